Background: an optimization exercise with open tools, aiming at small area. Do not read the settings as production practice.
Only simulation tests tie the RTL to the original design; equivalence was not proved.
The runs stand in the order in which they began. Some may have run side by side, so a run need not build on the results above it, and the first need not be the original design.
The series may have gaps, and a smaller design here may also do less where the tests do not look.
The flow treats the clock pin as an ideal source. Dropping or thinning the clock tree relies on that and would not hold on a real chip.
Power and IR drop assume default switching activity.

## config.mk

```make
export PLATFORM = sky130hd
export DESIGN_NAME = top_happy_birthday
export DESIGN_NICKNAME = top_happy_birthday
export VERILOG_FILES = /design/flow/design.v
export SDC_FILE = /design/flow/constraint.sdc
export NUM_CORES = 4
export LEC_CHECK = 0
export CAP_MARGIN = 20
export CORE_MARGIN = 2
export CORE_UTILIZATION = 40
export SLEW_MARGIN = 20
```

## constraint.sdc

```tcl
create_clock -name core_clock -period 13.0 [get_ports {i_clk}]
set_input_delay 2.6000 -clock core_clock [delete_from_list [all_inputs] [get_ports {i_clk}]]
set_output_delay 2.6000 -clock core_clock [all_outputs]
set_load 0.01 [all_outputs]
```

## design.v

```verilog
module bcd_to_7seg(
    input  [3:0] bcd,
    output reg [6:0] seg    
);
    always @(*) begin
        case(bcd)
            4'd0: seg = 7'b0000001;
            4'd1: seg = 7'b1001111;
            4'd2: seg = 7'b0010010;
            4'd3: seg = 7'b0000110;
            4'd4: seg = 7'b1001100;
            4'd5: seg = 7'b0100100;
            4'd6: seg = 7'b0100000;
            4'd7: seg = 7'b0001111;
            4'd8: seg = 7'b0000000;
            4'd9: seg = 7'b0000100;
            default: seg = 7'b1111111;
        endcase
    end
endmodule
module data_generator (
    input  wire       i_clk,     
    input  wire       i_rst,     
    input  wire       i_en,                
    output reg  [9:0] o_count    
);
    always @(posedge i_clk) begin
        if (i_rst) begin
            o_count <= 10'd0;
        end else if (i_en) begin
            if (o_count == 10'd1023)
                o_count <= 10'd0;
            else
                o_count <= o_count + 10'd1;
        end
    end
endmodule
module transmitter (
    input  wire        i_clk,        
    input  wire        i_rst,        
    input  wire        i_tx_ena_n,    
    input  wire [9:0]  i_data,       
    output reg         o_serial,     
    output reg         o_tx_done     
);
    reg [9:0] shift_reg;
    reg [3:0] bit_cnt;
    reg       busy;  
    always @(posedge i_clk) begin
        if (i_rst) begin
            shift_reg <= 10'd0;
            bit_cnt   <= 4'd0;
            o_serial  <= 1'b0;
            o_tx_done <= 1'b0;
            busy      <= 1'b0;  
        end else begin
            o_tx_done <= 1'b0; 
            if (!busy && !i_tx_ena_n) begin      
                shift_reg <= i_data;
                bit_cnt   <= 4'd0;
                busy      <= 1'b1;
            end else if (busy) begin                 
                o_serial  <= shift_reg[0];       
                shift_reg <= shift_reg >> 1;
                bit_cnt   <= bit_cnt + 1'b1;
                if (bit_cnt == 4'd9) begin
                    busy      <= 1'b0;
                    o_tx_done <= 1'b1;           
                end
            end
        end
    end
endmodule
module receiver (
    input  wire i_clk,       
    input  wire i_rst,       
    input  wire i_serial,    
    input  wire [8:0] i_pattern,   
    output reg  o_hit         
);
    reg [8:0] shift_reg;     
    always @(posedge i_clk) begin
        if (i_rst) begin
            shift_reg <= 9'd0;
            o_hit     <= 1'b0;
        end else begin
            shift_reg <= {i_serial, shift_reg[8:1]};
            if (shift_reg == i_pattern)
                o_hit <= 1'b1;
            else
                o_hit <= 1'b0;
        end
    end
endmodule
module one_sec_timer(
    input  wire i_clk,
    input  wire i_rst,
    output reg  o_sec_pulse
);
    reg [13:0] clk_cnt;
    always @(posedge i_clk) begin
        if (i_rst) begin
            clk_cnt <= 14'd0;
            o_sec_pulse <= 1'b0;
        end else begin
            if (clk_cnt == 14'd9999) begin   
                clk_cnt <= 14'd0;
                o_sec_pulse <= 1'b1;         
            end else begin
                clk_cnt <= clk_cnt + 14'd1;
                o_sec_pulse <= 1'b0;
            end
        end
    end
endmodule 
module hit_counter(
    input  wire       i_clk,
    input  wire       i_rst,
    input  wire       i_hit,
    input  wire       i_sec_pulse,
    output reg [13:0] o_hit_count  
);
    always @(posedge i_clk) begin
        if (i_rst) begin
            o_hit_count <= 14'd0;
        end else if (i_sec_pulse) begin
            o_hit_count <= 14'd0;  
        end else if (i_hit) begin      
            o_hit_count <= o_hit_count + 14'd1;
        end
    end
endmodule
module top_happy_birthday #(
    parameter integer NumDig = 4
)(
    input  wire                   i_clk,
    input  wire                   i_rst,
    input  wire                   i_tx_ena_n,
    input  wire  [8:0]            i_pattern,
    output wire  [NumDig*7-1 : 0]  o_hit_count,
    output wire                   o_hit_count_valid
);
    wire [9:0]  count_data;
    wire        serial_wire;
    wire        tx_done;
    wire        hit_pulse;
    wire        sec_pulse;
    wire [13:0] hit_count_raw;
    reg  [13:0] hit_count_latched;
    data_generator hb_counter (
        .i_clk   (i_clk),
        .i_rst   (i_rst),
        .i_en    (tx_done),
        .o_count (count_data)
    );
    transmitter hb_tx (
        .i_clk      (i_clk),
        .i_rst      (i_rst),
        .i_tx_ena_n (i_tx_ena_n),
        .i_data     (count_data),
        .o_serial   (serial_wire),
        .o_tx_done  (tx_done)
    );
    receiver hb_rx (
        .i_clk    (i_clk),
        .i_rst    (i_rst),
        .i_serial (serial_wire),
        .i_pattern(i_pattern),
        .o_hit    (hit_pulse)
    );
    one_sec_timer hb_timer (
        .i_clk       (i_clk),
        .i_rst       (i_rst),
        .o_sec_pulse (sec_pulse)
    );
    hit_counter hb_hit_counter (
        .i_clk       (i_clk),
        .i_rst       (i_rst),
        .i_hit       (hit_pulse),
        .i_sec_pulse (sec_pulse),
        .o_hit_count (hit_count_raw)
    );
    always @(posedge i_clk) begin
        if (i_rst)
            hit_count_latched <= 14'd0;
        else if (sec_pulse)
            hit_count_latched <= hit_count_raw;
    end
    reg [3:0] d0, d1, d2, d3;
    integer temp;
    always @(*) begin
        temp = hit_count_latched;
        d0 = temp % 10; temp = temp / 10;
        d1 = temp % 10; temp = temp / 10;
        d2 = temp % 10; temp = temp / 10;
        d3 = temp % 10;
    end
    wire [6:0] seg0, seg1, seg2, seg3;
    bcd_to_7seg u0 (.bcd(d0), .seg(seg0));
    bcd_to_7seg u1 (.bcd(d1), .seg(seg1));
    bcd_to_7seg u2 (.bcd(d2), .seg(seg2));
    bcd_to_7seg u3 (.bcd(d3), .seg(seg3));
    assign o_hit_count = {seg3, seg2, seg1, seg0};
    assign o_hit_count_valid = sec_pulse;
endmodule
```

## run.sh

```bash
#!/bin/bash
# synth_recipe.tcl (not shown) runs the flow's synth.tcl, then flattens the netlist and writes it again
# the make line also repeats each setting of config.mk as NAME=value (left out here)
make -C /OpenROAD-flow-scripts/flow DESIGN_CONFIG=/design/flow/config.mk WORK_HOME=/design/flow/orfs CLKGATE_MAP_FILE= SYNTH_SCRIPT=/design/flow/synth_recipe.tcl finish
```

==> key figures, run 1 <==
Place
  – DP HPWL: 22.8 mm
  – IO Port Bufs: 40
  – Routability congestion estimate from global placement: 0.938

Timing
  – Final period util: 0.966
  – Rel. slew slack: 0.384
  – Fmax achieved: 79.7 MHz
  – Max Slew Vio Count: 0
  – Minimum clock period: 12.55 ns
  – Final hold vios: 0
  – Slew @ Worst Pin: 0.922 ns
  – # setup viols final: 0
  – Clk_skew: 0.00309 ns

Worst hold path
  – Tightest Hold Check Type: reg -> reg
  – Worst hold endpoint: hb_timer.clk_cnt[0]
  – Hold depth: 1
  – Hold path start: hb_timer.clk_cnt[0]

Clock network
  – CTS H-Tree Depth: 3
  – CTS Sinks: 80
  – Cts hold-fix bufs: 0
  – CTS buffer count: 9
  – Worst skew pair latency: 0.33 ns
  – CTS tree: yes
  – Clock root cell: clkbuf_16
  – Clock Pin Slew Worst Setup and Hold Paths: 0.05 ns
  – Clk buf depth: 2

Global route
  – GRT overflow: 0
  – Largest net degree at the start of global routing: 51
  – Vias in the first global route: 10.2k
  – First-pass GRT wire length: 50.7 mm
  – Antenna violations before repair: 0
  – GR Util All Layers: 0.208

Run status
  – Outcome: no timing/DRC/antenna violations

Logic synthesis
  – Largest area contributor in the netlist: dfxtp_1
  – Synth top cells by count: 195 x nor2_1, 121 x nand2_1, 106 x a21oi_1, 80 x dfxtp_1, 77 x o21ai_0
  – Instance count of the mapped netlist: 1,502
  – EDFF count, synth: 0
  – Async set or reset register ratio after synthesis: 0
  – Post-Syn Nets: 1,559
  – Ys flop type: dfxtp_1
  – Share of the synthesized area in the top cell type: 0.148
  – Syn Area/Cell: 7.20 um^2
  – Yosys reg bits: 80
  – Netlist cell types: 119
  – Mapped cell area: 10,800 um^2
  – Count leader, synth: nor2_1
  – Largest cells by area after synthesis: dfxtp_1 15%, nor2_1 6.8%, ha_1 5.2%
  – Register area share after synthesis: 0.148
  – Yosys warns: 7

Critical path
  – Flop-to-flop setup slack: 11.28 ns
  – WP data arrival: 9.95 ns
  – Number of buffers and inverters on the critical path: 6
  – Critical path type: reg -> out
  – Slowest library cell on the worst path: clkdlybuf4s50_1
  – Worst Path Max Fanout: 16
  – Crit path max-delay family: compound AO/OA/AOI/OAI gates
  – RR Endpoint: hb_hit_counter.o_hit_count[13]
  – Worst Path Required: 10.40 ns
  – Crit path capture type: output port
  – R2R Path Start: hb_hit_counter.o_hit_count[3]
  – FF-to-FF path depth: 8
  – CP max stage delay: 0.55 ns
  – Critical path startpoint category: flip-flop

Drt
  – Vias: 11.6k
  – Router iterations before antenna repair: 7
  – DRT antenna net count: 0
  – Vias per std cell: 6.17
  – Average routed wire per standard cell: 16.6 um
  – DR iter-0 viols: 1,179
  – Final wirelength: 31.1 mm
  – Drt drc: 0

Cells and area
  – Ant diodes: 0
  – Nets@finish: 1,588
  – Leading registers by flop count: hb_hit_counter.o_hit_count (14), hb_timer.clk_cnt (14), hit_count_latched (14)
  – Layout cells sized above 1: 0.145
  – Layout area overhead: 14.0%
  – Fin util: 0.461

Job
  – Maxcap violations: 0

Die
  – Die Area: 28,400 um^2
  – IO Pins: 41
  – Chip height: 168 um
  – Core ar.: 26,700 um^2
  – Num rows: 60
  – Die Width: 168 um
  – Starting density of the core: 0.405
==> per-stage QoR <==
step                      setup TNS, ns  setup WS, ns  instance area [um^2]  hold WS [ns]  instances
after floorplan                       0          1.03                 10800         0.418       1502
after global placement                0        0.0404                 11500         0.433       1837
after detailed placement         -0.868        -0.183                 11500         0.445       1837
after CTS                             0       0.00323                 11900         0.453       1854
after global routing            -0.0954       -0.0386                 12300         0.469       1876
final                                 0         0.447                 12300         0.450       1876
==> worst max-delay path by stage <==
stage,start,to,cells past startpoint
after detailed placement,hit_count_latched[11],o_hit_count[25],45
after global routing,hit_count_latched[11],o_hit_count[22],42
after floorplan,hit_count_latched[11],o_hit_count[23],49
final,hit_count_latched[11],o_hit_count[21],39
after CTS,hit_count_latched[11],o_hit_count[9],37
after global placement,hit_count_latched[11],o_hit_count[26],45
==> routing by layer <==
| metal | global-route usage | vias up | wire length (um) |
|---|---|---|---|
| met5 | 0 | - | 0 |
| li1 | - | 5708 | - |
| met3 | 0.0192 | 65 | 1570 |
| met4 | 0.0637 | 0 | 811 |
| met1 | 0.278 | 5389 | 14000 |
| met2 | 0.355 | 406 | 14700 |
==> logic make-up (layout without fill, tap and decap cells) <==
group	Yosys count	in the layout	synth area share
buf+inv	146	179	0.0637
flops	80	80	0.148
xor+xnor	74	74	0.0637
mux	64	64	0.0616
compound gates	482	482	0.325
fa+ha+maj	52	52	0.0586
simple gates	604	604	0.280
==> final cells by class <==
| cell class | count | area (um^2) |
|---|---|---|
| repair buffers | 115 | 968 |
| inverters | 49 | 190 |
| well taps | 341 | 427 |
| clock buffers | 15 | 268 |
| flip-flops and latches | 80 | 1600 |
| multi-input cells | 1276 | 8880 |
| fillers | 2705 | 14400 |
==> repair_timing <==
item,4_1_cts,5_1_grt
endpoints found under the setup margin,21,27
buffers inserted,2,22
gates resized for setup,14,64
pin swaps,2,12
==> placed cells by master, fill, tap and decap left out, types with 22 or more instances in the layout <==
master | synthesis | routed
o21ai_0 | 77 | 75
a21oi_1 | 106 | 102
nor3_1 | 50 | 45
a211oi_1 | 26 | 22
nand3_1 | 42 | 41
nand2_1 | 121 | 116
clkdlybuf4s50_1 | 0 | 38
nor4_1 | 25 | 22
a31oi_1 | 29 | 26
nor2_1 | 195 | 191
buf_4 | 18 | 73
or3_1 | 24 | 22
xor2_1 | 25 | 24
dfxtp_1 | 80 | 80
inv_1 | 41 | 40
nand4_1 | 23 | 23
xnor2_1 | 45 | 41
ha_1 | 45 | 44
mux2i_1 | 54 | 54
Power of run 1 is not shown: the default activity estimate is doubtful for this run.
==> run 2: changes to the inputs <==
==> design.v (replaced) <==
module bcd_to_7seg(
    input  [3:0] bcd,
    output [6:0] seg
);
    wire A = bcd[3], B = bcd[2], C = bcd[1], D = bcd[0];
    assign seg[6] = ~A & ~C & (B ^ D);                   
    assign seg[5] = B & (C ^ D);                         
    assign seg[4] = ~B & C & ~D;                         
    assign seg[3] = (~A & ~B & ~C & D) | (B & ~(C ^ D));  
    assign seg[2] = D | (B & ~C);                        
    assign seg[1] = (~A & ~B & (C | D)) | (C & D);       
    assign seg[0] = (~A & ~B & ~C) | (B & C & D);        
endmodule
module transmitter (
    input  wire i_clk,
    input  wire i_rst,
    input  wire i_tx_ena_n,
    output reg  o_serial
);
    reg [9:0] cnt;
    reg       cy;      
    reg       bw;      
    reg [3:0] st;
    wire done = (st == 4'd11);
    wire busy = (st != 4'd0) && !done;
    wire load = !busy && !i_tx_ena_n;
    always @(posedge i_clk) begin
        if (i_rst) begin
            cnt      <= 10'd0;
            cy       <= 1'b0;
            bw       <= 1'b0;
            st       <= 4'd0;
            o_serial <= 1'b0;
        end else if (load) begin
            cy <= 1'b1;
            bw <= done;
            st <= 4'd1;
        end else if (busy) begin
            o_serial <= cnt[0] ^ bw;
            bw       <= bw & ~cnt[0];
            cnt      <= {cnt[0] ^ cy, cnt[9:1]};
            cy       <= cy & cnt[0];
            st       <= (st == 4'd10) ? 4'd11 : st + 4'd1;
        end else begin
            st <= 4'd0;
        end
    end
endmodule
module receiver (
    input  wire       i_clk,
    input  wire       i_rst,
    input  wire       i_serial,
    input  wire [8:0] i_pattern,
    output reg        o_hit
);
    reg [8:0] shift_reg;
    always @(posedge i_clk) begin
        if (i_rst) begin
            shift_reg <= 9'd0;
            o_hit     <= 1'b0;
        end else begin
            shift_reg <= {i_serial, shift_reg[8:1]};
            o_hit     <= (shift_reg == i_pattern);
        end
    end
endmodule
module one_sec_timer(
    input  wire i_clk,
    input  wire i_rst,
    output wire o_sec_pulse
);
    reg [13:0] s;
    wire fb = ~(s[13] ^ s[10] ^ s[9] ^ s[8]);
    assign o_sec_pulse = ~s[0] & ~s[1] & ~s[2] & ~s[3] & s[4] & ~s[6] &
                         s[7] & s[8] & ~s[9] & ~s[10] & ~s[11];
    always @(posedge i_clk) begin
        if (i_rst)
            s <= 14'd0;
        else if (o_sec_pulse)
            s <= 14'd1;
        else
            s <= {s[12:0], fb};
    end
endmodule
module hit_counter(
    input  wire        i_clk,
    input  wire        i_rst,
    input  wire        i_hit,
    input  wire        i_sec_pulse,
    output reg  [15:0] o_hit_count
);
    wire c0 = i_hit;
    wire c1 = c0 & (o_hit_count[3:0]   == 4'd9);
    wire c2 = c1 & (o_hit_count[7:4]   == 4'd9);
    wire c3 = c2 & (o_hit_count[11:8]  == 4'd9);
    function [3:0] inc10(input [3:0] d);
        inc10 = (d == 4'd9) ? 4'd0 : d + 4'd1;
    endfunction
    always @(posedge i_clk) begin
        if (i_rst || i_sec_pulse) begin
            o_hit_count <= 16'd0;
        end else begin
            if (c0) o_hit_count[3:0]   <= inc10(o_hit_count[3:0]);
            if (c1) o_hit_count[7:4]   <= inc10(o_hit_count[7:4]);
            if (c2) o_hit_count[11:8]  <= inc10(o_hit_count[11:8]);
            if (c3) o_hit_count[15:12] <= inc10(o_hit_count[15:12]);
        end
    end
endmodule
module top_happy_birthday #(
    parameter integer NumDig = 4
)(
    input  wire                   i_clk,
    input  wire                   i_rst,
    input  wire                   i_tx_ena_n,
    input  wire  [8:0]            i_pattern,
    output wire  [NumDig*7-1 : 0] o_hit_count,
    output wire                   o_hit_count_valid
);
    wire        serial_wire;
    wire        hit_pulse;
    wire        sec_pulse;
    wire [15:0] hit_count_bcd;
    reg  [15:0] hit_count_latched;
    transmitter hb_tx (
        .i_clk      (i_clk),
        .i_rst      (i_rst),
        .i_tx_ena_n (i_tx_ena_n),
        .o_serial   (serial_wire)
    );
    receiver hb_rx (
        .i_clk    (i_clk),
        .i_rst    (i_rst),
        .i_serial (serial_wire),
        .i_pattern(i_pattern),
        .o_hit    (hit_pulse)
    );
    one_sec_timer hb_timer (
        .i_clk       (i_clk),
        .i_rst       (i_rst),
        .o_sec_pulse (sec_pulse)
    );
    hit_counter hb_hit_counter (
        .i_clk       (i_clk),
        .i_rst       (i_rst),
        .i_hit       (hit_pulse),
        .i_sec_pulse (sec_pulse),
        .o_hit_count (hit_count_bcd)
    );
    always @(posedge i_clk) begin
        if (i_rst)
            hit_count_latched <= 16'd0;
        else if (sec_pulse)
            hit_count_latched <= hit_count_bcd;
    end
    wire [6:0] seg0, seg1, seg2, seg3;
    bcd_to_7seg u0 (.bcd(hit_count_latched[3:0]),   .seg(seg0));
    bcd_to_7seg u1 (.bcd(hit_count_latched[7:4]),   .seg(seg1));
    bcd_to_7seg u2 (.bcd(hit_count_latched[11:8]),  .seg(seg2));
    bcd_to_7seg u3 (.bcd(hit_count_latched[15:12]), .seg(seg3));
    assign o_hit_count = {seg3, seg2, seg1, seg0};
    assign o_hit_count_valid = sec_pulse;
endmodule
==> key figures, run 2 <==
Global route
  – Met3 Use GR: 0.0287
  – GRT met2 Usage: 0.212
  – First-pass GRT wire length: 9.96 mm
  – Largest net degree at the start of global routing: 53
  – GRT overflow: 0
  – GR peak layer: met2
  – Antenna violations before repair: 0
  – Vias in the first global route: 2,177
  – Met1 Use GR: 0.187
  – GR Util All Layers: 0.138

Logic synthesis
  – Yosys warns: 5
  – Post-synthesis adder-cell area fraction: 0.0495
  – Ys flop type: dfxtp_1
  – Register area share after synthesis: 0.445
  – EDFF count, synth: 0
  – Async set or reset register ratio after synthesis: 0
  – Netlist cell types: 44
  – Yosys reg bits: 73
  – Mapped cell area: 3290 um^2
  – Synth top cells by count: 73 x dfxtp_1, 39 x nor2_1, 28 x mux2i_1, 25 x nor2b_1, 16 x inv_1
  – Mux contribution to synthesized area: 0.0853
  – Count leader, synth: dfxtp_1
  – Post-Synth Simple-Gate Area: 0.244
  – Largest cells by area after synthesis: dfxtp_1 44%, mux2i_1 8.5%, ha_1 5.0%
  – Syn Area/Cell: 9.44 um^2
  – Instance count of the mapped netlist: 348
  – Post-Syn Nets: 373
  – Share of the synthesized area in the top cell type: 0.445
  – Synth Area in XOR/XNOR: 0.0640
  – Largest area contributor in the netlist: dfxtp_1
  – Compound-gate portion of the synthesized area: 0.0712
  – Largest family of logic cells by synthesized area: simple AND/OR/NAND/NOR gates

Critical path
  – Worst Path Max Fanout: 7
  – Worst Path Required: 10.40 ns
  – Flop-to-flop setup slack: 11.25 ns
  – RR Endpoint: hb_hit_counter.o_hit_count[15]
  – WP data arrival: 2.05 ns
  – R2R Path Start: hb_hit_counter.o_hit_count[2]
  – FF-to-FF path depth: 4
  – Critical path type: reg -> out
  – Critical path startpoint category: flip-flop
  – Crit path capture type: output port

Pwr
  – Leakage: 1.67 nW
  – Maximum VDD drop: 0.0000629 V
  – Pwr Density: 106 nW/um^2

Worst hold path
  – Tightest Hold Check Type: reg -> reg
  – Hold depth: 1
  – Worst hold endpoint: hb_timer.s[2]
  – Hold path start: hb_timer.s[1]

Timing
  – # setup viols final: 0
  – Setup TNS: 0 ns
  – Final period util: 0.357
  – Slew @ Worst Pin: 0.523 ns
  – Worst Setup Slack, final: 8.35 ns
  – Fmax achieved: 215 MHz
  – Minimum clock period: 4.65 ns
  – Final hold vios: 0
  – Rel. slew slack: 0.651
  – Max Slew Vio Count: 0
  – Clk_skew: 0.0113 ns
  – RSZ-0062 raised after global routing: false

Cells and area
  – Most frequent cells in the layout: 73 x dfxtp_1, 40 x clkdlybuf4s50_1, 39 x nor2_1, 28 x mux2i_1, 25 x nor2b_1
  – Filler cell count: 812
  – Layout cells sized above 1: 0.0694
  – Register Area: 1460 um^2
  – Ant diodes: 0
  – Fin util: 0.488
  – Layout area overhead: 20.3%
  – Multi-input gate area: 1690 um^2
  – Leading registers by flop count: hb_hit_counter.o_hit_count (16), hit_count_latched (16), hb_timer.s (14)
  – Commonest non-fill, non-tap cell in the layout: dfxtp_1
  – Nets@finish: 409

Clock network
  – CTS H-Tree Depth: 3
  – Clock root cell: clkbuf_8
  – Clk buf depth: 2
  – CTS Sinks: 73
  – Cts repair resizes: 0
  – CTS tree: yes
  – Cts hold-fix bufs: 0
  – Clock Pin Slew Worst Setup and Hold Paths: 0.08 ns
  – Post-CTS setup buffers: 0
  – CTS buffer count: 9
  – Worst skew pair latency: 0.34 ns

Die
  – Die Area: 8950 um^2
  – Core ar.: 8090 um^2
  – Num rows: 33
  – Starting density of the core: 0.406
  – IO Pins: 41
  – Die Width: 94.6 um
  – Chip height: 94.6 um

Drt
  – Router iterations before antenna repair: 4
  – Vias: 2,418
  – Final wirelength: 5.77 mm
  – Average routed wire per standard cell: 11.7 um
  – DRT antenna net count: 0
  – DR iter-0 viols: 83
  – Drt drc: 0
  – Vias per std cell: 4.89

Job
  – Maxcap violations: 0

Place
  – IO Port Bufs: 40
  – DP HPWL: 4.03 mm
  – Place WS: 8.55 ns
  – Routability congestion estimate from global placement: 0.698

Run status
  – Outcome: no timing/DRC/antenna violations
## run 2: cell types whose count changed after synthesis, sizes merged, moves of 32 or more
cell and delta:
nand2 -113, o21ai -75, buf -50, xnor2 -34, nand3 -35, nor2 -156
a21oi -101, nor3 -38, ha -32
## run 2: logic make-up (layout without fill, tap and decap cells)
kind of cell | Yosys count | count (layout)
flip-flops | 73 | 73
adder cells (fa/ha/maj) | 13 | 13
AND/OR/NAND/NOR | 141 | 141
AO/OA/AOI/OAI | 36 | 36
XOR/XNOR | 24 | 24
multiplexers | 28 | 28
buffers and inverters | 33 | 74
## run 2: per-stage QoR
| step | hold WS (ns) | total power, mW | cells | cell area (um^2) |
|---|---|---|---|---|
| after detailed placement | 0.456 | 0.254 | 478 | 3760 |
| after floorplan | 0.437 | 0.247 | 348 | 3290 |
| after global routing | 0.476 | 0.437 | 494 | 3950 |
| after global placement | 0.454 | 0.253 | 478 | 3760 |
| after CTS | 0.468 | 0.424 | 494 | 3950 |
| final | 0.464 | 0.419 | 494 | 3950 |
## run 2: cell type report
cell class / count / share of cell area
Multi-Input combinational cell: 242 / 0.427
Timing Repair Buffer: 42 / 0.105
Clock inverter: 7 / 0.0180
Sequential cell: 73 / 0.370
Tap cell: 105 / 0.0332
Clock buffer: 9 / 0.0313
Inverter: 16 / 0.0152
## run 2: critical path, stage by stage, from the launching register on
cell and delay, ns:
dfxtp_1 0.48, inv_1 0.10, ha_1 0.31, nand2b_1 0.14, o41ai_1 0.07, clkdlybuf4s50_1 0.60
## run 2: worst max path at each step
stage | slack, ns | startpoint | cells after the start | endpoint
final | 8.35 | hit_count_latched[4] | 5 | o_hit_count[10]
after global routing | 8.23 | hit_count_latched[9] | 5 | o_hit_count[17]
after CTS | 8.35 | hit_count_latched[4] | 5 | o_hit_count[10]
after detailed placement | 8.55 | i_rst | 5 | hb_hit_counter.o_hit_count[4]
after global placement | 8.59 | i_rst | 5 | hb_hit_counter.o_hit_count[0]
after floorplan | 9.18 | hb_timer.s[3] | 4 | o_hit_count_valid
## run 2: layer usage
metal  share of wire  vias up
li1                -     1257
met5               0        -
met1            0.51     1116
met2            0.44       35
met4           0.017        0
met3           0.032       10
## run 2: power by group
part | switching, mW | internal (mW)
logic | 0.0105 | 0.00928
clock network | 0.0833 | 0.0881
registers | 0.00180 | 0.226
total | 0.0956 | 0.324
==> run 3: changes to the inputs <==
==> flow/run.sh (new file) <==
#!/bin/bash
# Standard ORFS layout, with two changes that only affect buffer choice:
#  - the port buffers are sky130 buf_1 cells instead of the default choice;
#  - CTS builds its tree without dummy load cells.
set -euo pipefail
export BUFFER_PORTS_ARGS="-inputs -outputs -buffer_cell sky130_fd_sc_hd__buf_1"
export CTS_ARGS="-sink_clustering_enable -repair_clock_nets -dont_use_dummy_load"
bash standard.sh > make_flow.log 2>&1
==> standard.sh (new file) <==
#!/bin/bash
# synth_recipe.tcl (not shown) runs the flow's synth.tcl, then flattens the netlist and writes it again
# the make line also repeats each setting of config.mk as NAME=value (left out here)
make -C /OpenROAD-flow-scripts/flow DESIGN_CONFIG=/design/flow/config.mk WORK_HOME=/design/flow/orfs CLKGATE_MAP_FILE= SYNTH_SCRIPT=/design/flow/synth_recipe.tcl "${@:-finish}"
removed: run.sh
==> key figures, run 3 <==
Logic synthesis
  – Register area share after synthesis: 0.445
  – Mapped cell area: 3290 um^2
  – Post-Syn Nets: 373
  – Syn Area/Cell: 9.44 um^2
  – Yosys warns: 5
  – Largest cells by area after synthesis: dfxtp_1 44%, mux2i_1 8.5%, ha_1 5.0%
  – EDFF count, synth: 0
  – Synth top cells by count: 73 x dfxtp_1, 39 x nor2_1, 28 x mux2i_1, 25 x nor2b_1, 16 x inv_1
  – Netlist cell types: 44
  – Largest area contributor in the netlist: dfxtp_1
  – Ys flop type: dfxtp_1
  – Share of the synthesized area in the top cell type: 0.445
  – Count leader, synth: dfxtp_1
  – Yosys reg bits: 73
  – Async set or reset register ratio after synthesis: 0
  – Instance count of the mapped netlist: 348

Die
  – Chip height: 94.6 um
  – Die Width: 94.6 um
  – Core ar.: 8090 um^2
  – Die Area: 8950 um^2
  – IO Pins: 41
  – Num rows: 33
  – Starting density of the core: 0.406

Timing
  – # setup viols final: 0
  – Clk_skew: 0.0255 ns
  – RSZ-0062 raised after global routing: false
  – Slew @ Worst Pin: 0.990 ns
  – Setup TNS: 0 ns
  – Max Slew Vio Count: 0
  – Final hold vios: 0
  – Minimum clock period: 4.21 ns
  – Final period util: 0.324
  – Rel. slew slack: 0.340
  – Fmax achieved: 238 MHz

Clock network
  – Cts hold-fix bufs: 0
  – CTS tree: yes
  – Clk buf depth: 2
  – Clock Pin Slew Worst Setup and Hold Paths: 0.08 ns
  – Worst skew pair latency: 0.34 ns
  – Post-CTS setup buffers: 0
  – Clock root cell: clkbuf_8
  – CTS H-Tree Depth: 3
  – Cts repair resizes: 0
  – CTS buffer count: 9
  – CTS Sinks: 73

Critical path
  – FF-to-FF path depth: 4
  – Worst Path Required: 10.40 ns
  – Critical Path Start: hb_timer.s[3]
  – Worst-path cell chain: nor4b_1 > nand4_1 > buf_4 > inv_1 > buf_1
  – Slowest library cell on the worst path: dfxtp_1
  – Crit path max-delay family: buffers and inverters
  – RR Endpoint: hb_hit_counter.o_hit_count[15]
  – Number of buffers and inverters on the critical path: 3
  – Critical path type: reg -> out
  – Worst Path Max Fanout: 24
  – CP max stage delay: 0.32 ns
  – Critical path startpoint category: flip-flop
  – Crit path capture type: output port
  – R2R Path Start: hb_hit_counter.o_hit_count[2]
  – Flop-to-flop setup slack: 11.24 ns
  – WP data arrival: 1.61 ns

Worst hold path
  – Hold path start: hb_timer.s[0]
  – Hold depth: 1
  – Tightest Hold Check Type: reg -> reg
  – Worst hold endpoint: hb_timer.s[1]

Global route
  – Vias in the first global route: 2,049
  – GRT overflow: 0
  – First-pass GRT wire length: 9.12 mm
  – Largest net degree at the start of global routing: 53
  – Antenna violations before repair: 0
  – GR Util All Layers: 0.128

Job
  – Maxcap violations: 0

Pwr
  – Leakage: 1.55 nW
  – Total power: 0.375 mW
  – Maximum VDD drop: 0.0000448 V
  – Pwr Density: 104 nW/um^2

Drt
  – Average routed wire per standard cell: 11.4 um
  – DRT antenna net count: 0
  – Drt drc: 0
  – Vias per std cell: 4.86
  – Vias: 2,360
  – Router iterations before antenna repair: 4
  – DR iter-0 viols: 76
  – Final wirelength: 5.55 mm

Cells and area
  – Filler cell count: 811
  – Layout cells sized above 1: 0.0525
  – Commonest non-fill, non-tap cell in the layout: dfxtp_1
  – Most frequent cells in the layout: 73 x dfxtp_1, 39 x nor2_1, 39 x buf_1, 28 x mux2i_1, 25 x nor2b_1
  – Layout area overhead: 10.3%
  – Leading registers by flop count: hb_hit_counter.o_hit_count (16), hit_count_latched (16), hb_timer.s (14)
  – Nets@finish: 408
  – Ant diodes: 0

Place
  – IO Port Bufs: 40
  – DP HPWL: 3.84 mm
  – Routability congestion estimate from global placement: 0.719

Run status
  – Outcome: no timing/DRC/antenna violations
run 3: cell counts after synthesis:
Identical to the previous run, type by type.
run 3: worst max path at each step:
stage | cells after the start | to | slack, ns
final | 5 | o_hit_count_valid | 8.79
after global routing | 5 | o_hit_count_valid | 8.64
after CTS | 5 | o_hit_count_valid | 8.75
after detailed placement | 4 | hb_hit_counter.o_hit_count[0] | 8.64
after global placement | 4 | hb_hit_counter.o_hit_count[6] | 8.67
after floorplan | 4 | o_hit_count_valid | 9.18
run 3: cells by family (layout without fill, tap and decap cells):
logic type	count (synthesis)	after routing	share of synthesized area
flip-flops	73	73	0.445
buffers and inverters	33	66	0.0411
adder cells (fa/ha/maj)	13	13	0.0495
multiplexers	28	28	0.0853
AND/OR/NAND/NOR	141	141	0.244
AO/OA/AOI/OAI	36	36	0.0712
XOR/XNOR	24	24	0.0640
run 3: routing by layer:
layer	vias to the layer above	GRT usage	wire length [um]
li1	1254	-	-
met1	1063	0.170	2930
met2	33	0.199	2350
met3	10	0.0263	170
met4	0	0.0616	106
met5	-	0	0
run 3: area by class of cell:
type,instances,area (um^2),area share
clock buffer,9,124,0.0342
inverter,16,60.1,0.0166
multi-input combinational,242,1690,0.466
sequential,73,1460,0.403
tap,105,131,0.0362
timing repair buffer,41,159,0.0438
run 3: through the flow:
| step | hold slack [ns] | area (um^2) | setup slack, ns | cells | util |
|---|---|---|---|---|---|
| final | 0.459 | 3620 | 8.79 | 486 | 0.448 |
| after CTS | 0.463 | 3620 | 8.75 | 486 | 0.448 |
| after detailed placement | 0.453 | 3500 | 8.64 | 477 | 0.433 |
| after floorplan | 0.437 | 3290 | 9.18 | 348 | - |
| after global routing | 0.480 | 3620 | 8.64 | 486 | 0.448 |
| after global placement | 0.453 | 3500 | 8.67 | 477 | 0.433 |
run 3: power by group:
group	total (mW)	internal, mW	switching (mW)
Combinational	0.0172	0.00696	0.0102
Clock	0.130	0.0617	0.0682
Sequential	0.228	0.227	0.00182
==> run 4: changes to the inputs <==
==> flow/run.sh (replaced) <==
#!/bin/bash
set -euo pipefail
export BUFFER_PORTS_ARGS="-inputs -outputs -buffer_cell sky130_fd_sc_hd__buf_1"
export CTS_ARGS="-sink_clustering_enable -repair_clock_nets -dont_use_dummy_load -buf_list sky130_fd_sc_hd__clkbuf_16 -root_buf sky130_fd_sc_hd__clkbuf_16 -sink_clustering_size 100 -sink_clustering_max_diameter 500"
bash standard.sh > make_flow.log 2>&1
==> key figures, run 4 <==
Logic synthesis
  – Compound-gate portion of the synthesized area: 0.0712
  – Netlist cell types: 44
  – Mapped cell area: 3290 um^2
  – Post-Synth Simple-Gate Area: 0.244
  – Synth top cells by count: 73 x dfxtp_1, 39 x nor2_1, 28 x mux2i_1, 25 x nor2b_1, 16 x inv_1
  – Syn Area/Cell: 9.44 um^2
  – Post-synthesis adder-cell area fraction: 0.0495
  – Largest cells by area after synthesis: dfxtp_1 44%, mux2i_1 8.5%, ha_1 5.0%
  – Yosys reg bits: 73
  – Async set or reset register ratio after synthesis: 0
  – Count leader, synth: dfxtp_1
  – Largest family of logic cells by synthesized area: simple AND/OR/NAND/NOR gates
  – Ys flop type: dfxtp_1
  – Post-Syn Nets: 373
  – Synth Area in XOR/XNOR: 0.0640
  – Mux contribution to synthesized area: 0.0853
  – Instance count of the mapped netlist: 348
  – Yosys warns: 5
  – Largest area contributor in the netlist: dfxtp_1
  – Register area share after synthesis: 0.445
  – Share of the synthesized area in the top cell type: 0.445
  – EDFF count, synth: 0

Die
  – Num rows: 33
  – IO Pins: 41
  – Die Width: 94.6 um
  – Die Area: 8950 um^2
  – Chip height: 94.6 um
  – Core ar.: 8090 um^2
  – Starting density of the core: 0.406

Pwr
  – Sw Ratio: 0.198
  – P_int: 0.355 mW
  – Seq pwr share: 0.517
  – Combinational fraction of design power: 0.039
  – Total power: 0.443 mW
  – Maximum VDD drop: 0.0000661 V
  – Clock power share: 0.444
  – Pwr Density: 119 nW/um^2
  – Sw power: 0.0878 mW
  – Leakage: 1.59 nW

Timing
  – Max Slew Vio Count: 0
  – Clk_skew: 0.0160 ns
  – Final hold vios: 0
  – RSZ-0062 raised after global routing: false
  – Worst hold margin: 0.459 ns
  – Minimum clock period: 4.19 ns
  – Fmax achieved: 238 MHz
  – Worst Setup Slack, final: 8.81 ns
  – Setup TNS: 0 ns
  – # setup viols final: 0
  – Final period util: 0.323
  – Slew @ Worst Pin: 0.985 ns
  – Rel. slew slack: 0.343

Clock network
  – Cts repair resizes: 0
  – Worst skew pair latency: 0.33 ns
  – Clock Pin Slew Worst Setup and Hold Paths: 0.06 ns
  – CTS tree: yes
  – Cts hold-fix bufs: 0
  – CTS Sinks: 73
  – CTS H-Tree Depth: 3
  – Clock root cell: clkbuf_16
  – CTS buffer count: 9
  – Post-CTS setup buffers: 0
  – Clk buf depth: 2

Place
  – IO Port Bufs: 40
  – Place WS: 8.64 ns
  – Post-DP Area: 3500 um^2
  – Routability congestion estimate from global placement: 0.719
  – Placed cell count: 477
  – DP HPWL: 3.84 mm

Drt
  – Drt drc: 0
  – Vias per std cell: 4.86
  – Routed wire length on met3: 159 um
  – Final wirelength: 5.61 mm
  – Average routed wire per standard cell: 11.5 um
  – Router iterations before antenna repair: 4
  – DR iter-0 viols: 53
  – Met2 wire length: 2.42 mm
  – M1 WL: 2.92 mm
  – DRT antenna net count: 0
  – Vias: 2,361
  – Max Used Layer: met4

Critical path
  – CP max stage delay: 0.32 ns
  – Slowest library cell on the worst path: dfxtp_1
  – WP data arrival: 1.59 ns
  – Critical path startpoint category: flip-flop
  – R2R Path Start: hb_hit_counter.o_hit_count[0]
  – Worst-path cell chain: nor4b_1 > nand4_1 > buf_4 > inv_1 > buf_1
  – Worst Path Required: 10.40 ns
  – Critical Path Start: hb_timer.s[3]
  – Critical path type: reg -> out
  – Crit path capture type: output port
  – Worst Path Max Fanout: 24

Global route
  – Vias in the first global route: 2,066
  – First-pass GRT wire length: 9.26 mm
  – GRT overflow: 0
  – Antenna violations before repair: 0
  – GR Util All Layers: 0.132
  – Largest net degree at the start of global routing: 53

Cells and area
  – Layout cells sized above 1: 0.0525
  – Fin util: 0.460
  – Filler cell count: 801
  – Finished Cell Area: 3730 um^2
  – Leading registers by flop count: hb_hit_counter.o_hit_count (16), hit_count_latched (16), hb_timer.s (14)
  – Nets@finish: 408
  – Commonest non-fill, non-tap cell in the layout: dfxtp_1
  – Multi-input gate area: 1690 um^2
  – Ant diodes: 0
  – Register Area: 1460 um^2
  – Most frequent cells in the layout: 73 x dfxtp_1, 39 x nor2_1, 39 x buf_1, 28 x mux2i_1, 25 x nor2b_1
  – Post-route non-filler standard cell count: 486
  – Layout area overhead: 13.4%

Run status
  – Outcome: no timing/DRC/antenna violations

Job
  – Maxcap violations: 0

Worst hold path
  – Tightest Hold Check Type: reg -> reg
  – Hold path start: hb_timer.s[0]
## run 4: cells by family after synthesis
family,count (synthesis)
flops,73
fa+ha+maj,13
buf+inv,33
simple gates,141
compound gates,36
mux,28
xor+xnor,24
## run 4: final cells by class
| class | instances | share of cell area |
|---|---|---|
| Multi-Input combinational cell | 242 | 0.453 |
| Sequential cell | 73 | 0.392 |
| Clock buffer | 9 | 0.0604 |
| Timing Repair Buffer | 41 | 0.0426 |
| Tap cell | 105 | 0.0353 |
| Inverter | 16 | 0.0161 |
## run 4: worst max-delay path: cells and delay by family, from the launching register on
| kind | cells | cell delay, ns |
|---|---|---|
| AND/OR/NAND/NOR | 2 | 0.44 |
| flip-flops | 1 | 0.32 |
| buffers and inverters | 3 | 0.51 |
## run 4: routing by layer
metal | vias up | global-route usage
met1 | 1060 | 0.173
met3 | 8 | 0.0311
met2 | 33 | 0.202
met5 | - | 0
met4 | 0 | 0.0725
li1 | 1260 | -
## run 4: final timing paths
kind | slack (ns) | depth (start not counted) | end
max | 8.81 | 5 | o_hit_count_valid
min | 0.46 | 1 | hb_timer.s[1]
max reg2reg | 11.24 | 4 | hb_hit_counter.o_hit_count[15]
min reg2reg | 0.46 | 1 | hb_timer.s[1]
## run 4: power groups by stage
stage	Combinational, mW	Sequential (mW)	Clock, mW
floorplan	0.0143	0.233	0
global placement	0.0173	0.233	0
detailed placement	0.0175	0.233	0
CTS	0.0175	0.229	0.203
global route	0.0194	0.229	0.212
finish	0.0172	0.229	0.196
==> run 5: changes to the inputs <==
==> design.v (replaced) <==
module bcd_to_7seg(
    input  [3:0] bcd,
    output [6:0] seg
);
    wire [3:0] d = bcd;
    assign seg[6] = (~d[0] & d[1] & ~d[3]) | (d[2] & ~d[3]);  
    assign seg[5] = (d[0] & d[1] & d[3]);  
    assign seg[4] = (~d[0] & d[1] & d[2]);  
    assign seg[3] = (~d[0] & ~d[3]);  
    assign seg[2] = (~d[0] & ~d[2]) | (d[0] & d[1] & d[2]) | (~d[3]);  
    assign seg[1] = (~d[0] & ~d[1]) | (~d[0] & d[3]);  
    assign seg[0] = (~d[0] & ~d[1]) | (~d[1] & ~d[2]);  
endmodule
module transmitter (
    input  wire i_clk,
    input  wire i_rst,
    input  wire i_tx_ena_n,
    output reg  o_serial
);
    reg [9:0] cnt;
    reg       cy;
    reg       bw;
    reg [3:0] st;
    wire done = (~st[0] & st[2] & ~st[3]);
    wire busy = (st[0]) | (st[3]);
    wire load = !busy && !i_tx_ena_n;
    wire [3:0] st_next;         
    assign st_next[0] = (st[3]);
    assign st_next[1] = (~st[2] & ~st[3]) | (st[2] & st[3]);
    assign st_next[2] = (~st[1]) | (~st[3]);
    assign st_next[3] = (~st[0]) | (st[1] & ~st[2]) | (st[1] & ~st[3]);
    wire sh   = busy & ~i_rst;
    wire hold = ~busy & ~i_rst;
    always @(posedge i_clk)
        cnt <= ({10{sh}} & {cnt[0] ^ cy, cnt[9:1]}) | ({10{hold}} & cnt);
    always @(posedge i_clk) begin
        if (i_rst) begin
            cy       <= 1'b0;
            bw       <= 1'b0;
            st       <= 4'b0000;
            o_serial <= 1'b0;
        end else if (load) begin
            cy <= 1'b1;
            bw <= done;
            st <= 4'b1000;
        end else if (busy) begin
            o_serial <= cnt[0] ^ bw;
            bw       <= bw & ~cnt[0];
            cy       <= cy & cnt[0];
            st       <= st_next;
        end else begin
            st <= 4'b0000;
        end
    end
endmodule
module receiver (
    input  wire       i_clk,
    input  wire       i_rst,
    input  wire       i_serial,
    input  wire [8:0] i_pattern,
    output reg        o_hit
);
    localparam [8:0] INV = 9'b010101010;
    reg  [8:0] q;
    wire [8:0] shift_reg = q ^ INV;
    always @(posedge i_clk) begin
        if (i_rst) begin
            q     <= INV;
            o_hit <= 1'b0;
        end else begin
            q     <= {i_serial, shift_reg[8:1]} ^ INV;
            o_hit <= (shift_reg == i_pattern);
        end
    end
endmodule
module one_sec_timer(
    input  wire i_clk,
    input  wire i_rst,
    output wire o_sec_pulse
);
    localparam [13:0] INV = 14'b10101010101010;
    reg  [13:0] q;
    wire [13:0] s = q ^ INV;
    wire fb = ~(s[13] ^ s[10] ^ s[9] ^ s[8]);
    assign o_sec_pulse = ~s[0] & ~s[1] & ~s[2] & ~s[3] & s[4] & ~s[6] &
                         s[7] & s[8] & ~s[9] & ~s[10] & ~s[11];
    always @(posedge i_clk) begin
        if (i_rst)
            q <= INV;
        else if (o_sec_pulse)
            q <= 14'd1 ^ INV;
        else
            q <= {s[12:0], fb} ^ INV;
    end
endmodule
module hit_counter(
    input  wire        i_clk,
    input  wire        i_rst,
    input  wire        i_hit,
    input  wire        i_sec_pulse,
    output reg  [15:0] o_hit_count
);
    localparam [3:0] ZERO = 4'b1001;
    function [3:0] next_digit(input [3:0] d);
        next_digit = {(d[1] & d[2]) | (~d[3]),
                      (~d[1] & ~d[2]) | (~d[0] & ~d[3]),
                      (~d[0] & d[1]) | (d[2]),
                      (d[0] & d[2]) | (~d[2] & ~d[3])};
    endfunction
    function is_nine(input [3:0] d);
        is_nine = (d[0] & ~d[3]);
    endfunction
    wire c0 = i_hit;
    wire c1 = c0 & is_nine(o_hit_count[3:0]);
    wire c2 = c1 & is_nine(o_hit_count[7:4]);
    wire c3 = c2 & is_nine(o_hit_count[11:8]);
    always @(posedge i_clk) begin
        if (i_rst || i_sec_pulse) begin
            o_hit_count <= {4{ZERO}};
        end else begin
            if (c0) o_hit_count[3:0]   <= next_digit(o_hit_count[3:0]);
            if (c1) o_hit_count[7:4]   <= next_digit(o_hit_count[7:4]);
            if (c2) o_hit_count[11:8]  <= next_digit(o_hit_count[11:8]);
            if (c3) o_hit_count[15:12] <= next_digit(o_hit_count[15:12]);
        end
    end
endmodule
module top_happy_birthday #(
    parameter integer NumDig = 4
)(
    input  wire                   i_clk,
    input  wire                   i_rst,
    input  wire                   i_tx_ena_n,
    input  wire  [8:0]            i_pattern,
    output wire  [NumDig*7-1 : 0] o_hit_count,
    output wire                   o_hit_count_valid
);
    wire        serial_wire;
    wire        hit_pulse;
    wire        sec_pulse;
    wire [15:0] hit_count_bcd;
    reg  [15:0] hit_count_latched;
    transmitter hb_tx (
        .i_clk      (i_clk),
        .i_rst      (i_rst),
        .i_tx_ena_n (i_tx_ena_n),
        .o_serial   (serial_wire)
    );
    receiver hb_rx (
        .i_clk    (i_clk),
        .i_rst    (i_rst),
        .i_serial (serial_wire),
        .i_pattern(i_pattern),
        .o_hit    (hit_pulse)
    );
    one_sec_timer hb_timer (
        .i_clk       (i_clk),
        .i_rst       (i_rst),
        .o_sec_pulse (sec_pulse)
    );
    hit_counter hb_hit_counter (
        .i_clk       (i_clk),
        .i_rst       (i_rst),
        .i_hit       (hit_pulse),
        .i_sec_pulse (sec_pulse),
        .o_hit_count (hit_count_bcd)
    );
    localparam [3:0] ZERO = 4'b1001;   
    wire ld_new  = sec_pulse & ~i_rst;
    wire ld_keep = ~sec_pulse & ~i_rst;
    always @(posedge i_clk)
        hit_count_latched <= ({16{ld_new}} & hit_count_bcd) |
                             ({16{ld_keep}} & hit_count_latched) |
                             ({16{i_rst}} & {4{ZERO}});
    wire [6:0] seg0, seg1, seg2, seg3;
    bcd_to_7seg u0 (.bcd(hit_count_latched[3:0]),   .seg(seg0));
    bcd_to_7seg u1 (.bcd(hit_count_latched[7:4]),   .seg(seg1));
    bcd_to_7seg u2 (.bcd(hit_count_latched[11:8]),  .seg(seg2));
    bcd_to_7seg u3 (.bcd(hit_count_latched[15:12]), .seg(seg3));
    assign o_hit_count = {seg3, seg2, seg1, seg0};
    assign o_hit_count_valid = sec_pulse;
endmodule
==> flow/run.sh (replaced) <==
#!/bin/bash
# Standard ORFS layout, with two changes that only affect buffer choice:
#  - the port buffers are sky130 buf_1 cells instead of the default choice;
#  - CTS builds its tree without dummy load cells.
set -euo pipefail
export BUFFER_PORTS_ARGS="-inputs -outputs -buffer_cell sky130_fd_sc_hd__buf_1"
export CTS_ARGS="-sink_clustering_enable -repair_clock_nets -dont_use_dummy_load"
bash standard.sh > make_flow.log 2>&1
==> key figures, run 5 <==
Logic synthesis
  – Instance count of the mapped netlist: 340
  – Mapped cell area: 2980 um^2
  – Netlist cell types: 52
  – Syn Area/Cell: 8.75 um^2
  – Ys flop type: dfxtp_1
  – Async set or reset register ratio after synthesis: 0
  – Largest cells by area after synthesis: dfxtp_1 49%, nand2_1 6.9%, nor2_1 5.8%
  – EDFF count, synth: 0
  – Yosys warns: 5
  – Post-Syn Nets: 354
  – Count leader, synth: dfxtp_1
  – Synth top cells by count: 73 x dfxtp_1, 55 x nand2_1, 46 x nor2_1, 30 x a21oi_1, 17 x mux2i_1
  – Yosys reg bits: 73
  – Largest area contributor in the netlist: dfxtp_1
  – Register area share after synthesis: 0.491
  – Share of the synthesized area in the top cell type: 0.491

Clock network
  – Cts repair resizes: 0
  – CTS buffer count: 9
  – CTS H-Tree Depth: 3
  – Cts hold-fix bufs: 0
  – Post-CTS setup buffers: 0
  – Clock Pin Slew Worst Setup and Hold Paths: 0.06 ns
  – Worst skew pair latency: 0.34 ns
  – CTS Sinks: 73
  – CTS tree: yes
  – Clock root cell: clkbuf_8
  – Clk buf depth: 2

Die
  – IO Pins: 41
  – Num rows: 31
  – Chip height: 90.2 um
  – Starting density of the core: 0.412
  – Core ar.: 7210 um^2
  – Die Area: 8140 um^2
  – Die Width: 90.2 um

Cells and area
  – Layout area overhead: 10.4%
  – Filler cell count: 732
  – Layout cells sized above 1: 0.0568
  – Largest Register: hit_count_latched
  – Most frequent cells in the layout: 73 x dfxtp_1, 55 x nand2_1, 46 x nor2_1, 39 x buf_1, 30 x a21oi_1
  – Commonest non-fill, non-tap cell in the layout: dfxtp_1
  – Largest register FFs: 16
  – Leading registers by flop count: hit_count_latched (16), hb_timer.q (14), hb_hit_counter.o_hit_count (12)
  – Ant diodes: 0
  – Fin util: 0.455
  – Post-route non-filler standard cell count: 469
  – Nets@finish: 386

Pwr
  – Clock power share: 0.350
  – Combinational fraction of design power: 0.041
  – P_int: 0.294 mW
  – Sw power: 0.0828 mW
  – Leakage: 1.17 nW
  – Pwr Density: 115 nW/um^2
  – Seq pwr share: 0.609
  – Maximum VDD drop: 0.0000816 V
  – Sw Ratio: 0.220
  – Total power: 0.377 mW

Timing
  – Rel. slew slack: 0.401
  – Max Slew Vio Count: 0
  – Slew @ Worst Pin: 0.895 ns
  – Setup TNS: 0 ns
  – Fmax achieved: 231 MHz
  – Final hold vios: 0
  – Clk_skew: 0.0239 ns
  – RSZ-0062 raised after global routing: false
  – Final period util: 0.333
  – Minimum clock period: 4.33 ns
  – # setup viols final: 0
  – Worst hold margin: 0.360 ns

Global route
  – Antenna violations before repair: 0
  – GR Util All Layers: 0.141
  – Largest net degree at the start of global routing: 45
  – First-pass GRT wire length: 9.36 mm
  – GRT overflow: 0
  – Vias in the first global route: 2,097

Drt
  – Vias per std cell: 4.95
  – Vias: 2,321
  – Drt drc: 0
  – Average routed wire per standard cell: 11.7 um
  – DR iter-0 viols: 82
  – DRT antenna net count: 0
  – Final wirelength: 5.48 mm
  – Router iterations before antenna repair: 4

Critical path
  – Worst-path cell chain: or3_4 > nor3_4 > buf_4 > buf_1
  – Critical path startpoint category: flip-flop
  – Worst Path Max Fanout: 18
  – Critical path type: reg -> out
  – Slowest library cell on the worst path: or3_4
  – WP data arrival: 1.73 ns
  – FF-to-FF path depth: 4
  – Crit path capture type: output port
  – Worst Path Required: 10.40 ns
  – CP max stage delay: 0.42 ns

Worst hold path
  – Hold depth: 1
  – Tightest Hold Check Type: reg -> reg

Job
  – Maxcap violations: 0

Place
  – Routability congestion estimate from global placement: 0.760
  – Placed cell count: 460
  – IO Port Bufs: 40
  – DP HPWL: 3.68 mm

Run status
  – Outcome: no timing/DRC/antenna violations
## run 5: power by group through the flow
stage	combinational, mW	clock [mW]	sequential, mW
floorplan	0.0122	0	0.234
global placement	0.0155	0	0.234
global route	0.0179	0.144	0.230
CTS	0.0160	0.138	0.229
detailed placement	0.0159	0	0.234
finish	0.0156	0.132	0.229
## run 5: final cells by class
class | count | area (um^2) | area share
clock buffers | 9 | 124 | 0.0377
well taps | 99 | 124 | 0.0377
inverters | 12 | 45.0 | 0.0137
flip-flops and latches | 73 | 1460 | 0.445
multi-input cells | 235 | 1370 | 0.418
repair buffers | 41 | 159 | 0.0484
## run 5: final timing paths
kind	from	endpoint	slack, ns
max reg2reg	hb_timer.q[6]	hit_count_latched[7]	11.49
min	hb_timer.q[12]	hb_timer.q[13]	0.36
min reg2reg	hb_timer.q[12]	hb_timer.q[13]	0.36
max	hb_timer.q[6]	o_hit_count_valid	8.67
## run 5: cells by family after synthesis
family                     synth area share
muxes                                0.0572
buffers and inverters                0.0496
adders and majority gates           0.00841
xor gates and xnor gates             0.0353
AOI/OAI and AO/OA                     0.132
and+or+nand+nor                       0.227
DFF                                   0.491
## run 5: critical path, delay by kind of cell (launching register included)
kind	cells	cell delay (ns)
simple gates	2	0.58
buf+inv	2	0.51
flops	1	0.31
## run 5: through the flow
step | worst slack [ns] | area (um^2)
5_1_grt | 8.57 | 3290
6_report | 8.67 | 3290
2_1_floorplan | 9.22 | 2980
3_5_place_dp | 8.50 | 3160
3_3_place_gp | 8.56 | 3160
4_1_cts | 8.63 | 3290
## run 5: layer usage
metal	global-route usage	share of wire	vias to the layer above
li1	-	-	1216
met1	0.176	0.50	1057
met2	0.225	0.45	46
met3	0.0427	0.038	2
met4	0.0615	0.0049	0
met5	0	0	-
==> run 6: changes to the inputs <==
==> design.v: back to that of run 2 <==
==> flow/run.sh (replaced) <==
#!/bin/bash
# Standard ORFS layout, with changes that only affect buffer choice:
#  - the port buffers are sky130 buf_1 cells instead of the default choice;
#  - CTS builds its tree without dummy loads, and post_cts.tcl then downsizes
#    each clock buffer as far as the clock-pin slew allows.
set -euo pipefail
here=$(pwd)
export BUFFER_PORTS_ARGS="-inputs -outputs -buffer_cell sky130_fd_sc_hd__buf_1"
export CTS_ARGS="-sink_clustering_enable -repair_clock_nets -dont_use_dummy_load"
export POST_CTS_TCL=$here/flow/post_cts.tcl
export CLK_SLEW_LIMIT_NS=${CLK_SLEW_LIMIT_NS:-0.075}
bash standard.sh > make_flow.log 2>&1
==> flow/post_cts.tcl (new file) <==
set limit $::env(CLK_SLEW_LIMIT_NS)
set sizes {sky130_fd_sc_hd__clkbuf_1 sky130_fd_sc_hd__clkbuf_2 sky130_fd_sc_hd__clkbuf_4 sky130_fd_sc_hd__clkbuf_8 sky130_fd_sc_hd__clkbuf_16}
proc worst_clk_slew {} {
  estimate_parasitics -placement
  set w 0.0
  foreach p [get_pins -of_objects [all_registers] -filter "name==CLK"] {
    set s [get_property $p slew_max]
    if {$s > $w} { set w $s }
  }
  return $w
}
set bufs {}
foreach inst [[ord::get_db_block] getInsts] {
  if {[string match "clkbuf_*_i_clk" [$inst getName]]} { lappend bufs [$inst getName] }
}
# leaves (level > 0) first, then the root
set bufs [lsort -decreasing $bufs]
puts "clock buffers: $bufs; worst clock slew [worst_clk_slew]"
foreach b $bufs {
  set orig [[[ord::get_db_block] findInst $b] getMaster]
  set orig [$orig getName]
  foreach s $sizes {
    if {$s eq $orig} { break }
    replace_cell $b $s
    set w [worst_clk_slew]
    if {$w <= $limit} { puts "$b: $orig -> $s (worst clock slew $w)"; break }
    replace_cell $b $orig
  }
}
puts "worst clock slew after sizing [worst_clk_slew]"
detailed_placement
check_placement -verbose
estimate_parasitics -placement
==> key figures, run 6 <==
Global route
  – Vias in the first global route: 2,049
  – Antenna violations before repair: 0
  – GR Util All Layers: 0.128
  – First-pass GRT wire length: 9.12 mm
  – Largest net degree at the start of global routing: 53
  – GRT overflow: 0

Die
  – Chip height: 94.6 um
  – Num rows: 33
  – Die Area: 8950 um^2
  – IO Pins: 41
  – Starting density of the core: 0.406
  – Die Width: 94.6 um
  – Core ar.: 8090 um^2

Timing
  – Final hold vios: 0
  – Minimum clock period: 4.21 ns
  – RSZ-0062 raised after global routing: false
  – Rel. slew slack: 0.340
  – # setup viols final: 0
  – Final period util: 0.324
  – Setup TNS: 0 ns
  – Fmax achieved: 238 MHz
  – Slew @ Worst Pin: 0.990 ns
  – Worst hold margin: 0.459 ns
  – Max Slew Vio Count: 0
  – Clk_skew: 0.0255 ns

Cells and area
  – Leading registers by flop count: hb_hit_counter.o_hit_count (16), hit_count_latched (16), hb_timer.s (14)
  – Finished Cell Area: 3620 um^2
  – Fin util: 0.448
  – Layout cells sized above 1: 0.0525
  – Ant diodes: 0
  – Post-route non-filler standard cell count: 486
  – Nets@finish: 408
  – Commonest non-fill, non-tap cell in the layout: dfxtp_1
  – Layout area overhead: 10.3%
  – Most frequent cells in the layout: 73 x dfxtp_1, 39 x nor2_1, 39 x buf_1, 28 x mux2i_1, 25 x nor2b_1

Logic synthesis
  – Yosys warns: 5
  – Count leader, synth: dfxtp_1
  – Mapped cell area: 3290 um^2
  – Share of the synthesized area in the top cell type: 0.445
  – Syn Area/Cell: 9.44 um^2
  – Post-Syn Nets: 373
  – Register area share after synthesis: 0.445
  – Async set or reset register ratio after synthesis: 0
  – Largest cells by area after synthesis: dfxtp_1 44%, mux2i_1 8.5%, ha_1 5.0%
  – Netlist cell types: 44
  – EDFF count, synth: 0
  – Largest area contributor in the netlist: dfxtp_1
  – Ys flop type: dfxtp_1
  – Synth top cells by count: 73 x dfxtp_1, 39 x nor2_1, 28 x mux2i_1, 25 x nor2b_1, 16 x inv_1
  – Instance count of the mapped netlist: 348
  – Yosys reg bits: 73

Critical path
  – Crit path capture type: output port
  – WP data arrival: 1.61 ns
  – Worst-path cell chain: nor4b_1 > nand4_1 > buf_4 > inv_1 > buf_1
  – Crit path max-delay family: buffers and inverters
  – Critical path type: reg -> out
  – Slowest library cell on the worst path: dfxtp_1
  – CP max stage delay: 0.32 ns
  – Flop-to-flop setup slack: 11.24 ns
  – RR Endpoint: hb_hit_counter.o_hit_count[15]
  – Worst Path Max Fanout: 24
  – Worst Path Required: 10.40 ns
  – FF-to-FF path depth: 4
  – Number of buffers and inverters on the critical path: 3
  – R2R Path Start: hb_hit_counter.o_hit_count[2]
  – Critical path startpoint category: flip-flop
  – CP Depth: 5

Place
  – DP HPWL: 3.84 mm
  – Post-DP Area: 3500 um^2
  – Routability congestion estimate from global placement: 0.719
  – IO Port Bufs: 40
  – Placed cell count: 477

Drt
  – Drt drc: 0
  – Final wirelength: 5.55 mm
  – Router iterations before antenna repair: 4
  – DR iter-0 viols: 76
  – Vias: 2,360
  – Vias per std cell: 4.86
  – Average routed wire per standard cell: 11.4 um
  – DRT antenna net count: 0

Clock network
  – CTS Sinks: 73
  – CTS tree: yes
  – Clock Pin Slew Worst Setup and Hold Paths: 0.08 ns
  – Worst skew pair latency: 0.34 ns

Worst hold path
  – Hold depth: 1
  – Tightest Hold Check Type: reg -> reg
  – Hold path start: hb_timer.s[0]
  – Worst hold endpoint: hb_timer.s[1]

Pwr
  – Pwr Density: 104 nW/um^2
  – Maximum VDD drop: 0.0000448 V
  – Leakage: 1.55 nW

Run status
  – Outcome: no timing/DRC/antenna violations

Job
  – Maxcap violations: 0
## run 6: power by group
group | switching, mW | leakage (nW) | internal, mW | total, mW
Clock | 0.0682 | 0.0647 | 0.0617 | 0.130
Sequential | 0.00182 | 0.590 | 0.227 | 0.228
Combinational | 0.0102 | 0.893 | 0.00696 | 0.0172
## run 6: how the worst max path moves through the flow
stage	slack (ns)	end	from
2_1_floorplan	9.18	o_hit_count_valid	hb_timer.s[3]
3_3_place_gp	8.67	hb_hit_counter.o_hit_count[6]	i_rst
3_5_place_dp	8.64	hb_hit_counter.o_hit_count[0]	i_rst
5_1_grt	8.64	o_hit_count_valid	hb_timer.s[1]
6_report	8.79	o_hit_count_valid	hb_timer.s[3]
## run 6: logic make-up after synthesis
family	synth area share
XOR/XNOR	0.0640
buffers and inverters	0.0411
adder cells (fa/ha/maj)	0.0495
flip-flops	0.445
AO/OA/AOI/OAI	0.0712
multiplexers	0.0853
AND/OR/NAND/NOR	0.244
## run 6: per-layer routing
| layer | global-route usage | part of all wire | vias up |
|---|---|---|---|
| met5 | 0 | 0 | - |
| met4 | 0.0616 | 0.019 | 0 |
| met1 | 0.170 | 0.53 | 1063 |
| met3 | 0.0263 | 0.031 | 10 |
| met2 | 0.199 | 0.42 | 33 |
| li1 | - | - | 1254 |
## run 6: area by class of cell
cell class | count | area, um^2
Clock buffer | 9 | 124
Fill cell | 811 | 4470
Inverter | 16 | 60.1
Multi-Input combinational cell | 242 | 1690
Sequential cell | 73 | 1460
Tap cell | 105 | 131
Timing Repair Buffer | 41 | 159
## run 6: stage by stage
step	power [mW]	setup slack, ns
final	0.375	8.79
after global routing	0.391	8.64
after floorplan	0.247	9.18
after global placement	0.251	8.67
after detailed placement	0.251	8.64
## run 6: worst reg2reg max path: stages (launching register included)
cell,delay (ns)
dfxtp_1,0.36
and4b_1,0.51
nand4_4,0.16
or4b_1,0.49
a31oi_1,0.16
==> run 7: changes to the inputs <==
--- a/flow/run.sh
+++ b/flow/run.sh
@@ -9,4 +9,4 @@
 export CTS_ARGS="-sink_clustering_enable -repair_clock_nets -dont_use_dummy_load"
 export POST_CTS_TCL=$here/flow/post_cts.tcl
-export CLK_SLEW_LIMIT_NS=${CLK_SLEW_LIMIT_NS:-0.075}
+export CLK_SLEW_LIMIT_NS=${CLK_SLEW_LIMIT_NS:-0.115}
 bash standard.sh > make_flow.log 2>&1
==> key figures, run 7 <==
Timing
  – Rel. slew slack: 0.340
  – # setup viols final: 0
  – Minimum clock period: 4.35 ns
  – Slew @ Worst Pin: 0.991 ns
  – Fmax achieved: 230 MHz
  – Final hold vios: 0
  – Max Slew Vio Count: 0
  – Setup TNS: 0 ns
  – Final period util: 0.335
  – RSZ-0062 raised after global routing: false
  – Clk_skew: 0.0275 ns

Critical path
  – Critical Path Sink: o_hit_count[10]
  – Critical Path Start: hit_count_latched[5]
  – RR Endpoint: hb_hit_counter.o_hit_count[15]
  – FF-to-FF path depth: 4
  – Flop-to-flop setup slack: 11.23 ns
  – Critical path startpoint category: flip-flop
  – Crit path capture type: output port
  – R2R Path Start: hb_rx.o_hit
  – Worst Path Required: 10.40 ns
  – Critical path type: reg -> out
  – WP data arrival: 1.75 ns
  – Worst Path Max Fanout: 7

Clock network
  – Worst skew pair latency: 0.47 ns
  – CTS Sinks: 73
  – CTS tree: yes
  – Clock Pin Slew Worst Setup and Hold Paths: 0.10 ns

Global route
  – GRT overflow: 0
  – Antenna violations before repair: 0
  – Vias in the first global route: 2,043
  – GRT met2 Usage: 0.199
  – Largest net degree at the start of global routing: 53
  – First-pass GRT wire length: 9.14 mm
  – Met3 Use GR: 0.0287
  – GR Util All Layers: 0.129
  – GR peak layer: met2
  – Met1 Use GR: 0.171

Pwr
  – Combinational fraction of design power: 0.050
  – Sw power: 0.0773 mW
  – Clock power share: 0.287
  – Sw Ratio: 0.225
  – P_int: 0.267 mW
  – Seq pwr share: 0.663
  – Pwr Density: 96.3 nW/um^2
  – Leakage: 1.53 nW
  – Maximum VDD drop: 0.0000393 V

Drt
  – Drt drc: 0
  – Final wirelength: 5.57 mm
  – DR iter-0 viols: 60
  – Vias: 2,363
  – Vias per std cell: 4.86
  – DRT antenna net count: 0
  – Average routed wire per standard cell: 11.5 um
  – Router iterations before antenna repair: 4

Die
  – Chip height: 94.6 um
  – Starting density of the core: 0.406
  – IO Pins: 41
  – Num rows: 33
  – Die Width: 94.6 um
  – Core ar.: 8090 um^2
  – Die Area: 8950 um^2

Cells and area
  – Most frequent cells in the layout: 73 x dfxtp_1, 39 x nor2_1, 39 x buf_1, 28 x mux2i_1, 25 x nor2b_1
  – Commonest non-fill, non-tap cell in the layout: dfxtp_1
  – Multi-input gate area: 1690 um^2
  – Fin util: 0.441
  – Ant diodes: 0
  – Filler cell count: 819
  – Leading registers by flop count: hb_hit_counter.o_hit_count (16), hit_count_latched (16), hb_timer.s (14)
  – Nets@finish: 408
  – Layout cells sized above 1: 0.0525
  – Layout area overhead: 8.72%
  – Register Area: 1460 um^2

Logic synthesis
  – Synth top cells by count: 73 x dfxtp_1, 39 x nor2_1, 28 x mux2i_1, 25 x nor2b_1, 16 x inv_1
  – Count leader, synth: dfxtp_1
  – Yosys warns: 5
  – Instance count of the mapped netlist: 348
  – Mapped cell area: 3290 um^2
  – Ys flop type: dfxtp_1
  – Largest cells by area after synthesis: dfxtp_1 44%, mux2i_1 8.5%, ha_1 5.0%
  – Register area share after synthesis: 0.445
  – Post-Syn Nets: 373
  – Share of the synthesized area in the top cell type: 0.445
  – Yosys reg bits: 73
  – Syn Area/Cell: 9.44 um^2
  – Largest area contributor in the netlist: dfxtp_1
  – Async set or reset register ratio after synthesis: 0
  – EDFF count, synth: 0
  – Netlist cell types: 44

Job
  – Maxcap violations: 0

Place
  – IO Port Bufs: 40
  – DP HPWL: 3.84 mm
  – Routability congestion estimate from global placement: 0.719

Worst hold path
  – Tightest Hold Check Type: reg -> reg

Run status
  – Outcome: no timing/DRC/antenna violations
run 7: critical path, cell delays in order (launching register included):
cell	delay (ns)
dfxtp_1	0.48
inv_1	0.12
ha_1	0.29
nand2b_1	0.14
o41ai_1	0.07
buf_1	0.19
run 7: area by class of cell:
cell class                 count  share of cell area
clock buffer                   9              0.0200
inverter                      16              0.0168
multi-input combinational    242               0.473
sequential                    73               0.409
tap                          105              0.0368
timing repair buffer          41              0.0445
run 7: cells by family (layout without fill, tap and decap cells):
logic type / count (synthesis) / after routing / share of synthesized area
AND/OR/NAND/NOR: 141 / 141 / 0.244
adder cells (fa/ha/maj): 13 / 13 / 0.0495
XOR/XNOR: 24 / 24 / 0.0640
multiplexers: 28 / 28 / 0.0853
buffers and inverters: 33 / 66 / 0.0411
AO/OA/AOI/OAI: 36 / 36 / 0.0712
flip-flops: 73 / 73 / 0.445
run 7: worst min path at each step:
stage	startpoint	endpoint	cells past startpoint
5_1_grt	hb_timer.s[12]	hb_timer.s[13]	1
6_report	hb_timer.s[12]	hb_timer.s[13]	1
3_5_place_dp	hb_timer.s[5]	hb_timer.s[6]	1
3_3_place_gp	hb_timer.s[5]	hb_timer.s[6]	1
2_1_floorplan	hb_timer.s[12]	hb_timer.s[13]	1
run 7: per-stage QoR:
stage	area [um^2]	total power [mW]	worst slack, ns	hold WS [ns]	std cells
finish	3570	0.344	8.65	0.443	486
global route	3570	0.360	8.50	0.455	486
detailed placement	3500	0.251	8.64	0.453	477
global placement	3500	0.251	8.67	0.453	477
floorplan	3290	0.247	9.18	0.437	348
run 7: power by group through the flow:
stage | Sequential (mW) | Clock (mW) | Combinational (mW)
6_report | 0.228 | 0.0987 | 0.0172
5_1_grt | 0.229 | 0.112 | 0.0194
3_5_place_dp | 0.233 | 0 | 0.0175
2_1_floorplan | 0.233 | 0 | 0.0143
3_3_place_gp | 0.233 | 0 | 0.0173
run 7: metal layers:
metal / wire length [um] / vias up / share of wire
met2: 2330 / 32 / 0.42
met5: 0 / - / 0
met3: 160 / 11 / 0.029
met4: 123 / 0 / 0.022
met1: 2950 / 1065 / 0.53
li1: - / 1255 / -
==> run 8: changes to the inputs <==
==> design.v: back to that of run 5 <==
--- a/flow/run.sh
+++ b/flow/run.sh
@@ -3,5 +3,7 @@
 #  - the port buffers are sky130 buf_1 cells instead of the default choice;
 #  - CTS builds its tree without dummy loads, and post_cts.tcl then downsizes
-#    each clock buffer as far as the clock-pin slew allows.
+#    each clock buffer as far as the clock-pin slew allows;
+#  - after global routing, repair_timing -recover_power downsizes gates that
+#    have slack to spare.
 set -euo pipefail
 here=$(pwd)
@@ -10,3 +12,4 @@
 export POST_CTS_TCL=$here/flow/post_cts.tcl
 export CLK_SLEW_LIMIT_NS=${CLK_SLEW_LIMIT_NS:-0.115}
+export RECOVER_POWER=${RECOVER_POWER:-100}
 bash standard.sh > make_flow.log 2>&1
==> key figures, run 8 <==
Cells and area
  – Nets@finish: 386
  – Post-route non-filler standard cell count: 469
  – Most frequent cells in the layout: 73 x dfxtp_1, 55 x nand2_1, 46 x nor2_1, 39 x buf_1, 30 x a21oi_1
  – Leading registers by flop count: hit_count_latched (16), hb_timer.q (14), hb_hit_counter.o_hit_count (12)
  – Commonest non-fill, non-tap cell in the layout: dfxtp_1
  – Fin util: 0.446
  – Layout cells sized above 1: 0.0351
  – Ant diodes: 0
  – Multi-input gate area: 1360 um^2
  – Layout area overhead: 8.20%
  – Largest register FFs: 16
  – Register Area: 1460 um^2
  – Largest Register: hit_count_latched
  – Filler cell count: 729

Logic synthesis
  – Async set or reset register ratio after synthesis: 0
  – Mapped cell area: 2980 um^2
  – Instance count of the mapped netlist: 340
  – EDFF count, synth: 0
  – Share of the synthesized area in the top cell type: 0.491
  – Count leader, synth: dfxtp_1
  – Largest cells by area after synthesis: dfxtp_1 49%, nand2_1 6.9%, nor2_1 5.8%
  – Yosys reg bits: 73
  – Ys flop type: dfxtp_1
  – Largest area contributor in the netlist: dfxtp_1
  – Post-Syn Nets: 354
  – Yosys warns: 5
  – Synth top cells by count: 73 x dfxtp_1, 55 x nand2_1, 46 x nor2_1, 30 x a21oi_1, 17 x mux2i_1
  – Syn Area/Cell: 8.75 um^2
  – Netlist cell types: 52
  – Register area share after synthesis: 0.491

Critical path
  – WP data arrival: 2.79 ns
  – Worst-path cell chain: or3_4 > nor3_4 > clkbuf_1 > buf_1
  – Crit path capture type: output port
  – Critical path type: reg -> out
  – Worst Path Required: 10.40 ns
  – CP max stage delay: 0.93 ns
  – RR Endpoint: hit_count_latched[7]
  – FF-to-FF path depth: 4
  – Worst Path Max Fanout: 18
  – Slowest library cell on the worst path: clkbuf_1
  – R2R Path Start: hb_timer.q[6]
  – Flop-to-flop setup slack: 10.81 ns
  – Critical path startpoint category: flip-flop

Job
  – Maxcap violations: 1

Timing
  – RSZ-0062 raised after global routing: false
  – Final hold vios: 0
  – Clk_skew: 0.0334 ns
  – Minimum clock period: 5.39 ns
  – Max Slew Vio Count: 45
  – Final period util: 0.415
  – Slew @ Worst Pin: 1.84 ns
  – Rel. slew slack: -0.230
  – Worst hold margin: 0.367 ns
  – Fmax achieved: 185 MHz
  – # setup viols final: 0
  – Setup TNS: 0 ns

Die
  – Core ar.: 7210 um^2
  – Die Area: 8140 um^2
  – IO Pins: 41
  – Starting density of the core: 0.412
  – Num rows: 31
  – Die Width: 90.2 um
  – Chip height: 90.2 um

Drt
  – Router iterations before antenna repair: 4
  – Vias per std cell: 4.94
  – DR iter-0 viols: 96
  – Drt drc: 0
  – Average routed wire per standard cell: 11.7 um
  – Final wirelength: 5.50 mm
  – Vias: 2,315
  – DRT antenna net count: 0

Place
  – DP HPWL: 3.68 mm
  – Placed cell count: 460
  – IO Port Bufs: 40
  – Routability congestion estimate from global placement: 0.760

Worst hold path
  – Worst hold endpoint: hb_timer.q[13]
  – Hold path start: hb_timer.q[12]
  – Hold depth: 1
  – Tightest Hold Check Type: reg -> reg

Run status
  – Outcome: failed layout checks
  – Violated Checks: max-capacitance violations, max-slew violations

Global route
  – Vias in the first global route: 2,098
  – GRT overflow: 0
  – GR Util All Layers: 0.142
  – Antenna violations before repair: 0
  – Largest net degree at the start of global routing: 45
  – First-pass GRT wire length: 9.40 mm

Pwr
  – Total power: 0.348 mW
  – Pwr Density: 108 nW/um^2
  – Maximum VDD drop: 0.0000811 V
  – Leakage: 1.14 nW

Clock network
  – Clock Pin Slew Worst Setup and Hold Paths: 0.10 ns
  – Worst skew pair latency: 0.75 ns
  – CTS tree: yes
  – CTS Sinks: 73
-- run 8: cell count changes after synthesis, sizes merged, moves of 9 or more --
| cell | before | now |
|---|---|---|
| mux2i | 28 | 17 |
| nor2b | 25 | 2 |
| ha | 13 | 2 |
| nand2 | 10 | 55 |
| a21oi | 9 | 30 |
| nor3 | 14 | 5 |
-- run 8: worst max path at each step --
stage               slack (ns)                end           from  depth (start not counted)
finish                    7.61  o_hit_count_valid  hb_timer.q[6]                          4
global route              7.35  o_hit_count_valid  hb_timer.q[6]                          4
detailed placement        8.50          flip-flop          i_rst                          4
global placement          8.56          flip-flop          i_rst                          4
floorplan                 9.22  o_hit_count_valid  hb_timer.q[6]                          4
-- run 8: kinds of logic after synthesis --
kind of cell    synth area share
fa+ha+maj                0.00841
buf+inv                   0.0496
mux                       0.0572
xor+xnor                  0.0353
simple gates               0.227
compound gates             0.132
flops                      0.491
-- run 8: layer usage --
metal | GRT usage | up-vias | wire length, um
met2 | 0.226 | 48 | 2400
met3 | 0.0553 | 7 | 254
li1 | - | 1215 | -
met1 | 0.176 | 1045 | 2790
met4 | 0.0500 | 0 | 53
met5 | 0 | - | 0
-- run 8: report_power, final --
group          total, mW  internal, mW  switching, mW
logic             0.0153       0.00504         0.0103
registers          0.229         0.227        0.00227
clock network      0.104        0.0357         0.0681
-- run 8: through the flow --
stage | setup slack [ns] | cell area (um^2)
floorplan | 9.22 | 2980
global placement | 8.56 | 3160
finish | 7.61 | 3220
detailed placement | 8.50 | 3160
global route | 7.35 | 3220
-- run 8: final cells by class --
class / instances / share of cell area
flip-flops and latches: 73 / 0.454
well taps: 99 / 0.0385
clock buffers: 9 / 0.0237
multi-input cells: 235 / 0.422
inverters: 12 / 0.0140
repair buffers: 41 / 0.0478
-- run 8: critical path, delay by kind of cell (launching register included) --
family	cells	cell delay, ns
flip-flops	1	0.33
AND/OR/NAND/NOR	2	0.56
buffers and inverters	2	1.15
==> run 9: changes to the inputs <==
--- a/flow/run.sh
+++ b/flow/run.sh
@@ -4,6 +4,6 @@
 #  - CTS builds its tree without dummy loads, and post_cts.tcl then downsizes
 #    each clock buffer as far as the clock-pin slew allows;
-#  - after global routing, repair_timing -recover_power downsizes gates that
-#    have slack to spare.
+#  - post_cts.tcl also downsizes logic gates to drive strength 1 (timing has
+#    ample slack).
 set -euo pipefail
 here=$(pwd)
@@ -12,4 +12,4 @@
 export POST_CTS_TCL=$here/flow/post_cts.tcl
 export CLK_SLEW_LIMIT_NS=${CLK_SLEW_LIMIT_NS:-0.115}
-export RECOVER_POWER=${RECOVER_POWER:-100}
+
 bash standard.sh > make_flow.log 2>&1
--- a/flow/post_cts.tcl
+++ b/flow/post_cts.tcl
@@ -32,2 +32,29 @@
 check_placement -verbose
 estimate_parasitics -placement
+
+# Downsize logic gates to drive strength 1 (or 0 where that is the smallest):
+# synthesis maps some gates at higher drive strengths than this design's
+# slack needs. Registers, clock buffers and plain buffers are left alone; the
+# repair_design run after global routing fixes any slew or load this causes.
+set lib_cells {}
+foreach c [get_lib_cells sky130_fd_sc_hd__*] { dict set lib_cells [get_name $c] 1 }
+set downsized 0
+foreach inst [[ord::get_db_block] getInsts] {
+  set m [[$inst getMaster] getName]
+  if {![regexp {^sky130_fd_sc_hd__([a-z0-9]+)_([0-9]+)$} $m -> base size]} { continue }
+  if {[regexp {^(df|sdf|edf|clk|buf|dly|tap|fill|decap|conb|diode)} $base]} { continue }
+  foreach s {0 1} {
+    set cand sky130_fd_sc_hd__${base}_$s
+    if {$s < $size && [dict exists $lib_cells $cand]} {
+      replace_cell [$inst getName] $cand
+      incr downsized
+      break
+    }
+  }
+}
+puts "downsized $downsized gates"
+detailed_placement
+check_placement -verbose
+estimate_parasitics -placement
+report_worst_slack -max
+report_check_types -max_slew -max_capacitance
==> key figures, run 9 <==
Run status
  – Outcome: no timing/DRC/antenna violations

Place
  – Routability congestion estimate from global placement: 0.760
  – DP HPWL: 3.68 mm
  – IO Port Bufs: 40
  – Post-DP Area: 3160 um^2

Clock network
  – CTS Sinks: 73
  – Worst skew pair latency: 0.75 ns
  – Clock Pin Slew Worst Setup and Hold Paths: 0.10 ns
  – CTS tree: yes

Global route
  – Antenna violations before repair: 0
  – GRT overflow: 0
  – Largest net degree at the start of global routing: 45
  – First-pass GRT wire length: 9.43 mm
  – GR Util All Layers: 0.143
  – Vias in the first global route: 2,103

Cells and area
  – Layout cells sized above 1: 0.0297
  – Register Area: 1460 um^2
  – Multi-input gate area: 1330 um^2
  – Leading registers by flop count: hit_count_latched (16), hb_timer.q (14), hb_hit_counter.o_hit_count (12)
  – Most frequent cells in the layout: 73 x dfxtp_1, 55 x nand2_1, 46 x nor2_1, 39 x buf_1, 30 x a21oi_1
  – Commonest non-fill, non-tap cell in the layout: dfxtp_1
  – Largest Register: hit_count_latched
  – Filler cell count: 735
  – Nets@finish: 386
  – Ant diodes: 0
  – Finished Cell Area: 3200 um^2
  – Layout area overhead: 7.44%
  – Largest register FFs: 16

Timing
  – Slew @ Worst Pin: 0.887 ns
  – Setup TNS: 0 ns
  – # setup viols final: 0
  – Fmax achieved: 208 MHz
  – Final hold vios: 0
  – Clk_skew: 0.0330 ns
  – Minimum clock period: 4.82 ns
  – Final period util: 0.371
  – RSZ-0062 raised after global routing: false
  – Rel. slew slack: 0.407
  – Max Slew Vio Count: 0

Critical path
  – Crit path capture type: output port
  – Critical path startpoint category: flip-flop
  – Critical path type: reg -> out
  – Worst Path Max Fanout: 18
  – CP max stage delay: 0.42 ns
  – WP data arrival: 2.22 ns
  – Number of buffers and inverters on the critical path: 2
  – Worst-path cell chain: or3_1 > nor3_1 > buf_4 > buf_1
  – Worst Path Required: 10.40 ns
  – Slowest library cell on the worst path: or3_1
  – Crit path max-delay family: simple AND/OR/NAND/NOR gates

Logic synthesis
  – Post-Syn Nets: 354
  – Synth top cells by count: 73 x dfxtp_1, 55 x nand2_1, 46 x nor2_1, 30 x a21oi_1, 17 x mux2i_1
  – Largest area contributor in the netlist: dfxtp_1
  – Largest cells by area after synthesis: dfxtp_1 49%, nand2_1 6.9%, nor2_1 5.8%
  – Yosys warns: 5
  – Ys flop type: dfxtp_1
  – Register area share after synthesis: 0.491
  – Instance count of the mapped netlist: 340
  – Netlist cell types: 52
  – Share of the synthesized area in the top cell type: 0.491
  – Count leader, synth: dfxtp_1
  – Syn Area/Cell: 8.75 um^2
  – Yosys reg bits: 73
  – EDFF count, synth: 0
  – Async set or reset register ratio after synthesis: 0
  – Mapped cell area: 2980 um^2

Pwr
  – Maximum VDD drop: 0.0000810 V
  – Pwr Density: 109 nW/um^2
  – Leakage: 1.14 nW
  – Total power: 0.348 mW

Die
  – Chip height: 90.2 um
  – IO Pins: 41
  – Starting density of the core: 0.412
  – Die Width: 90.2 um
  – Die Area: 8140 um^2
  – Num rows: 31
  – Core ar.: 7210 um^2

Drt
  – Vias: 2,311
  – Vias per std cell: 4.93
  – Final wirelength: 5.50 mm
  – Drt drc: 0
  – Average routed wire per standard cell: 11.7 um
  – Router iterations before antenna repair: 4
  – DR iter-0 viols: 92
  – DRT antenna net count: 0

Worst hold path
  – Tightest Hold Check Type: reg -> reg

Job
  – Maxcap violations: 0
-- run 9: logic make-up after synthesis --
group / count (synthesis) / synth area share
simple gates: 142 / 0.227
flops: 73 / 0.491
compound gates: 62 / 0.132
buf+inv: 32 / 0.0496
mux: 17 / 0.0572
xor+xnor: 12 / 0.0353
fa+ha+maj: 2 / 0.00841
-- run 9: worst paths after layout --
check,start,endpoint,slack (ns),depth (start not counted)
worst max-delay path,hb_timer.q[6],o_hit_count_valid,8.18,4
worst min-delay path,hb_timer.q[12],hb_timer.q[13],0.37,1
worst max register to register,hb_timer.q[6],hb_hit_counter.o_hit_count[6],11.30,3
worst min register to register,hb_timer.q[12],hb_timer.q[13],0.37,1
-- run 9: cell type report --
type	count	area share
clock buffers	9	0.0239
inverters	12	0.0141
multi-input cells	235	0.416
flip-flops and latches	73	0.457
well taps	99	0.0387
repair buffers	41	0.0497
-- run 9: stage by stage --
step,setup slack [ns],util,hold WS [ns],instances
2_1_floorplan,9.22,-,0.343,340
3_3_place_gp,8.56,0.438,0.351,460
3_5_place_dp,8.50,0.438,0.348,460
5_1_grt,7.99,0.443,0.384,469
6_report,8.18,0.443,0.367,469
-- run 9: worst register-to-register path, stage by stage (launching register included) --
cell	delay (ns)
dfxtp_1	0.32
or3_1	0.42
o31ai_2	0.68
nor3_1	0.13
-- run 9: routing by layer --
metal | vias up | GRT usage | share of wire
met4 | 0 | 0.0500 | 0.0096
li1 | 1216 | - | -
met1 | 1038 | 0.177 | 0.51
met5 | - | 0 | 0
met3 | 7 | 0.0553 | 0.047
met2 | 50 | 0.226 | 0.44
-- run 9: where the power goes --
part           total [mW]  switching [mW]  internal [mW]
Sequential          0.229         0.00222          0.227
Combinational      0.0153          0.0103        0.00501
Clock               0.103          0.0678         0.0357
Total               0.348          0.0803          0.268
==> run 10: changes to the inputs <==
--- a/design.v
+++ b/design.v
@@ -6,7 +6,7 @@
     assign seg[6] = (~d[0] & d[1] & ~d[3]) | (d[2] & ~d[3]);  
     assign seg[5] = (d[0] & d[1] & d[3]);  
-    assign seg[4] = (~d[0] & d[1] & d[2]);  
+    assign seg[4] = (~d[0] & ~d[2] & d[3]);  
     assign seg[3] = (~d[0] & ~d[3]);  
-    assign seg[2] = (~d[0] & ~d[2]) | (d[0] & d[1] & d[2]) | (~d[3]);  
+    assign seg[2] = (d[1] & d[2]) | (~d[3]);  
     assign seg[1] = (~d[0] & ~d[1]) | (~d[0] & d[3]);  
     assign seg[0] = (~d[0] & ~d[1]) | (~d[1] & ~d[2]);  
@@ -22,12 +22,12 @@
     reg       bw;
     reg [3:0] st;
-    wire done = (~st[0] & st[2] & ~st[3]);
-    wire busy = (st[0]) | (st[3]);
+    wire done = (st[0] & st[1] & ~st[3]);
+    wire busy = (~st[0]) | (~st[1]);
     wire load = !busy && !i_tx_ena_n;
     wire [3:0] st_next;         
-    assign st_next[0] = (st[3]);
-    assign st_next[1] = (~st[2] & ~st[3]) | (st[2] & st[3]);
-    assign st_next[2] = (~st[1]) | (~st[3]);
-    assign st_next[3] = (~st[0]) | (st[1] & ~st[2]) | (st[1] & ~st[3]);
+    assign st_next[0] = (~st[2] & ~st[3]);
+    assign st_next[1] = (~st[0] & ~st[1]);
+    assign st_next[2] = (st[0]) | (~st[1] & ~st[3]);
+    assign st_next[3] = (~st[0] & st[2]) | (st[2] & ~st[3]);
     wire sh   = busy & ~i_rst;
     wire hold = ~busy & ~i_rst;
@@ -36,12 +36,10 @@
     always @(posedge i_clk) begin
         if (i_rst) begin
-            cy       <= 1'b0;
-            bw       <= 1'b0;
-            st       <= 4'b0000;
+            st       <= 4'b1111;
             o_serial <= 1'b0;
         end else if (load) begin
             cy <= 1'b1;
             bw <= done;
-            st <= 4'b1000;
+            st <= 4'b1101;
         end else if (busy) begin
             o_serial <= cnt[0] ^ bw;
@@ -50,5 +48,5 @@
             st       <= st_next;
         end else begin
-            st <= 4'b0000;
+            st <= 4'b1111;
         end
     end
@@ -82,7 +80,7 @@
     reg  [13:0] q;
     wire [13:0] s = q ^ INV;
-    wire fb = ~(s[13] ^ s[10] ^ s[9] ^ s[8]);
-    assign o_sec_pulse = ~s[0] & ~s[1] & ~s[2] & ~s[3] & s[4] & ~s[6] &
-                         s[7] & s[8] & ~s[9] & ~s[10] & ~s[11];
+    wire fb = ~(s[13] ^ s[12]);
+    assign o_sec_pulse = s[0] & s[1] & s[3] & ~s[5] & s[6] & ~s[7] & ~s[8] &
+                         ~s[9] & ~s[10] & s[11] & s[12];
     always @(posedge i_clk) begin
         if (i_rst)
@@ -103,6 +101,6 @@
     localparam [3:0] ZERO = 4'b1001;
     function [3:0] next_digit(input [3:0] d);
-        next_digit = {(d[1] & d[2]) | (~d[3]),
-                      (~d[1] & ~d[2]) | (~d[0] & ~d[3]),
+        next_digit = {(~d[0] & ~d[2]) | (d[0] & d[1] & d[2]) | (~d[3]),
+                      (~d[0] & ~d[2]) | (~d[1] & ~d[2]),
                       (~d[0] & d[1]) | (d[2]),
                       (d[0] & d[2]) | (~d[2] & ~d[3])};
==> key figures, run 10 <==
Cells and area
  – Register Area: 1480 um^2
  – Layout area overhead: 8.67%
  – Leading registers by flop count: hit_count_latched (16), hb_timer.q (14), hb_hit_counter.o_hit_count (12)
  – Fin util: 0.450
  – Most frequent cells in the layout: 71 x dfxtp_1, 47 x nor2_1, 43 x nand2_1, 39 x buf_1, 30 x a21oi_1
  – Multi-input gate area: 1180 um^2
  – Filler cell count: 684
  – Commonest non-fill, non-tap cell in the layout: dfxtp_1
  – Largest register FFs: 16
  – Largest Register: hit_count_latched
  – Finished Cell Area: 3060 um^2
  – Layout cells sized above 1: 0.0316
  – Ant diodes: 0
  – Nets@finish: 364

Global route
  – GRT overflow: 0
  – First-pass GRT wire length: 7.98 mm
  – GR Util All Layers: 0.135
  – Largest net degree at the start of global routing: 49
  – Vias in the first global route: 1,797
  – Antenna violations before repair: 0

Die
  – Chip height: 87.9 um
  – Starting density of the core: 0.414
  – IO Pins: 41
  – Die Area: 7720 um^2
  – Die Width: 87.9 um
  – Num rows: 30
  – Core ar.: 6790 um^2

Pwr
  – Pwr Density: 114 nW/um^2
  – Leakage: 1.13 nW
  – Total power: 0.348 mW
  – Maximum VDD drop: 0.0000528 V

Critical path
  – Crit path capture type: output port
  – Crit path max-delay family: simple AND/OR/NAND/NOR gates
  – Critical path type: reg -> out
  – R2R Path Start: hb_timer.q[3]
  – Flop-to-flop setup slack: 10.91 ns
  – RR Endpoint: hb_hit_counter.o_hit_count[1]
  – Slowest library cell on the worst path: or3_1
  – Worst Path Max Fanout: 28
  – Number of buffers and inverters on the critical path: 2
  – FF-to-FF path depth: 5
  – WP data arrival: 1.90 ns
  – CP max stage delay: 0.36 ns
  – CP Depth: 4
  – Critical path startpoint category: flip-flop
  – Worst Path Required: 10.40 ns
  – Worst-path cell chain: or3_1 > nor3_1 > buf_4 > buf_1

Logic synthesis
  – Yosys reg bits: 73
  – Async set or reset register ratio after synthesis: 0
  – Largest cells by area after synthesis: dfxtp_1 51%, nor2_1 6.3%, nand2_1 5.7%
  – Largest area contributor in the netlist: dfxtp_1
  – Ys flop type: dfxtp_1
  – Post-Syn Nets: 327
  – Instance count of the mapped netlist: 313
  – Synth top cells by count: 71 x dfxtp_1, 47 x nor2_1, 43 x nand2_1, 30 x a21oi_1, 15 x o21ai_0
  – Count leader, synth: dfxtp_1
  – EDFF count, synth: 2
  – Syn Area/Cell: 8.99 um^2
  – Mapped cell area: 2810 um^2
  – Share of the synthesized area in the top cell type: 0.505
  – Yosys warns: 5
  – Register area share after synthesis: 0.527
  – Netlist cell types: 41

Drt
  – DRT antenna net count: 0
  – Router iterations before antenna repair: 4
  – Vias per std cell: 4.86
  – Final wirelength: 4.89 mm
  – Vias: 2,159
  – DR iter-0 viols: 76
  – Average routed wire per standard cell: 11.0 um
  – Drt drc: 0

Worst hold path
  – Worst hold endpoint: hb_timer.q[3]
  – Hold path start: hb_timer.q[2]
  – Hold depth: 1
  – Tightest Hold Check Type: reg -> reg

Place
  – IO Port Bufs: 40
  – Post-DP Area: 3010 um^2
  – DP HPWL: 3.19 mm
  – Place WS: 8.64 ns
  – Routability congestion estimate from global placement: 0.732

Timing
  – # setup viols final: 0
  – Final period util: 0.346
  – RSZ-0062 raised after global routing: false
  – Rel. slew slack: 0.402
  – Setup TNS: 0 ns
  – Minimum clock period: 4.50 ns
  – Worst Setup Slack, final: 8.50 ns
  – Clk_skew: 0.0618 ns
  – Final hold vios: 0
  – Slew @ Worst Pin: 0.896 ns
  – Max Slew Vio Count: 0
  – Fmax achieved: 222 MHz

Run status
  – Outcome: no timing/DRC/antenna violations

Clock network
  – CTS Sinks: 73
  – Clock Pin Slew Worst Setup and Hold Paths: 0.09 ns
  – CTS tree: yes
  – Worst skew pair latency: 0.50 ns

Job
  – Maxcap violations: 0
-- run 10: cell count changes in the layout (fill, tap and decap cells not counted), moves of 3 or more --
cell / before / now
nand2_1: 55 / 43
and3_1: 8 / 4
nand4b_1: 1 / 4
o21ai_0: 8 / 15
nand2b_1: 2 / 7
o211ai_1: 5 / 1
nand3_1: 7 / 2
mux2i_1: 17 / 8
a211o_1: 0 / 9
-- run 10: worst max path at each step --
stage	startpoint	end
2_1_floorplan	hb_timer.q[3]	o_hit_count_valid
5_1_grt	hb_timer.q[3]	o_hit_count_valid
6_report	hb_timer.q[3]	o_hit_count_valid
3_5_place_dp	i_rst	flip-flop
3_3_place_gp	i_rst	flip-flop
-- run 10: report_power, final --
part | internal (mW) | switching [mW] | total (mW)
sequential | 0.229 | 0.00220 | 0.231
combinational | 0.00479 | 0.00964 | 0.0144
clock | 0.0351 | 0.0680 | 0.103
-- run 10: per-stage QoR --
step / hold slack (ns) / instances
after floorplan: 0.343 / 313
after global placement: 0.348 / 435
after detailed placement: 0.350 / 435
after global routing: 0.375 / 444
final: 0.349 / 444
-- run 10: final cells by class --
type / instances / share of cell area
repair buffers: 41 / 0.0520
flip-flops and latches: 73 / 0.485
clock buffers: 9 / 0.0246
inverters: 12 / 0.0147
multi-input cells: 213 / 0.385
well taps: 96 / 0.0393
-- run 10: cell families after synthesis --
family                   after synthesis  synth area share
buffers and inverters                 27            0.0440
XOR/XNOR                              10            0.0311
AO/OA/AOI/OAI                         69             0.152
flip-flops                            73             0.527
AND/OR/NAND/NOR                      124             0.209
adder cells (fa/ha/maj)                2           0.00890
multiplexers                           8            0.0285
-- run 10: layer usage --
layer / vias to the layer above / track usage / share of wire
li1: 1131 / - / -
met1: 990 / 0.167 / 0.51
met2: 27 / 0.203 / 0.44
met3: 11 / 0.0424 / 0.028
met4: 0 / 0.0839 / 0.027
met5: - / 0 / 0
==> run 11: changes to the inputs <==
--- a/config.mk
+++ b/config.mk
@@ -8,4 +8,4 @@
 export CAP_MARGIN = 20
 export CORE_MARGIN = 2
-export CORE_UTILIZATION = 40
+export CORE_UTILIZATION = 70
 export SLEW_MARGIN = 20
==> key figures, run 11 <==
Run status
  – Outcome: no timing/DRC/antenna violations

Cells and area
  – Multi-input gate area: 1180 um^2
  – Register Area: 1480 um^2
  – Finished Cell Area: 2990 um^2
  – Layout cells sized above 1: 0.0287
  – Commonest non-fill, non-tap cell in the layout: dfxtp_1
  – Leading registers by flop count: hit_count_latched (16), hb_timer.q (14), hb_hit_counter.o_hit_count (12)
  – Nets@finish: 364
  – Largest register FFs: 16
  – Layout area overhead: 6.23%
  – Filler cell count: 304
  – Largest Register: hit_count_latched
  – Ant diodes: 0
  – Most frequent cells in the layout: 71 x dfxtp_1, 47 x nor2_1, 43 x nand2_1, 39 x buf_1, 30 x a21oi_1

Global route
  – Vias in the first global route: 1,843
  – First-pass GRT wire length: 7.71 mm
  – Largest net degree at the start of global routing: 49
  – Met1 Use GR: 0.286
  – Antenna violations before repair: 0
  – GR peak layer: met2
  – Met3 Use GR: 0.0417
  – GR Util All Layers: 0.226
  – GRT overflow: 0
  – GRT met2 Usage: 0.371

Logic synthesis
  – EDFF count, synth: 2
  – Synth top cells by count: 71 x dfxtp_1, 47 x nor2_1, 43 x nand2_1, 30 x a21oi_1, 15 x o21ai_0
  – Netlist cell types: 41
  – Share of the synthesized area in the top cell type: 0.505
  – Async set or reset register ratio after synthesis: 0
  – Register area share after synthesis: 0.527
  – Syn Area/Cell: 8.99 um^2
  – Largest area contributor in the netlist: dfxtp_1
  – Yosys warns: 5
  – Largest cells by area after synthesis: dfxtp_1 51%, nor2_1 6.3%, nand2_1 5.7%
  – Mapped cell area: 2810 um^2
  – Instance count of the mapped netlist: 313
  – Ys flop type: dfxtp_1
  – Yosys reg bits: 73
  – Count leader, synth: dfxtp_1
  – Post-Syn Nets: 327

Worst hold path
  – Hold path start: hb_timer.q[2]
  – Worst hold endpoint: hb_timer.q[3]
  – Hold depth: 1
  – Tightest Hold Check Type: reg -> reg

Die
  – Die Area: 4540 um^2
  – IO Pins: 41
  – Core ar.: 3940 um^2
  – Die Width: 67.4 um
  – Chip height: 67.4 um
  – Starting density of the core: 0.713
  – Num rows: 23

Pwr
  – Clock power share: 0.275
  – Seq pwr share: 0.682
  – Sw power: 0.0762 mW
  – Leakage: 1.12 nW
  – Combinational fraction of design power: 0.043
  – Total power: 0.339 mW
  – Sw Ratio: 0.225
  – Pwr Density: 113 nW/um^2
  – P_int: 0.263 mW
  – Maximum VDD drop: 0.0000943 V

Critical path
  – CP max stage delay: 0.36 ns
  – Flop-to-flop setup slack: 10.95 ns
  – Worst-path cell chain: or3_1 > nor3_1 > buf_4 > buf_1
  – Crit path capture type: output port
  – RR Endpoint: hb_hit_counter.o_hit_count[1]
  – Critical path type: reg -> out
  – WP data arrival: 2.10 ns
  – Worst Path Required: 10.40 ns
  – Critical path startpoint category: flip-flop
  – Worst Path Max Fanout: 28
  – FF-to-FF path depth: 5
  – Slowest library cell on the worst path: or3_1
  – R2R Path Start: hb_timer.q[3]

Drt
  – DR iter-0 viols: 75
  – Vias: 2,223
  – Vias per std cell: 5.59
  – Router iterations before antenna repair: 4
  – Average routed wire per standard cell: 12.4 um
  – Drt drc: 0
  – Final wirelength: 4.93 mm
  – DRT antenna net count: 0

Clock network
  – CTS Sinks: 73
  – Clock Pin Slew Worst Setup and Hold Paths: 0.10 ns
  – CTS tree: yes
  – Worst skew pair latency: 0.69 ns

Timing
  – Final hold vios: 0
  – Max Slew Vio Count: 0
  – Rel. slew slack: 0.401
  – # setup viols final: 0
  – RSZ-0062 raised after global routing: false
  – Minimum clock period: 4.70 ns
  – Fmax achieved: 213 MHz
  – Final period util: 0.361
  – Worst hold margin: 0.376 ns
  – Slew @ Worst Pin: 0.898 ns
  – Setup TNS: 0 ns
  – Clk_skew: 0.0172 ns

Job
  – Maxcap violations: 0

Place
  – Post-DP Area: 2960 um^2
  – IO Port Bufs: 40
  – Routability congestion estimate from global placement: 0.728
  – DP HPWL: 3.38 mm
[run 11: cell types whose count changed in the layout (fill, tap and decap cells not counted)]
cell,delta
clkbuf_8,-2
clkbuf_1,+1
clkbuf_2,-2
clkbuf_4,+3
[run 11: layout make-up]
cell class                 count  share of cell area
inverter                      12              0.0151
timing repair buffer          41              0.0532
multi-input combinational    213               0.394
sequential                    73               0.496
tap                           50              0.0209
clock buffer                   9              0.0214
[run 11: worst max path at each step]
stage | start | to | cells after the start
after floorplan | hb_timer.q[3] | o_hit_count_valid | 3
final | hb_timer.q[3] | o_hit_count_valid | 4
after global placement | i_rst | flip-flop | 3
after global routing | hb_timer.q[3] | o_hit_count_valid | 4
after detailed placement | i_rst | flip-flop | 3
[run 11: logic make-up (layout without fill, tap and decap cells)]
kind of cell / after synthesis / count (layout) / share of synthesized area
buf+inv: 27 / 62 / 0.0440
simple gates: 124 / 124 / 0.209
xor+xnor: 10 / 10 / 0.0311
flops: 73 / 73 / 0.527
fa+ha+maj: 2 / 2 / 0.00890
compound gates: 69 / 69 / 0.152
mux: 8 / 8 / 0.0285
[run 11: layer usage]
| metal | vias up | part of all wire |
|---|---|---|
| met2 | 48 | 0.45 |
| li1 | 1131 | - |
| met1 | 1033 | 0.50 |
| met3 | 11 | 0.034 |
| met4 | 0 | 0.017 |
| met5 | - | 0 |
[run 11: critical path, delay by kind of cell (launching register included)]
family / cells / cell delay (ns)
buffers and inverters: 2 / 0.54
DFF: 1 / 0.32
and+or+nand+nor: 2 / 0.54
[run 11: per-stage QoR]
stage | setup WS [ns] | utilization | std cells
after global routing | 8.24 | 0.758 | 398
after detailed placement | 8.66 | 0.750 | 389
after global placement | 8.73 | 0.750 | 389
after floorplan | 9.19 | - | 313
final | 8.30 | 0.758 | 398
[run 11: power by group through the flow]
stage | Sequential [mW] | Clock [mW] | Combinational (mW)
3_5_place_dp | 0.236 | 0 | 0.0149
5_1_grt | 0.232 | 0.103 | 0.0170
2_1_floorplan | 0.236 | 0 | 0.0115
6_report | 0.231 | 0.0932 | 0.0147
3_3_place_gp | 0.236 | 0 | 0.0145
==> run 12: changes to the inputs <==
--- a/flow/run.sh
+++ b/flow/run.sh
@@ -1,4 +1,7 @@
 #!/bin/bash
-# Standard ORFS layout, with changes that only affect buffer choice:
+# Standard ORFS layout of the standard synthesis, with changes to how the
+# layout is made:
+#  - after the standard synthesis, reopt.ys.sh re-maps the combinational
+#    logic for area with ABC (registers are kept exactly as synthesised);
 #  - the port buffers are sky130 buf_1 cells instead of the default choice;
 #  - CTS builds its tree without dummy loads, and post_cts.tcl then downsizes
@@ -6,4 +9,6 @@
 #  - post_cts.tcl also downsizes logic gates to drive strength 1 (timing has
 #    ample slack).
+# Each tool's output goes to a log file here (make_*.log, reopt_yosys.log),
+# besides ORFS's own logs under orfs/logs.
 set -euo pipefail
 here=$(pwd)
@@ -12,4 +17,10 @@
 export POST_CTS_TCL=$here/flow/post_cts.tcl
 export CLK_SLEW_LIMIT_NS=${CLK_SLEW_LIMIT_NS:-0.115}
+res=$here/orfs/results/$FLOW_PLATFORM/top_happy_birthday/base
 
+bash standard.sh synth > make_synth.log 2>&1
+cp "$res/1_2_yosys.v" "$here/standard_synth.v"
+export DONT_USE_LIST="$(grep -o 'sky130_fd_sc_hd__lpflow[a-z0-9_]*\|sky130_fd_sc_hd__probe[a-z0-9_]*' $FLOW_HOME/platforms/sky130hd/config.mk | sort -u | tr '\n' ' ')"
+bash flow/reopt.ys.sh "$here/standard_synth.v" "$res/1_2_yosys.v" "$here/reopt_yosys.log"
+rm -f "$res/1_synth.odb"
 bash standard.sh > make_flow.log 2>&1
==> flow/area.abc (new file) <==
strash
dch -f
map -a
strash
dch -f
map -a
strash
dch -f
map -a
topo
==> flow/mkcells.py (new file) <==
#!/usr/bin/env python3
"""Writes Verilog models of the sky130hd library cells: combinational cells as
assign statements from their liberty functions, sequential cells as
blackboxes (so a re-mapping keeps every register instance as it is)."""
import re, sys
lib = open(sys.argv[1]).read()
out = []
for m in re.finditer(r'\n\s*cell\s*\(\s*"?(sky130_fd_sc_hd__\w+)"?\s*\)\s*\{', lib):
    name = m.group(1)
    # cell body: up to next "cell (" at same level (approximate)
    start = m.end()
    nxt = re.search(r'\n\s*cell\s*\(', lib[start:])
    body = lib[start: start + nxt.start()] if nxt else lib[start:]
    seq = bool(re.search(r'\b(ff|latch|statetable)\s*\(', body))
    pins = []
    for pm in re.finditer(r'\n\s*pin\s*\(\s*"?(\w+)"?\s*\)\s*\{', body):
        ps = pm.end()
        # pin block: find matching brace
        depth = 1; i = ps
        while depth and i < len(body):
            if body[i] == '{': depth += 1
            elif body[i] == '}': depth -= 1
            i += 1
        pb = body[ps:i]
        d = re.search(r'direction\s*:\s*"?(\w+)"?', pb)
        f = re.search(r'\n\s*function\s*:\s*"([^"]*)"', pb)
        pins.append((pm.group(1), d.group(1) if d else None, f.group(1) if f else None))
    ins = [p for p in pins if p[1] == 'input']
    outs = [p for p in pins if p[1] == 'output']
    if not outs: continue
    ports = ", ".join([f"input {p[0]}" for p in ins] + [f"output {p[0]}" for p in outs])
    if seq or any(p[2] is None for p in outs):
        out.append(f"(* blackbox *)\nmodule {name}({ports});\nendmodule\n")
        continue
    lines = [f"module {name}({ports});"]
    for p in outs:
        f = p[2]
        f = f.replace('!', '~').replace('+', '|').replace('*', '&')
        f = re.sub(r'(?<=[\w)])\s+(?=[\w(~])', ' & ', f)
        lines.append(f"  assign {p[0]} = {f};")
    lines.append("endmodule\n")
    out.append("\n".join(lines))
open(sys.argv[2], "w").write("\n".join(out))
==> flow/reopt.ys.sh (new file) <==
#!/bin/bash
# Re-map the combinational logic of the standard synthesis netlist for area.
# Every register instance is kept as it is (name, cell type and connections):
# the library's sequential cells are read as blackboxes, the combinational
# cells as their logic functions, and ABC re-maps only the logic between them.
# usage: reopt.ys.sh IN.v OUT.v LOG
set -euo pipefail
here=$(cd "$(dirname "$0")"; pwd)
IN=$1; OUT=$2; LOG=$3
LIB=$FLOW_HOME/platforms/sky130hd/lib/sky130_fd_sc_hd__tt_025C_1v80.lib
YOSYS=$FLOW_HOME/../tools/install/yosys/bin/yosys
[[ -x $YOSYS ]] || YOSYS=yosys
tmp=$(mktemp -d "$PWD/reopt.XXXXXX")
python3 "$here/mkcells.py" "$LIB" "$tmp/cells.v"
DU=""
for c in $DONT_USE_LIST; do DU="$DU -dont_use $c"; done
printf 'set_driving_cell sky130_fd_sc_hd__buf_1\nset_load 5\n' > "$tmp/abc.constr"
"$YOSYS" -l "$LOG" -p "
read_verilog $tmp/cells.v
read_verilog $IN
hierarchy -top $FLOW_TOP
flatten
techmap
opt -purge
abc -liberty $LIB $DU -script $here/area.abc -constr $tmp/abc.constr -D 13000
read_liberty -lib $LIB
opt_clean -purge
hilomap -singleton -hicell sky130_fd_sc_hd__conb_1 HI -locell sky130_fd_sc_hd__conb_1 LO
check -assert
stat -liberty $LIB
write_verilog -noattr -nohex -nodec $OUT
" > /dev/null
rm -rf "$tmp"
==> key figures, run 12 <==
Cells and area
  – Layout cells sized above 1: 0.0270
  – Layout area overhead: 11.0%
  – Ant diodes: 0
  – Largest Register: hit_count_latched
  – Nets@finish: 385
  – Fin util: 0.802
  – Largest register FFs: 16
  – Leading registers by flop count: hit_count_latched (16), hb_timer.q (14), hb_hit_counter.o_hit_count (12)
  – Most frequent cells in the layout: 71 x dfxtp_1, 49 x clkinv_1, 44 x nor2_1, 40 x nand2_1, 40 x buf_1
  – Post-route non-filler standard cell count: 419
  – Commonest non-fill, non-tap cell in the layout: dfxtp_1

Timing
  – Worst Setup Slack, final: 8.56 ns
  – Minimum clock period: 4.44 ns
  – Fmax achieved: 225 MHz
  – Max Slew Vio Count: 0
  – # setup viols final: 0
  – Setup TNS: 0 ns
  – Final hold vios: 0
  – Rel. slew slack: 0.411
  – Clk_skew: 0.0180 ns
  – RSZ-0062 raised after global routing: false
  – Final period util: 0.342
  – Slew @ Worst Pin: 0.880 ns

Drt
  – DRT antenna net count: 0
  – Final wirelength: 5.07 mm
  – Vias: 2,270
  – Average routed wire per standard cell: 12.1 um
  – Drt drc: 0
  – Router iterations before antenna repair: 4
  – DR iter-0 viols: 118
  – Vias per std cell: 5.42

Critical path
  – Worst Path Max Fanout: 25
  – WP data arrival: 1.84 ns
  – CP max stage delay: 0.34 ns
  – Worst-path cell chain: nor3_1 > nand4_1 > nor2_1 > buf_4 > buf_1
  – Worst Path Required: 10.40 ns
  – Crit path capture type: output port
  – Number of buffers and inverters on the critical path: 2
  – Crit path max-delay family: buffers and inverters
  – Critical path type: reg -> out
  – Slowest library cell on the worst path: dfxtp_1
  – Critical path startpoint category: flip-flop

Pwr
  – Leakage: 1.02 nW
  – Maximum VDD drop: 0.0000916 V
  – Pwr Density: 116 nW/um^2
  – Total power: 0.339 mW

Die
  – Die Area: 4260 um^2
  – Starting density of the core: 0.722
  – Num rows: 22
  – Die Width: 65.2 um
  – Chip height: 65.2 um
  – IO Pins: 41
  – Core ar.: 3630 um^2

Place
  – Place WS: 8.51 ns
  – Placed cell count: 410
  – DP HPWL: 3.46 mm
  – IO Port Bufs: 40
  – Routability congestion estimate from global placement: 0.850

Clock network
  – Worst skew pair latency: 0.69 ns
  – CTS Sinks: 73
  – Clock Pin Slew Worst Setup and Hold Paths: 0.11 ns
  – CTS tree: yes

Global route
  – Vias in the first global route: 2,024
  – Antenna violations before repair: 0
  – GRT overflow: 0
  – First-pass GRT wire length: 8.51 mm
  – Largest net degree at the start of global routing: 26
  – GR Util All Layers: 0.263

Run status
  – Outcome: no timing/DRC/antenna violations

Worst hold path
  – Tightest Hold Check Type: reg -> reg

Job
  – Maxcap violations: 0

Logic synthesis
  – Mapped cell area: 2630 um^2
  – Syn Area/Cell: 8.20 um^2
  – Yosys warns: 5
  – Post-Syn Nets: 332
  – Instance count of the mapped netlist: 320
==> run 12: cell type report <==
cell class                      count  area, um^2
Multi-Input combinational cell    198         960
Timing Repair Buffer               42         165
Fill cell                         257         719
Tap cell                           48        60.1
Clock buffer                        9        63.8
Sequential cell                    73        1480
Inverter                           49         184
==> run 12: metal layers <==
| layer | wire length [um] | GRT usage | vias to the layer above | share of wire |
|---|---|---|---|---|
| met4 | 80 | 0.0911 | 0 | 0.016 |
| met5 | 0 | 0 | - | 0 |
| met2 | 2420 | 0.444 | 62 | 0.48 |
| met1 | 2310 | 0.310 | 1024 | 0.46 |
| met3 | 259 | 0.0925 | 7 | 0.051 |
| li1 | - | - | 1177 | - |
==> run 12: power breakdown <==
part / internal (mW) / switching (mW)
Combinational: 0.00525 / 0.0107
Sequential: 0.229 / 0.00227
Clock: 0.0292 / 0.0628
Total: 0.263 / 0.0758
==> run 12: path summary, 6_finish.rpt <==
path                       from                             to  slack, ns  cells past startpoint
setup / recovery  hb_timer.q[1]              o_hit_count_valid       8.56                      5
hold / removal    hb_timer.q[4]                  hb_timer.q[5]       0.39                      1
setup reg to reg  hb_timer.q[8]  hb_hit_counter.o_hit_count[6]      10.71                      7
hold reg to reg   hb_timer.q[4]                  hb_timer.q[5]       0.39                      1
==> run 12: worst register-to-register path, delay by kind of cell, from the launching register on <==
family | cells | cell delay (ns)
AND/OR/NAND/NOR | 3 | 0.84
buffers and inverters | 3 | 0.78
flip-flops | 1 | 0.35
AO/OA/AOI/OAI | 1 | 0.26
==> run 12: per-stage QoR <==
step	hold slack, ns	cell area [um^2]
detailed placement	0.362	2850
global placement	0.370	2850
finish	0.388	2910
floorplan	0.352	2630
global route	0.396	2910
==> run 13: changes to the inputs <==
--- a/flow/run.sh
+++ b/flow/run.sh
@@ -4,6 +4,8 @@
 #  - after the standard synthesis, reopt.ys.sh re-maps the combinational
 #    logic for area with ABC (registers are kept exactly as synthesised);
+#    the smallest of several ABC scripts' results is kept;
 #  - the port buffers are sky130 buf_1 cells instead of the default choice;
-#  - CTS builds its tree without dummy loads, and post_cts.tcl then downsizes
+#  - CTS builds its tree without dummy loads; post_cts.tcl merges its leaf
+#    buffers in sibling pairs and then downsizes
 #    each clock buffer as far as the clock-pin slew allows;
 #  - post_cts.tcl also downsizes logic gates to drive strength 1 (timing has
@@ -17,4 +19,5 @@
 export POST_CTS_TCL=$here/flow/post_cts.tcl
 export CLK_SLEW_LIMIT_NS=${CLK_SLEW_LIMIT_NS:-0.115}
+export CLK_MERGE_PAIRS=${CLK_MERGE_PAIRS:-1}
 res=$here/orfs/results/$FLOW_PLATFORM/top_happy_birthday/base
 
@@ -22,5 +25,14 @@
 cp "$res/1_2_yosys.v" "$here/standard_synth.v"
 export DONT_USE_LIST="$(grep -o 'sky130_fd_sc_hd__lpflow[a-z0-9_]*\|sky130_fd_sc_hd__probe[a-z0-9_]*' $FLOW_HOME/platforms/sky130hd/config.mk | sort -u | tr '\n' ' ')"
-bash flow/reopt.ys.sh "$here/standard_synth.v" "$res/1_2_yosys.v" "$here/reopt_yosys.log"
+# Several ABC scripts (map*.abc: plain area mapping, and deep AIG synthesis
+# with different settings before it) run side by side; the smallest result
+# is used.
+for s in 0 1 2 3; do
+  bash flow/reopt.ys.sh "$here/standard_synth.v" "$here/reopt_$s.v" "$here/reopt_yosys_$s.log" "$here/flow/map$s.abc" "$here/reopt_$s.stat" &
+done
+wait
+best=$(python3 flow/pick.py $here/reopt_[0-3].stat)
+echo "using $best" > reopt_choice.log
+cp "$here/reopt_$best.v" "$res/1_2_yosys.v"
 rm -f "$res/1_synth.odb"
 bash standard.sh > make_flow.log 2>&1
==> flow/map0.abc (new file) <==
strash
dch -f
map -a
strash
dch -f
map -a
strash
dch -f
map -a
topo
==> flow/map1.abc (new file) <==
strash
&get -n
&deepsyn -T 240
&put
strash
dch -f
map -a
strash
dch -f
map -a
strash
dch -f
map -a
topo
==> flow/map2.abc (new file) <==
strash
&get -n
&deepsyn -T 240 -o
&put
strash
dch -f
map -a
strash
dch -f
map -a
strash
dch -f
map -a
topo
==> flow/map3.abc (new file) <==
strash
&get -n
&deepsyn -T 240 -S 3
&put
strash
dch -f
map -a
strash
dch -f
map -a
strash
dch -f
map -a
topo
==> flow/pick.py (new file) <==
# Print the index of the smallest total cell area among reopt_<i>.stat files.
import re, sys
best = None
for f in sys.argv[1:]:
    try:
        a = float(re.search(r'Chip area for module .*?: ([\d.]+)', open(f).read()).group(1))
    except Exception:
        continue
    i = re.search(r'reopt_(\d+)\.stat$', f).group(1)
    if best is None or a < best[0]:
        best = (a, i)
print(best[1])
--- a/flow/post_cts.tcl
+++ b/flow/post_cts.tcl
@@ -10,4 +10,39 @@
   return $w
 }
+# Merge the CTS leaf buffers in sibling pairs (clkbuf_<l>_<2k> and
+# clkbuf_<l>_<2k+1>, which the H-tree placed side by side): the sinks of the
+# second move onto the first, and the second is removed. The sizing below
+# then picks each remaining buffer's size.
+proc merge_leaf_pairs {} {
+  set block [ord::get_db_block]
+  set leaves {}
+  foreach inst [$block getInsts] {
+    if {[regexp {^clkbuf_(\d+)_(\d+)__f_i_clk$} [$inst getName] -> lvl idx]} { dict set leaves $idx $inst }
+  }
+  foreach idx [lsort -integer [dict keys $leaves]] {
+    if {$idx % 2 == 1 || ![dict exists $leaves [expr {$idx + 1}]]} { continue }
+    set keep [dict get $leaves $idx]
+    set gone [dict get $leaves [expr {$idx + 1}]]
+    set knet [[$keep findITerm X] getNet]
+    set gnet [[$gone findITerm X] getNet]
+    set gin  [[$gone findITerm A] getNet]
+    set pins {}
+    foreach it [$gnet getITerms] {
+      if {[$it getInst] ne $gone} { lappend pins "[[$it getInst] getName]/[[$it getMTerm] getName]" }
+    }
+    foreach p $pins {
+      disconnect_pin [$gnet getName] $p
+      connect_pin [$knet getName] $p
+    }
+    set gname [$gone getName]
+    set gnet_name [$gnet getName]
+    disconnect_pin [$gin getName] $gname/A
+    delete_instance $gname
+    delete_net $gnet_name
+    puts "merged $gname into [$keep getName] ([llength $pins] sinks moved)"
+  }
+}
+if {[info exists ::env(CLK_MERGE_PAIRS)] && $::env(CLK_MERGE_PAIRS)} { merge_leaf_pairs }
+
 set bufs {}
 foreach inst [[ord::get_db_block] getInsts] {
--- a/flow/reopt.ys.sh
+++ b/flow/reopt.ys.sh
@@ -4,8 +4,8 @@
 # the library's sequential cells are read as blackboxes, the combinational
 # cells as their logic functions, and ABC re-maps only the logic between them.
-# usage: reopt.ys.sh IN.v OUT.v LOG
+# usage: reopt.ys.sh IN.v OUT.v LOG ABC_SCRIPT STAT
 set -euo pipefail
 here=$(cd "$(dirname "$0")"; pwd)
-IN=$1; OUT=$2; LOG=$3
+IN=$1; OUT=$2; LOG=$3; SCRIPT=$4; STAT=$5
 LIB=$FLOW_HOME/platforms/sky130hd/lib/sky130_fd_sc_hd__tt_025C_1v80.lib
 YOSYS=$FLOW_HOME/../tools/install/yosys/bin/yosys
@@ -23,10 +23,10 @@
 techmap
 opt -purge
-abc -liberty $LIB $DU -script $here/area.abc -constr $tmp/abc.constr -D 13000
+abc -liberty $LIB $DU -script $SCRIPT -constr $tmp/abc.constr -D 13000
 read_liberty -lib $LIB
 opt_clean -purge
 hilomap -singleton -hicell sky130_fd_sc_hd__conb_1 HI -locell sky130_fd_sc_hd__conb_1 LO
 check -assert
-stat -liberty $LIB
+tee -q -o $STAT stat -liberty $LIB
 write_verilog -noattr -nohex -nodec $OUT
 " > /dev/null
removed: flow/area.abc
==> key figures, run 13 <==
Run status
  – Outcome: no timing/DRC/antenna violations

Timing
  – Final period util: 0.339
  – Worst hold margin: 0.391 ns
  – Fmax achieved: 227 MHz
  – Final hold vios: 0
  – RSZ-0062 raised after global routing: false
  – Rel. slew slack: 0.654
  – Max Slew Vio Count: 0
  – Setup TNS: 0 ns
  – # setup viols final: 0
  – Worst Setup Slack, final: 8.60 ns
  – Slew @ Worst Pin: 0.519 ns
  – Clk_skew: 0.0221 ns
  – Minimum clock period: 4.40 ns

Clock network
  – CTS Sinks: 73
  – Clock Pin Slew Worst Setup and Hold Paths: 0.11 ns
  – Worst skew pair latency: 0.32 ns

Critical path
  – Crit path top cell by count: o21ai_0
  – Worst Path Required: 13.22 ns
  – Worst Path Max Fanout: 22
  – Flop-to-flop setup slack: 10.64 ns
  – CP max stage delay: 0.45 ns
  – RR Endpoint: hb_hit_counter.o_hit_count[15]
  – Crit path max-delay family: buffers and inverters
  – Number of buffers and inverters on the critical path: 3
  – Worst-path cell chain: buf_1 > nor2_1 > buf_4 > clkinv_1 > nor3_1 > o21ai_0 > o221ai_1 > o21ai_0
  – Critical path startpoint category: input pin
  – Crit path capture type: flip-flop
  – WP data arrival: 4.62 ns
  – R2R Path Start: hb_timer.q[6]
  – Critical path type: in -> reg
  – FF-to-FF path depth: 11
  – Slowest library cell on the worst path: clkinv_1

Global route
  – Vias in the first global route: 1,919
  – Largest net degree at the start of global routing: 23
  – First-pass GRT wire length: 7.79 mm
  – GRT overflow: 0
  – Antenna violations before repair: 0
  – GR Util All Layers: 0.237

Drt
  – DRT antenna net count: 0
  – Drt drc: 0
  – DR iter-0 viols: 127
  – Router iterations before antenna repair: 4
  – Vias per std cell: 5.39
  – Final wirelength: 4.56 mm
  – Vias: 2,182
  – Average routed wire per standard cell: 11.3 um

Worst hold path
  – Hold path start: hb_timer.q[0]
  – Hold depth: 1
  – Worst hold endpoint: hb_timer.q[1]
  – Tightest Hold Check Type: reg -> reg

Place
  – Placed cell count: 400
  – IO Port Bufs: 40
  – Routability congestion estimate from global placement: 0.889
  – DP HPWL: 3.40 mm
  – Place WS: 8.27 ns
  – Post-DP Area: 2800 um^2

Die
  – IO Pins: 41
  – Core ar.: 3610 um^2
  – Die Area: 4190 um^2
  – Die Width: 64.7 um
  – Num rows: 22
  – Starting density of the core: 0.716
  – Chip height: 64.7 um

Logic synthesis
  – Mapped cell area: 2580 um^2
  – Yosys warns: 5
  – Post-Syn Nets: 323
  – Syn Area/Cell: 8.30 um^2
  – Instance count of the mapped netlist: 311

Cells and area
  – Largest Register: hit_count_latched
  – Multi-input gate area: 916 um^2
  – Filler cell count: 273
  – Largest register FFs: 16
  – Finished Cell Area: 2870 um^2
  – Register Area: 1480 um^2
  – Layout area overhead: 11.1%
  – Most frequent cells in the layout: 71 x dfxtp_1, 49 x clkinv_1, 43 x nor2_1, 40 x buf_1, 37 x nand2_1
  – Commonest non-fill, non-tap cell in the layout: dfxtp_1
  – Leading registers by flop count: hit_count_latched (16), hb_timer.q (14), hb_hit_counter.o_hit_count (12)
  – Ant diodes: 0
  – Post-route non-filler standard cell count: 405
  – Layout cells sized above 1: 0.0168
  – Nets@finish: 371

Job
  – Maxcap violations: 0

Pwr
  – Leakage: 0.971 nW
  – Pwr Density: 120 nW/um^2
  – Maximum VDD drop: 0.000154 V
run 13: worst max-delay path by stage:
stage          slack, ns                             end   from  depth (start not counted)
2_1_floorplan       8.28  hb_hit_counter.o_hit_count[15]  i_rst                          6
3_3_place_gp        8.37  hb_hit_counter.o_hit_count[15]  i_rst                          8
3_5_place_dp        8.27  hb_hit_counter.o_hit_count[15]  i_rst                          8
5_1_grt             8.39  hb_hit_counter.o_hit_count[15]  i_rst                          8
6_report            8.60  hb_hit_counter.o_hit_count[15]  i_rst                          8
run 13: per-stage QoR:
stage          power, mW   util
5_1_grt            0.358  0.795
3_3_place_gp       0.255  0.776
6_report           0.344  0.795
2_1_floorplan      0.250      -
3_5_place_dp       0.256  0.776
run 13: area by class of cell:
| cell class | instances | area share |
|---|---|---|
| Sequential cell | 73 | 0.517 |
| Multi-Input combinational cell | 189 | 0.319 |
| Inverter | 49 | 0.0641 |
| Timing Repair Buffer | 41 | 0.0550 |
| Clock buffer | 5 | 0.0240 |
| Tap cell | 48 | 0.0209 |
run 13: worst reg2reg max path: stages, from the launching register on:
cell and delay, ns:
dfxtp_1 0.33, nand2_1 0.05, nor2_1 0.03, nand4_1 0.06
nor3_1 0.07, nor2_1 0.09, buf_4 0.26, clkinv_1 0.46
nor3_1 0.46, o21ai_0 0.19, o221ai_1 0.16, o21ai_0 0.10
run 13: power breakdown:
group	total [mW]	internal [mW]	switching, mW	leakage [nW]
Clock	0.0924	0.0351	0.0573	0.0359
Sequential	0.234	0.230	0.00362	0.596
Combinational	0.0173	0.00572	0.0116	0.339
Total	0.344	0.271	0.0725	0.971
run 13: routing by layer:
metal | wire length, um | track usage
met5 | 0 | 0
met2 | 2280 | 0.421
met4 | 61 | 0.0718
met3 | 225 | 0.0747
met1 | 1990 | 0.271
==> run 14: changes to the inputs <==
--- a/design.v
+++ b/design.v
@@ -4,11 +4,11 @@
 );
     wire [3:0] d = bcd;
-    assign seg[6] = (~d[0] & d[1] & ~d[3]) | (d[2] & ~d[3]);  
-    assign seg[5] = (d[0] & d[1] & d[3]);  
-    assign seg[4] = (~d[0] & ~d[2] & d[3]);  
-    assign seg[3] = (~d[0] & ~d[3]);  
-    assign seg[2] = (d[1] & d[2]) | (~d[3]);  
-    assign seg[1] = (~d[0] & ~d[1]) | (~d[0] & d[3]);  
-    assign seg[0] = (~d[0] & ~d[1]) | (~d[1] & ~d[2]);  
+    assign seg[6] = (~d[0] & ~d[2] & d[3]) | (d[1] & ~d[2] & ~d[3]);  
+    assign seg[5] = (~d[0] & ~d[1] & d[2]) | (~d[0] & d[1] & ~d[3]);  
+    assign seg[4] = (d[0] & ~d[1] & ~d[2]);  
+    assign seg[3] = (d[1] & ~d[2]) | (~d[2] & d[3]);  
+    assign seg[2] = (~d[0] & ~d[1]) | (d[1] & ~d[2]) | (~d[0] & d[3]);  
+    assign seg[1] = (d[0] & ~d[2]) | (~d[1] & ~d[3]);  
+    assign seg[0] = (d[0] & d[1]);  
 endmodule
 module transmitter (
@@ -35,15 +35,15 @@
         cnt <= ({10{sh}} & {cnt[0] ^ cy, cnt[9:1]}) | ({10{hold}} & cnt);
     always @(posedge i_clk) begin
+        cy <= ~busy | (cy & cnt[0]);
+        bw <= busy ? (bw & ~cnt[0]) : done;
+    end
+    always @(posedge i_clk) begin
         if (i_rst) begin
             st       <= 4'b1111;
             o_serial <= 1'b0;
         end else if (load) begin
-            cy <= 1'b1;
-            bw <= done;
             st <= 4'b1101;
         end else if (busy) begin
             o_serial <= cnt[0] ^ bw;
-            bw       <= bw & ~cnt[0];
-            cy       <= cy & cnt[0];
             st       <= st_next;
         end else begin
@@ -99,13 +99,13 @@
     output reg  [15:0] o_hit_count
 );
-    localparam [3:0] ZERO = 4'b1001;
+    localparam [3:0] ZERO = 4'b0111;
     function [3:0] next_digit(input [3:0] d);
-        next_digit = {(~d[0] & ~d[2]) | (d[0] & d[1] & d[2]) | (~d[3]),
-                      (~d[0] & ~d[2]) | (~d[1] & ~d[2]),
-                      (~d[0] & d[1]) | (d[2]),
-                      (d[0] & d[2]) | (~d[2] & ~d[3])};
+        next_digit = {(~d[0] & ~d[2]) | (~d[0] & ~d[3]) | (d[0] & d[3]),
+                      (d[3]),
+                      (d[2]),
+                      (d[1])};
     endfunction
     function is_nine(input [3:0] d);
-        is_nine = (d[0] & ~d[3]);
+        is_nine = (~d[0] & d[1] & d[3]);
     endfunction
     wire c0 = i_hit;
@@ -164,5 +164,5 @@
         .o_hit_count (hit_count_bcd)
     );
-    localparam [3:0] ZERO = 4'b1001;   
+    localparam [3:0] ZERO = 4'b0111;   
     wire ld_new  = sec_pulse & ~i_rst;
     wire ld_keep = ~sec_pulse & ~i_rst;
--- a/flow/run.sh
+++ b/flow/run.sh
@@ -6,7 +6,7 @@
 #    the smallest of several ABC scripts' results is kept;
 #  - the port buffers are sky130 buf_1 cells instead of the default choice;
-#  - CTS builds its tree without dummy loads; post_cts.tcl merges its leaf
-#    buffers in sibling pairs and then downsizes
-#    each clock buffer as far as the clock-pin slew allows;
+#  - CTS builds its tree without dummy loads; post_cts.tcl then sizes each
+#    clock buffer to the smallest that keeps the clock-pin slew limit
+#    (CLK_MERGE_PAIRS=1 would also merge the leaf buffers in pairs; off);
 #  - post_cts.tcl also downsizes logic gates to drive strength 1 (timing has
 #    ample slack).
@@ -19,5 +19,5 @@
 export POST_CTS_TCL=$here/flow/post_cts.tcl
 export CLK_SLEW_LIMIT_NS=${CLK_SLEW_LIMIT_NS:-0.115}
-export CLK_MERGE_PAIRS=${CLK_MERGE_PAIRS:-1}
+export CLK_MERGE_PAIRS=${CLK_MERGE_PAIRS:-0}
 res=$here/orfs/results/$FLOW_PLATFORM/top_happy_birthday/base
 
--- a/flow/post_cts.tcl
+++ b/flow/post_cts.tcl
@@ -52,13 +52,12 @@
 set bufs [lsort -decreasing $bufs]
 puts "clock buffers: $bufs; worst clock slew [worst_clk_slew]"
+# Start every clock buffer at the largest size, then take each (leaves first,
+# then the root) down to the smallest size that keeps the limit.
+foreach b $bufs { replace_cell $b [lindex $sizes end] }
 foreach b $bufs {
-  set orig [[[ord::get_db_block] findInst $b] getMaster]
-  set orig [$orig getName]
   foreach s $sizes {
-    if {$s eq $orig} { break }
     replace_cell $b $s
     set w [worst_clk_slew]
-    if {$w <= $limit} { puts "$b: $orig -> $s (worst clock slew $w)"; break }
-    replace_cell $b $orig
+    if {$w <= $limit} { puts "$b: -> $s (worst clock slew $w)"; break }
   }
 }
==> key figures, run 14 <==
Timing
  – Worst hold margin: 0.376 ns
  – Final period util: 0.333
  – Rel. slew slack: 0.611
  – # setup viols final: 0
  – Slew @ Worst Pin: 0.583 ns
  – Minimum clock period: 4.33 ns
  – Final hold vios: 0
  – Clk_skew: 0.0237 ns
  – Fmax achieved: 231 MHz
  – RSZ-0062 raised after global routing: false
  – Max Slew Vio Count: 0
  – Setup TNS: 0 ns

Critical path
  – Worst Path Max Fanout: 3
  – Flop-to-flop setup slack: 10.63 ns
  – Critical path startpoint category: flip-flop
  – WP data arrival: 1.73 ns
  – Worst Path Required: 10.40 ns
  – Crit path capture type: output port
  – Critical path type: reg -> out

Die
  – Num rows: 21
  – IO Pins: 41
  – Die Width: 64.5 um
  – Die Area: 4160 um^2
  – Chip height: 64.5 um
  – Starting density of the core: 0.749
  – Core ar.: 3420 um^2

Logic synthesis
  – Mapped cell area: 2560 um^2
  – Instance count of the mapped netlist: 301
  – Yosys warns: 5
  – Syn Area/Cell: 8.50 um^2
  – Post-Syn Nets: 313

Cells and area
  – Leading registers by flop count: hb_hit_counter.o_hit_count (16), hit_count_latched (16), hb_timer.q (14)
  – Layout cells sized above 1: 0.0285
  – Filler cell count: 231
  – Layout area overhead: 10.9%
  – Ant diodes: 0
  – Commonest non-fill, non-tap cell in the layout: dfxtp_1
  – Most frequent cells in the layout: 73 x dfxtp_1, 55 x nor2_1, 53 x clkinv_1, 40 x buf_1, 24 x nand2_1
  – Nets@finish: 365

Run status
  – Outcome: no timing/DRC/antenna violations

Drt
  – Average routed wire per standard cell: 11.8 um
  – Final wirelength: 4.70 mm
  – Vias: 2,151
  – Vias per std cell: 5.42
  – Drt drc: 0
  – DR iter-0 viols: 101
  – DRT antenna net count: 0
  – Router iterations before antenna repair: 5

Place
  – IO Port Bufs: 40
  – Routability congestion estimate from global placement: 0.802
  – DP HPWL: 3.38 mm

Clock network
  – Clock Pin Slew Worst Setup and Hold Paths: 0.11 ns
  – CTS tree: yes
  – CTS Sinks: 73
  – Worst skew pair latency: 0.48 ns

Global route
  – Largest net degree at the start of global routing: 21
  – Vias in the first global route: 1,929
  – GR Util All Layers: 0.257
  – First-pass GRT wire length: 8.20 mm
  – GRT overflow: 0
  – Antenna violations before repair: 0

Worst hold path
  – Tightest Hold Check Type: reg -> reg

Pwr
  – Pwr Density: 120 nW/um^2
  – Maximum VDD drop: 0.000121 V
  – Leakage: 0.993 nW

Job
  – Maxcap violations: 0
run 14: cell count changes in the layout (fill, tap and decap cells not counted), moves of 5 or more:
cell and change:
a211oi_1 +5, a21oi_1 -7, a22oi_1 +18, clkbuf_4 +8
clkbuf_8 -5, nand2_1 -13, nand3_1 -5, nor2_1 +12
nor3_1 -5, o21ai_0 -22
run 14: report_power, final:
part           internal, mW  switching (mW)
Sequential            0.228         0.00271
Clock                0.0302          0.0633
Combinational       0.00518          0.0103
Total                 0.264          0.0762
run 14: area by class of cell:
class                           count  area [um^2]  area share
Multi-Input combinational cell    175          897       0.316
Sequential cell                    73         1460       0.515
Inverter                           53          199      0.0701
Tap cell                           46         57.6      0.0203
Clock buffer                        9         65.1      0.0229
Timing Repair Buffer               41          158      0.0556
run 14: stage by stage:
stage	cells	instance area [um^2]	power (mW)	setup slack (ns)	utilization
after floorplan	301	2560	0.246	8.65	-
after global placement	388	2770	0.251	8.68	0.812
after detailed placement	388	2770	0.251	8.63	0.812
after global routing	397	2840	0.355	8.55	0.831
final	397	2840	0.340	8.67	0.831
run 14: critical path, cell delays in order, from the launching register on:
cell,delay (ns)
dfxtp_1,0.34
nor3_1,0.20
clkinv_1,0.09
nor4_1,0.41
buf_1,0.20
run 14: worst paths after layout:
check,from,end,cells past startpoint
setup / recovery,hb_timer.q[1],o_hit_count_valid,4
hold reg to reg,hb_timer.q[2],hb_timer.q[3],1
hold / removal,hb_timer.q[2],hb_timer.q[3],1
setup reg to reg,hb_hit_counter.o_hit_count[3],hb_hit_counter.o_hit_count[12],13
run 14: per-layer routing:
metal	routed length [um]	track usage
met4	110	0.136
met1	2150	0.325
met2	2250	0.421
met5	0	0
met3	178	0.0469
==> run 15: changes to the inputs <==
--- a/flow/run.sh
+++ b/flow/run.sh
@@ -8,5 +8,5 @@
 #  - CTS builds its tree without dummy loads; post_cts.tcl then sizes each
 #    clock buffer to the smallest that keeps the clock-pin slew limit
-#    (CLK_MERGE_PAIRS=1 would also merge the leaf buffers in pairs; off);
+#    after merging the leaf buffers in sibling pairs;
 #  - post_cts.tcl also downsizes logic gates to drive strength 1 (timing has
 #    ample slack).
@@ -19,5 +19,5 @@
 export POST_CTS_TCL=$here/flow/post_cts.tcl
 export CLK_SLEW_LIMIT_NS=${CLK_SLEW_LIMIT_NS:-0.115}
-export CLK_MERGE_PAIRS=${CLK_MERGE_PAIRS:-0}
+export CLK_MERGE_PAIRS=${CLK_MERGE_PAIRS:-1}
 res=$here/orfs/results/$FLOW_PLATFORM/top_happy_birthday/base
 
==> key figures, run 15 <==
Pwr
  – Pwr Density: 121 nW/um^2
  – Sw Ratio: 0.218
  – Sw power: 0.0748 mW
  – Combinational fraction of design power: 0.045
  – Clock power share: 0.282
  – Leakage: 0.987 nW
  – Seq pwr share: 0.673
  – Maximum VDD drop: 0.000125 V
  – P_int: 0.269 mW

Timing
  – # setup viols final: 0
  – Slew @ Worst Pin: 0.597 ns
  – Setup TNS: 0 ns
  – Final period util: 0.342
  – Rel. slew slack: 0.602
  – RSZ-0062 raised after global routing: false
  – Max Slew Vio Count: 0
  – Fmax achieved: 225 MHz
  – Minimum clock period: 4.45 ns
  – Final hold vios: 0
  – Clk_skew: 0.0188 ns

Drt
  – Average routed wire per standard cell: 12.3 um
  – Vias per std cell: 5.49
  – Final wirelength: 4.82 mm
  – Router iterations before antenna repair: 4
  – DR iter-0 viols: 97
  – Vias: 2,156
  – Drt drc: 0
  – DRT antenna net count: 0

Place
  – Placed cell count: 388
  – IO Port Bufs: 40
  – DP HPWL: 3.38 mm
  – Routability congestion estimate from global placement: 0.802

Logic synthesis
  – Mapped cell area: 2560 um^2
  – Post-Syn Nets: 313
  – Syn Area/Cell: 8.50 um^2
  – Instance count of the mapped netlist: 301
  – Yosys warns: 5

Critical path
  – Worst Path Max Fanout: 3
  – Crit path capture type: output port
  – Worst Path Required: 10.40 ns
  – Slowest library cell on the worst path: nor4_1
  – Critical path type: reg -> out
  – Critical path startpoint category: flip-flop
  – Worst-path cell chain: nor3_1 > clkinv_1 > nor4_1 > buf_1
  – Flop-to-flop setup slack: 10.68 ns
  – FF-to-FF path depth: 13
  – R2R Path Start: hb_hit_counter.o_hit_count[3]
  – RR Endpoint: hb_hit_counter.o_hit_count[12]
  – WP data arrival: 1.85 ns
  – CP max stage delay: 0.42 ns

Cells and area
  – Layout area overhead: 11.1%
  – Post-route non-filler standard cell count: 393
  – Commonest non-fill, non-tap cell in the layout: dfxtp_1
  – Ant diodes: 0
  – Leading registers by flop count: hb_hit_counter.o_hit_count (16), hit_count_latched (16), hb_timer.q (14)
  – Filler cell count: 220
  – Nets@finish: 361
  – Most frequent cells in the layout: 73 x dfxtp_1, 55 x nor2_1, 53 x clkinv_1, 40 x buf_1, 24 x nand2_1
  – Layout cells sized above 1: 0.0144

Die
  – Die Width: 64.5 um
  – Starting density of the core: 0.749
  – IO Pins: 41
  – Die Area: 4160 um^2
  – Num rows: 21
  – Chip height: 64.5 um
  – Core ar.: 3420 um^2

Clock network
  – Worst skew pair latency: 0.61 ns
  – CTS Sinks: 73
  – Clock Pin Slew Worst Setup and Hold Paths: 0.10 ns

Worst hold path
  – Tightest Hold Check Type: reg -> reg
  – Hold path start: hb_timer.q[2]
  – Hold depth: 1
  – Worst hold endpoint: hb_timer.q[3]

Run status
  – Outcome: no timing/DRC/antenna violations

Global route
  – Antenna violations before repair: 0
  – First-pass GRT wire length: 8.41 mm
  – Vias in the first global route: 1,972
  – GR Util All Layers: 0.257
  – Largest net degree at the start of global routing: 23
  – GRT overflow: 0

Job
  – Maxcap violations: 0
-- run 15: changes by cell type in the layout (fill, tap and decap cells not counted) --
cell       previous run  this run
clkbuf_8              0         3
clkbuf_2              1         0
clkbuf_4              8         0
clkbuf_1              0         1
clkbuf_16             0         1
-- run 15: worst max-delay path by stage --
stage	from	to	slack, ns	cells after the start
after floorplan	i_rst	hb_hit_counter.o_hit_count[10]	8.65	4
after global placement	i_rst	hb_hit_counter.o_hit_count[10]	8.68	6
after detailed placement	i_rst	hb_hit_counter.o_hit_count[10]	8.63	6
after global routing	hb_timer.q[10]	o_hit_count_valid	8.37	4
final	hb_timer.q[10]	o_hit_count_valid	8.55	4
-- run 15: cell type report --
| class | instances | area [um^2] | share of cell area |
|---|---|---|---|
| repair buffers | 41 | 158 | 0.0555 |
| flip-flops and latches | 73 | 1460 | 0.514 |
| clock buffers | 5 | 70.1 | 0.0246 |
| well taps | 46 | 57.6 | 0.0202 |
| inverters | 53 | 199 | 0.0700 |
| multi-input cells | 175 | 897 | 0.316 |
-- run 15: per-layer routing --
layer  vias to the layer above  track usage  wire length (um)
met2                        57        0.443              2350
met4                         0       0.0824               100
li1                       1119            -                 -
met5                         -            0                 0
met3                        10       0.0590               198
met1                       970        0.322              2170
-- run 15: metrics by stage --
stage | worst slack, ns | instance area [um^2] | hold slack (ns) | utilization | total power [mW]
after floorplan | 8.65 | 2560 | 0.352 | - | 0.246
after global placement | 8.68 | 2770 | 0.355 | 0.812 | 0.251
after detailed placement | 8.63 | 2770 | 0.376 | 0.812 | 0.251
after global routing | 8.37 | 2840 | 0.395 | 0.832 | 0.356
final | 8.55 | 2840 | 0.392 | 0.832 | 0.343
-- run 15: worst max-delay path, delay by kind of cell (launching register included) --
kind                   cells  cell delay (ns)
buffers and inverters      2             0.30
flip-flops                 1             0.33
AND/OR/NAND/NOR            2             0.61
-- run 15: power groups by stage --
stage,logic (mW),clock network [mW],registers [mW]
finish,0.0156,0.0967,0.231
global route,0.0174,0.107,0.232
detailed placement,0.0152,0,0.236
global placement,0.0148,0,0.236
floorplan,0.0104,0,0.236
==> run 16: changes to the inputs <==
--- a/flow/run.sh
+++ b/flow/run.sh
@@ -8,5 +8,5 @@
 #  - CTS builds its tree without dummy loads; post_cts.tcl then sizes each
 #    clock buffer to the smallest that keeps the clock-pin slew limit
-#    after merging the leaf buffers in sibling pairs;
+#    (CLK_MERGE_PAIRS=1 would also merge the leaf buffers in pairs; off);
 #  - post_cts.tcl also downsizes logic gates to drive strength 1 (timing has
 #    ample slack).
@@ -19,5 +19,5 @@
 export POST_CTS_TCL=$here/flow/post_cts.tcl
 export CLK_SLEW_LIMIT_NS=${CLK_SLEW_LIMIT_NS:-0.115}
-export CLK_MERGE_PAIRS=${CLK_MERGE_PAIRS:-1}
+export CLK_MERGE_PAIRS=${CLK_MERGE_PAIRS:-0}
 res=$here/orfs/results/$FLOW_PLATFORM/top_happy_birthday/base
 
@@ -28,9 +28,9 @@
 # with different settings before it) run side by side; the smallest result
 # is used.
-for s in 0 1 2 3; do
+for s in 0 1 2 3 4 5; do
   bash flow/reopt.ys.sh "$here/standard_synth.v" "$here/reopt_$s.v" "$here/reopt_yosys_$s.log" "$here/flow/map$s.abc" "$here/reopt_$s.stat" &
 done
 wait
-best=$(python3 flow/pick.py $here/reopt_[0-3].stat)
+best=$(python3 flow/pick.py $here/reopt_[0-5].stat)
 echo "using $best" > reopt_choice.log
 cp "$here/reopt_$best.v" "$res/1_2_yosys.v"
==> flow/map3.abc (replaced) <==
strash
&get -n
&deepsyn -T 240 -S 3
&put
strash
dch -f
amap
strash
dch -f
amap
strash
dch -f
amap
topo
==> flow/map4.abc (new file) <==
strash
&get -n
&deepsyn -T 240 -o
&put
strash
dch -f
amap
strash
dch -f
amap
strash
dch -f
amap
topo
==> flow/map5.abc (new file) <==
strash
&get -n
&deepsyn -T 240 -o
&put
strash
dch -f
map -a
strash
dch -f
map -a
strash
dch -f
map -a
strash
dch -f
map -a
strash
dch -f
map -a
strash
dch -f
amap
topo
==> key figures, run 16 <==
Run status
  – Outcome: no timing/DRC/antenna violations

Clock network
  – Worst skew pair latency: 0.39 ns
  – CTS tree: yes
  – CTS Sinks: 73
  – Clock Pin Slew Worst Setup and Hold Paths: 0.10 ns

Cells and area
  – Finished Cell Area: 2810 um^2
  – Layout area overhead: 11.1%
  – Commonest non-fill, non-tap cell in the layout: dfxtp_1
  – Filler cell count: 237
  – Post-route non-filler standard cell count: 380
  – Most frequent cells in the layout: 73 x dfxtp_1, 44 x nor2_1, 40 x buf_1, 38 x clkinv_1, 31 x nand2_1
  – Layout cells sized above 1: 0.0299
  – Nets@finish: 348
  – Leading registers by flop count: hb_hit_counter.o_hit_count (16), hit_count_latched (16), hb_timer.q (14)
  – Ant diodes: 0

Timing
  – RSZ-0062 raised after global routing: false
  – Final period util: 0.331
  – Clk_skew: 0.0184 ns
  – Fmax achieved: 233 MHz
  – Minimum clock period: 4.30 ns
  – Final hold vios: 0
  – Rel. slew slack: 0.580
  – Setup TNS: 0 ns
  – Max Slew Vio Count: 0
  – # setup viols final: 0
  – Slew @ Worst Pin: 0.629 ns

Worst hold path
  – Tightest Hold Check Type: reg -> reg
  – Hold depth: 1
  – Worst hold endpoint: hb_timer.q[3]
  – Hold path start: hb_timer.q[2]

Drt
  – Vias: 2,068
  – Drt drc: 0
  – DR iter-0 viols: 109
  – Final wirelength: 4.68 mm
  – Vias per std cell: 5.44
  – Average routed wire per standard cell: 12.3 um
  – Router iterations before antenna repair: 4
  – DRT antenna net count: 0

Logic synthesis
  – Instance count of the mapped netlist: 284
  – Yosys warns: 5
  – Post-Syn Nets: 296
  – Mapped cell area: 2530 um^2
  – Syn Area/Cell: 8.91 um^2

Critical path
  – CP max stage delay: 0.47 ns
  – Critical path type: reg -> out
  – Number of buffers and inverters on the critical path: 2
  – Slowest library cell on the worst path: or4_1
  – R2R Path Start: hb_timer.q[1]
  – Worst Path Required: 10.40 ns
  – Crit path max-delay family: simple AND/OR/NAND/NOR gates
  – Flop-to-flop setup slack: 10.65 ns
  – Crit path capture type: output port
  – WP data arrival: 1.70 ns
  – Worst Path Max Fanout: 2
  – FF-to-FF path depth: 8
  – Critical path startpoint category: flip-flop
  – Worst-path cell chain: clkinv_1 > or4_1 > nor3_1 > buf_1
  – RR Endpoint: hb_hit_counter.o_hit_count[6]

Die
  – IO Pins: 41
  – Starting density of the core: 0.741
  – Chip height: 64.1 um
  – Die Area: 4110 um^2
  – Core ar.: 3420 um^2
  – Num rows: 21
  – Die Width: 64.1 um

Global route
  – GRT overflow: 0
  – Vias in the first global route: 1,915
  – Largest net degree at the start of global routing: 20
  – First-pass GRT wire length: 8.05 mm
  – Antenna violations before repair: 0
  – GR Util All Layers: 0.254

Place
  – Placed cell count: 371
  – DP HPWL: 3.20 mm
  – IO Port Bufs: 40
  – Routability congestion estimate from global placement: 0.766
  – Post-DP Area: 2750 um^2

Pwr
  – Maximum VDD drop: 0.000107 V
  – Leakage: 0.969 nW
  – Pwr Density: 121 nW/um^2

Job
  – Maxcap violations: 0
[run 16: final cells by class]
cell class / count / area (um^2) / area share
Timing Repair Buffer: 41 / 158 / 0.0561
Sequential cell: 73 / 1460 / 0.520
Inverter: 38 / 143 / 0.0507
Multi-Input combinational cell: 173 / 927 / 0.330
Tap cell: 46 / 57.6 / 0.0205
Clock buffer: 9 / 65.1 / 0.0231
[run 16: worst max-delay path by stage]
stage             startpoint                              to  slack, ns  depth (start not counted)
3_5_place_dp           i_rst   hb_hit_counter.o_hit_count[6]       8.51                          6
5_1_grt        hb_timer.q[5]               o_hit_count_valid       8.63                          4
3_3_place_gp           i_rst  hb_hit_counter.o_hit_count[13]       8.58                          6
2_1_floorplan          i_rst  hb_hit_counter.o_hit_count[12]       8.58                          4
6_report       hb_timer.q[5]               o_hit_count_valid       8.70                          4
[run 16: stage by stage]
stage	setup WS, ns	util	total power, mW	hold WS [ns]
after floorplan	8.58	-	0.244	0.343
after global placement	8.58	0.804	0.249	0.360
after detailed placement	8.51	0.804	0.250	0.364
after global routing	8.63	0.823	0.351	0.409
final	8.70	0.823	0.339	0.389
[run 16: layer usage]
layer	GRT usage	routed length (um)	share of wire	up-vias
met4	0.112	91	0.019	0
met3	0.0687	234	0.050	11
met5	0	0	0	-
met2	0.410	2050	0.44	56
li1	-	-	-	1088
met1	0.319	2300	0.49	913
[run 16: power by group]
| part | switching, mW | total, mW | internal (mW) | leakage [nW] |
|---|---|---|---|---|
| Sequential | 0.00229 | 0.230 | 0.228 | 0.592 |
| Combinational | 0.0102 | 0.0152 | 0.00499 | 0.336 |
| Clock | 0.0631 | 0.0938 | 0.0307 | 0.0410 |
| Total | 0.0756 | 0.339 | 0.263 | 0.969 |
[run 16: worst reg2reg max path, stage by stage, from the launching register on]
cell,delay [ns]
dfxtp_1,0.32
or3_1,0.37
or3_1,0.32
nor4_1,0.27
nor2_1,0.07
buf_4,0.23
clkinv_1,0.31
or2_0,0.24
o22a_1,0.16
==> run 17: changes to the inputs <==
--- a/flow/run.sh
+++ b/flow/run.sh
@@ -18,5 +18,5 @@
 export CTS_ARGS="-sink_clustering_enable -repair_clock_nets -dont_use_dummy_load"
 export POST_CTS_TCL=$here/flow/post_cts.tcl
-export CLK_SLEW_LIMIT_NS=${CLK_SLEW_LIMIT_NS:-0.115}
+export CLK_SLEW_LIMIT_NS=${CLK_SLEW_LIMIT_NS:-0.100}
 export CLK_MERGE_PAIRS=${CLK_MERGE_PAIRS:-0}
 res=$here/orfs/results/$FLOW_PLATFORM/top_happy_birthday/base
==> key figures, run 17 <==
Run status
  – Outcome: no timing/DRC/antenna violations

Die
  – IO Pins: 41
  – Starting density of the core: 0.741
  – Chip height: 64.1 um
  – Core ar.: 3420 um^2
  – Num rows: 21
  – Die Width: 64.1 um
  – Die Area: 4110 um^2

Cells and area
  – Ant diodes: 0
  – Commonest non-fill, non-tap cell in the layout: dfxtp_1
  – Layout area overhead: 11.4%
  – Layout cells sized above 1: 0.0299
  – Most frequent cells in the layout: 73 x dfxtp_1, 44 x nor2_1, 40 x buf_1, 38 x clkinv_1, 31 x nand2_1
  – Filler cell count: 234
  – Post-route non-filler standard cell count: 380
  – Leading registers by flop count: hb_hit_counter.o_hit_count (16), hit_count_latched (16), hb_timer.q (14)
  – Nets@finish: 348

Timing
  – # setup viols final: 0
  – Setup TNS: 0 ns
  – Final hold vios: 0
  – RSZ-0062 raised after global routing: false
  – Max Slew Vio Count: 0
  – Slew @ Worst Pin: 0.622 ns
  – Final period util: 0.331
  – Clk_skew: 0.0250 ns
  – Rel. slew slack: 0.585
  – Minimum clock period: 4.30 ns
  – Fmax achieved: 233 MHz
  – Worst hold margin: 0.389 ns

Critical path
  – Crit path capture type: output port
  – WP data arrival: 1.70 ns
  – Critical path startpoint category: flip-flop
  – Worst Path Max Fanout: 2
  – Worst Path Required: 10.40 ns
  – Flop-to-flop setup slack: 10.65 ns
  – Critical path type: reg -> out

Logic synthesis
  – Syn Area/Cell: 8.91 um^2
  – Yosys warns: 5
  – Post-Syn Nets: 296
  – Mapped cell area: 2530 um^2
  – Instance count of the mapped netlist: 284

Place
  – Routability congestion estimate from global placement: 0.766
  – Placed cell count: 371
  – IO Port Bufs: 40
  – DP HPWL: 3.20 mm

Global route
  – First-pass GRT wire length: 8.07 mm
  – Vias in the first global route: 1,915
  – GRT overflow: 0
  – Antenna violations before repair: 0
  – GR Util All Layers: 0.254
  – Largest net degree at the start of global routing: 20

Worst hold path
  – Tightest Hold Check Type: reg -> reg

Drt
  – Vias per std cell: 5.44
  – Vias: 2,068
  – DR iter-0 viols: 116
  – Average routed wire per standard cell: 12.3 um
  – DRT antenna net count: 0
  – Final wirelength: 4.67 mm
  – Router iterations before antenna repair: 4
  – Drt drc: 0

Clock network
  – Clock Pin Slew Worst Setup and Hold Paths: 0.10 ns
  – CTS Sinks: 73
  – CTS tree: yes
  – Worst skew pair latency: 0.39 ns

Pwr
  – Total power: 0.344 mW
  – Pwr Density: 122 nW/um^2
  – Leakage: 0.972 nW
  – Maximum VDD drop: 0.000107 V

Job
  – Maxcap violations: 0
==> run 17: final timing paths <==
path                      start                            end  cells past startpoint
setup / recovery  hb_timer.q[9]              o_hit_count_valid                      4
hold / removal    hb_timer.q[2]                  hb_timer.q[3]                      1
setup reg to reg  hb_timer.q[1]  hb_hit_counter.o_hit_count[6]                      8
hold reg to reg   hb_timer.q[2]                  hb_timer.q[3]                      1
==> run 17: metal layers <==
| layer | vias up | global-route usage | wire length [um] | share of wire |
|---|---|---|---|---|
| li1 | 1092 | - | - | - |
| met1 | 907 | 0.320 | 2290 | 0.49 |
| met2 | 58 | 0.410 | 2060 | 0.44 |
| met3 | 11 | 0.0687 | 219 | 0.047 |
| met4 | 0 | 0.112 | 94 | 0.020 |
| met5 | - | 0 | 0 | 0 |
==> run 17: worst max-delay path, stage by stage, from the launching register on <==
cell and delay [ns]:
dfxtp_1 0.35, clkinv_1 0.07, or4_1 0.51, nor3_1 0.20
buf_1 0.18
==> run 17: area by class of cell <==
type,count,area [um^2],share of cell area
Clock buffer,9,73.8,0.0262
Inverter,38,143,0.0506
Multi-Input combinational cell,173,927,0.329
Sequential cell,73,1460,0.518
Tap cell,46,57.6,0.0204
Timing Repair Buffer,41,158,0.0559
==> run 17: power breakdown <==
part	internal (mW)	switching, mW	leakage, nW
sequential	0.228	0.00229	0.592
combinational	0.00499	0.0102	0.336
clock	0.0354	0.0632	0.0440
==> run 17: stage by stage <==
| step | setup WS (ns) | area [um^2] | util |
|---|---|---|---|
| after floorplan | 8.58 | 2530 | - |
| after global placement | 8.58 | 2750 | 0.804 |
| after detailed placement | 8.51 | 2750 | 0.804 |
| after global routing | 8.63 | 2820 | 0.826 |
| final | 8.70 | 2820 | 0.826 |

-- afterwards: timing with drivers on the ports --
The flow's constraints put no driver on any port. The routed layouts listed below were extracted and timed again, unchanged, in two steps.
Step 1: set_driving_cell puts a clkbuf_16 on i_clk and a buf_2 on each other input, an assumption about the parent block.
Step 2 also shifts input and output timing later by t, the mid clock arrival at the registers, as if the neighbouring blocks saw the same clock.
Three values: ideal ports, drivers, drivers and shift; two values: the first two.
run	shift t [ns]	slack for setup (ns)	worst setup path at the end
run 1	0.360	0.447 / 0.416 / 0.776	register to output
run 2	0.360	8.353 / 8.326 / 8.579	input to register
run 3	0.356	8.793 / 8.765 / 8.679	input to register
run 4	0.352	8.806 / 8.772 / 8.680	input to register
run 5	0.361	8.669 / 8.641 / 8.547	input to register
run 6	0.356	8.793 / 8.765 / 8.679	input to register
run 7	0.485	8.645 / 8.619 / 8.682	input to register
run 8	0.762	7.608 / 7.580 / 7.185	input to register
run 9	0.764	8.182 / 8.155 / 8.260	input to register
run 10	0.498	8.502 / 8.477 / 8.648	input to register
run 11	0.705	8.305 / 8.282 / 8.669	input to register
run 12	0.707	8.559 / 8.535 / 8.538	input to register
run 13	0.340	8.596 / 8.603 / 8.263	input to register
run 14	0.488	8.675 / 8.654 / 8.589	input to register
run 15	0.625	8.550 / 8.525 / 8.580	input to register
run 16	0.409	8.699 / 8.674 / 8.494	input to register
run 17	0.402	8.701 / 8.676 / 8.501	input to register
The setup slack of run 8, which loses most, moves by -0.028 ns with the drivers and by -0.423 ns with both steps.
